Source: an optimization exercise on an open RTL-to-GDS flow (aim: small area). Production flows keep margins and buffers that such runs may drop. At most, simulation tests tie the RTL to the original design; equivalence was not proved. Runs are listed by start time; runs that overlapped did not see each other's results, and the first one shown may already differ from the original design. Some runs may be left out. An edit can pass the tests and still lose a function that they never use. No functional check of the RTL was part of runs 1, 5, 6 and 10. No driver is modelled on the clock port, so clocking that relies on it looks cheaper here than on a real chip. No activity file was given, so power comes from the tool's default toggle rates.

==> flow/design.v <==
`timescale 1ns / 1ps
module debouncer(
    input clk, button, 
    output reg clean,
    output reg [7:0] db_cnt
    );
    wire cnt_max = 8'hFF;
    always @(posedge clk) begin
        if(button == 0) begin
            db_cnt <= 0;
            clean <= 0;
            end
        else if(db_cnt == cnt_max) 
                clean <= 1; 
        else
            db_cnt <= db_cnt + 1; 
    end
endmodule
`timescale 1ns / 1ps
module button_inputs(
    input clk, reset,
    input up, down, left, right,   
    output reg [2:0] direction   
);
    wire c_up, c_down, c_left, c_right;
    debouncer clean_up(.clk(clk), .button(up), .clean(c_up));
    debouncer clean_down(.clk(clk), .button(down), .clean(c_down));
    debouncer clean_left(.clk(clk), .button(left), .clean(c_left));
    debouncer clean_right(.clk(clk), .button(right), .clean(c_right));
    always @(posedge clk) begin
        if (reset)
            direction <= 3'b100;
        else begin
            if (c_up) direction <= 3'b011;         
            else if (c_down) direction <= 3'b001;   
            else if (c_left) direction <= 3'b010;  
            else if (c_right) direction <= 3'b000;  
        end
    end
endmodule
`timescale 1ns / 1ps
module apple_gen(
    input [9:0] headx,  
    input [9:0] heady,
    input clk,
    input reset,
    input endgame,
    output reg [9:0] applex,
    output reg [9:0] appley,
    output reg [7:0] score_cnt  
    );
    reg [11:0] counter;  
    reg [9:0] ax, ay;
    always@ (posedge clk) begin
        if(reset || endgame) begin
            applex<=200;
            appley<=240;
            counter <= 2000;  
            score_cnt <= 0;
         end
         else begin
        if(counter == 4000)
            counter <= 0;
        else
        counter <= counter + 1;
        if(headx < applex + 20 && headx > applex - 20 && heady < appley + 20 && heady > appley - 20) begin  
            score_cnt <= score_cnt + 1;
            ax = (counter % 28) + 3;
            ay = (counter % 20) + 3;
            if(headx == ax && heady == ay && headx == 0 && heady == 0) begin  
                ax = ax + 4;
                ay = ay + 7;
            end
            else if(headx == ax && heady == ay) begin  
                ax = ax - 1;
                ay = ay - 1;
            end
            applex <= ax*5'd20;
            appley <= ay*5'd20;
        end
        end
    end
endmodule
`timescale 1ns / 1ps
module end_game(
    input vga_clk,
    input resetButton,
    input [7:0] score_cnt,
    input [9:0] current_x,  
    input [9:0] current_y,
    input [9:0] xPixel,
    input [9:0] yPixel,
    input [199:0] stored_x,  
    input [199:0] stored_y, 
    output reg endgame,
    output reg border
    );
    reg body;
    reg borderCollision;
    always @ (*)
    begin
        border = (xPixel < 10 || (xPixel > 630 && xPixel < 640) || yPixel < 10 || (yPixel > 470 && yPixel < 480));  
	   if (((current_x<10) || ((current_x+20)>630)) || ((current_y<10) || ((current_y+20)>470)))  
	       borderCollision = 1;
	   else
	       borderCollision = 0;
	end
    always@(*) begin  
        body = ((current_x == stored_x[9:0] && current_y == stored_y[9:0] && (score_cnt >= 8'd0))
        ||  (current_x == stored_x[19:10] && current_y == stored_y[19:10] && (score_cnt >= 8'd0))
        ||  (current_x == stored_x[29:20] && current_y == stored_y[29:20] && (score_cnt > 8'd0))
        ||  (current_x == stored_x[39:30] && current_y == stored_y[39:30] && (score_cnt > 8'd1))
        ||  (current_x == stored_x[49:40] && current_y == stored_y[49:40] && (score_cnt > 8'd2))
        ||  (current_x == stored_x[59:50] && current_y == stored_y[59:50] && (score_cnt > 8'd3))
        ||  (current_x == stored_x[69:60] && current_y == stored_y[69:60] && (score_cnt > 8'd4))
        ||  (current_x == stored_x[79:70] && current_y == stored_y[79:70] && (score_cnt > 8'd5))
        ||  (current_x == stored_x[89:80] && current_y == stored_y[89:80] && (score_cnt > 8'd6))
        ||  (current_x == stored_x[99:90] && current_y == stored_y[99:90] && (score_cnt > 8'd7))
        ||  (current_x == stored_x[109:100] && current_y == stored_y[109:100] && (score_cnt > 8'd8))
        ||  (current_x == stored_x[119:110] && current_y == stored_y[119:110] && (score_cnt > 8'd9))
        ||  (current_x == stored_x[129:120] && current_y == stored_y[129:120] && (score_cnt > 8'd10))
        ||  (current_x == stored_x[139:130] && current_y == stored_y[139:130] && (score_cnt > 8'd11))
        ||  (current_x == stored_x[149:140] && current_y == stored_y[149:140] && (score_cnt > 8'd12))
        ||  (current_x == stored_x[159:150] && current_y == stored_y[159:150] && (score_cnt > 8'd13))
        ||  (current_x == stored_x[169:160] && current_y == stored_y[169:160] && (score_cnt > 8'd14))
        ||  (current_x == stored_x[179:170] && current_y == stored_y[179:170] && (score_cnt > 8'd15))
        ||  (current_x == stored_x[189:180] && current_y == stored_y[189:180] && (score_cnt > 8'd16))
        ||  (current_x == stored_x[199:190] && current_y == stored_y[199:190] && (score_cnt > 8'd17))); 
    end
    always @(posedge vga_clk) begin     
        if (body || borderCollision) 
            endgame <= 1;
        else
           endgame <= 0;
        end
endmodule
`timescale 1ns / 1ps
module vga_display(
    input [2:0] inmove,
    input resetButton,
    input step,
    input [9:0] x,
    input [9:0] y,
    input clk,
    input di,
    input palette,
    output reg [3:0] r,
    output reg [3:0] g,
    output reg [3:0] b,
    output reg [7:0] score_cnt
    );
    reg [9:0] headx;
    reg [9:0] heady;
    wire [9:0] applex;
    wire [9:0] appley;
    reg [199:0] stored_x;
    reg [199:0] stored_y;
    wire endgame;
    wire border;
    wire [7:0] score_cnt_temp;
    apple_gen AppleGen(.headx(headx), .heady (heady), .clk(clk), .score_cnt(score_cnt_temp), .endgame(endgame), .applex(applex), .appley(appley), .reset(resetButton));
    end_game lose(.vga_clk(clk),.resetButton(resetButton), .score_cnt(score_cnt), .current_x(headx), .current_y(heady), .stored_x(stored_x), .stored_y(stored_y), .xPixel(x), .yPixel(y), .endgame(endgame), .border(border));
    always @ (posedge clk) begin
        if(resetButton) begin
            headx <= 10'd380;
            heady <= 10'd280;
            stored_x[199:20] <= 180'b0;  
            stored_y[199:20] <= 180'b0;
            stored_x[9:0] <= 10'd360;  
            stored_y[9:0] <= 10'd280;
            stored_x[19:10] <= 10'd340;  
            stored_y[19:10] <= 10'd280;
            score_cnt <= 0;
        end
        else if(step) begin
            if(endgame) begin
                headx <= 10'd380;
                heady <= 10'd280;
                stored_x[199:20] <= 180'b0;  
                stored_y[199:20] <= 180'b0;
                stored_x[9:0] <= 10'd360;  
                stored_y[9:0] <= 10'd280;
                stored_x[19:10] <= 10'd340;  
                stored_y[19:10] <= 10'd280;
                score_cnt <= 0;
            end
            else begin
                case(inmove)
                    3'b000 : begin
                        stored_x <= {stored_x[189:0], headx};    
                        stored_y <= {stored_y[189:0], heady};
                        headx <= headx + 20;  
                        score_cnt <= score_cnt_temp;
                    end
                    3'b001 : begin
                        stored_x <= {stored_x[189:0], headx};  
                        stored_y <= {stored_y[189:0], heady};
                        heady <= heady - 20;
                        score_cnt <= score_cnt_temp;
                    end
                    3'b010 : begin
                        stored_x <= {stored_x[189:0], headx};  
                        stored_y <= {stored_y[189:0], heady};
                        headx <= headx - 20;
                        score_cnt <= score_cnt_temp;
                    end
                    3'b011 : begin
                        stored_x <= {stored_x[189:0], headx};  
                        stored_y <= {stored_y[189:0], heady};
                        heady <= heady + 20;
                        score_cnt <= score_cnt_temp;
                    end
                    3'b100 : begin  
                        headx <= 10'd380;
                        heady <= 10'd280;
                        stored_x[199:20] <= 180'b0;  
                        stored_y[199:20] <= 180'b0;
                        stored_x[9:0] <= 10'd360;  
                        stored_y[9:0] <= 10'd280;
                        stored_x[19:10] <= 10'd340;  
                        stored_y[19:10] <= 10'd280;
                        score_cnt <= 0;
                    end
                    default : ;
                endcase
            end
        end
    end
    always @ (posedge clk) begin
    if(di) begin
        if(~endgame) begin 
            if(((x < (applex + 20)) && (x >= applex)) && ((y < (appley + 20)) && (y >= appley))) begin   
               r = (palette) ? 4'hF : 4'h9;
               g = (palette) ? 4'h0 : 4'h5;
               b = (palette) ? 4'h0 : 4'h1;
            end
            else if(((x < (headx + 20)) && (x >= headx)) && ((y < (heady + 20)) && (y >= heady))) begin   
                r = (palette) ? 8'hCC : 4'h0;
                g = (palette) ? 8'h00 : 4'h0;
                b = (palette) ? 8'h00 : 4'h0;
            end
            else if(((x < (stored_x[9:0] + 20)) && (x >= stored_x[9:0])) && ((y < (stored_y[9:0] + 20)) && (y >= stored_y[9:0]))) begin   
                r = (palette) ? 8'h66 : 4'hF;
                g = (palette) ? 8'h99 : 4'h0;
                b = (palette) ? 8'h00 : 4'h0;
            end
            else if(((x < (stored_x[19:10] + 20)) && (x >= stored_x[19:10])) && ((y < (stored_y[19:10] + 20)) && (y >= stored_y[19:10]))) begin
                r = (palette) ? 8'h33 : 4'hE;
                g = (palette) ? 8'h99 : 4'hE;
                b = (palette) ? 8'h00 : 4'h2;
            end
            else if(((x < (stored_x[29:20] + 20)) && (x >= stored_x[29:20])) && ((y < (stored_y[29:20] + 20)) && (y >= stored_y[29:20])) && (score_cnt > 8'd0) ) begin
                r = (palette) ? 8'h66 : 4'h0;
                g = (palette) ? 8'h99 : 4'h0;
                b = (palette) ? 8'h00 : 4'h0;
            end
            else if(((x < (stored_x[39:30] + 20)) && (x >= stored_x[39:30])) && ((y < (stored_y[39:30] + 20)) && (y >= stored_y[39:30])) && (score_cnt > 8'd1)) begin
                r = (palette) ? 8'h33 : 4'hF;
                g = (palette) ? 8'h99 : 4'h0;
                b = (palette) ? 8'h00 : 4'h0;
            end
            else if(((x < (stored_x[49:40] + 20)) && (x >= stored_x[49:40])) && ((y < (stored_y[49:40] + 20)) && (y >= stored_y[49:40])) && (score_cnt > 8'd2)) begin
                r = (palette) ? 8'h66 : 4'hE;
                g = (palette) ? 8'h99 : 4'hE;
                b = (palette) ? 8'h00 : 4'h2;
            end
            else if(((x < (stored_x[59:50] + 20)) && (x >= stored_x[59:50])) && ((y < (stored_y[59:50] + 20)) && (y >= stored_y[59:50])) && (score_cnt > 8'd3)) begin
                r = (palette) ? 8'h33 : 4'h0;
                g = (palette) ? 8'h99 : 4'h0;
                b = (palette) ? 8'h00 : 4'h0;
            end
            else if(((x < (stored_x[69:60] + 20)) && (x >= stored_x[69:60])) && ((y < (stored_y[69:60] + 20)) && (y >= stored_y[69:60])) && (score_cnt > 8'd4)) begin
                r = (palette) ? 8'h66 : 4'hF;
                g = (palette) ? 8'h99 : 4'h0;
                b = (palette) ? 8'h00 : 4'h0;
            end
            else if(((x < (stored_x[79:70] + 20)) && (x >= stored_x[79:70])) && ((y < (stored_y[79:70] + 20)) && (y >= stored_y[79:70])) && (score_cnt > 8'd5)) begin
                r = (palette) ? 8'h33 : 4'hE;
                g = (palette) ? 8'h99 : 4'hE;
                b = (palette) ? 8'h00 : 4'h2;
            end
            else if(((x < (stored_x[89:80] + 20)) && (x >= stored_x[89:80])) && ((y < (stored_y[89:80] + 20)) && (y >= stored_y[89:80])) && (score_cnt > 8'd6)) begin
                r = (palette) ? 8'h66 : 4'h0;
                g = (palette) ? 8'h99 : 4'h0;
                b = (palette) ? 8'h00 : 4'h0;
            end
            else if(((x < (stored_x[99:90] + 20)) && (x >= stored_x[99:90])) && ((y < (stored_y[99:90] + 20)) && (y >= stored_y[99:90])) && (score_cnt > 8'd7)) begin
                r = (palette) ? 8'h33 : 4'hF;
                g = (palette) ? 8'h99 : 4'h0;
                b = (palette) ? 8'h00 : 4'h0;
            end
            else if(((x < (stored_x[109:100] + 20)) && (x >= stored_x[109:100])) && ((y < (stored_y[109:100] + 20)) && (y >= stored_y[109:100])) && (score_cnt > 8'd8)) begin
                r = (palette) ? 8'h66 : 4'hE;
                g = (palette) ? 8'h99 : 4'hE;
                b = (palette) ? 8'h00 : 4'h2;
            end
            else if(((x < (stored_x[119:110] + 20)) && (x >= stored_x[119:110])) && ((y < (stored_y[119:110] + 20)) && (y >= stored_y[119:110])) && (score_cnt > 8'd9)) begin
                r = (palette) ? 8'h33 : 4'h0;
                g = (palette) ? 8'h99 : 4'h0;
                b = (palette) ? 8'h00 : 4'h0;
            end
            else if(((x < (stored_x[129:120] + 20)) && (x >= stored_x[129:120])) && ((y < (stored_y[129:120] + 20)) && (y >= stored_y[129:120])) && (score_cnt > 8'd10)) begin
                r = (palette) ? 8'h66 : 4'hF;
                g = (palette) ? 8'h99 : 4'h0;
                b = (palette) ? 8'h00 : 4'h0;
            end
            else if(((x < (stored_x[139:130] + 20)) && (x >= stored_x[139:130])) && ((y < (stored_y[139:130] + 20)) && (y >= stored_y[139:130])) && (score_cnt > 8'd11)) begin
                r = (palette) ? 8'h33 : 4'hE;
                g = (palette) ? 8'h99 : 4'hE;
                b = (palette) ? 8'h00 : 4'h2;
            end
            else if(((x < (stored_x[149:140] + 20)) && (x >= stored_x[149:140])) && ((y < (stored_y[149:140] + 20)) && (y >= stored_y[149:140])) && (score_cnt > 8'd12)) begin
                r = (palette) ? 8'h66 : 4'h0;
                g = (palette) ? 8'h99 : 4'h0;
                b = (palette) ? 8'h00 : 4'h0;
            end
            else if(((x < (stored_x[159:150] + 20)) && (x >= stored_x[159:150])) && ((y < (stored_y[159:150] + 20)) && (y >= stored_y[159:150])) && (score_cnt > 8'd13)) begin
                r = (palette) ? 8'h33 : 4'hF;
                g = (palette) ? 8'h99 : 4'h0;
                b = (palette) ? 8'h00 : 4'h0;
            end
            else if(((x < (stored_x[169:160] + 20)) && (x >= stored_x[169:160])) && ((y < (stored_y[169:160] + 20)) && (y >= stored_y[169:160])) && (score_cnt > 8'd14)) begin
                r = (palette) ? 8'h66 : 4'hE;
                g = (palette) ? 8'h99 : 4'hE;
                b = (palette) ? 8'h00 : 4'h2;
            end
            else if(((x < (stored_x[179:170] + 20)) && (x >= stored_x[179:170])) && ((y < (stored_y[179:170] + 20)) && (y >= stored_y[179:170])) && (score_cnt > 8'd15)) begin
                r = (palette) ? 8'h33 : 4'h0;
                g = (palette) ? 8'h99 : 4'h0;
                b = (palette) ? 8'h00 : 4'h0;
            end
            else if(((x < (stored_x[189:180] + 20)) && (x >= stored_x[189:180])) && ((y < (stored_y[189:180] + 20)) && (y >= stored_y[189:180])) && (score_cnt > 8'd16)) begin
                r = (palette) ? 8'h66 : 4'hF;
                g = (palette) ? 8'h99 : 4'h0;
                b = (palette) ? 8'h00 : 4'h0;
            end
            else if(((x < (stored_x[199:190] + 20)) && (x >= stored_x[199:190])) && ((y < (stored_y[199:190] + 20)) && (y >= stored_y[199:190])) && (score_cnt > 8'd17)) begin
                r = (palette) ? 8'h33 : 4'hE;
                g = (palette) ? 8'h99 : 4'hE;
                b = (palette) ? 8'h00 : 4'h2;
            end
            else if(border) begin  
            r = (palette) ? 5'd27 : 4'h6;
            g = (palette) ? 7'd117 : 4'h0;
            b = (palette) ? 2'd2 : 4'h0;
            end
            else if(x % 20 == 0 || y % 20 == 0) begin  
            r = (palette) ? 4'h1 : 4'h8;
            g = (palette) ? 4'h3 : 4'h7;
            b = (palette) ? 4'h6 : 4'h5;
            end
            else begin   
            r = (palette) ? 4'h0 : 4'hB;
            g = (palette) ? 4'h6 : 4'hA;
            b = (palette) ? 4'h0 : 4'h6;
            end
        end
        else begin  
            r = 4'h8;
            g = 4'h0;
            b = 4'h0;
            end
    end
    else begin
        r = 4'h0;
        g = 4'h0;
        b = 4'h0;
    end
end
endmodule
`timescale 1ns / 1ps
module vga_display_2(
    input clk,
    input reset,
    output reg [9:0] x,
    output reg [9:0] y,
    output v_sync,
    output h_sync,
    output disp
    );
    parameter HA_END = 639;           
    parameter HS_STA = HA_END + 30;   
    parameter HS_END = HS_STA + 96;   
    parameter LINE   = 799;           
    parameter VA_END = 479;           
    parameter VS_STA = VA_END + 18;   
    parameter VS_END = VS_STA + 2;    
    parameter SCREEN = 524;           
    assign h_sync = ~(x >= HS_STA && x < HS_END);   
    assign v_sync = ~(y >= VS_STA && y < VS_END);   
    assign disp = (x <= HA_END  && y <= VA_END);    
    always@(posedge clk)
    begin
    if(reset)
    begin
        x <= 0;
        y <= 0;
    end
    else if(x == LINE)
    begin
        x <= 0;
        y <= (y == SCREEN) ? 0 : y + 1;
    end
    else
    begin
        x <= x + 1;
    end
    end
    endmodule
`timescale 1ns / 1ps
module refclk(clk, reset, newClk, tick);
    input clk, reset;
    output newClk;
    output tick;
    reg [29:0] cnt;
    parameter toggleVal = 10_000-1;  
    reg tempClk;
    assign newClk = tempClk;
    assign tick = ~(cnt < toggleVal) & ~tempClk;
    always@(posedge clk)
    begin
        if(reset)
        begin
            cnt <=0;
            tempClk <= 0;
        end
        else
        begin
            if(cnt < toggleVal)
                cnt <= cnt + 1;
            else
            begin
                cnt <= 0;
                tempClk <= ~tempClk;
            end
       end
    end
endmodule
`timescale 1ns / 1ps
module refcnt(
input clk,
input reset,
input tick,
output reg [2:0] refcnt
    );
always@(posedge clk)
    if (reset)
        refcnt <= 0;
    else if (tick)
        refcnt <= refcnt +1;  
endmodule
`timescale 1ns / 1ps
module anodes(
input [2:0] refcnt,
output reg [7:0] anode
    );
always@(*)
begin
    case(refcnt)  
   3'b000: anode = 8'b11111110; 
   3'b001: anode = 8'b11111101; 
   3'b010: anode = 8'b11111011; 
   3'b011: anode = 8'b11110111; 
   3'b100: anode = 8'b11101111; 
   3'b101: anode = 8'b11011111; 
   3'b110: anode = 8'b10111111; 
   3'b111: anode = 8'b01111111; 
    endcase
end
endmodule
`timescale 1ns / 1ps
module countercontrol(
input [7:0]outscore,  
input [2:0] refcnt, 
output reg [7:0] dig   
    );
    always@(*)
    begin
    case(refcnt)
        3'd000: begin  
            dig = outscore % 10; 
        end
        3'd001: begin  
            if(outscore > 6'b111011)begin
                dig = 8'b00000110;
            end
            else if(outscore > 6'b110001) begin
                dig = 8'b00000101;
            end
            else if(outscore > 6'b100111) begin
                dig = 8'b00000100;
            end
            else if(outscore > 5'b11101) begin
                dig = 8'b00000011;
            end
            else if(outscore > 5'b10011) begin
                dig = 8'b00000010;
            end
            else if(outscore > 4'b1001) begin
                dig = 8'b00000001;
            end
            else
                dig = 8'b11111111;
        end
        3'd2: dig = 8'b11111110; 
        3'd3: dig = 8'b00001110; 
        3'd4: dig = 8'b00001011; 
        3'd5: dig = 8'b00000000; 
        3'd6: dig = 8'b00001100; 
        3'd7: dig = 8'b00001010; 
     endcase
  end
endmodule
`timescale 1ns / 1ps
module counter(
input [7:0] digit,
output  reg  A,
output reg B,
output reg C,
output reg D,
output reg E,
output reg F,
output reg G
    );
reg [6:0] encde;
always@ (*) begin
    case(digit)
        8'b00000000 : encde = 7'b1111110; 
        8'b00000001 : encde = 7'b0110000; 
        8'b00000010 : encde = 7'b1101101; 
        8'b00000011 : encde = 7'b1111001; 
        8'b00000100 : encde = 7'b0110011; 
        8'b00000101 : encde = 7'b1011011; 
        8'b00000110 : encde = 7'b1011111; 
        8'b00000111 : encde = 7'b1110000; 
        8'b00001000 : encde = 7'b1111111; 
        8'b00001001 : encde = 7'b1111011; 
        8'b00001010 : encde = 7'b1011011; 
        8'b00001100 : encde = 7'b1001110; 
        8'b00001011 : encde = 7'b1000110; 
        8'b00001110 : encde = 7'b1001111; 
        8'b00010001 : encde = 7'b0001110; 
        8'b11111110 : encde = 7'b0000001; 
        8'b11111111 : encde = 7'b0000000; 
        default : encde = 7'b0000000;
        endcase
   A = ~encde[6];
   B = ~encde[5];
   C = ~encde[4];
   D = ~encde[3];
   E = ~encde[2];
   F = ~encde[1];
   G = ~encde[0];
end
endmodule
`timescale 1ns / 1ps
module topmodule(
    input clk,
    input reset,
    input [7:0]outscore,
    output [7:0]anode,
    output wire A,
    output wire B,
    output wire C,
    output wire D,
    output wire E,
    output wire F,
    output wire G
    );
wire div_refclk;
wire ref_tick;
wire [2:0] refcnt;
wire [7:0] dig;
refclk refreshclock(.clk(clk), .reset(reset), .newClk(div_refclk), .tick(ref_tick));
refcnt refreshcounter(.clk(clk), .reset(reset), .tick(ref_tick), .refcnt(refcnt));
anodes anodez(.refcnt(refcnt), .anode(anode));
countercontrol digcontrol(.outscore(outscore), .refcnt(refcnt), .dig(dig));
counter digitz(.digit(dig), .A(A),.B(B),.C(C),.D(D),.E(E),.F(F),.G(G));
endmodule
`timescale 1ns / 1ps
module snake_game(
    input clk,
    input resetButton,
    input palette,
    input step,
    input up, down, left, right,
    output [3:0]r,
    output [3:0]g,
    output [3:0]b,
    output vsync,
    output hsync,
    output [7:0]anode,
    output wire A,
    output wire B,
    output wire C,
    output wire D,
    output wire E,
    output wire F,
    output wire G,
    output wire [7:0] score_cnt
    );
    wire [9:0] x, y;
    wire di;
    wire [2:0] direction;
    button_inputs fpga(.clk(clk), .reset(resetButton), .up(up), .down(down), .left(left), .right(right), .direction(direction));
    vga_display snakemover( .inmove(direction), .x(x), .y(y), .di(di), .resetButton(resetButton), .step(step), .clk(clk), .r(r), .g(g), .b(b), .score_cnt(score_cnt), .palette(palette));
    vga_display_2 VGArefresh(.clk(clk), .reset(resetButton), .x(x), .y(y), .v_sync(vsync), .h_sync(hsync), .disp(di));
    topmodule top(.clk(clk), .reset(resetButton), .outscore(score_cnt), .anode(anode), .A(A), .B(B), .C(C), .D(D), .E(E), .F(F), .G(G));
endmodule
==> flow/run.sh <==
#!/bin/bash
# synth_recipe.tcl (not shown) runs the flow's synth.tcl, then flattens the netlist and writes it again
# the make line also repeats each setting of config.mk as NAME=value (left out here)
make -C /OpenROAD-flow-scripts/flow DESIGN_CONFIG=/design/flow/config.mk WORK_HOME=/design/flow/orfs CLKGATE_MAP_FILE= SYNTH_SCRIPT=/design/flow/synth_recipe.tcl finish
==> flow/config.mk <==
export PLATFORM = sky130hd
export DESIGN_NAME = snake_game
export DESIGN_NICKNAME = snake_game
export VERILOG_FILES = /design/flow/design.v
export SDC_FILE = /design/flow/constraint.sdc
export NUM_CORES = 4
export LEC_CHECK = 0
export CAP_MARGIN = 20
export CORE_MARGIN = 2
export CORE_UTILIZATION = 40
export PLACE_DENSITY = 0.6
export SLEW_MARGIN = 20
==> flow/constraint.sdc <==
create_clock -name core_clock -period 20.0 [get_ports {clk}]
set_input_delay 4.0000 -clock core_clock [delete_from_list [all_inputs] [get_ports {clk}]]
set_output_delay 4.0000 -clock core_clock [all_outputs]
set_load 0.01 [all_outputs]
==> results of run 1 <==
-- cells by family (layout without fill, tap and decap cells) --
family | Yosys count | in the layout | share of synthesized area
simple gates | 1797 | 1797 | 0.164
fa+ha+maj | 935 | 935 | 0.215
mux | 32 | 32 | 0.00610
flops | 513 | 513 | 0.189
xor+xnor | 750 | 750 | 0.122
other cells | 1 | 19 | 0.0000690
buf+inv | 926 | 782 | 0.0658
compound gates | 1905 | 1905 | 0.237
-- power by group through the flow --
| stage | Combinational (mW) | Clock (mW) | Sequential, mW |
|---|---|---|---|
| 4_1_cts | 1.20 | 1.36 | 1.19 |
| 5_1_grt | 1.33 | 1.40 | 1.20 |
| 3_5_place_dp | 1.19 | 0 | 1.21 |
| 3_3_place_gp | 1.18 | 0 | 1.21 |
| 6_report | 1.22 | 1.34 | 1.19 |
| 2_1_floorplan | 0.883 | 0 | 1.13 |
-- registers in the layout, summed over array words and instances, names as in the netlist, 8 cells and up --
register,cells
anode,8
fpga.clean_left.db_cnt,8
snakemover.AppleGen.score_cnt,8
snakemover.AppleGen.applex,8
VGArefresh.y,10
snakemover.heady,8
fpga.clean_up.db_cnt,8
fpga.clean_down.db_cnt,8
snakemover.AppleGen.appley,8
snakemover.stored_y,160
snakemover.AppleGen.counter,12
snakemover.headx,8
fpga.clean_right.db_cnt,8
top.refreshclock.cnt,30
VGArefresh.x,10
snakemover.score_cnt,8
snakemover.stored_x,180
-- worst max-delay path, cell delays in order, from the launching register on --
cell	delay (ns)
dfxtp_1	0.58
nor2_1	0.12
inv_1	0.09
ha_1	0.27
nand2b_1	0.16
o21ai_0	0.29
and2_0	0.60
and3_1	0.29
o311a_1	0.47
o21ai_0	0.20
and3_1	0.25
o311ai_2	0.67
a21boi_0	0.26
o211ai_1	0.14
xnor2_1	0.23
o21a_1	0.23
nand3_1	0.20
xnor2_1	0.19
nand2_1	0.07
o211ai_1	0.28
or2_2	0.42
or3_1	0.30
nor4_1	0.46
nor2_1	0.10
clkdlybuf4s50_1	0.50
-- routing by layer --
layer / share of wire / track usage / vias to the layer above
met3: 0.058 / 0.0318 / 302
met1: 0.46 / 0.337 / 23900
li1: - / - / 24200
met2: 0.45 / 0.405 / 1508
met5: 0.00016 / 0 / -
met4: 0.033 / 0.0809 / 4
-- Yosys cell counts, types with 20 or more instances --
cell / instances
ha_1: 925
nor2_1: 605
inv_1: 544
dfxtp_1: 513
xnor2_1: 446
a21oi_1: 413
a22oi_1: 345
a21o_1: 334
clkbuf_1: 311
xor2_1: 297
o21ai_0: 279
nand2_1: 206
nand2b_1: 178
nor3_1: 168
nand3_1: 167
nor2b_1: 127
nor4_1: 92
nand4_1: 84
o2111ai_1: 55
o22ai_1: 53
o21bai_1: 48
a31oi_1: 42
o21a_1: 41
o211ai_1: 39
buf_1: 33
a211oi_1: 30
and2_1: 30
and3_1: 30
mux2i_1: 26
or3_1: 24
o31ai_1: 20
-- through the flow --
stage / hold slack [ns] / power [mW] / utilization
floorplan: 0.413 / 2.01 / -
finish: 0.446 / 3.75 / 0.434
CTS: 0.449 / 3.75 / 0.434
detailed placement: 0.441 / 2.40 / 0.416
global placement: 0.428 / 2.39 / 0.416
global route: 0.466 / 3.93 / 0.434
-- worst paths after layout --
check | to | start | slack [ns]
min reg2reg | top.refreshclock.cnt[0]$_SDFF_PP0_ | top.refreshclock.cnt[0]$_SDFF_PP0_ | 0.45
max | F | snakemover.score_cnt[5]$_SDFFE_PP0P_ | 7.97
max reg2reg | snakemover.AppleGen.appley[9]$_SDFFE_PP0P_ | snakemover.AppleGen.counter[10]$_SDFF_PP1_ | 8.84
min | top.refreshclock.cnt[0]$_SDFF_PP0_ | top.refreshclock.cnt[0]$_SDFF_PP0_ | 0.45
-- final cells by class --
cell class / instances / area [um2] / area share
timing repair buffer: 111 / 976 / 0.0166
sequential: 513 / 10300 / 0.176
clock inverter: 33 / 452 / 0.00770
inverter: 550 / 2060 / 0.0352
antenna: 2 / 5.00 / 0.0000853
clock buffer: 88 / 1970 / 0.0336
multi-input combinational: 5436 / 40600 / 0.693
tap: 1781 / 2230 / 0.0380
==> out/qor.txt, run 1 <==
Startpoint Class: flop
most common cell after layout, fill and taps aside: ha_1
DR vias/cell: 5.85
initial antenna violation count: 4
first-pass GRT wire length: 277,000 um
Final HPWL DP: 122,000 um
register area share after synthesis: 0.189
H-tree depth: 3
post-route ant nets: 0
Fill cells: 13,500
clock power share: 0.357
max cap viols: 0
die width: 373 um
Placed Area: 0.0562 mm2
fin. max-slew vios: 0
CTS tree: built
DR iter-0 viols: 4,385
Internal: 2.32 mW
Top FF cell, synth: dfxtp_1
endpoints failing setup: 0
Num CTS Buffers: 68
Die Y: 373 um
Remaining Overflow, GRT: 0
Net Sw Frac: 0.382
dpl ws: 8.32 ns
Crit path required time: 16.00 ns
area delta synth->final: 7.93%
CTS root buffer: clkbuf_16
Clock transition at path regs: 0.06 ns
core area: 0.135 mm2
pin count of the biggest net entering global routing: 224
Avg WL per Cell: 20.8 um
Post-Synthesis Cells: 6,859
top cells by area, synth: ha_1 21%, dfxtp_1 19%, xnor2_1 7.2%
ys async rst share: 0
DRC: 0
worst setup margin: 7.97 ns
Max Fanout on Critical Path: 14
Leakage: 24.5 nW
Clock Sinks: 513
Synth cell types: 115
DIE AREA: 0.139 mm2
port bufs: 43
RD Place Congestion: 0.889
post-CTS setup buffer count: 0
Synth Cell Area: 0.0544 mm2
# nets final: 7,615
Seq pwr share: 0.318
min cycle time layout: 12.03 ns
min-delay worst type: reg2reg
max_slew headroom: 0.202
area share of the largest cell type after synthesis: 0.213
Final period util: 0.602
Synth Register Bits: 513
hold_buf cts: 0
Post-synth EDFFs: 0
Power Dens Cells: 63.9 mW/mm2
Ys Warns: 11
Worst EP arrival: 8.03 ns
Comb power frac: 0.325
Worst-Margin Slew: 1.19 ns
RSZ-0062 raised after global routing: false
NetSw: 1.43 mW
status: no timing/DRC/antenna violations
setup skew after layout: 0.0366 ns
DR vias: 49,800
fmax: 83.1 MHz
Peak supply drop: 0.0576 mV
Initial Util: 0.402
Crit Path Class: reg2out
hold path cells: 1
Final TNS setup: 0 ns
DRT Wirelength: 177,000 um
Final Cell Area: 0.0587 mm2
Yosys top cell by area: ha_1
Total GRT Usage: 0.248
drt pass-1 iters: 7
PostCTS Resize Cnt: 0
post-route insts no fill: 8,514
cell count after placement: 8,389
most frequent cells in the layout: 925 x ha_1, 604 x nor2_1, 544 x inv_1
share of layout cells above drive strength 1: 0.0425
final hold violations: 0
CP endpoint kind: output pin
R2R depth: 32
Skew-Pair Late Insertion Delay: 0.67 ns
vias in the first global route: 47,000
Avg Cell Area, Syn: 7.93 um2
CTS max path bufs: 3
I/O pin count: 45
# rows: 135
==> run 2, diff against run 1 <==
==> flow/design.v (replaced) <==
`timescale 1ns / 1ps
module snake_game(
    input clk,
    input resetButton,
    input palette,
    input step,
    input up, down, left, right,
    output [3:0]r,
    output [3:0]g,
    output [3:0]b,
    output vsync,
    output hsync,
    output [7:0]anode,
    output wire A,
    output wire B,
    output wire C,
    output wire D,
    output wire E,
    output wire F,
    output wire G,
    output wire [7:0] score_cnt
    );
    reg [5:0] col;    
    reg [4:0] xm;     
    reg [4:0] row;    
    reg [4:0] ym;     
    wire xm_end = (xm == 5'd19);
    wire line_end = xm_end && (col == 6'd39);
    always @(posedge clk) begin
        if (resetButton) begin
            col <= 0; xm <= 0; row <= 0; ym <= 0;
        end else begin
            if (xm_end) begin
                xm <= 0;
                if (col == 6'd39) begin
                    col <= 0;
                    if (row == 5'd26 && ym == 5'd4) begin
                        row <= 0; ym <= 0;
                    end else if (ym == 5'd19) begin
                        ym <= 0; row <= row + 1'b1;
                    end else
                        ym <= ym + 1'b1;
                end else
                    col <= col + 1'b1;
            end else
                xm <= xm + 1'b1;
        end
    end
    wire hs_on = ((col > 6'd33) || (col == 6'd33 && xm >= 5'd9)) &&
                 ((col < 6'd38) || (col == 6'd38 && xm <= 5'd4));
    assign hsync = ~hs_on;
    assign vsync = ~(row == 5'd24 && (ym == 5'd17 || ym == 5'd18));
    wire di = (col < 6'd32) && (row < 5'd24);
    reg [3:0] btn_d;           
    reg       pend_v;          
    reg [1:0] pend_c;
    reg       dir_none;        
    reg [1:0] dir_c;           
    wire [3:0] btn = {up, down, left, right};
    wire [3:0] clean = btn & btn_d;
    always @(posedge clk) begin
        btn_d <= btn;
        pend_v <= |clean;
        pend_c <= clean[3] ? 2'b11 : clean[2] ? 2'b10 : clean[1] ? 2'b01 : 2'b00;
        if (resetButton)
            dir_none <= 1'b1;
        else if (pend_v) begin
            dir_none <= 1'b0;
            dir_c <= pend_c;
        end
    end
    reg [4:0] hc, hr;           
    reg [39:0] mv;              
    reg [7:0] score;            
    reg endgame;
    reg [7:0] ascore;           
    reg [4:0] ac, ar;           
    assign score_cnt = score;
    wire restart = resetButton || (step && (endgame || dir_none));
    always @(posedge clk) begin
        if (restart) begin
            hc <= 5'd19; hr <= 5'd14;
            mv[3:0] <= 4'b0000;
            score <= 0;
        end else if (step) begin
            case (dir_c)
                2'b00: hc <= hc + 1'b1;
                2'b01: hc <= hc - 1'b1;
                2'b10: hr <= hr - 1'b1;
                2'b11: hr <= hr + 1'b1;
            endcase
            mv <= {mv[37:0], dir_c};
            score <= ascore;
        end
    end
    wire [4:0] dx0 = hc - col[4:0];
    wire [4:0] dy0 = hr - row;
    function [4:0] incdec(input [4:0] x, input e, input s);
        integer j;
        reg c;
        begin
            c = e;
            for (j = 0; j < 5; j = j + 1) begin
                incdec[j] = x[j] ^ c;
                c = c & ~(x[j] ^ s);
            end
        end
    endfunction
    wire [4:0] tx [0:20];
    wire [4:0] ty [0:20];
    assign tx[0] = dx0;
    assign ty[0] = dy0;
    wire [19:0] hit;       
    wire [19:0] bump;      
    genvar i;
    generate
        for (i = 0; i < 20; i = i + 1) begin : chain
            wire [1:0] m = mv[2*i+1:2*i];
            assign tx[i+1] = incdec(tx[i], ~m[1], m[0]);
            assign ty[i+1] = incdec(ty[i], m[1], ~m[0]);
            wire vis;
            if (i < 2) begin : v0
                assign vis = 1'b1;
            end else begin : v1
                assign vis = (score > i - 2);
            end
            assign hit[i] = vis && (tx[i+1] == 5'd0) && (ty[i+1] == 5'd0);
            if (i % 2 == 1) begin : b1
                assign bump[i] = vis && (tx[i+1] == dx0) && (ty[i+1] == dy0);
            end else begin : b0
                assign bump[i] = 1'b0;
            end
        end
    endgenerate
    wire border_hit = (hc == 5'd0) || (hc == 5'd31) || (hr == 5'd0) || (hr == 5'd23);
    always @(posedge clk)
        endgame <= border_hit || (|bump);
    reg [4:0] q;
    reg [4:0] c28;    
    reg [4:0] c20;    
    wire eat = (hc == ac) && (hr == ar);
    always @(posedge clk) begin
        if (resetButton || endgame) begin
            ac <= 5'd10; ar <= 5'd12;
            q <= 5'd14; c28 <= 5'd15; c20 <= 5'd3;
            ascore <= 0;
        end else begin
            if (q == 5'd28 && c28 == 5'd27 && c20 == 5'd3) begin
                q <= 0; c28 <= 5'd3; c20 <= 5'd3;
            end else begin
                c28 <= (c28 == 5'd30) ? 5'd3 : c28 + 1'b1;
                c20 <= (c20 == 5'd22) ? 5'd3 : c20 + 1'b1;
                if (c28 == 5'd30 && c20 == 5'd22)
                    q <= q + 1'b1;
            end
            if (eat) begin
                ascore <= ascore + 1'b1;
                ac <= c28;
                ar <= c20;
            end
        end
    end
    wire apple_pix = (col[4:0] == ac) && (row == ar);
    wire head_pix = (dx0 == 5'd0) && (dy0 == 5'd0);
    wire border_pix = (col == 6'd0 && xm < 5'd10) || (col == 6'd31 && xm > 5'd10) ||
                      (row == 5'd0 && ym < 5'd10) || (row == 5'd23 && ym > 5'd10);
    wire grid_pix = (xm == 5'd0) || (ym == 5'd0);
    reg [11:0] seg_rgb;
    reg seg_any;
    integer k;
    always @(*) begin
        seg_rgb = 12'h000;
        seg_any = 1'b0;
        for (k = 19; k >= 0; k = k - 1) begin
            if (hit[k]) begin
                seg_any = 1'b1;
                if (palette)
                    seg_rgb = (k % 2 == 0) ? 12'h690 : 12'h390;
                else
                    seg_rgb = (k % 3 == 0) ? 12'hF00 : (k % 3 == 1) ? 12'hEE2 : 12'h000;
            end
        end
    end
    reg [11:0] rgb_n;
    always @(*) begin
        if (!di) rgb_n = 12'h000;
        else if (endgame) rgb_n = 12'h800;
        else if (apple_pix) rgb_n = palette ? 12'hF00 : 12'h951;
        else if (head_pix) rgb_n = palette ? 12'hC00 : 12'h000;
        else if (seg_any) rgb_n = seg_rgb;
        else if (border_pix) rgb_n = palette ? 12'hB52 : 12'h600;
        else if (grid_pix) rgb_n = palette ? 12'h136 : 12'h875;
        else rgb_n = palette ? 12'h060 : 12'hBA6;
    end
    reg [11:0] rgb;
    always @(posedge clk) rgb <= rgb_n;
    assign r = rgb[11:8];
    assign g = rgb[7:4];
    assign b = rgb[3:0];
    reg [2:0] refcnt;
    reg [2:0] row5;
    always @(*) begin
        case (row)
            5'd0, 5'd5, 5'd10, 5'd15, 5'd20, 5'd25: row5 = 3'd0;
            5'd1, 5'd6, 5'd11, 5'd16, 5'd21, 5'd26: row5 = 3'd1;
            5'd2, 5'd7, 5'd12, 5'd17, 5'd22: row5 = 3'd2;
            5'd3, 5'd8, 5'd13, 5'd18, 5'd23: row5 = 3'd3;
            default: row5 = 3'd4;
        endcase
    end
    wire tick_line = (row5 == 3'd0 && ym == 5'd12) || (row5 == 3'd1 && ym == 5'd17) ||
                     (row5 == 3'd3 && ym == 5'd2) || (row5 == 3'd4 && ym == 5'd7);
    wire tick = tick_line && col == 6'd19 && xm_end;
    always @(posedge clk)
        if (resetButton) refcnt <= 0;
        else if (tick) refcnt <= refcnt + 1'b1;
    assign anode = ~(8'd1 << refcnt);
    reg [6:0] seg7;    
    reg [3:0] ones;
    always @(*) begin
        ones = score % 10;
        case (refcnt)
            3'd0: case (ones)
                4'd0: seg7 = 7'b1111110;
                4'd1: seg7 = 7'b0110000;
                4'd2: seg7 = 7'b1101101;
                4'd3: seg7 = 7'b1111001;
                4'd4: seg7 = 7'b0110011;
                4'd5: seg7 = 7'b1011011;
                4'd6: seg7 = 7'b1011111;
                4'd7: seg7 = 7'b1110000;
                4'd8: seg7 = 7'b1111111;
                default: seg7 = 7'b1111011;
            endcase
            3'd1: begin
                if (score > 8'd59) seg7 = 7'b1011111;
                else if (score > 8'd49) seg7 = 7'b1011011;
                else if (score > 8'd39) seg7 = 7'b0110011;
                else if (score > 8'd29) seg7 = 7'b1111001;
                else if (score > 8'd19) seg7 = 7'b1101101;
                else if (score > 8'd9) seg7 = 7'b0110000;
                else seg7 = 7'b0000000;
            end
            3'd2: seg7 = 7'b0000001;
            3'd3: seg7 = 7'b1001111;
            3'd4: seg7 = 7'b1000110;
            3'd5: seg7 = 7'b1111110;
            3'd6: seg7 = 7'b1001110;
            default: seg7 = 7'b1011011;
        endcase
    end
    assign {A, B, C, D, E, F, G} = ~seg7;
endmodule
==> run 2 against run 1 <==
Compared with the run above: first-iteration DRC count shrank 69%; non-clock buffer count decreased by 48; still clean on timing, DRC and antenna; critical path depth unchanged; fmax up 11%.
==> out/qor.txt, run 2 <==
status: no timing/DRC/antenna violations
DR iter-0 viols: 1,381 (-69%)
CTS max path bufs: 2 (-1)
Skew-Pair Late Insertion Delay: 0.49 ns (-0.18 ns)
final hold violations: 0 (unchanged)
CTS tree: built
drt pass-1 iters: 5 (-2)
max FFs per register: 40 (-78%)
DIE AREA: 0.0476 mm2 (-66%)
CP endpoint kind: output pin
Avg Cell Area, Syn: 8.13 um2 (+2.5%)
Clock Sinks: 140 (-73%)
initial antenna violation count: 0 (-4)
ys async rst share: 0 (unchanged)
Post-synth top cells: 237 x xnor2_1, 214 x nor2_1, 182 x nand2_1
Startpoint Class: flop
post-route ant nets: 0 (unchanged)
Post-synth EDFFs: 38 (+38)
met2 routed WL: 25,400 um (-68%)
max_slew headroom: 0.233 (+0.0308)
Avg WL per Cell: 19.1 um (-8.4%)
endpoints failing setup: 0 (unchanged)
Ys Warns: 1 (-10)
I/O pin count: 45 (unchanged)
post-CTS setup buffer count: 0 (unchanged)
Yosys top cell by area: xnor2_1
Initial Util: 0.405 (+0.00221)
Worst EP arrival: 6.84 ns (-1.19 ns)
Remaining Overflow, GRT: 0 (unchanged)
DR top layer: met4
top cells by area, synth: xnor2_1 11%, dfxtp_1 11%, edfxtp_1 6.2%
most frequent cells in the layout: 236 x xnor2_1, 214 x nor2_1, 182 x nand2_1
pin count of the biggest net entering global routing: 37 (-83%)
hold_buf cts: 0 (unchanged)
DRT Wirelength: 54,100 um (-69%)
Top FF cell, synth: dfxtp_1
Max Fanout on Critical Path: 19 (+5)
port bufs: 43 (unchanged)
Synth Register Bits: 140 (-73%)
Fill cells: 4,537 (-66%)
share of layout cells above drive strength 1: 0.0815 (+0.0390)
Ant. Diodes: 0 (-2)
fmax: 92.3 MHz (+11%)
vias in the first global route: 15,600 (-67%)
PostCTS Resize Cnt: 0 (unchanged)
DR vias: 16,400 (-67%)
largest reg by FF count: mv
Die Y: 218 um (-41%)
fin. max-slew vios: 0 (unchanged)
Clock transition at path regs: 0.07 ns (about the same)
# rows: 78 (-42%)
area share of the largest cell type after synthesis: 0.113 (-0.0998)
core area: 0.0454 mm2 (-66%)
Final period util: 0.542 (-0.0596)
Num CTS Buffers: 17 (-75%)
Post-Synthesis Cells: 2,259 (-67%)
min cycle time layout: 10.84 ns (-1.19 ns)
count leader, synth: xnor2_1
wire length on met3: 2950 um (-71%)
wl on met1: 24,300 um (-70%)
# nets final: 2,285 (-70%)
H-tree depth: 4 (+1)
Synth Cell Area: 0.0184 mm2 (-66%)
max cap viols: 0 (unchanged)
Final TNS setup: 0 ns (unchanged)
most common cell after layout, fill and taps aside: xnor2_1
Crit path required time: 16.00 ns (about the same)
CTS root buffer: clkbuf_16
DRC: 0 (unchanged)
Synth cell types: 127 (+10%)
largest registers: mv (40), rgb (11)
Total GRT Usage: 0.227 (-0.0211)
DR vias/cell: 5.79 (-1.0%)
Final HPWL DP: 40,400 um (-67%)
area delta synth->final: 7.63%
Crit Path Class: reg2out
RSZ-0062 raised after global routing: false
Worst-Margin Slew: 1.14 ns (-0.0452 ns)
register area share after synthesis: 0.173 (-0.0155)
die width: 218 um (-41%)
min-delay worst type: reg2reg
setup skew after layout: 0.0258 ns (-0.0107 ns)
first-pass GRT wire length: 86,200 um (-69%)
RD Place Congestion: 0.917 (+3.2%)
-- run 2: cells by family (layout without fill, tap and decap cells) --
logic type      Yosys count  after routing  synth area share
compound gates          417            417             0.155
other cells               1              1          0.000204
mux                     100            100            0.0579
buf+inv                 203            178            0.0448
simple gates            890            890             0.251
flops                   140            140             0.173
fa+ha+maj                57             57            0.0403
xor+xnor                451            451             0.278
-- run 2: final timing paths --
kind / from / endpoint / slack, ns / cells after the start
worst min-delay path: pend_c[1]$_SDFF_PP1_ / dir_c[1]$_DFFE_PP_ / 0.42 / 0
worst min register to register: pend_c[1]$_SDFF_PP1_ / dir_c[1]$_DFFE_PP_ / 0.42 / 0
worst max-delay path: score[5]$_SDFFE_PP0P_ / G / 9.16 / 24
worst max register to register: hc[0]$_SDFFE_PP1P_ / rgb[4]$_SDFF_PP0_ / 10.13 / 28
-- run 2: metal layers --
| metal | vias up | GRT usage |
|---|---|---|
| li1 | 7986 | - |
| met1 | 7814 | 0.299 |
| met2 | 537 | 0.377 |
| met3 | 84 | 0.0349 |
| met4 | 0 | 0.0771 |
| met5 | - | 0 |
-- run 2: layout make-up --
cell class              count  area, um2  area share
clock inverters            14        130     0.00659
flip-flops and latches    140       3180       0.161
well taps                 600        751      0.0380
repair buffers             63        581      0.0294
inverters                  83        312      0.0158
clock buffers              18        429      0.0217
multi-input cells        1916      14400       0.727
-- run 2: critical path, cell delays in order (launching register included) --
cell and delay (ns):
dfxtp_1 0.69, nor2_1 0.18, inv_1 0.11, ha_1 0.27
nor3_1 0.14, o21ai_0 0.09, a21boi_0 0.27, nand2b_1 0.16
nand2b_1 0.41, mux2_2 0.39, o2111ai_1 0.08, o311ai_0 0.16
a21oi_1 0.22, and3_1 0.39, o21ai_0 0.21, or2_2 0.31
a221oi_1 0.27, a211oi_1 0.14, xnor2_1 0.42, ha_1 0.23
nor2_1 0.04, nor2_1 0.17, a21oi_1 0.08, a2111oi_0 0.32
clkdlybuf4s50_1 0.62
-- run 2: through the flow --
step	setup WS, ns	instance area (um2)	std cells	utilization	hold WS, ns
after floorplan	10.89	18400	2259	-	0.386
after global placement	9.97	19200	2802	0.423	0.394
after detailed placement	9.75	19200	2802	0.423	0.389
after CTS	9.15	19800	2834	0.435	0.421
after global routing	8.34	19800	2834	0.435	0.424
final	9.16	19800	2834	0.435	0.417
Power of run 2 is not shown: the default activity estimate is doubtful for this run.
==> run 3, diff against run 2 <==
--- a/flow/design.v
+++ b/flow/design.v
@@ -76,4 +76,6 @@
     reg [7:0] ascore;           
     reg [4:0] ac, ar;           
+    reg [3:0] aones;            
+    reg [3:0] dones;            
     assign score_cnt = score;
     wire restart = resetButton || (step && (endgame || dir_none));
@@ -83,4 +85,5 @@
             mv[3:0] <= 4'b0000;
             score <= 0;
+            dones <= 0;
         end else if (step) begin
             case (dir_c)
@@ -92,19 +95,9 @@
             mv <= {mv[37:0], dir_c};
             score <= ascore;
+            dones <= aones;
         end
     end
     wire [4:0] dx0 = hc - col[4:0];
     wire [4:0] dy0 = hr - row;
-    function [4:0] incdec(input [4:0] x, input e, input s);
-        integer j;
-        reg c;
-        begin
-            c = e;
-            for (j = 0; j < 5; j = j + 1) begin
-                incdec[j] = x[j] ^ c;
-                c = c & ~(x[j] ^ s);
-            end
-        end
-    endfunction
     wire [4:0] tx [0:20];
     wire [4:0] ty [0:20];
@@ -117,6 +110,5 @@
         for (i = 0; i < 20; i = i + 1) begin : chain
             wire [1:0] m = mv[2*i+1:2*i];
-            assign tx[i+1] = incdec(tx[i], ~m[1], m[0]);
-            assign ty[i+1] = incdec(ty[i], m[1], ~m[0]);
+            snake_step st(.tx(tx[i]), .ty(ty[i]), .m(m), .ox(tx[i+1]), .oy(ty[i+1]));
             wire vis;
             if (i < 2) begin : v0
@@ -145,4 +137,5 @@
             q <= 5'd14; c28 <= 5'd15; c20 <= 5'd3;
             ascore <= 0;
+            aones <= 0;
         end else begin
             if (q == 5'd28 && c28 == 5'd27 && c20 == 5'd3) begin
@@ -156,4 +149,5 @@
             if (eat) begin
                 ascore <= ascore + 1'b1;
+                aones <= (ascore == 8'd255 || aones == 4'd9) ? 4'd0 : aones + 1'b1;
                 ac <= c28;
                 ar <= c20;
@@ -166,33 +160,36 @@
                       (row == 5'd0 && ym < 5'd10) || (row == 5'd23 && ym > 5'd10);
     wire grid_pix = (xm == 5'd0) || (ym == 5'd0);
-    reg [11:0] seg_rgb;
-    reg seg_any;
+    reg seg_any, fpar;
+    reg [1:0] fm3;
     integer k;
     always @(*) begin
-        seg_rgb = 12'h000;
-        seg_any = 1'b0;
-        for (k = 19; k >= 0; k = k - 1) begin
+        seg_any = 1'b0; fpar = 1'b0; fm3 = 2'd0;
+        for (k = 19; k >= 0; k = k - 1)
             if (hit[k]) begin
-                seg_any = 1'b1;
-                if (palette)
-                    seg_rgb = (k % 2 == 0) ? 12'h690 : 12'h390;
-                else
-                    seg_rgb = (k % 3 == 0) ? 12'hF00 : (k % 3 == 1) ? 12'hEE2 : 12'h000;
-            end
-        end
-    end
-    reg [11:0] rgb_n;
-    always @(*) begin
-        if (!di) rgb_n = 12'h000;
-        else if (endgame) rgb_n = 12'h800;
-        else if (apple_pix) rgb_n = palette ? 12'hF00 : 12'h951;
-        else if (head_pix) rgb_n = palette ? 12'hC00 : 12'h000;
-        else if (seg_any) rgb_n = seg_rgb;
-        else if (border_pix) rgb_n = palette ? 12'hB52 : 12'h600;
-        else if (grid_pix) rgb_n = palette ? 12'h136 : 12'h875;
-        else rgb_n = palette ? 12'h060 : 12'hBA6;
-    end
+                seg_any = 1'b1; fpar = k % 2; fm3 = k % 3;
+            end
+    end
+    reg [3:0] code_n;
+    always @(*) begin
+        if (!di) code_n = 4'd0;
+        else if (endgame) code_n = 4'd1;
+        else if (apple_pix) code_n = palette ? 4'd2 : 4'd3;
+        else if (head_pix) code_n = palette ? 4'd4 : 4'd0;
+        else if (seg_any) code_n = palette ? (fpar ? 4'd6 : 4'd5) :
+                                   (fm3 == 2'd0 ? 4'd2 : fm3 == 2'd1 ? 4'd7 : 4'd0);
+        else if (border_pix) code_n = palette ? 4'd8 : 4'd9;
+        else if (grid_pix) code_n = palette ? 4'd10 : 4'd11;
+        else code_n = palette ? 4'd12 : 4'd13;
+    end
+    reg [3:0] code;
+    always @(posedge clk) code <= code_n;
     reg [11:0] rgb;
-    always @(posedge clk) rgb <= rgb_n;
+    always @(*)
+        case (code)
+            4'd0: rgb = 12'h000;  4'd1: rgb = 12'h800;  4'd2: rgb = 12'hF00;  4'd3: rgb = 12'h951;
+            4'd4: rgb = 12'hC00;  4'd5: rgb = 12'h690;  4'd6: rgb = 12'h390;  4'd7: rgb = 12'hEE2;
+            4'd8: rgb = 12'hB52;  4'd9: rgb = 12'h600;  4'd10: rgb = 12'h136; 4'd11: rgb = 12'h875;
+            4'd12: rgb = 12'h060; 4'd13: rgb = 12'hBA6; default: rgb = 12'h000;
+        endcase
     assign r = rgb[11:8];
     assign g = rgb[7:4];
@@ -219,5 +216,5 @@
     reg [3:0] ones;
     always @(*) begin
-        ones = score % 10;
+        ones = dones;
         case (refcnt)
             3'd0: case (ones)
@@ -252,2 +249,21 @@
     assign {A, B, C, D, E, F, G} = ~seg7;
 endmodule
+module snake_step(
+    input [4:0] tx, ty,
+    input [1:0] m,
+    output [4:0] ox, oy
+    );
+    function [4:0] incdec(input [4:0] x, input e, input s);
+        integer j;
+        reg c;
+        begin
+            c = e;
+            for (j = 0; j < 5; j = j + 1) begin
+                incdec[j] = x[j] ^ c;
+                c = c & ~(x[j] ^ s);
+            end
+        end
+    endfunction
+    assign ox = incdec(tx, ~m[1], m[0]);
+    assign oy = incdec(ty, m[1], ~m[0]);
+endmodule
--- a/flow/config.mk
+++ b/flow/config.mk
@@ -11,2 +11,3 @@
 export PLACE_DENSITY = 0.6
 export SLEW_MARGIN = 20
+export SYNTH_HIERARCHICAL = 1
==> run 3 against run 2 <==
Compared with the run above: area after synthesis fell by 18%; hold slack lost 0.0064 ns; wire length shrank 27%.
==> out/qor.txt, run 3 <==
status: no timing/DRC/antenna violations
CP max stage delay: 0.95 ns (+0.26 ns)
count leader, synth: xor2_1
DR iter-0 viols: 838 (-39%)
pin count of the biggest net entering global routing: 37 (unchanged)
max_slew headroom: 0.344 (+0.112)
Post-synth top cells: 209 x xor2_1, 204 x xnor2_1, 143 x nor2_1
Top FF cell, synth: dfxtp_1
slowest CP cell: ha_1
R2R Path Start: hr[0]$_SDFFE_PP0P_
Crit path max-delay family: XOR/XNOR gates
Worst Path Buf+Inv: 2 (unchanged)
largest reg by FF count: mv
first-pass GRT wire length: 63,700 um (-26%)
min-delay worst type: reg2reg
met2 routed WL: 18,100 um (-29%)
Worst EP arrival: 15.39 ns (+8.55 ns)
hold_buf cts: 0 (unchanged)
Initial Util: 0.408 (+0.00375)
Startpoint Class: flop
drt pass-1 iters: 5 (unchanged)
Min-Delay Endpoint: dir_c[0]$_DFFE_PP_
Synth cell types: 81 (-36%)
# nets final: 1,869 (-18%)
DR top layer: met4
endpoints failing setup: 0 (unchanged)
top cells by area, synth: dfxtp_1 15%, xor2_1 12%, xnor2_1 12%
port bufs: 43 (unchanged)
most common cell after layout, fill and taps aside: xor2_1
max FFs per register: 40 (unchanged)
Remaining Overflow, GRT: 0 (unchanged)
final hold violations: 0 (unchanged)
DRT Wirelength: 39,400 um (-27%)
Synth Cell Area: 0.0150 mm2 (-18%)
Num CTS Buffers: 17 (unchanged)
Final TNS setup: 0 ns (unchanged)
Avg WL per Cell: 17.3 um (-9.4%)
CTS tree: built
Post-Synthesis Cells: 1,814 (-20%)
H-tree depth: 4 (unchanged)
initial antenna violation count: 0 (unchanged)
Clock transition at path regs: 0.07 ns (about the same)
Post-synth EDFFs: 38 (unchanged)
Ant. Diodes: 0 (unchanged)
register area share after synthesis: 0.223 (+0.0492)
hold path cells: 0 (unchanged)
core area: 0.0368 mm2 (-19%)
area delta synth->final: 8.35%
cell count after placement: 2,248 (-20%)
RD Place Congestion: 0.843 (-8.2%)
most frequent cells in the layout: 209 x xor2_1, 198 x xnor2_1, 143 x nor2_1
Final period util: 0.750 (+0.208)
area share of the largest cell type after synthesis: 0.147 (+0.0336)
post-route insts no fill: 2,280 (-20%)
Crit. Startpoint: hr[0]$_SDFFE_PP0P_
Avg Cell Area, Syn: 8.28 um2 (+1.9%)
Final HPWL DP: 29,000 um (-28%)
RSZ-0062 raised after global routing: false
Crit path required time: 20.39 ns (+4.39 ns)
Die Y: 198 um (-9.4%)
max cap viols: 0 (unchanged)
ys async rst share: 0 (unchanged)
setup skew after layout: 0.0107 ns (-0.0151 ns)
Fill cells: 3,626 (-20%)
Ys Warns: 8 (+7)
Max Fanout on Critical Path: 11 (-8)
die width: 198 um (-9.4%)
post-CTS setup buffer count: 0 (unchanged)
DR vias: 12,900 (-22%)
DR vias/cell: 5.65 (-2.6%)
Finished Core Util: 0.442 (+0.00695)
Clock Sinks: 148 (+5.7%)
wire length on met3: 1880 um (-36%)
R2R depth: 38 (+36%)
vias in the first global route: 12,000 (-24%)
largest registers: mv (40), ascore (8), score (8)
PostCTS Resize Cnt: 0 (unchanged)
Crit Path Class: reg2reg
Synth Register Bits: 148 (+5.7%)
min cycle time layout: 15.01 ns (+4.17 ns)
share of layout cells above drive strength 1: 0.0828 (+0.00131)
wl on met1: 18,700 um (-23%)
internal reg-to-reg setup slack: 4.99 ns (-5.14 ns)
fmax: 66.6 MHz (-28%)
CTS max path bufs: 2 (unchanged)
post-route ant nets: 0 (unchanged)
DIE AREA: 0.0391 mm2 (-18%)
Total GRT Usage: 0.205 (-0.0225)
Crit Reg-Reg Endpoint: code[2]$_SDFF_PP0_
fin. max-slew vios: 0 (unchanged)
CP endpoint kind: flop
Hold Path Origin: pend_c[0]$_SDFF_PP1_
CTS root buffer: clkbuf_16
I/O pin count: 45 (unchanged)
Worst-Margin Slew: 0.984 ns (-0.159 ns)
# rows: 70 (-10%)
Yosys top cell by area: dfxtp_1
DRC: 0 (unchanged)
CP most frequent cell: xor2_1
Skew-Pair Late Insertion Delay: 0.46 ns (-0.03 ns)
-- run 3: worst reg2reg max path, delay by kind of cell (launching register included) --
family / cells / cell delay, ns
XOR/XNOR: 21 / 10.51
buffers and inverters: 2 / 0.47
AND/OR/NAND/NOR: 6 / 1.22
AO/OA/AOI/OAI: 8 / 1.32
adder cells (fa/ha/maj): 1 / 0.95
flip-flops: 1 / 0.47
-- run 3: kinds of logic (layout without fill, tap and decap cells) --
logic type,after synthesis,in the layout,synth area share
AO/OA/AOI/OAI,299,299,0.130
XOR/XNOR,413,413,0.241
adder cells (fa/ha/maj),62,62,0.0536
buffers and inverters,147,145,0.0498
flip-flops,148,148,0.223
multiplexers,36,36,0.0245
other,1,1,0.000250
AND/OR/NAND/NOR,708,708,0.279
-- run 3: how the worst max path moves through the flow --
stage | cells past startpoint | slack, ns | endpoint
2_1_floorplan | 38 | 8.66 | code[2]$_SDFF_PP0_
3_3_place_gp | 38 | 5.50 | code[2]$_SDFF_PP0_
3_5_place_dp | 35 | 5.35 | code[2]$_SDFF_PP0_
4_1_cts | 36 | 5.28 | code[2]$_SDFF_PP0_
5_1_grt | 38 | 3.71 | code[2]$_SDFF_PP0_
6_report | 38 | 4.99 | code[2]$_SDFF_PP0_
-- run 3: area by class of cell --
cell class              instances  area, um2  share of cell area
multi-input cells            1519      11000               0.675
flip-flops and latches        148       3340               0.205
well taps                     468        586              0.0360
repair buffers                 57        536              0.0329
clock buffers                  17        425              0.0261
inverters                      56        210              0.0129
clock inverters                15        189              0.0116
-- run 3: modules after synthesis, one instance, submodules excluded --
| module | flops+latches | area [um2] | cells inside | copies in the design |
|---|---|---|---|---|
| snake_game | 148 | 9960 | 1134 | 1 |
| snake_step | 0 | 253 | 34 | 20 |
-- run 3: through the flow --
stage | hold slack [ns] | instance area [um2] | setup WS, ns
finish | 0.411 | 16300 | 4.99
global route | 0.413 | 16300 | 3.71
CTS | 0.411 | 16300 | 5.28
detailed placement | 0.394 | 15700 | 5.35
global placement | 0.394 | 15700 | 5.50
floorplan | 0.386 | 15000 | 8.66
-- run 3: per-layer routing --
metal | global-route usage | up-vias
met2 | 0.332 | 268
met4 | 0.0674 | 0
met1 | 0.273 | 6108
li1 | - | 6448
met3 | 0.0380 | 47
met5 | 0 | -
Power of run 3 is left out: the tool's default activity adds up to more than one toggle a clock period on the data nets, which glitch-free logic cannot reach.
==> run 4, diff against run 3 <==
==> flow/design.v (replaced) <==
`timescale 1ns / 1ps
module snake_game(
    input clk,
    input resetButton,
    input palette,
    input step,
    input up, down, left, right,
    output [3:0]r,
    output [3:0]g,
    output [3:0]b,
    output vsync,
    output hsync,
    output [7:0]anode,
    output wire A,
    output wire B,
    output wire C,
    output wire D,
    output wire E,
    output wire F,
    output wire G,
    output wire [7:0] score_cnt
    );
    reg [5:0] col;    
    reg [4:0] xm;     
    reg [4:0] row;    
    reg [4:0] ym;     
    wire xm_end = (xm == 5'd19);
    always @(posedge clk) begin
        if (resetButton) begin
            col <= 0; xm <= 0; row <= 0; ym <= 0;
        end else begin
            if (xm_end) begin
                xm <= 0;
                if (col == 6'd39) begin
                    col <= 0;
                    if (row == 5'd26 && ym == 5'd4) begin
                        row <= 0; ym <= 0;
                    end else if (ym == 5'd19) begin
                        ym <= 0; row <= row + 1'b1;
                    end else
                        ym <= ym + 1'b1;
                end else
                    col <= col + 1'b1;
            end else
                xm <= xm + 1'b1;
        end
    end
    wire hs_on = ((col > 6'd33) || (col == 6'd33 && xm >= 5'd9)) &&
                 ((col < 6'd38) || (col == 6'd38 && xm <= 5'd4));
    assign hsync = ~hs_on;
    assign vsync = ~(row == 5'd24 && (ym == 5'd17 || ym == 5'd18));
    wire di = (col < 6'd32) && (row < 5'd24);
    reg [3:0] btn_d;           
    reg       pend_v;          
    reg [1:0] pend_c;
    reg       dir_none;        
    reg [1:0] dir_c;           
    wire [3:0] btn = {up, down, left, right};
    wire [3:0] clean = btn & btn_d;
    always @(posedge clk) begin
        btn_d <= btn;
        pend_v <= |clean;
        pend_c <= clean[3] ? 2'b11 : clean[2] ? 2'b10 : clean[1] ? 2'b01 : 2'b00;
        if (resetButton)
            dir_none <= 1'b1;
        else if (pend_v) begin
            dir_none <= 1'b0;
            dir_c <= pend_c;
        end
    end
    reg [4:0] hc, hr;           
    reg [39:0] mv;              
    reg [7:0] score;            
    reg [3:0] dones;            
    reg endgame;
    reg [1:0] delta;            
    reg [4:0] ac, ar;           
    assign score_cnt = score;
    wire restart = resetButton || (step && (endgame || dir_none));
    wire [8:0] nscore = {1'b0, score} + {7'b0, delta};
    wire [3:0] sones = dones + {2'b0, delta};
    wire [3:0] nones = nscore[8] ? {2'b0, nscore[1:0]} :
                       (sones >= 4'd10) ? sones - 4'd10 : sones;
    always @(posedge clk) begin
        if (restart) begin
            hc <= 5'd19; hr <= 5'd14;
            mv[3:0] <= 4'b0000;
            score <= 0;
            dones <= 0;
        end else if (step) begin
            case (dir_c)
                2'b00: hc <= hc + 1'b1;
                2'b01: hc <= hc - 1'b1;
                2'b10: hr <= hr - 1'b1;
                2'b11: hr <= hr + 1'b1;
            endcase
            mv <= {mv[37:0], dir_c};
            score <= nscore[7:0];
            dones <= nones;
        end
    end
    wire [4:0] dx0 = hc - col[4:0];
    wire [4:0] dy0 = hr - row;
    wire [4:0] ux [0:10];
    wire [4:0] uy [0:10];
    assign ux[0] = dx0;
    assign uy[0] = dy0;
    wire [19:0] hit;       
    wire [19:0] bump;      
    wire [19:0] vis;
    genvar i;
    generate
        for (i = 0; i < 20; i = i + 1) begin : vg
            if (i < 2) begin : v0
                assign vis[i] = 1'b1;
            end else begin : v1
                assign vis[i] = (score > i - 2);
            end
        end
        for (i = 0; i < 10; i = i + 1) begin : chain
            wire [1:0] ma = mv[4*i+1:4*i];
            snake_link2 link(.tx(ux[i]), .ty(uy[i]), .ma(ma), .mb(mv[4*i+3:4*i+2]),
                .ox(ux[i+1]), .oy(uy[i+1]));
            wire [4:0] vx = ma[1] ? 5'd0 : (ma[0] ? 5'b11111 : 5'd1);
            wire [4:0] vy = ma[1] ? (ma[0] ? 5'd1 : 5'b11111) : 5'd0;
            assign hit[2*i] = vis[2*i] && (ux[i] == vx) && (uy[i] == vy);
            assign hit[2*i+1] = vis[2*i+1] && (ux[i+1] == 5'd0) && (uy[i+1] == 5'd0);
            assign bump[2*i] = 1'b0;
            assign bump[2*i+1] = vis[2*i+1] && (ux[i+1] == dx0) && (uy[i+1] == dy0);
        end
    endgenerate
    wire border_hit = (hc == 5'd0) || (hc == 5'd31) || (hr == 5'd0) || (hr == 5'd23);
    always @(posedge clk)
        endgame <= border_hit || (|bump);
    reg [4:0] q;
    reg [4:0] c28;    
    reg [4:0] c20;    
    wire eat = (hc == ac) && (hr == ar);
    always @(posedge clk) begin
        if (resetButton || endgame) begin
            ac <= 5'd10; ar <= 5'd12;
            q <= 5'd14; c28 <= 5'd15; c20 <= 5'd3;
            delta <= 0;
        end else begin
            if (q == 5'd28 && c28 == 5'd27 && c20 == 5'd3) begin
                q <= 0; c28 <= 5'd3; c20 <= 5'd3;
            end else begin
                c28 <= (c28 == 5'd30) ? 5'd3 : c28 + 1'b1;
                c20 <= (c20 == 5'd22) ? 5'd3 : c20 + 1'b1;
                if (c28 == 5'd30 && c20 == 5'd22)
                    q <= q + 1'b1;
            end
            delta <= (step ? 2'd0 : delta) + eat;
            if (eat) begin
                ac <= c28;
                ar <= c20;
            end
        end
    end
    wire apple_pix = (col[4:0] == ac) && (row == ar);
    wire head_pix = (dx0 == 5'd0) && (dy0 == 5'd0);
    wire border_pix = (col == 6'd0 && xm < 5'd10) || (col == 6'd31 && xm > 5'd10) ||
                      (row == 5'd0 && ym < 5'd10) || (row == 5'd23 && ym > 5'd10);
    wire grid_pix = (xm == 5'd0) || (ym == 5'd0);
    wire [3:0] code_n;
    snake_colour colour(.di(di), .endgame(endgame), .apple_pix(apple_pix), .head_pix(head_pix),
        .border_pix(border_pix), .grid_pix(grid_pix), .palette(palette), .hit(hit), .code(code_n));
    reg [3:0] code;
    always @(posedge clk) code <= code_n;
    snake_rgb rgbdec(.code(code), .r(r), .g(g), .b(b));
    reg [2:0] refcnt;
    reg [2:0] row5;
    always @(*) begin
        case (row)
            5'd0, 5'd5, 5'd10, 5'd15, 5'd20, 5'd25: row5 = 3'd0;
            5'd1, 5'd6, 5'd11, 5'd16, 5'd21, 5'd26: row5 = 3'd1;
            5'd2, 5'd7, 5'd12, 5'd17, 5'd22: row5 = 3'd2;
            5'd3, 5'd8, 5'd13, 5'd18, 5'd23: row5 = 3'd3;
            default: row5 = 3'd4;
        endcase
    end
    wire tick_line = (row5 == 3'd0 && ym == 5'd12) || (row5 == 3'd1 && ym == 5'd17) ||
                     (row5 == 3'd3 && ym == 5'd2) || (row5 == 3'd4 && ym == 5'd7);
    wire tick = tick_line && col == 6'd19 && xm_end;
    always @(posedge clk)
        if (resetButton) refcnt <= 0;
        else if (tick) refcnt <= refcnt + 1'b1;
    assign anode = ~(8'd1 << refcnt);
    snake_seg7 seg7(.refcnt(refcnt), .score(score), .ones(dones), .seg({A, B, C, D, E, F, G}));
endmodule
module snake_link2(
    input [4:0] tx, ty,
    input [1:0] ma, mb,
    output [4:0] ox, oy
    );
    function [2:0] negvx(input [1:0] m);
        negvx = m[1] ? 3'd0 : (m[0] ? 3'd1 : 3'b111);
    endfunction
    function [2:0] negvy(input [1:0] m);
        negvy = m[1] ? (m[0] ? 3'b111 : 3'd1) : 3'd0;
    endfunction
    wire [2:0] dx = negvx(ma) + negvx(mb);
    wire [2:0] dy = negvy(ma) + negvy(mb);
    assign ox = tx + {{2{dx[2]}}, dx};
    assign oy = ty + {{2{dy[2]}}, dy};
endmodule
module snake_colour(
    input di, endgame, apple_pix, head_pix, border_pix, grid_pix, palette,
    input [19:0] hit,
    output reg [3:0] code
    );
    reg seg_any, fpar;
    reg [1:0] fm3;
    integer k;
    always @(*) begin
        seg_any = 1'b0; fpar = 1'b0; fm3 = 2'd0;
        for (k = 19; k >= 0; k = k - 1)
            if (hit[k]) begin
                seg_any = 1'b1; fpar = k % 2; fm3 = k % 3;
            end
    end
    always @(*) begin
        if (!di) code = 4'd0;
        else if (endgame) code = 4'd1;
        else if (apple_pix) code = palette ? 4'd2 : 4'd3;
        else if (head_pix) code = palette ? 4'd4 : 4'd0;
        else if (seg_any) code = palette ? (fpar ? 4'd6 : 4'd5) :
                                 (fm3 == 2'd0 ? 4'd2 : fm3 == 2'd1 ? 4'd7 : 4'd0);
        else if (border_pix) code = palette ? 4'd8 : 4'd9;
        else if (grid_pix) code = palette ? 4'd10 : 4'd11;
        else code = palette ? 4'd12 : 4'd13;
    end
endmodule
module snake_rgb(
    input [3:0] code,
    output [3:0] r, g, b
    );
    reg [11:0] rgb;
    always @(*)
        case (code)
            4'd0: rgb = 12'h000;  4'd1: rgb = 12'h800;  4'd2: rgb = 12'hF00;  4'd3: rgb = 12'h951;
            4'd4: rgb = 12'hC00;  4'd5: rgb = 12'h690;  4'd6: rgb = 12'h390;  4'd7: rgb = 12'hEE2;
            4'd8: rgb = 12'hB52;  4'd9: rgb = 12'h600;  4'd10: rgb = 12'h136; 4'd11: rgb = 12'h875;
            4'd12: rgb = 12'h060; 4'd13: rgb = 12'hBA6; default: rgb = 12'h000;
        endcase
    assign r = rgb[11:8];
    assign g = rgb[7:4];
    assign b = rgb[3:0];
endmodule
module snake_seg7(
    input [2:0] refcnt,
    input [7:0] score,
    input [3:0] ones,
    output [6:0] seg
    );
    reg [6:0] lit;    
    always @(*) begin
        case (refcnt)
            3'd0: case (ones)
                4'd0: lit = 7'b1111110;
                4'd1: lit = 7'b0110000;
                4'd2: lit = 7'b1101101;
                4'd3: lit = 7'b1111001;
                4'd4: lit = 7'b0110011;
                4'd5: lit = 7'b1011011;
                4'd6: lit = 7'b1011111;
                4'd7: lit = 7'b1110000;
                4'd8: lit = 7'b1111111;
                default: lit = 7'b1111011;
            endcase
            3'd1: begin
                if (score > 8'd59) lit = 7'b1011111;
                else if (score > 8'd49) lit = 7'b1011011;
                else if (score > 8'd39) lit = 7'b0110011;
                else if (score > 8'd29) lit = 7'b1111001;
                else if (score > 8'd19) lit = 7'b1101101;
                else if (score > 8'd9) lit = 7'b0110000;
                else lit = 7'b0000000;
            end
            3'd2: lit = 7'b0000001;
            3'd3: lit = 7'b1001111;
            3'd4: lit = 7'b1000110;
            3'd5: lit = 7'b1111110;
            3'd6: lit = 7'b1001110;
            default: lit = 7'b1011011;
        endcase
    end
    assign seg = ~lit;
endmodule
==> run 4 against run 3 <==
Compared with the run above: still clean on timing, DRC and antenna; global-route usage is 0.070 points higher; die area is 4.9% lower; non-clock buffer count is 1 lower; area after synthesis is 5.0% lower; sequential cell count is 17 lower; cell area is 3.8% lower.
==> out/qor.txt, run 4 <==
Worst EP arrival: 12.03 ns (-3.36 ns)
Crit path max-delay family: XOR/XNOR gates
DR iter-0 viols: 857 (+2.3%)
Skew-Pair Late Insertion Delay: 0.44 ns (-0.02 ns)
min cycle time layout: 11.65 ns (-3.36 ns)
Final TNS setup: 0 ns (unchanged)
internal reg-to-reg setup slack: 8.35 ns (+3.36 ns)
DR vias/cell: 5.56 (-1.4%)
fmax: 85.8 MHz (+29%)
hold path cells: 0 (unchanged)
Worst Path Buf+Inv: 1 (-1)
most common cell after layout, fill and taps aside: ha_1
Worst path depth: 33 (-13%)
Avg Cell Area, Syn: 8.97 um2 (+8.4%)
max FFs per register: 40 (unchanged)
hold_buf cts: 0 (unchanged)
Synth Register Bits: 131 (-11%)
first-pass GRT wire length: 59,900 um (-5.9%)
vias in the first global route: 11,200 (-6.7%)
area of the multi-input gates: 0.0105 mm2 (-4.0%)
die width: 193 um (-2.5%)
initial antenna violation count: 0 (unchanged)
R2R depth: 33 (-13%)
status: no timing/DRC/antenna violations
DIE AREA: 0.0372 mm2 (-4.9%)
# rows: 69 (-1.4%)
min-delay worst type: reg2reg
CTS root buffer: clkbuf_16
final hold violations: 0 (unchanged)
CTS max path bufs: 2 (unchanged)
Clock Sinks: 131 (-11%)
endpoints failing setup: 0 (unchanged)
Synth Cell Area: 0.0143 mm2 (-5.0%)
CTS tree: built
DRT Wirelength: 36,900 um (-6.4%)
Clock transition at path regs: 0.07 ns (about the same)
register area share after synthesis: 0.211 (-0.0120)
Ys Warns: 11 (+3)
core area: 0.0353 mm2 (-4.0%)
count leader, synth: ha_1
DRC: 0 (unchanged)
setup skew after layout: 0.0154 ns (+0.00473 ns)
Avg WL per Cell: 17.6 um (+1.9%)
Num CTS Buffers: 17 (unchanged)
CP most frequent cell: ha_1
Total GRT Usage: 0.205 (+0.000697)
Final period util: 0.583 (-0.168)
RD Place Congestion: 0.882 (+4.6%)
RSZ-0062 raised after global routing: false
area delta synth->final: 9.80%
largest reg by FF count: mv
ys async rst share: 0 (unchanged)
Worst-Margin Slew: 1.04 ns (+0.0589 ns)
slowest CP cell: or4_4
Initial Util: 0.404 (-0.00442)
# nets final: 1,839 (-1.6%)
CP endpoint kind: flop
share of layout cells above drive strength 1: 0.0741 (-0.00868)
Fill cells: 3,399 (-6.3%)
max cap viols: 0 (unchanged)
DR vias: 11,700 (-9.5%)
CP max stage delay: 0.55 ns (-0.40 ns)
drt pass-1 iters: 5 (unchanged)
max_slew headroom: 0.299 (-0.0457)
H-tree depth: 4 (unchanged)
Synth cell types: 106 (+31%)
top cells by area, synth: ha_1 14%, dfxtp_1 13%, xnor2_1 8.5%
Crit path required time: 20.37 ns (-0.02 ns)
Ant. Diodes: 0 (unchanged)
Startpoint Class: flop
Post-synth EDFFs: 38 (unchanged)
most frequent cells in the layout: 165 x ha_1, 139 x xnor2_1, 111 x inv_1
Die Y: 193 um (-2.5%)
Top FF cell, synth: dfxtp_1
Post-synth top cells: 165 x ha_1, 139 x xnor2_1, 111 x inv_1
port bufs: 43 (unchanged)
pin count of the biggest net entering global routing: 37 (unchanged)
Crit Path Class: reg2reg
fin. max-slew vios: 0 (unchanged)
area share of the largest cell type after synthesis: 0.145 (-0.00186)
PostCTS Resize Cnt: 0 (unchanged)
largest registers: mv (40), score (8), col (6)
I/O pin count: 45 (unchanged)
post-CTS setup buffer count: 0 (unchanged)
post-route ant nets: 0 (unchanged)
Storage cell area: 0.00300 mm2 (-10%)
Yosys top cell by area: ha_1
Post-Synthesis Cells: 1,589 (-12%)
Remaining Overflow, GRT: 0 (unchanged)
Final HPWL DP: 28,300 um (-2.2%)
Max Fanout on Critical Path: 7 (-4)
-- run 4: per-stage QoR --
stage	util	worst slack (ns)	hold slack [ns]	instances	area, um2
2_1_floorplan	-	10.25	0.386	1589	14300
4_1_cts	0.443	8.03	0.407	2093	15700
3_5_place_dp	0.427	8.07	0.391	2061	15100
3_3_place_gp	0.427	8.25	0.390	2061	15100
5_1_grt	0.443	7.63	0.416	2094	15700
6_report	0.443	8.35	0.404	2094	15700
-- run 4: cell type report --
type,count,area share
Timing Repair Buffer,56,0.0337
Sequential cell,131,0.192
Multi-Input combinational cell,1301,0.674
Inverter,113,0.0271
Tap cell,461,0.0368
Clock inverter,14,0.00959
Clock buffer,18,0.0274
-- run 4: path summary, 6_finish.rpt --
kind / start / endpoint
setup / recovery: col[2]$_SDFFE_PP0N_ / code[1]$_DFF_P_
hold reg to reg: pend_c[0]$_SDFF_PP1_ / dir_c[0]$_DFFE_PP_
setup reg to reg: col[2]$_SDFFE_PP0N_ / code[1]$_DFF_P_
hold / removal: pend_c[0]$_SDFF_PP1_ / dir_c[0]$_DFFE_PP_
-- run 4: worst reg2reg max path, delay by kind of cell (launching register included) --
kind,cells,cell delay [ns]
buf+inv,1,0.16
simple gates,7,2.12
compound gates,3,0.41
fa+ha+maj,11,3.96
flops,1,0.47
xor+xnor,11,4.47
-- run 4: modules after synthesis, one instance, submodules excluded --
module        area [um2]  cells inside
snake_colour         387            64
snake_link2          368            38
snake_seg7           433            67
snake_game          9350          1025
snake_rgb            415            53
-- run 4: cells by family after synthesis --
kind of cell / after synthesis / synth area share
flops: 131 / 0.211
compound gates: 287 / 0.137
buf+inv: 157 / 0.0503
mux: 39 / 0.0281
simple gates: 531 / 0.208
fa+ha+maj: 212 / 0.210
other cells: 1 / 0.000263
xor+xnor: 231 / 0.155
-- run 4: routing by layer --
metal  up-vias  part of all wire  routed length (um)  global-route usage
met4         0             0.020                 721              0.0619
met1      5564              0.48               17600               0.285
li1       5746                 -                   -                   -
met3        43             0.047                1740              0.0340
met5         -                 0                   0                   0
met2       299              0.46               16800               0.325
Power of run 4 is left out for the same reason.
==> run 5, diff against run 4 <==
--- a/flow/design.v
+++ b/flow/design.v
@@ -108,13 +108,18 @@
     wire [19:0] hit;       
     wire [19:0] bump;      
-    wire [19:0] vis;
+    wire [10:0] fx0, fxp, fxm, fy0, fyp, fym;
     genvar i;
     generate
-        for (i = 0; i < 20; i = i + 1) begin : vg
-            if (i < 2) begin : v0
-                assign vis[i] = 1'b1;
-            end else begin : v1
-                assign vis[i] = (score > i - 2);
-            end
+        for (i = 0; i < 11; i = i + 1) begin : fl
+            wire xh0 = (ux[i][4:1] == 4'd0);
+            wire xh1 = (ux[i][4:1] == 4'hF);
+            wire yh0 = (uy[i][4:1] == 4'd0);
+            wire yh1 = (uy[i][4:1] == 4'hF);
+            assign fx0[i] = xh0 & ~ux[i][0];
+            assign fxp[i] = xh0 & ux[i][0];
+            assign fxm[i] = xh1 & ux[i][0];
+            assign fy0[i] = yh0 & ~uy[i][0];
+            assign fyp[i] = yh0 & uy[i][0];
+            assign fym[i] = yh1 & uy[i][0];
         end
         for (i = 0; i < 10; i = i + 1) begin : chain
@@ -122,10 +127,13 @@
             snake_link2 link(.tx(ux[i]), .ty(uy[i]), .ma(ma), .mb(mv[4*i+3:4*i+2]),
                 .ox(ux[i+1]), .oy(uy[i+1]));
-            wire [4:0] vx = ma[1] ? 5'd0 : (ma[0] ? 5'b11111 : 5'd1);
-            wire [4:0] vy = ma[1] ? (ma[0] ? 5'd1 : 5'b11111) : 5'd0;
-            assign hit[2*i] = vis[2*i] && (ux[i] == vx) && (uy[i] == vy);
-            assign hit[2*i+1] = vis[2*i+1] && (ux[i+1] == 5'd0) && (uy[i+1] == 5'd0);
+            assign hit[2*i] = ma[1] ? (fx0[i] & (ma[0] ? fyp[i] : fym[i])) :
+                                      (fy0[i] & (ma[0] ? fxm[i] : fxp[i]));
+            assign hit[2*i+1] = fx0[i+1] & fy0[i+1];
             assign bump[2*i] = 1'b0;
-            assign bump[2*i+1] = vis[2*i+1] && (ux[i+1] == dx0) && (uy[i+1] == dy0);
+            if (i == 0) begin : b0
+                assign bump[1] = (mv[1] == mv[3]) && (mv[0] != mv[2]);
+            end else begin : b1
+                assign bump[2*i+1] = (score > 2*i - 1) && (ux[i+1] == dx0) && (uy[i+1][4:1] == dy0[4:1]);
+            end
         end
     endgenerate
@@ -159,5 +167,5 @@
     end
     wire apple_pix = (col[4:0] == ac) && (row == ar);
-    wire head_pix = (dx0 == 5'd0) && (dy0 == 5'd0);
+    wire head_pix = fx0[0] & fy0[0];
     wire border_pix = (col == 6'd0 && xm < 5'd10) || (col == 6'd31 && xm > 5'd10) ||
                       (row == 5'd0 && ym < 5'd10) || (row == 5'd23 && ym > 5'd10);
@@ -165,5 +173,5 @@
     wire [3:0] code_n;
     snake_colour colour(.di(di), .endgame(endgame), .apple_pix(apple_pix), .head_pix(head_pix),
-        .border_pix(border_pix), .grid_pix(grid_pix), .palette(palette), .hit(hit), .code(code_n));
+        .border_pix(border_pix), .grid_pix(grid_pix), .palette(palette), .hit(hit), .score(score), .code(code_n));
     reg [3:0] code;
     always @(posedge clk) code <= code_n;
@@ -208,16 +216,19 @@
     input di, endgame, apple_pix, head_pix, border_pix, grid_pix, palette,
     input [19:0] hit,
+    input [7:0] score,
     output reg [3:0] code
     );
-    reg seg_any, fpar;
+    reg hit_any, fpar;
     reg [1:0] fm3;
+    reg [4:0] fidx;
     integer k;
     always @(*) begin
-        seg_any = 1'b0; fpar = 1'b0; fm3 = 2'd0;
+        hit_any = 1'b0; fpar = 1'b0; fm3 = 2'd0; fidx = 5'd0;
         for (k = 19; k >= 0; k = k - 1)
             if (hit[k]) begin
-                seg_any = 1'b1; fpar = k % 2; fm3 = k % 3;
-            end
-    end
+                hit_any = 1'b1; fpar = k % 2; fm3 = k % 3; fidx = k;
+            end
+    end
+    wire seg_any = hit_any && (fidx < 5'd2 || {3'b0, fidx} <= score + 8'd1);
     always @(*) begin
         if (!di) code = 4'd0;
==> flow/flow/run.sh (new file) <==
#!/bin/bash
# Layout flow: the standard ORFS flow (standard.sh), with two changes:
#  - ABC maps the logic with an area-oriented script (Yosys, registers and
#    everything else in synthesis unchanged);
#  - ports are buffered with sky130_fd_sc_hd__buf_1.
# Each tool's output goes to orfs/logs/ as usual; make's output to flow.log.
set -euo pipefail
W=$(pwd)
rm -rf "$W/scripts"
cp -r "$FLOW_HOME/scripts" "$W/scripts"
cat > "$W/scripts/abc_speed.script" <<'ABC'
&get -n
&st
&syn2
&dch
&nf -R 1000 -p
&st
&syn2
&dch
&nf -R 1000 -p
&put
ABC
export SCRIPTS_DIR="$W/scripts"
export BUFFER_PORTS_ARGS="-buffer_cell sky130_fd_sc_hd__buf_1"
bash standard.sh > "$W/flow.log" 2>&1
==> flow/standard.sh (new file) <==
#!/bin/bash
# synth_recipe.tcl (not shown) runs the flow's synth.tcl, then flattens the netlist and writes it again
# the make line also repeats each setting of config.mk as NAME=value (left out here)
make -C /OpenROAD-flow-scripts/flow DESIGN_CONFIG=/design/flow/config.mk WORK_HOME=/design/flow/orfs CLKGATE_MAP_FILE= SYNTH_SCRIPT=/design/flow/synth_recipe.tcl "${@:-finish}"
--- a/flow/config.mk
+++ b/flow/config.mk
@@ -9,4 +9,5 @@
 export CORE_MARGIN = 2
 export CORE_UTILIZATION = 40
+export CTS_BUF_LIST = sky130_fd_sc_hd__clkbuf_8
 export PLACE_DENSITY = 0.6
 export SLEW_MARGIN = 20
removed: flow/run.sh
==> run 5 against run 4 <==
Compared with the run above: sequential share of layout area increased by 2.1 points; largest cell class unchanged; global-route usage shrank 0.51 points; wire length fell by 11%; highest routed layer is now met5.
==> out/qor.txt, run 5 <==
RD Place Congestion: 0.829 (-6.0%)
min-delay worst type: reg2reg
Post-synth top cells: 171 x ha_1, 139 x xnor2_1, 118 x a21oi_1
CP endpoint kind: flop
post-route ant nets: 0 (unchanged)
Crit path required time: 20.42 ns (+0.05 ns)
# nets final: 1,780 (-3.2%)
min cycle time layout: 13.08 ns (+1.42 ns)
max cap viols: 0 (unchanged)
Remaining Overflow, GRT: 0 (unchanged)
Avg WL per Cell: 16.7 um (-5.4%)
Synth Cell Area: 0.0129 mm2 (-9.5%)
Total GRT Usage: 0.200 (-0.00514)
DRT Wirelength: 32,900 um (-11%)
H-tree depth: 4 (unchanged)
slowest CP cell: dfxtp_1
Die Y: 184 um (-4.8%)
core area: 0.0316 mm2 (-10%)
register area share after synthesis: 0.233 (+0.0222)
pin count of the biggest net entering global routing: 37 (unchanged)
hold_buf cts: 0 (unchanged)
area share of the largest cell type after synthesis: 0.166 (+0.0211)
PostCTS Resize Cnt: 0 (unchanged)
DRC: 0 (unchanged)
Initial Util: 0.408 (+0.00395)
Max Fanout on Critical Path: 8 (+1)
# rows: 65 (-5.8%)
post-CTS setup buffer count: 0 (unchanged)
fmax: 76.5 MHz (-11%)
Worst EP arrival: 13.50 ns (+1.47 ns)
ys async rst share: 0 (unchanged)
DIE AREA: 0.0337 mm2 (-9.3%)
setup skew after layout: 0.0260 ns (+0.0106 ns)
Yosys top cell by area: ha_1
CTS root buffer: clkbuf_8
Top FF cell, synth: dfxtp_1
max FFs per register: 40 (unchanged)
Synth Register Bits: 131 (unchanged)
Ys Warns: 11 (unchanged)
largest reg by FF count: mv
initial antenna violation count: 1 (+1)
drt pass-1 iters: 5 (unchanged)
DR vias: 10,900 (-6.2%)
top cells by area, synth: ha_1 17%, dfxtp_1 14%, xnor2_1 9.4%
post-route insts no fill: 1,970 (-5.9%)
die width: 184 um (-4.8%)
final hold violations: 0 (unchanged)
Post-Synthesis Cells: 1,480 (-6.9%)
Startpoint Class: flop
vias in the first global route: 10,600 (-4.5%)
max_slew headroom: 0.311 (+0.0121)
cell count after placement: 1,938 (-6.0%)
largest registers: mv (40), score (8), col (6)
most frequent cells in the layout: 171 x ha_1, 139 x xnor2_1, 118 x a21oi_1
share of layout cells above drive strength 1: 0.0306 (-0.0435)
CP most frequent cell: ha_1
CTS max path bufs: 2 (unchanged)
I/O pin count: 45 (unchanged)
Clock transition at path regs: 0.11 ns (+0.04 ns)
area delta synth->final: 9.27%
endpoints failing setup: 0 (unchanged)
Post-synth EDFFs: 38 (unchanged)
first-pass GRT wire length: 54,000 um (-9.9%)
Final HPWL DP: 25,300 um (-11%)
RSZ-0062 raised after global routing: false
Num CTS Buffers: 17 (unchanged)
Final TNS setup: 0 ns (unchanged)
Crit Path Class: reg2reg
port bufs: 43 (unchanged)
Clock Sinks: 131 (unchanged)
fin. max-slew vios: 0 (unchanged)
Worst-Margin Slew: 1.03 ns (-0.00978 ns)
Final period util: 0.654 (+0.0711)
CP max stage delay: 0.53 ns (-0.02 ns)
DR vias/cell: 5.55 (-0.29%)
CTS tree: built
status: no timing/DRC/antenna violations
DR iter-0 viols: 641 (-25%)
most common cell after layout, fill and taps aside: ha_1
count leader, synth: ha_1
Skew-Pair Late Insertion Delay: 0.49 ns (+0.05 ns)
Synth cell types: 58 (-45%)
Ant. Diodes: 0 (unchanged)
Avg Cell Area, Syn: 8.72 um2 (-2.9%)
-- run 5: changes by cell type after synthesis, sizes merged, moves of 13 or more --
| cell | delta |
|---|---|
| clkinv | +113 |
| inv | -113 |
| o21ai | +27 |
| clkbuf | -25 |
| mux2i | -25 |
| a21oi | +19 |
| buf | -17 |
| nand4 | -15 |
| and3 | -13 |
| xnor3 | -13 |
-- run 5: routing by layer --
layer	part of all wire	routed length [um]	global-route usage	up-vias
li1	-	-	-	5501
met1	0.46	15000	0.251	5208
met2	0.49	16000	0.348	167
met3	0.035	1140	0.0353	52
met4	0.022	708	0.0646	2
met5	0.00052	17	0	-
-- run 5: Yosys stat by module, one instance, submodules excluded --
module / times used / cell area (um2) / cells inside / flip-flops and latches
snake_rgb: 1 / 303 / 48 / 0
snake_seg7: 1 / 364 / 61 / 0
snake_link2: 10 / 360 / 38 / 0
snake_colour: 1 / 598 / 105 / 0
snake_game: 1 / 8030 / 886 / 131
-- run 5: cell families (layout without fill, tap and decap cells) --
| group | Yosys count | in the layout | synth area share |
|---|---|---|---|
| AOI/OAI and AO/OA | 351 | 351 | 0.170 |
| xor gates and xnor gates | 210 | 210 | 0.143 |
| adders and majority gates | 217 | 217 | 0.237 |
| buffers and inverters | 114 | 202 | 0.0335 |
| DFF | 131 | 131 | 0.233 |
| muxes | 9 | 9 | 0.00698 |
| other | 1 | 1 | 0.000291 |
| and+or+nand+nor | 447 | 447 | 0.176 |
-- run 5: final timing paths --
kind,start,endpoint,slack (ns),cells past startpoint
worst max-delay path,row[0]$_SDFFE_PP0N_,code[1]$_DFF_P_,6.92,55
worst min-delay path,pend_c[0]$_SDFF_PP1_,dir_c[0]$_DFFE_PP_,0.41,0
worst min register to register,pend_c[0]$_SDFF_PP1_,dir_c[0]$_DFFE_PP_,0.41,0
worst max register to register,row[0]$_SDFFE_PP0N_,code[1]$_DFF_P_,6.92,55
-- run 5: through the flow --
step	setup WS, ns	instance area, um2	hold WS [ns]	util
2_1_floorplan	8.70	12900	0.386	-
3_3_place_gp	7.23	13700	0.388	0.432
3_5_place_dp	7.22	13700	0.389	0.432
4_1_cts	7.11	14100	0.411	0.446
5_1_grt	6.04	14100	0.418	0.446
6_report	6.92	14100	0.411	0.446
-- run 5: layout make-up --
cell class / instances / area, um2
clock buffer: 17 / 234
timing repair buffer: 57 / 267
inverter: 113 / 424
tap: 402 / 503
sequential: 131 / 3000
clock inverter: 15 / 189
fill: 3135 / 17500
multi-input combinational: 1235 / 9480
-- run 5: critical path, delay by kind of cell, from the launching register on --
family	cells	cell delay, ns
compound gates	9	1.31
xor+xnor	11	3.75
fa+ha+maj	13	4.28
buf+inv	3	0.67
flops	1	0.53
simple gates	19	2.43
Power of run 5 is left out for the same reason.
==> run 6, diff against run 5 <==
--- a/flow/design.v
+++ b/flow/design.v
@@ -25,8 +25,9 @@
     reg [4:0] row;    
     reg [4:0] ym;     
+    reg [2:0] row5;   
     wire xm_end = (xm == 5'd19);
     always @(posedge clk) begin
         if (resetButton) begin
-            col <= 0; xm <= 0; row <= 0; ym <= 0;
+            col <= 0; xm <= 0; row <= 0; ym <= 0; row5 <= 0;
         end else begin
             if (xm_end) begin
@@ -35,7 +36,8 @@
                     col <= 0;
                     if (row == 5'd26 && ym == 5'd4) begin
-                        row <= 0; ym <= 0;
+                        row <= 0; ym <= 0; row5 <= 0;
                     end else if (ym == 5'd19) begin
                         ym <= 0; row <= row + 1'b1;
+                        row5 <= (row5 == 3'd4) ? 3'd0 : row5 + 1'b1;
                     end else
                         ym <= ym + 1'b1;
@@ -134,5 +136,7 @@
                 assign bump[1] = (mv[1] == mv[3]) && (mv[0] != mv[2]);
             end else begin : b1
-                assign bump[2*i+1] = (score > 2*i - 1) && (ux[i+1] == dx0) && (uy[i+1][4:1] == dy0[4:1]);
+                localparam W = (2*i + 2 < 8) ? 3 : (2*i + 2 < 16) ? 4 : 5;
+                assign bump[2*i+1] = (score > 2*i - 1) && (ux[i+1][W-1:0] == dx0[W-1:0]) &&
+                                     (uy[i+1][W-1:1] == dy0[W-1:1]);
             end
         end
@@ -178,14 +182,4 @@
     snake_rgb rgbdec(.code(code), .r(r), .g(g), .b(b));
     reg [2:0] refcnt;
-    reg [2:0] row5;
-    always @(*) begin
-        case (row)
-            5'd0, 5'd5, 5'd10, 5'd15, 5'd20, 5'd25: row5 = 3'd0;
-            5'd1, 5'd6, 5'd11, 5'd16, 5'd21, 5'd26: row5 = 3'd1;
-            5'd2, 5'd7, 5'd12, 5'd17, 5'd22: row5 = 3'd2;
-            5'd3, 5'd8, 5'd13, 5'd18, 5'd23: row5 = 3'd3;
-            default: row5 = 3'd4;
-        endcase
-    end
     wire tick_line = (row5 == 3'd0 && ym == 5'd12) || (row5 == 3'd1 && ym == 5'd17) ||
                      (row5 == 3'd3 && ym == 5'd2) || (row5 == 3'd4 && ym == 5'd7);
@@ -232,13 +226,13 @@
     wire seg_any = hit_any && (fidx < 5'd2 || {3'b0, fidx} <= score + 8'd1);
     always @(*) begin
-        if (!di) code = 4'd0;
-        else if (endgame) code = 4'd1;
-        else if (apple_pix) code = palette ? 4'd2 : 4'd3;
-        else if (head_pix) code = palette ? 4'd4 : 4'd0;
-        else if (seg_any) code = palette ? (fpar ? 4'd6 : 4'd5) :
-                                 (fm3 == 2'd0 ? 4'd2 : fm3 == 2'd1 ? 4'd7 : 4'd0);
-        else if (border_pix) code = palette ? 4'd8 : 4'd9;
-        else if (grid_pix) code = palette ? 4'd10 : 4'd11;
-        else code = palette ? 4'd12 : 4'd13;
+        if (!di) code = 4'd8;
+        else if (endgame) code = 4'd9;
+        else if (apple_pix) code = palette ? 4'd0 : 4'd1;
+        else if (head_pix) code = palette ? 4'd4 : 4'd8;
+        else if (seg_any) code = palette ? (fpar ? 4'd13 : 4'd12) :
+                                 (fm3 == 2'd0 ? 4'd0 : fm3 == 2'd1 ? 4'd11 : 4'd8);
+        else if (border_pix) code = palette ? 4'd2 : 4'd10;
+        else if (grid_pix) code = palette ? 4'd15 : 4'd3;
+        else code = palette ? 4'd7 : 4'd5;
     end
 endmodule
@@ -250,8 +244,19 @@
     always @(*)
         case (code)
-            4'd0: rgb = 12'h000;  4'd1: rgb = 12'h800;  4'd2: rgb = 12'hF00;  4'd3: rgb = 12'h951;
-            4'd4: rgb = 12'hC00;  4'd5: rgb = 12'h690;  4'd6: rgb = 12'h390;  4'd7: rgb = 12'hEE2;
-            4'd8: rgb = 12'hB52;  4'd9: rgb = 12'h600;  4'd10: rgb = 12'h136; 4'd11: rgb = 12'h875;
-            4'd12: rgb = 12'h060; 4'd13: rgb = 12'hBA6; default: rgb = 12'h000;
+            4'd0: rgb = 12'hF00;
+            4'd1: rgb = 12'h951;
+            4'd2: rgb = 12'hB52;
+            4'd3: rgb = 12'h875;
+            4'd4: rgb = 12'hC00;
+            4'd5: rgb = 12'hBA6;
+            4'd7: rgb = 12'h060;
+            4'd8: rgb = 12'h000;
+            4'd9: rgb = 12'h800;
+            4'd10: rgb = 12'h600;
+            4'd11: rgb = 12'hEE2;
+            4'd12: rgb = 12'h690;
+            4'd13: rgb = 12'h390;
+            4'd15: rgb = 12'h136;
+            default: rgb = 12'h000;
         endcase
     assign r = rgb[11:8];
==> flow/flow/run.sh (replaced) <==
#!/bin/bash
# Layout flow: the standard ORFS flow (standard.sh), with these changes:
#  - ABC maps the logic with an area-oriented script (Yosys, registers and
#    everything else in synthesis unchanged);
#  - ports are buffered with sky130_fd_sc_hd__buf_1;
#  - clock tree: clkbuf_8 buffers, no dummy loads.
# Each tool's output goes to orfs/logs/ as usual; make's output to flow.log.
set -euo pipefail
W=$(pwd)
rm -rf "$W/scripts"
cp -r "$FLOW_HOME/scripts" "$W/scripts"
cat > "$W/scripts/abc_speed.script" <<'ABC'
&get -n
&st
&syn2
&dch
&nf -R 1000 -p
&st
&syn2
&dch
&nf -R 1000 -p
&put
ABC
export SCRIPTS_DIR="$W/scripts"
export BUFFER_PORTS_ARGS="-buffer_cell sky130_fd_sc_hd__buf_1"
export CTS_ARGS="-sink_clustering_enable -repair_clock_nets -dont_use_dummy_load -buf_list sky130_fd_sc_hd__clkbuf_8"
bash standard.sh > "$W/flow.log" 2>&1
--- a/flow/config.mk
+++ b/flow/config.mk
@@ -9,5 +9,5 @@
 export CORE_MARGIN = 2
 export CORE_UTILIZATION = 40
-export CTS_BUF_LIST = sky130_fd_sc_hd__clkbuf_8
+export GPL_TIMING_DRIVEN = 0
 export PLACE_DENSITY = 0.6
 export SLEW_MARGIN = 20
==> run 6 against run 5 <==
Compared with the run above: utilization is 0.51 points lower; register-to-register slack worse by 0.38 ns; area after synthesis is 2.9% lower; sequential cell count stayed put; die area is 2.8% lower; fmax is 2.8% lower; first-iteration DRC count is 12% lower; count of clock-buffer cells in the layout stayed put; setup slack worse by 0.38 ns; cell area is 3.9% lower; global-route usage is 0.98 points lower; critical path type unchanged.
==> out/qor.txt, run 6 <==
Skew-Pair Late Insertion Delay: 0.48 ns (about the same)
first-pass GRT wire length: 50,900 um (-5.8%)
core area: 0.0307 mm2 (-2.8%)
CP endpoint kind: flop
Final period util: 0.673 (+0.0191)
Remaining Overflow, GRT: 0 (unchanged)
DR vias: 10,400 (-4.9%)
area share of the largest cell type after synthesis: 0.164 (-0.00209)
ys async rst share: 0 (unchanged)
max_slew headroom: 0.336 (+0.0257)
Hold WS: 0.393 ns (-0.0185 ns)
DR iter-0 viols: 565 (-12%)
largest reg by FF count: mv
die width: 181 um (-1.4%)
Fill cells: 3,055 (-2.6%)
Synth Cell Area: 0.0125 mm2 (-2.9%)
status: no timing/DRC/antenna violations
most frequent cells in the layout: 164 x ha_1, 122 x xnor2_1, 113 x a21oi_1
top cells by area, synth: ha_1 16%, dfxtp_1 15%, edfxtp_1 9.1%
area delta synth->final: 8.09%
post-CTS setup buffer count: 0 (unchanged)
Total GRT Usage: 0.190 (-0.00979)
Worst-Margin Slew: 0.994 ns (-0.0385 ns)
Top FF cell, synth: dfxtp_1
# nets final: 1,722 (-3.3%)
DIE AREA: 0.0328 mm2 (-2.8%)
CTS tree: built
Synth Register Bits: 131 (unchanged)
hold_buf cts: 0 (unchanged)
fin. max-slew vios: 0 (unchanged)
Clock transition at path regs: 0.08 ns (-0.03 ns)
Avg WL per Cell: 15.8 um (-5.1%)
H-tree depth: 4 (unchanged)
CP most frequent cell: nor2_1
register area share after synthesis: 0.240 (+0.00688)
Storage cell area: 0.00300 mm2 (unchanged)
Initial Util: 0.408 (about the same)
RD Place Congestion: 0.826 (-0.40%)
final hold violations: 0 (unchanged)
largest registers: mv (40), score (8), col (6)
pin count of the biggest net entering global routing: 25 (-32%)
DRT Wirelength: 30,000 um (-8.6%)
Final HPWL DP: 23,600 um (-6.8%)
share of layout cells above drive strength 1: 0.0226 (-0.00798)
Worst EP arrival: 13.81 ns (+0.31 ns)
CP max stage delay: 1.15 ns (+0.62 ns)
Startpoint Class: flop
min cycle time layout: 13.46 ns (+0.383 ns)
Yosys top cell by area: ha_1
setup skew after layout: 0.0292 ns (+0.00313 ns)
DRC: 0 (unchanged)
drt pass-1 iters: 5 (unchanged)
Crit path required time: 20.35 ns (-0.07 ns)
DR vias/cell: 5.48 (-1.3%)
# rows: 64 (-1.5%)
Clock Sinks: 131 (unchanged)
Num CTS Buffers: 17 (unchanged)
Post-synth EDFFs: 38 (unchanged)
I/O pin count: 45 (unchanged)
CTS root buffer: clkbuf_8
most common cell after layout, fill and taps aside: ha_1
max FFs per register: 40 (unchanged)
Final TNS setup: 0 ns (unchanged)
CTS max path bufs: 2 (unchanged)
PostCTS Resize Cnt: 0 (unchanged)
Ant. Diodes: 0 (unchanged)
port bufs: 43 (unchanged)
max cap viols: 0 (unchanged)
Crit Path Class: reg2reg
count leader, synth: ha_1
area of the multi-input gates: 0.00918 mm2 (-3.2%)
post-route ant nets: 0 (unchanged)
min-delay worst type: reg2reg
vias in the first global route: 10,300 (-3.6%)
Max Fanout on Critical Path: 13 (+5)
fmax: 74.3 MHz (-2.8%)
Ys Warns: 11 (unchanged)
RSZ-0062 raised after global routing: false
Post-synth top cells: 164 x ha_1, 123 x xnor2_1, 113 x a21oi_1
Die Y: 181 um (-1.4%)
Post-Synthesis Cells: 1,433 (-3.2%)
Avg Cell Area, Syn: 8.75 um2 (+0.32%)
Synth cell types: 59 (+1.7%)
slowest CP cell: fa_1
initial antenna violation count: 0 (-1)
endpoints failing setup: 0 (unchanged)
## run 6: cell types whose count changed in the layout (fill, tap and decap cells not counted), moves of 6 or more
| cell | delta |
|---|---|
| a31oi_1 | -6 |
| buf_4 | -8 |
| clkinv_1 | -11 |
| ha_1 | -7 |
| nor2_1 | +8 |
| nor3b_1 | -7 |
| o21ai_0 | -9 |
| o22ai_1 | -7 |
| xnor2_1 | -17 |
| xor2_1 | +8 |
## run 6: worst paths after layout
path | start | to | slack (ns) | cells after the start
max | row[0]$_SDFFE_PP0P_ | code[3]$_DFF_P_ | 6.54 | 50
min | pend_c[0]$_SDFF_PP1_ | dir_c[0]$_DFFE_PP_ | 0.39 | 0
max reg2reg | row[0]$_SDFFE_PP0P_ | code[3]$_DFF_P_ | 6.54 | 50
min reg2reg | pend_c[0]$_SDFF_PP1_ | dir_c[0]$_DFFE_PP_ | 0.39 | 0
## run 6: cell families (layout without fill, tap and decap cells)
logic type               Yosys count  in the layout  share of synthesized area
buffers and inverters            103            172                     0.0312
AO/OA/AOI/OAI                    309            309                      0.153
XOR/XNOR                         205            205                      0.143
adder cells (fa/ha/maj)          210            210                      0.237
AND/OR/NAND/NOR                  465            465                      0.188
other                              1              1                   0.000299
flip-flops                       131            131                      0.240
multiplexers                       9              9                    0.00719
## run 6: cell type report
| cell class | count | share of cell area |
|---|---|---|
| buffer | 1 | 0.000554 |
| sequential | 131 | 0.222 |
| multi-input combinational | 1199 | 0.678 |
| clock buffer | 17 | 0.0173 |
| inverter | 102 | 0.0283 |
| tap | 396 | 0.0366 |
| timing repair buffer | 52 | 0.0179 |
## run 6: critical path, delay by kind of cell (launching register included)
| kind | cells | cell delay [ns] |
|---|---|---|
| adder cells (fa/ha/maj) | 13 | 5.41 |
| XOR/XNOR | 9 | 3.33 |
| AND/OR/NAND/NOR | 17 | 2.41 |
| AO/OA/AOI/OAI | 10 | 1.59 |
| flip-flops | 1 | 0.48 |
| buffers and inverters | 1 | 0.09 |
## run 6: Yosys stat by module, one instance, submodules excluded
module	area, um2	flip-flops and latches
snake_colour	627	0
snake_game	7730	131
snake_link2	360	0
snake_rgb	200	0
snake_seg7	372	0
## run 6: per-layer routing
| layer | track usage | share of wire |
|---|---|---|
| met5 | 0 | 0 |
| met4 | 0.0481 | 0.015 |
| met3 | 0.0335 | 0.034 |
| met2 | 0.330 | 0.48 |
| met1 | 0.245 | 0.47 |
## run 6: through the flow
stage	instances	area (um2)	util	setup WS, ns
5_1_grt	1898	13500	0.441	5.59
3_5_place_dp	1881	13300	0.433	6.61
3_3_place_gp	1872	13200	0.429	5.92
2_1_floorplan	1433	12500	-	9.01
6_report	1898	13500	0.441	6.54
4_1_cts	1898	13500	0.441	6.50
Power of run 6 is left out for the same reason.
==> run 7, diff against run 6 <==
--- a/flow/design.v
+++ b/flow/design.v
@@ -102,41 +102,37 @@
         end
     end
-    wire [4:0] dx0 = hc - col[4:0];
-    wire [4:0] dy0 = hr - row;
-    wire [4:0] ux [0:10];
-    wire [4:0] uy [0:10];
-    assign ux[0] = dx0;
-    assign uy[0] = dy0;
+    wire [5:0] dx6 = {1'b0, hc} - col;
+    wire [5:0] dy6 = {1'b0, hr} - {1'b0, row};
+    wire [5:0] dp = dx6 + dy6;
+    wire [5:0] dq = dx6 - dy6;
+    wire rp = dp[0];
+    wire [4:0] cp [0:10];
+    wire [4:0] cq [0:10];
+    assign cp[0] = dp[5:1];
+    assign cq[0] = dq[5:1];
     wire [19:0] hit;       
     wire [19:0] bump;      
-    wire [10:0] fx0, fxp, fxm, fy0, fyp, fym;
+    wire [10:0] fp0, fp1, fq0, fq1;
     genvar i;
     generate
         for (i = 0; i < 11; i = i + 1) begin : fl
-            wire xh0 = (ux[i][4:1] == 4'd0);
-            wire xh1 = (ux[i][4:1] == 4'hF);
-            wire yh0 = (uy[i][4:1] == 4'd0);
-            wire yh1 = (uy[i][4:1] == 4'hF);
-            assign fx0[i] = xh0 & ~ux[i][0];
-            assign fxp[i] = xh0 & ux[i][0];
-            assign fxm[i] = xh1 & ux[i][0];
-            assign fy0[i] = yh0 & ~uy[i][0];
-            assign fyp[i] = yh0 & uy[i][0];
-            assign fym[i] = yh1 & uy[i][0];
+            assign fp0[i] = (cp[i] == 5'd0);
+            assign fp1[i] = (cp[i] == 5'h1F);
+            assign fq0[i] = (cq[i] == 5'd0);
+            assign fq1[i] = (cq[i] == 5'h1F);
         end
         for (i = 0; i < 10; i = i + 1) begin : chain
             wire [1:0] ma = mv[4*i+1:4*i];
-            snake_link2 link(.tx(ux[i]), .ty(uy[i]), .ma(ma), .mb(mv[4*i+3:4*i+2]),
-                .ox(ux[i+1]), .oy(uy[i+1]));
-            assign hit[2*i] = ma[1] ? (fx0[i] & (ma[0] ? fyp[i] : fym[i])) :
-                                      (fy0[i] & (ma[0] ? fxm[i] : fxp[i]));
-            assign hit[2*i+1] = fx0[i+1] & fy0[i+1];
+            snake_link2 link(.tp(cp[i]), .tq(cq[i]), .ma(ma), .mb(mv[4*i+3:4*i+2]),
+                .op(cp[i+1]), .oq(cq[i+1]));
+            assign hit[2*i] = rp & ((ma[1] == ma[0]) ? fp0[i] : fp1[i]) & (ma[0] ? fq1[i] : fq0[i]);
+            assign hit[2*i+1] = ~rp & fp0[i+1] & fq0[i+1];
             assign bump[2*i] = 1'b0;
             if (i == 0) begin : b0
                 assign bump[1] = (mv[1] == mv[3]) && (mv[0] != mv[2]);
             end else begin : b1
-                localparam W = (2*i + 2 < 8) ? 3 : (2*i + 2 < 16) ? 4 : 5;
-                assign bump[2*i+1] = (score > 2*i - 1) && (ux[i+1][W-1:0] == dx0[W-1:0]) &&
-                                     (uy[i+1][W-1:1] == dy0[W-1:1]);
+                localparam W = (i + 1 < 4) ? 2 : (i + 1 < 8) ? 3 : 4;
+                assign bump[2*i+1] = (score > 2*i - 1) && (cp[i+1][W-1:0] == cp[0][W-1:0]) &&
+                                     (cq[i+1][W-1:0] == cq[0][W-1:0]);
             end
         end
@@ -171,5 +167,5 @@
     end
     wire apple_pix = (col[4:0] == ac) && (row == ar);
-    wire head_pix = fx0[0] & fy0[0];
+    wire head_pix = ~rp & fp0[0] & fq0[0];
     wire border_pix = (col == 6'd0 && xm < 5'd10) || (col == 6'd31 && xm > 5'd10) ||
                       (row == 5'd0 && ym < 5'd10) || (row == 5'd23 && ym > 5'd10);
@@ -192,18 +188,22 @@
 endmodule
 module snake_link2(
-    input [4:0] tx, ty,
+    input [4:0] tp, tq,
     input [1:0] ma, mb,
-    output [4:0] ox, oy
+    output [4:0] op, oq
     );
-    function [2:0] negvx(input [1:0] m);
-        negvx = m[1] ? 3'd0 : (m[0] ? 3'd1 : 3'b111);
-    endfunction
-    function [2:0] negvy(input [1:0] m);
-        negvy = m[1] ? (m[0] ? 3'b111 : 3'd1) : 3'd0;
+    function [4:0] incdec(input [4:0] x, input e, input s);
+        integer j;
+        reg c;
+        begin
+            c = e;
+            for (j = 0; j < 5; j = j + 1) begin
+                incdec[j] = x[j] ^ c;
+                c = c & ~(x[j] ^ s);
+            end
+        end
     endfunction
-    wire [2:0] dx = negvx(ma) + negvx(mb);
-    wire [2:0] dy = negvy(ma) + negvy(mb);
-    assign ox = tx + {{2{dx[2]}}, dx};
-    assign oy = ty + {{2{dy[2]}}, dy};
+    wire pa = (ma[1] == ma[0]), pb = (mb[1] == mb[0]);
+    assign op = incdec(tp, pa == pb, ~pa);
+    assign oq = incdec(tq, ma[0] == mb[0], ma[0]);
 endmodule
 module snake_colour(
--- a/flow/flow/run.sh
+++ b/flow/flow/run.sh
@@ -4,5 +4,5 @@
 #    everything else in synthesis unchanged);
 #  - ports are buffered with sky130_fd_sc_hd__buf_1;
-#  - clock tree: clkbuf_8 buffers, no dummy loads.
+#  - clock tree: clkbuf_8 buffers in clusters of up to 40 flip-flops, no dummy loads.
 # Each tool's output goes to orfs/logs/ as usual; make's output to flow.log.
 set -euo pipefail
@@ -24,4 +24,4 @@
 export SCRIPTS_DIR="$W/scripts"
 export BUFFER_PORTS_ARGS="-buffer_cell sky130_fd_sc_hd__buf_1"
-export CTS_ARGS="-sink_clustering_enable -repair_clock_nets -dont_use_dummy_load -buf_list sky130_fd_sc_hd__clkbuf_8"
+export CTS_ARGS="-sink_clustering_enable -repair_clock_nets -dont_use_dummy_load -buf_list sky130_fd_sc_hd__clkbuf_8 -sink_clustering_size 40 -sink_clustering_max_diameter 150"
 bash standard.sh > "$W/flow.log" 2>&1
--- a/flow/config.mk
+++ b/flow/config.mk
@@ -6,9 +6,9 @@
 export NUM_CORES = 4
 export LEC_CHECK = 0
-export CAP_MARGIN = 20
+export CAP_MARGIN = 0
 export CORE_MARGIN = 2
 export CORE_UTILIZATION = 40
 export GPL_TIMING_DRIVEN = 0
 export PLACE_DENSITY = 0.6
-export SLEW_MARGIN = 20
+export SLEW_MARGIN = 0
 export SYNTH_HIERARCHICAL = 1
==> run 7 against run 6 <==
Compared with the run above: synthesized cell count is 2.9% higher; sequential cell count unchanged; clock skew shrank 0.0053 ns; global-route usage grew 0.62 points; area after synthesis decreased by 6.3%; via count increased by 1.3%; critical path depth grew 3; cell area decreased by 6.0%.
==> out/qor.txt, run 7 <==
Num CTS Buffers: 17 (unchanged)
status: no timing/DRC/antenna violations
I/O pin count: 45 (unchanged)
hold_buf cts: 0 (unchanged)
Skew-Pair Late Insertion Delay: 0.46 ns (-0.02 ns)
Initial Util: 0.408 (about the same)
Finished Core Util: 0.442 (+0.00180)
Post-synth EDFFs: 38 (unchanged)
CTS max path bufs: 2 (unchanged)
fmax: 68.4 MHz (-7.9%)
CP most frequent cell: xnor2_1
Synth cell types: 56 (-5.1%)
PostCTS Resize Cnt: 0 (unchanged)
min-delay worst type: reg2reg
min cycle time layout: 14.62 ns (+1.16 ns)
first-pass GRT wire length: 49,400 um (-2.9%)
H-tree depth: 4 (unchanged)
Max Fanout on Critical Path: 13 (unchanged)
Final period util: 0.731 (+0.0578)
CTS tree: built
Die Y: 175 um (-3.1%)
count leader, synth: xnor2_1
most frequent cells in the layout: 175 x xnor2_1, 139 x nand2_1, 139 x nor2_1
setup skew after layout: 0.0239 ns (-0.00531 ns)
worst setup margin: 5.38 ns (-1.16 ns)
CTS root buffer: clkbuf_8
Remaining Overflow, GRT: 0 (unchanged)
max_slew headroom: 0.264 (-0.0725)
endpoints failing setup: 0 (unchanged)
Clock Sinks: 131 (unchanged)
Hold Path Origin: pend_c[0]$_SDFF_PP1_
Crit. Startpoint: hc[0]$_SDFFE_PP1P_
port bufs: 43 (unchanged)
pin count of the biggest net entering global routing: 27 (+8.0%)
slowest CP cell: fa_1
DR iter-0 viols: 613 (+8.5%)
top cells by area, synth: dfxtp_1 16%, xnor2_1 13%, edfxtp_1 9.7%
Post-synth top cells: 178 x xnor2_1, 139 x nand2_1, 139 x nor2_1
Total GRT Usage: 0.197 (+0.00624)
die width: 175 um (-3.1%)
Worst-Margin Slew: 1.10 ns (+0.102 ns)
Final HPWL DP: 22,500 um (-4.5%)
Startpoint Class: flop
CP max stage delay: 1.20 ns (+0.05 ns)
Ant. Diodes: 0 (unchanged)
DRT Wirelength: 29,600 um (-1.5%)
core area: 0.0288 mm2 (-6.4%)
DIE AREA: 0.0307 mm2 (-6.2%)
share of layout cells above drive strength 1: 0.0195 (-0.00316)
Avg Cell Area, Syn: 7.96 um2 (-8.9%)
Synth Cell Area: 0.0117 mm2 (-6.3%)
RSZ-0062 raised after global routing: false
max FFs per register: 40 (unchanged)
Final TNS setup: 0 ns (unchanged)
R2R Path Start: hc[0]$_SDFFE_PP1P_
final hold violations: 0 (unchanged)
DR vias/cell: 5.47 (about the same)
Worst EP arrival: 14.95 ns (+1.14 ns)
DR vias: 10,500 (+1.3%)
# rows: 62 (-3.1%)
CP endpoint kind: flop
RD Place Congestion: 0.844 (+2.2%)
post-route ant nets: 0 (unchanged)
Avg WL per Cell: 15.4 um (-2.8%)
largest registers: mv (40), score (8), col (6)
fin. max-slew vios: 0 (unchanged)
Crit path required time: 20.34 ns (about the same)
max cap viols: 0 (unchanged)
Clock transition at path regs: 0.09 ns (about the same)
Ys Warns: 11 (unchanged)
dpl ws: 5.51 ns (-1.09 ns)
# nets final: 1,634 (-5.1%)
most common cell after layout, fill and taps aside: xnor2_1
area delta synth->final: 8.44%
ys async rst share: 0 (unchanged)
Yosys top cell by area: dfxtp_1
Top FF cell, synth: dfxtp_1
Synth Register Bits: 131 (unchanged)
register area share after synthesis: 0.256 (+0.0162)
vias in the first global route: 9,875 (-3.8%)
post-CTS setup buffer count: 0 (unchanged)
area share of the largest cell type after synthesis: 0.159 (-0.00514)
initial antenna violation count: 0 (unchanged)
largest reg by FF count: mv
DRC: 0 (unchanged)
Crit Path Class: reg2reg
drt pass-1 iters: 5 (unchanged)
Post-Synthesis Cells: 1,474 (+2.9%)
-- run 7: cell count changes after synthesis, sizes merged, moves of 28 or more --
cell / previous run / this run
nor3: 39 / 72
nand2: 107 / 139
ha: 164 / 76
fa: 46 / 8
a21o: 54 / 16
nor2: 108 / 139
xnor2: 123 / 178
xor2: 82 / 110
-- run 7: area by class of cell --
type,instances,area (um2)
fillers,2899,16100
multi-input cells,1263,8470
flip-flops and latches,131,3000
well taps,384,480
inverters,79,297
repair buffers,49,241
clock buffers,17,234
plain buffers,1,7.51
-- run 7: kinds of logic (layout without fill, tap and decap cells) --
logic type | after synthesis | after routing | share of synthesized area
mux | 17 | 17 | 0.0145
fa+ha+maj | 84 | 84 | 0.0946
buf+inv | 80 | 146 | 0.0259
simple gates | 597 | 597 | 0.251
flops | 131 | 131 | 0.256
compound gates | 276 | 276 | 0.143
other cells | 1 | 1 | 0.000319
xor+xnor | 288 | 288 | 0.215
-- run 7: Yosys stat by module, one instance, submodules excluded --
module        cells  flip-flops and latches  area, um2
snake_colour    110                       0        627
snake_game      918                     131       8110
snake_link2      35                       0        243
snake_rgb        32                       0        200
snake_seg7       64                       0        372
-- run 7: routing by layer --
| layer | track usage | routed length [um] | vias to the layer above |
|---|---|---|---|
| met1 | 0.262 | 14300 | 4938 |
| li1 | - | - | 5397 |
| met4 | 0.0542 | 464 | 0 |
| met3 | 0.0320 | 1050 | 31 |
| met2 | 0.329 | 13800 | 164 |
| met5 | 0 | 0 | - |
-- run 7: final timing paths --
kind	endpoint	slack (ns)	cells past startpoint
worst max register to register	code[3]$_DFF_P_	5.38	53
worst min-delay path	dir_c[0]$_DFFE_PP_	0.39	0
worst max-delay path	code[3]$_DFF_P_	5.38	53
worst min register to register	dir_c[0]$_DFFE_PP_	0.39	0
-- run 7: worst max-delay path: cells and delay by family, from the launching register on --
| family | cells | cell delay, ns |
|---|---|---|
| AOI/OAI and AO/OA | 10 | 1.51 |
| xor gates and xnor gates | 19 | 7.13 |
| adders and majority gates | 4 | 2.21 |
| buffers and inverters | 2 | 0.59 |
| DFF | 1 | 0.47 |
| and+or+nand+nor | 18 | 2.54 |
-- run 7: per-stage QoR --
stage	hold slack [ns]	instance area (um2)	instances
global route	0.400	12700	1924
CTS	0.397	12700	1924
floorplan	0.386	11700	1474
global placement	0.391	12400	1901
finish	0.392	12700	1924
detailed placement	0.389	12500	1907
Power of run 7 is left out for the same reason.
==> run 8, diff against run 7 <==
==> flow/flow/run.sh (replaced) <==
#!/bin/bash
# Layout flow: the standard ORFS flow (standard.sh), with these changes:
#  - ABC maps the logic with an area-oriented script (Yosys, registers and
#    everything else in synthesis unchanged);
#  - ports are buffered with sky130_fd_sc_hd__buf_1;
#  - clock tree: clkbuf_8 buffers in clusters of up to 25 flip-flops, no dummy loads.
# Each tool's output goes to orfs/logs/ as usual; make's output to flow.log.
set -euo pipefail
W=$(pwd)
rm -rf "$W/scripts"
cp -r "$FLOW_HOME/scripts" "$W/scripts"
cat > "$W/scripts/abc_speed.script" <<'ABC'
&get -n
&st
&syn2
&dch
&nf -R 1000 -p
&st
&syn2
&dch
&nf -R 1000 -p
&put
ABC
export SCRIPTS_DIR="$W/scripts"
export BUFFER_PORTS_ARGS="-buffer_cell sky130_fd_sc_hd__buf_1"
export CTS_ARGS="-sink_clustering_enable -repair_clock_nets -dont_use_dummy_load -buf_list sky130_fd_sc_hd__clkbuf_8 -sink_clustering_size 25 -sink_clustering_max_diameter 80"
bash standard.sh > "$W/flow.log" 2>&1
--- a/flow/config.mk
+++ b/flow/config.mk
@@ -6,9 +6,9 @@
 export NUM_CORES = 4
 export LEC_CHECK = 0
-export CAP_MARGIN = 0
+export CAP_MARGIN = 20
 export CORE_MARGIN = 2
 export CORE_UTILIZATION = 40
 export GPL_TIMING_DRIVEN = 0
 export PLACE_DENSITY = 0.6
-export SLEW_MARGIN = 0
+export SLEW_MARGIN = 20
 export SYNTH_HIERARCHICAL = 1
==> run 8 against run 7 <==
Compared with the run above: still clean on timing, DRC and antenna; hold slack better by 0.019 ns; die area is the same; area after synthesis did not move; sequential share of layout area is essentially flat; utilization is essentially flat; wire length is 0.78% higher.
==> out/qor.txt, run 8 <==
Clock transition at path regs: 0.09 ns (about the same)
Storage cell area: 0.00300 mm2 (unchanged)
post-route ant nets: 0 (unchanged)
Min-Delay Endpoint: dir_c[0]$_DFFE_PP_
Avg WL per Cell: 15.5 um (+0.67%)
Hold Path Origin: pend_c[0]$_SDFF_PP1_
setup skew after layout: 0.0255 ns (+0.00166 ns)
hold_buf cts: 0 (unchanged)
Crit Reg-Reg Endpoint: code[3]$_DFF_P_
Worst EP arrival: 14.83 ns (-0.12 ns)
fin. max-slew vios: 0 (unchanged)
area of the multi-input gates: 0.00847 mm2 (unchanged)
Final TNS setup: 0 ns (unchanged)
CP most frequent cell: xnor2_1
initial antenna violation count: 0 (unchanged)
PostCTS Resize Cnt: 0 (unchanged)
fmax: 69.0 MHz (+0.89%)
Ys Warns: 11 (unchanged)
CP endpoint kind: flop
min cycle time layout: 14.49 ns (-0.129 ns)
DR iter-0 viols: 665 (+8.5%)
DRT Wirelength: 29,800 um (+0.78%)
port bufs: 43 (unchanged)
max_slew headroom: 0.334 (+0.0700)
Placed Area: 0.0125 mm2 (about the same)
Remaining Overflow, GRT: 0 (unchanged)
R2R depth: 53 (unchanged)
Fill cells: 2,909 (+0.34%)
first-pass GRT wire length: 49,900 um (+0.98%)
vias in the first global route: 9,998 (+1.2%)
register area share after synthesis: 0.256 (unchanged)
Die Y: 175 um (unchanged)
final hold violations: 0 (unchanged)
most common cell after layout, fill and taps aside: xnor2_1
Post-Synthesis Cells: 1,474 (unchanged)
R2R Path Start: hc[0]$_SDFFE_PP1P_
drt pass-1 iters: 5 (unchanged)
# rows: 62 (unchanged)
pin count of the biggest net entering global routing: 27 (unchanged)
# nets final: 1,636 (+0.12%)
Total GRT Usage: 0.199 (+0.00208)
Final period util: 0.724 (-0.00646)
internal reg-to-reg setup slack: 5.51 ns (+0.13 ns)
core area: 0.0288 mm2 (unchanged)
hold path cells: 0 (unchanged)
status: no timing/DRC/antenna violations
CTS tree: built
largest reg by FF count: mv
CP max stage delay: 1.20 ns (about the same)
share of layout cells above drive strength 1: 0.0208 (+0.00127)
DRC: 0 (unchanged)
DIE AREA: 0.0307 mm2 (unchanged)
I/O pin count: 45 (unchanged)
area delta synth->final: 8.47% (about the same)
endpoints failing setup: 0 (unchanged)
Skew-Pair Late Insertion Delay: 0.46 ns (about the same)
Synth Register Bits: 131 (unchanged)
max FFs per register: 40 (unchanged)
wire length on met3: 1160 um (+11%)
die width: 175 um (unchanged)
Top FF cell, synth: dfxtp_1
Final Cell Area: 0.0127 mm2 (about the same)
CTS max path bufs: 2 (unchanged)
H-tree depth: 4 (unchanged)
RD Place Congestion: 0.844 (unchanged)
wl on met1: 14,300 um (about the same)
area share of the largest cell type after synthesis: 0.159 (unchanged)
Clock Sinks: 131 (unchanged)
largest registers: mv (40), score (8), col (6)
Final HPWL DP: 22,600 um (+0.23%)
Post-synth top cells: 178 x xnor2_1, 139 x nand2_1, 139 x nor2_1
RSZ-0062 raised after global routing: false
Synth cell types: 56 (unchanged)
Crit path required time: 20.34 ns (about the same)
DR vias: 10,600 (+1.0%)
top cells by area, synth: dfxtp_1 16%, xnor2_1 13%, edfxtp_1 9.7%
met2 routed WL: 13,700 um (-0.20%)
Post-synth EDFFs: 38 (unchanged)
count leader, synth: xnor2_1
Startpoint Class: flop
DR vias/cell: 5.52 (+0.93%)
post-CTS setup buffer count: 0 (unchanged)
Crit Path Class: reg2reg
DR top layer: met4
slowest CP cell: fa_1
Worst-Margin Slew: 0.992 ns (-0.104 ns)
Num CTS Buffers: 17 (unchanged)
Synth Cell Area: 0.0117 mm2 (unchanged)
ys async rst share: 0 (unchanged)
most frequent cells in the layout: 175 x xnor2_1, 139 x nand2_1, 139 x nor2_1
min-delay worst type: reg2reg
CTS root buffer: clkbuf_8
max cap viols: 0 (unchanged)
Max Fanout on Critical Path: 13 (unchanged)
Ant. Diodes: 0 (unchanged)
Avg Cell Area, Syn: 7.96 um2 (unchanged)
Finished Core Util: 0.442 (about the same)
Yosys top cell by area: dfxtp_1
Initial Util: 0.408 (unchanged)
run 8: Yosys stat by module (local to each module, per instance):
module / cell area (um2) / flip-flops and latches / cells inside
snake_game: 8110 / 131 / 918
snake_link2: 243 / 0 / 35
snake_colour: 627 / 0 / 110
snake_seg7: 372 / 0 / 64
snake_rgb: 200 / 0 / 32
run 8: kinds of logic after synthesis:
kind of cell	share of synthesized area
other	0.000319
XOR/XNOR	0.215
AND/OR/NAND/NOR	0.251
multiplexers	0.0145
adder cells (fa/ha/maj)	0.0946
buffers and inverters	0.0259
flip-flops	0.256
AO/OA/AOI/OAI	0.143
run 8: worst max-delay path by stage:
stage	startpoint	end	slack, ns	cells past startpoint
2_1_floorplan	hc[0]$_SDFFE_PP1P_	code[3]$_DFF_P_	8.42	54
3_3_place_gp	hc[0]$_SDFFE_PP1P_	code[3]$_DFF_P_	5.73	53
3_5_place_dp	hc[0]$_SDFFE_PP1P_	code[3]$_DFF_P_	5.53	53
4_1_cts	hc[0]$_SDFFE_PP1P_	code[3]$_DFF_P_	5.47	53
5_1_grt	hc[0]$_SDFFE_PP1P_	code[3]$_DFF_P_	3.87	54
6_report	hc[0]$_SDFFE_PP1P_	code[3]$_DFF_P_	5.51	53
run 8: area by class of cell:
type | count | share of cell area
Inverter | 79 | 0.0233
Multi-Input combinational cell | 1263 | 0.665
Timing Repair Buffer | 51 | 0.0193
Sequential cell | 131 | 0.236
Buffer | 1 | 0.000590
Clock buffer | 17 | 0.0184
Tap cell | 384 | 0.0377
run 8: stage by stage:
stage / hold WS, ns / setup WS [ns] / cells
2_1_floorplan: 0.386 / 8.42 / 1474
4_1_cts: 0.412 / 5.47 / 1926
3_5_place_dp: 0.389 / 5.53 / 1909
5_1_grt: 0.418 / 3.87 / 1926
3_3_place_gp: 0.391 / 5.73 / 1901
6_report: 0.411 / 5.51 / 1926
run 8: metal layers:
| metal | global-route usage | up-vias |
|---|---|---|
| li1 | - | 5408 |
| met1 | 0.266 | 4988 |
| met2 | 0.326 | 203 |
| met3 | 0.0333 | 40 |
| met4 | 0.0622 | 0 |
| met5 | 0 | - |
run 8: worst max-delay path, delay by kind of cell, from the launching register on:
family	cells	cell delay, ns
fa+ha+maj	4	2.21
xor+xnor	19	7.05
flops	1	0.47
buf+inv	2	0.58
simple gates	18	2.53
compound gates	10	1.50
Power of run 8 is left out for the same reason.
==> run 9, diff against run 8 <==
--- a/flow/design.v
+++ b/flow/design.v
@@ -111,5 +111,5 @@
     assign cp[0] = dp[5:1];
     assign cq[0] = dq[5:1];
-    wire [19:0] hit;       
+    wire [9:0] phit;       
     wire [19:0] bump;      
     wire [10:0] fp0, fp1, fq0, fq1;
@@ -126,6 +126,6 @@
             snake_link2 link(.tp(cp[i]), .tq(cq[i]), .ma(ma), .mb(mv[4*i+3:4*i+2]),
                 .op(cp[i+1]), .oq(cq[i+1]));
-            assign hit[2*i] = rp & ((ma[1] == ma[0]) ? fp0[i] : fp1[i]) & (ma[0] ? fq1[i] : fq0[i]);
-            assign hit[2*i+1] = ~rp & fp0[i+1] & fq0[i+1];
+            assign phit[i] = rp ? (((ma[1] == ma[0]) ? fp0[i] : fp1[i]) & (ma[0] ? fq1[i] : fq0[i])) :
+                                  (fp0[i+1] & fq0[i+1]);
             assign bump[2*i] = 1'b0;
             if (i == 0) begin : b0
@@ -173,5 +173,5 @@
     wire [3:0] code_n;
     snake_colour colour(.di(di), .endgame(endgame), .apple_pix(apple_pix), .head_pix(head_pix),
-        .border_pix(border_pix), .grid_pix(grid_pix), .palette(palette), .hit(hit), .score(score), .code(code_n));
+        .border_pix(border_pix), .grid_pix(grid_pix), .palette(palette), .phit(phit), .odd(~rp), .score(score), .code(code_n));
     reg [3:0] code;
     always @(posedge clk) code <= code_n;
@@ -209,19 +209,23 @@
 module snake_colour(
     input di, endgame, apple_pix, head_pix, border_pix, grid_pix, palette,
-    input [19:0] hit,
+    input [9:0] phit,
+    input odd,
     input [7:0] score,
     output reg [3:0] code
     );
-    reg hit_any, fpar;
-    reg [1:0] fm3;
-    reg [4:0] fidx;
+    reg hit_any;
+    reg [3:0] fpair;
     integer k;
     always @(*) begin
-        hit_any = 1'b0; fpar = 1'b0; fm3 = 2'd0; fidx = 5'd0;
-        for (k = 19; k >= 0; k = k - 1)
-            if (hit[k]) begin
-                hit_any = 1'b1; fpar = k % 2; fm3 = k % 3; fidx = k;
+        hit_any = 1'b0; fpair = 4'd0;
+        for (k = 9; k >= 0; k = k - 1)
+            if (phit[k]) begin
+                hit_any = 1'b1; fpair = k;
             end
     end
+    wire [4:0] fidx = {fpair, odd};
+    wire fpar = odd;
+    reg [1:0] fm3;
+    always @(*) fm3 = fidx % 3;
     wire seg_any = hit_any && (fidx < 5'd2 || {3'b0, fidx} <= score + 8'd1);
     always @(*) begin
--- a/flow/flow/run.sh
+++ b/flow/flow/run.sh
@@ -14,9 +14,13 @@
 &st
 &syn2
-&dch
+&dch -f
 &nf -R 1000 -p
 &st
-&syn2
-&dch
+&syn4
+&dch -f
+&nf -R 1000 -p
+&st
+&syn4
+&dch -f
 &nf -R 1000 -p
 &put
==> run 9 against run 8 <==
Compared with the run above: synthesized cell count is 1.6% lower; count of clock-buffer cells in the layout did not move; global-route usage fell by 0.89 points; highest routed layer unchanged; first-iteration DRC count decreased by 3.6%; non-clock buffer count decreased by 5; cell area is 1.7% lower; fmax decreased by 8.0%; critical path depth is 3 higher; sequential cell count stayed put.
==> out/qor.txt, run 9 <==
status: no timing/DRC/antenna violations
Max Fanout on Critical Path: 16 (+3)
H-tree depth: 4 (unchanged)
Yosys top cell by area: dfxtp_1
core area: 0.0285 mm2 (-0.81%)
Worst Setup EP: code[3]$_DFF_P_
max cap viols: 0 (unchanged)
CTS max path bufs: 2 (unchanged)
DIE AREA: 0.0302 mm2 (-1.7%)
fmax: 63.5 MHz (-8.0%)
DR iter-0 viols: 641 (-3.6%)
share of layout cells above drive strength 1: 0.0198 (-0.000937)
register area share after synthesis: 0.260 (+0.00447)
count leader, synth: nand2_1
Startpoint Class: flop
DR vias: 10,400 (-2.0%)
R2R Path Start: hc[0]$_SDFFE_PP1P_
CTS root buffer: clkbuf_8
Skew-Pair Late Insertion Delay: 0.46 ns (about the same)
CTS tree: built
fin. max-slew vios: 0 (unchanged)
Crit Path Class: reg2reg
min cycle time layout: 15.75 ns (+1.26 ns)
# rows: 62 (unchanged)
Worst EP arrival: 16.01 ns (+1.18 ns)
PostCTS Resize Cnt: 0 (unchanged)
R2R depth: 56 (+5.7%)
final hold violations: 0 (unchanged)
initial antenna violation count: 0 (unchanged)
Final TNS setup: 0 ns (unchanged)
area share of the largest cell type after synthesis: 0.161 (+0.00277)
post-CTS setup buffer count: 0 (unchanged)
Synth Cell Area: 0.0115 mm2 (-1.7%)
ys async rst share: 0 (unchanged)
post-route ant nets: 0 (unchanged)
Fill cells: 2,960 (+1.8%)
slowest CP cell: fa_1
Synth Register Bits: 131 (unchanged)
Post-synth top cells: 157 x nand2_1, 146 x nor2_1, 128 x xnor2_1
I/O pin count: 45 (unchanged)
Initial Util: 0.404 (-0.00373)
CP max stage delay: 1.14 ns (-0.06 ns)
RD Place Congestion: 0.861 (+2.0%)
Worst-Margin Slew: 1.14 ns (+0.147 ns)
# nets final: 1,611 (-1.5%)
Ant. Diodes: 0 (unchanged)
Crit Reg-Reg Endpoint: code[3]$_DFF_P_
RSZ-0062 raised after global routing: false
worst setup margin: 4.25 ns (-1.26 ns)
Clock Sinks: 131 (unchanged)
most frequent cells in the layout: 157 x nand2_1, 145 x nor2_1, 125 x xnor2_1
CP most frequent cell: o21ai_0
Num CTS Buffers: 17 (unchanged)
Post-Synthesis Cells: 1,451 (-1.6%)
max FFs per register: 40 (unchanged)
DRC: 0 (unchanged)
internal reg-to-reg setup slack: 4.25 ns (-1.26 ns)
Post-synth EDFFs: 38 (unchanged)
dpl ws: 4.47 ns (-1.07 ns)
endpoints failing setup: 0 (unchanged)
Final period util: 0.787 (+0.0631)
Crit path required time: 20.27 ns (-0.07 ns)
Die Y: 174 um (-0.84%)
min-delay worst type: reg2reg
Total GRT Usage: 0.190 (-0.00889)
Avg Cell Area, Syn: 7.95 um2 (-0.16%)
first-pass GRT wire length: 47,400 um (-4.9%)
port bufs: 43 (unchanged)
largest reg by FF count: mv
die width: 174 um (-0.84%)
Ys Warns: 11 (unchanged)
pin count of the biggest net entering global routing: 30 (+11%)
CP endpoint kind: flop
drt pass-1 iters: 5 (unchanged)
vias in the first global route: 9,492 (-5.1%)
Avg WL per Cell: 15.0 um (-3.4%)
largest registers: mv (40), score (8), col (6)
top cells by area, synth: dfxtp_1 16%, edfxtp_1 9.9%, xnor2_1 9.7%
DRT Wirelength: 28,400 um (-4.8%)
Final HPWL DP: 21,500 um (-4.8%)
Remaining Overflow, GRT: 0 (unchanged)
Crit. Startpoint: hc[0]$_SDFFE_PP1P_
Top FF cell, synth: dfxtp_1
DR vias/cell: 5.49 (-0.58%)
hold_buf cts: 0 (unchanged)
most common cell after layout, fill and taps aside: nand2_1
Clock transition at path regs: 0.08 ns (about the same)
Synth cell types: 60 (+7.1%)
setup skew after layout: 0.0356 ns (+0.0101 ns)
area delta synth->final: 8.49% (about the same)
max_slew headroom: 0.234 (-0.100)
## run 9: cell types whose count changed in the layout (fill, tap and decap cells not counted), moves of 12 or more
cell,delta
a21oi_1,-21
a21o_1,+18
o21ai_0,+17
and4_1,-12
nand2_1,+18
nor4_1,-15
nor3_1,-25
xnor2_1,-50
## run 9: modules after synthesis, one instance, submodules excluded
module	cells inside	flip-flops and latches	area, um2
snake_colour	99	0	579
snake_game	919	131	8080
snake_link2	34	0	231
snake_seg7	60	0	377
snake_rgb	33	0	183
## run 9: through the flow
step	cell area (um2)	utilization	hold slack (ns)	cells
after detailed placement	12300	0.430	0.394	1881
after CTS	12500	0.438	0.414	1898
after floorplan	11500	-	0.386	1451
after global placement	12200	0.427	0.386	1878
final	12500	0.438	0.412	1898
after global routing	12500	0.438	0.419	1898
## run 9: cell families (layout without fill, tap and decap cells)
kind of cell | after synthesis | in the layout | share of synthesized area
mux | 11 | 11 | 0.00965
xor+xnor | 240 | 240 | 0.182
other cells | 1 | 1 | 0.000325
fa+ha+maj | 87 | 87 | 0.0996
compound gates | 339 | 339 | 0.191
simple gates | 566 | 566 | 0.232
flops | 131 | 131 | 0.260
buf+inv | 76 | 139 | 0.0251
## run 9: worst min-delay path by stage
stage / from / to / cells past startpoint
finish: pend_c[0]$_SDFF_PP1_ / dir_c[0]$_DFFE_PP_ / 0
global route: pend_c[0]$_SDFF_PP1_ / dir_c[0]$_DFFE_PP_ / 0
CTS: pend_c[0]$_SDFF_PP1_ / dir_c[0]$_DFFE_PP_ / 0
detailed placement: pend_c[0]$_SDFF_PP1_ / dir_c[0]$_DFFE_PP_ / 0
global placement: pend_c[1]$_SDFF_PP1_ / dir_c[1]$_DFFE_PP_ / 0
floorplan: pend_c[0]$_SDFF_PP1_ / dir_c[0]$_DFFE_PP_ / 0
## run 9: worst max-delay path: cells and delay by family (launching register included)
family | cells | cell delay [ns]
and+or+nand+nor | 15 | 2.66
muxes | 1 | 0.11
AOI/OAI and AO/OA | 32 | 9.17
xor gates and xnor gates | 1 | 0.20
adders and majority gates | 5 | 2.45
buffers and inverters | 2 | 0.47
DFF | 1 | 0.47
## run 9: routing by layer
layer | GRT usage | vias up | routed length, um
li1 | - | 5357 | -
met1 | 0.256 | 4849 | 13700
met2 | 0.318 | 192 | 13200
met3 | 0.0268 | 25 | 1070
met4 | 0.0494 | 0 | 431
met5 | 0 | - | 0
## run 9: layout make-up
cell class,instances,area [um2],area share
buffer,1,7.51,0.000600
clock buffer,17,234,0.0187
inverter,75,283,0.0226
multi-input combinational,1244,8300,0.663
sequential,131,3000,0.240
tap,384,480,0.0384
timing repair buffer,46,211,0.0169
Power of run 9 is not shown: the default activity estimate is doubtful for this run.
==> run 10, diff against run 9 <==
--- a/flow/design.v
+++ b/flow/design.v
@@ -148,14 +148,14 @@
         if (resetButton || endgame) begin
             ac <= 5'd10; ar <= 5'd12;
-            q <= 5'd14; c28 <= 5'd15; c20 <= 5'd3;
+            q <= 5'd30; c28 <= 5'd15; c20 <= 5'd3;
             delta <= 0;
         end else begin
-            if (q == 5'd28 && c28 == 5'd27 && c20 == 5'd3) begin
-                q <= 0; c28 <= 5'd3; c20 <= 5'd3;
+            if (q == 5'd20 && c28 == 5'd27 && c20 == 5'd3) begin
+                q <= 5'd1; c28 <= 5'd3; c20 <= 5'd3;
             end else begin
                 c28 <= (c28 == 5'd30) ? 5'd3 : c28 + 1'b1;
                 c20 <= (c20 == 5'd22) ? 5'd3 : c20 + 1'b1;
                 if (c28 == 5'd30 && c20 == 5'd22)
-                    q <= q + 1'b1;
+                    q <= {q[3:0], q[4] ^ q[2]};
             end
             delta <= (step ? 2'd0 : delta) + eat;
--- a/flow/config.mk
+++ b/flow/config.mk
@@ -6,9 +6,9 @@
 export NUM_CORES = 4
 export LEC_CHECK = 0
-export CAP_MARGIN = 20
+export CAP_MARGIN = 0
 export CORE_MARGIN = 2
-export CORE_UTILIZATION = 40
+export CORE_UTILIZATION = 60
 export GPL_TIMING_DRIVEN = 0
-export PLACE_DENSITY = 0.6
-export SLEW_MARGIN = 20
+export PLACE_DENSITY = 0.75
+export SLEW_MARGIN = 0
 export SYNTH_HIERARCHICAL = 1
==> run 10 against run 9 <==
Compared with the run above: utilization rose by 21 points; highest routed layer unchanged; critical endpoint unchanged; wire length fell by 3.2%; count of clock-buffer cells in the layout did not move; die area fell by 33%.
==> out/qor.txt, run 10 <==
Final period util: 0.762 (-0.0251)
DIE AREA: 0.0203 mm2 (-33%)
Final Cell Area: 0.0122 mm2 (-2.7%)
RSZ-0062 raised after global routing: false
most frequent cells in the layout: 149 x nand2_1, 141 x xnor2_1, 139 x nor2_1
Ant. Diodes: 0 (unchanged)
Worst EP arrival: 15.48 ns (-0.53 ns)
internal reg-to-reg setup slack: 4.75 ns (+0.50 ns)
final hold violations: 0 (unchanged)
H-tree depth: 4 (unchanged)
largest reg by FF count: mv
CTS tree: built
Synth Cell Area: 0.0115 mm2 (-0.50%)
register area share after synthesis: 0.262 (+0.00130)
CP most frequent cell: o21ai_0
DR iter-0 viols: 638 (-0.47%)
hold_buf cts: 0 (unchanged)
Worst-Margin Slew: 1.39 ns (+0.253 ns)
port bufs: 43 (unchanged)
R2R depth: 56 (unchanged)
ys async rst share: 0 (unchanged)
pin count of the biggest net entering global routing: 46 (+53%)
Hold Path Origin: pend_c[0]$_SDFF_PP1_
slowest CP cell: fa_1
setup skew after layout: 0.0373 ns (+0.00171 ns)
status: no timing/DRC/antenna violations
largest registers: mv (40), score (8), col (6)
CP max stage delay: 1.13 ns (about the same)
Ys Warns: 11 (unchanged)
Remaining Overflow, GRT: 0 (unchanged)
core area: 0.0188 mm2 (-34%)
hold path cells: 0 (unchanged)
max FFs per register: 40 (unchanged)
# nets final: 1,586 (-1.6%)
DRT Wirelength: 27,500 um (-3.2%)
R2R Path Start: hc[0]$_SDFFE_PP1P_
Min-Delay Endpoint: dir_c[0]$_DFFE_PP_
Final TNS setup: 0 ns (unchanged)
CP endpoint kind: flop
CTS root buffer: clkbuf_8
I/O pin count: 45 (unchanged)
Hold WS: 0.409 ns (-0.00281 ns)
Startpoint Class: flop
vias in the first global route: 9,663 (+1.8%)
area share of the largest cell type after synthesis: 0.162 (+0.000809)
Crit Path Class: reg2reg
cell count after placement: 1,708 (-9.2%)
endpoints failing setup: 0 (unchanged)
drt pass-1 iters: 5 (unchanged)
CTS max path bufs: 2 (unchanged)
Post-synth EDFFs: 38 (unchanged)
Placed Area: 0.0119 mm2 (-2.7%)
first-pass GRT wire length: 45,600 um (-3.9%)
share of layout cells above drive strength 1: 0.0134 (-0.00640)
max cap viols: 0 (unchanged)
Synth cell types: 57 (-5.0%)
Yosys top cell by area: dfxtp_1
Crit path required time: 20.24 ns (-0.03 ns)
initial antenna violation count: 0 (unchanged)
# rows: 50 (-19%)
Post-synth top cells: 149 x nand2_1, 141 x xnor2_1, 139 x nor2_1
post-CTS setup buffer count: 0 (unchanged)
max_slew headroom: 0.0654 (-0.168)
fin. max-slew vios: 0 (unchanged)
Die Y: 142 um (-18%)
Num CTS Buffers: 17 (unchanged)
Synth Register Bits: 131 (unchanged)
Avg Cell Area, Syn: 8.02 um2 (+0.89%)
post-route ant nets: 0 (unchanged)
count leader, synth: nand2_1
top cells by area, synth: dfxtp_1 16%, xnor2_1 11%, edfxtp_1 9.9%
Final HPWL DP: 20,600 um (-3.8%)
DRC: 0 (unchanged)
Crit Reg-Reg Endpoint: code[3]$_DFF_P_
Total GRT Usage: 0.275 (+0.0849)
DR vias: 10,500 (+0.78%)
Initial Util: 0.612 (+0.208)
Max Fanout on Critical Path: 14 (-2)
post-route insts no fill: 1,725 (-9.1%)
Clock Sinks: 131 (unchanged)
die width: 142 um (-18%)
Top FF cell, synth: dfxtp_1
PostCTS Resize Cnt: 0 (unchanged)
area delta synth->final: 6.07%
Clock transition at path regs: 0.08 ns (about the same)
Post-Synthesis Cells: 1,431 (-1.4%)
min-delay worst type: reg2reg
min cycle time layout: 15.25 ns (-0.501 ns)
most common cell after layout, fill and taps aside: nand2_1
DR vias/cell: 6.09 (+11%)
RD Place Congestion: 0.890 (+3.4%)
fmax: 65.6 MHz (+3.3%)
Avg WL per Cell: 15.9 um (+6.5%)
Skew-Pair Late Insertion Delay: 0.46 ns (about the same)
[run 10: changes by cell type after synthesis, moves of 4 or more]
cell      before  now
a221o_1        1    6
clkinv_1      75   71
nor2_1       146  139
xor2_1       112  106
nand2_1      157  149
xnor2_1      128  141
[run 10: area by class of cell]
type	count	area [um2]
Clock buffer	17	234
Inverter	71	268
Timing Repair Buffer	43	161
Sequential cell	131	3000
Buffer	1	7.51
Tap cell	234	293
Multi-Input combinational cell	1228	8210
Fill cell	1687	6590
[run 10: Yosys stat by module, one instance, submodules excluded]
module / flip-flops and latches / area (um2)
snake_seg7: 0 / 377
snake_rgb: 0 / 181
snake_colour: 0 / 579
snake_game: 131 / 8030
snake_link2: 0 / 231
[run 10: layer usage]
metal,GRT usage,vias up,wire (um)
met4,0.0948,0,817
met1,0.342,4919,12300
met3,0.0485,57,1170
met5,0,-,0
met2,0.480,244,13200
li1,-,5284,-
[run 10: how the worst max path moves through the flow]
| stage | start | to | slack [ns] |
|---|---|---|---|
| 4_1_cts | hc[0]$_SDFFE_PP1P_ | code[3]$_DFF_P_ | 4.88 |
| 5_1_grt | hc[0]$_SDFFE_PP1P_ | code[3]$_DFF_P_ | 3.19 |
| 2_1_floorplan | hc[0]$_SDFFE_PP1P_ | code[3]$_DFF_P_ | 8.06 |
| 6_report | hc[0]$_SDFFE_PP1P_ | code[3]$_DFF_P_ | 4.75 |
| 3_3_place_gp | hc[0]$_SDFFE_PP1P_ | code[3]$_DFF_P_ | 5.11 |
| 3_5_place_dp | hc[0]$_SDFFE_PP1P_ | code[3]$_DFF_P_ | 5.02 |
[run 10: cells by family after synthesis]
kind of cell	Yosys count	synth area share
AND/OR/NAND/NOR	556	0.232
multiplexers	11	0.00970
flip-flops	131	0.262
adder cells (fa/ha/maj)	85	0.0979
XOR/XNOR	247	0.188
other	1	0.000327
buffers and inverters	72	0.0239
AO/OA/AOI/OAI	328	0.186
[run 10: metrics by stage]
step | util | worst slack [ns]
after floorplan | - | 8.06
after global placement | 0.636 | 5.11
after detailed placement | 0.636 | 5.02
after CTS | 0.649 | 4.88
after global routing | 0.649 | 3.19
final | 0.649 | 4.75
[run 10: critical path: cells and delay by family (launching register included)]
family | cells | cell delay, ns
AND/OR/NAND/NOR | 15 | 2.60
XOR/XNOR | 1 | 0.21
multiplexers | 1 | 0.11
AO/OA/AOI/OAI | 32 | 8.68
adder cells (fa/ha/maj) | 5 | 2.46
flip-flops | 1 | 0.48
buffers and inverters | 2 | 0.49
Power of run 10 is not shown: the default activity estimate is doubtful for this run.
==> run 11, diff against run 10 <==
--- a/flow/design.v
+++ b/flow/design.v
@@ -133,5 +133,5 @@
             end else begin : b1
                 localparam W = (i + 1 < 4) ? 2 : (i + 1 < 8) ? 3 : 4;
-                assign bump[2*i+1] = (score > 2*i - 1) && (cp[i+1][W-1:0] == cp[0][W-1:0]) &&
+                assign bump[2*i+1] = ((|score[7:5]) || (score[4:0] >= 2*i)) && (cp[i+1][W-1:0] == cp[0][W-1:0]) &&
                                      (cq[i+1][W-1:0] == cq[0][W-1:0]);
             end
@@ -228,5 +228,5 @@
     reg [1:0] fm3;
     always @(*) fm3 = fidx % 3;
-    wire seg_any = hit_any && (fidx < 5'd2 || {3'b0, fidx} <= score + 8'd1);
+    wire seg_any = hit_any && ((|score[7:5]) || ({1'b0, fidx} <= {1'b0, score[4:0]} + 6'd1));
     always @(*) begin
         if (!di) code = 4'd8;
==> run 11 against run 10 <==
Compared with the run above: still clean; first-iteration DRC count shrank 5.3%; area after synthesis shrank 0.84%; clock skew down 0.011 ns; global-route usage is 0.15 points higher; die area is 0.81% lower; synthesized cell count down 1.0%.
==> out/qor.txt, run 11 <==
cell count after placement: 1,695 (-0.76%)
endpoints failing setup: 0 (unchanged)
final hold violations: 0 (unchanged)
Skew-Pair Late Insertion Delay: 0.44 ns (-0.02 ns)
port bufs: 43 (unchanged)
slowest CP cell: fa_1
# nets final: 1,572 (-0.88%)
Worst EP arrival: 15.09 ns (-0.39 ns)
Post-synth top cells: 142 x nand2_1, 139 x nor2_1, 136 x xnor2_1
Avg Cell Area, Syn: 8.04 um2 (+0.21%)
pin count of the biggest net entering global routing: 44 (-4.3%)
Final TNS setup: 0 ns (unchanged)
status: no timing/DRC/antenna violations
Crit Path Class: reg2reg
share of layout cells above drive strength 1: 0.0162 (+0.00282)
core area: 0.0186 mm2 (-0.67%)
DR vias/cell: 5.97 (-2.0%)
PostCTS Resize Cnt: 0 (unchanged)
Ys Warns: 11 (unchanged)
area delta synth->final: 6.45%
Num CTS Buffers: 17 (unchanged)
RSZ-0062 raised after global routing: false
Worst-Margin Slew: 1.06 ns (-0.330 ns)
post-route insts no fill: 1,712 (-0.75%)
fmax: 68.0 MHz (+3.7%)
Yosys top cell by area: dfxtp_1
Die Y: 142 um (-0.41%)
CP max stage delay: 1.12 ns (about the same)
Synth Register Bits: 131 (unchanged)
die width: 142 um (-0.41%)
Post-Synthesis Cells: 1,416 (-1.0%)
most frequent cells in the layout: 142 x nand2_1, 139 x nor2_1, 134 x xnor2_1
H-tree depth: 4 (unchanged)
first-pass GRT wire length: 45,700 um (+0.23%)
Post-synth EDFFs: 38 (unchanged)
Hold WS: 0.410 ns (+0.000642 ns)
Ant. Diodes: 0 (unchanged)
Synth cell types: 59 (+3.5%)
min cycle time layout: 14.70 ns (-0.545 ns)
Fill cells: 1,682 (-0.30%)
Initial Util: 0.611 (-0.00106)
Top FF cell, synth: dfxtp_1
DR vias: 10,200 (-2.8%)
post-route ant nets: 0 (unchanged)
Clock transition at path regs: 0.08 ns (about the same)
most common cell after layout, fill and taps aside: nand2_1
Avg WL per Cell: 15.6 um (-2.3%)
Final Cell Area: 0.0121 mm2 (-0.48%)
largest registers: mv (40), score (8), col (6)
CTS max path bufs: 2 (unchanged)
largest reg by FF count: mv
CTS tree: built
Final HPWL DP: 20,100 um (-2.8%)
Final period util: 0.735 (-0.0273)
CP endpoint kind: flop
Synth Cell Area: 0.0114 mm2 (-0.84%)
max cap viols: 0 (unchanged)
drt pass-1 iters: 5 (unchanged)
setup skew after layout: 0.0260 ns (-0.0113 ns)
hold_buf cts: 0 (unchanged)
fin. max-slew vios: 0 (unchanged)
area share of the largest cell type after synthesis: 0.164 (+0.00137)
RD Place Congestion: 0.900 (+1.1%)
Crit path max-delay family: compound AO/OA/AOI/OAI gates
CTS root buffer: clkbuf_8
Worst Path Buf+Inv: 2 (unchanged)
max FFs per register: 40 (unchanged)
min-delay worst type: reg2reg
I/O pin count: 45 (unchanged)
DRT Wirelength: 26,600 um (-3.1%)
ys async rst share: 0 (unchanged)
register area share after synthesis: 0.264 (+0.00221)
Remaining Overflow, GRT: 0 (unchanged)
Startpoint Class: flop
DIE AREA: 0.0201 mm2 (-0.81%)
vias in the first global route: 9,528 (-1.4%)
count leader, synth: nand2_1
top cells by area, synth: dfxtp_1 16%, xnor2_1 10%, edfxtp_1 10%
Clock Sinks: 131 (unchanged)
Placed Area: 0.0119 mm2 (-0.56%)
Max Fanout on Critical Path: 14 (unchanged)
initial antenna violation count: 0 (unchanged)
# rows: 50 (unchanged)
DRC: 0 (unchanged)
Total GRT Usage: 0.276 (+0.00152)
Crit path required time: 20.38 ns (+0.14 ns)
post-CTS setup buffer count: 0 (unchanged)
max_slew headroom: 0.287 (+0.221)
DR iter-0 viols: 604 (-5.3%)
[run 11: path summary, 6_finish.rpt]
path | cells past startpoint | to | slack (ns) | startpoint
max | 53 | code[0]$_DFF_P_ | 5.30 | hc[0]$_SDFFE_PP1P_
max reg2reg | 53 | code[0]$_DFF_P_ | 5.30 | hc[0]$_SDFFE_PP1P_
min reg2reg | 0 | dir_c[1]$_DFFE_PP_ | 0.41 | pend_c[1]$_SDFF_PP1_
min | 0 | dir_c[1]$_DFFE_PP_ | 0.41 | pend_c[1]$_SDFF_PP1_
[run 11: stage by stage]
| stage | worst slack (ns) | utilization |
|---|---|---|
| final | 5.30 | 0.650 |
| after floorplan | 8.05 | - |
| after global placement | 5.83 | 0.635 |
| after global routing | 3.74 | 0.650 |
| after CTS | 5.47 | 0.650 |
| after detailed placement | 5.54 | 0.637 |
[run 11: final cells by class]
type	count	area (um2)	share of cell area
plain buffers	1	7.51	0.000620
clock buffers	17	234	0.0193
inverters	77	290	0.0240
multi-input cells	1207	8110	0.669
flip-flops and latches	131	3000	0.248
well taps	234	293	0.0242
repair buffers	45	184	0.0152
[run 11: Yosys stat by module, one instance, submodules excluded]
module        area (um2)  cells inside
snake_game          8010           895
snake_link2          231            34
snake_rgb            181            31
snake_colour         494            85
snake_seg7           387            65
[run 11: cell families after synthesis]
kind of cell / Yosys count / share of synthesized area
AO/OA/AOI/OAI: 316 / 0.183
multiplexers: 11 / 0.00967
buffers and inverters: 78 / 0.0261
adder cells (fa/ha/maj): 84 / 0.0976
AND/OR/NAND/NOR: 545 / 0.228
other: 1 / 0.000329
XOR/XNOR: 250 / 0.192
flip-flops: 131 / 0.264
[run 11: metal layers]
layer / part of all wire / track usage
met1: 0.46 / 0.354
met2: 0.49 / 0.482
met3: 0.029 / 0.0439
met4: 0.019 / 0.0779
met5: 0 / 0
Power of run 11 is not shown: default switching activity piles up to over one toggle a cycle in this logic, so the estimate is an artifact.
==> run 12, diff against run 11 <==
--- a/flow/config.mk
+++ b/flow/config.mk
@@ -8,7 +8,7 @@
 export CAP_MARGIN = 0
 export CORE_MARGIN = 2
-export CORE_UTILIZATION = 60
+export CORE_UTILIZATION = 72
 export GPL_TIMING_DRIVEN = 0
-export PLACE_DENSITY = 0.75
+export PLACE_DENSITY = 0.88
 export SLEW_MARGIN = 0
 export SYNTH_HIERARCHICAL = 1
==> run 12 against run 11 <==
Compared with the run above: register-to-register slack worse by 0.32 ns; utilization up 14 points; first-iteration DRC count up 51%; sequential cell count unchanged; synthesized cell count unchanged; fmax down 2.2%; via count up 4.1%; count of clock-buffer cells in the layout unchanged; hold slack better by 0.0024 ns; critical path depth up 2; area after synthesis unchanged; clock skew up 0.012 ns; critical path type unchanged; critical endpoint is now code[3]$_DFF_P_; highest routed layer unchanged.
==> out/qor.txt, run 12 <==
status: no timing/DRC/antenna violations
RD Place Congestion: 0.869 (-3.5%)
area of the multi-input gates: 0.00811 mm2 (unchanged)
max cap viols: 0 (unchanged)
Synth cell types: 59 (unchanged)
Crit Path Class: reg2reg
DR iter-0 viols: 912 (+51%)
DIE AREA: 0.0168 mm2 (-16%)
CTS tree: built
Ant. Diodes: 0 (unchanged)
Fill cells: 1,120 (-33%)
DR vias/cell: 6.30 (+5.6%)
Storage cell area: 0.00300 mm2 (unchanged)
CTS max path bufs: 2 (unchanged)
most frequent cells in the layout: 142 x nand2_1, 139 x nor2_1, 134 x xnor2_1
top cells by area, synth: dfxtp_1 16%, xnor2_1 10%, edfxtp_1 10%
setup skew after layout: 0.0376 ns (+0.0116 ns)
vias in the first global route: 9,754 (+2.4%)
Remaining Overflow, GRT: 0 (unchanged)
min cycle time layout: 15.03 ns (+0.323 ns)
share of layout cells above drive strength 1: 0.0149 (-0.00133)
Initial Util: 0.743 (+0.133)
Post-synth EDFFs: 38 (unchanged)
initial antenna violation count: 0 (unchanged)
Total GRT Usage: 0.329 (+0.0533)
DRT Wirelength: 27,400 um (+2.9%)
# nets final: 1,570 (-0.13%)
Num CTS Buffers: 17 (unchanged)
RSZ-0062 raised after global routing: false
core area: 0.0153 mm2 (-18%)
max FFs per register: 40 (unchanged)
DRC: 0 (unchanged)
Final HPWL DP: 20,200 um (+0.43%)
fin. max-slew vios: 0 (unchanged)
Synth Cell Area: 0.0114 mm2 (unchanged)
CTS root buffer: clkbuf_8
Top FF cell, synth: dfxtp_1
Clock transition at path regs: 0.09 ns (about the same)
Post-Synthesis Cells: 1,416 (unchanged)
Worst-Margin Slew: 1.09 ns (+0.0251 ns)
Worst EP arrival: 15.32 ns (+0.23 ns)
Avg Cell Area, Syn: 8.04 um2 (unchanged)
register area share after synthesis: 0.264 (unchanged)
H-tree depth: 4 (unchanged)
# rows: 45 (-10%)
post-route ant nets: 0 (unchanged)
endpoints failing setup: 0 (unchanged)
post-CTS setup buffer count: 0 (unchanged)
PostCTS Resize Cnt: 0 (unchanged)
hold_buf cts: 0 (unchanged)
Die Y: 130 um (-8.5%)
most common cell after layout, fill and taps aside: nand2_1
largest registers: mv (40), score (8), col (6)
Skew-Pair Late Insertion Delay: 0.47 ns (+0.03 ns)
slowest CP cell: fa_1
I/O pin count: 45 (unchanged)
DR vias: 10,600 (+4.1%)
Clock Sinks: 131 (unchanged)
count leader, synth: nand2_1
ys async rst share: 0 (unchanged)
Yosys top cell by area: dfxtp_1
Final TNS setup: 0 ns (unchanged)
die width: 130 um (-8.5%)
area delta synth->final: 6.00%
drt pass-1 iters: 5 (unchanged)
fmax: 66.6 MHz (-2.2%)
Avg WL per Cell: 16.3 um (+4.5%)
port bufs: 43 (unchanged)
CP most frequent cell: o21ai_0
area share of the largest cell type after synthesis: 0.164 (unchanged)
Crit path required time: 20.29 ns (-0.09 ns)
Max Fanout on Critical Path: 14 (unchanged)
Startpoint Class: flop
max_slew headroom: 0.271 (-0.0152)
first-pass GRT wire length: 45,200 um (-1.1%)
final hold violations: 0 (unchanged)
Ys Warns: 11 (unchanged)
min-delay worst type: reg2reg
Post-synth top cells: 142 x nand2_1, 139 x nor2_1, 136 x xnor2_1
CP endpoint kind: flop
pin count of the biggest net entering global routing: 44 (unchanged)
Synth Register Bits: 131 (unchanged)
largest reg by FF count: mv
CP max stage delay: 1.12 ns (about the same)
Final period util: 0.751 (+0.0162)
## run 12: cell types whose count changed in the layout (fill, tap and decap cells not counted)
| cell | delta |
|---|---|
| buf_6 | -2 |
## run 12: critical path: cells and delay by family (launching register included)
family	cells	cell delay [ns]
flip-flops	1	0.45
buffers and inverters	2	0.51
adder cells (fa/ha/maj)	5	2.44
AND/OR/NAND/NOR	14	2.45
multiplexers	1	0.11
XOR/XNOR	1	0.21
AO/OA/AOI/OAI	32	8.66
## run 12: cell type report
cell class	count	share of cell area
inverters	77	0.0241
multi-input cells	1207	0.672
repair buffers	43	0.0134
flip-flops and latches	131	0.249
well taps	211	0.0219
plain buffers	1	0.000622
clock buffers	17	0.0194
## run 12: layer usage
| layer | track usage | routed length, um |
|---|---|---|
| met3 | 0.0521 | 1380 |
| met4 | 0.115 | 700 |
| met1 | 0.406 | 11700 |
| met5 | 0 | 0 |
| met2 | 0.586 | 13600 |
## run 12: modules after synthesis (local to each module, per instance)
module,flops+latches,area [um2],cells,times used
snake_link2,0,231,34,10
snake_colour,0,494,85,1
snake_seg7,0,387,65,1
snake_rgb,0,181,31,1
snake_game,131,8010,895,1
## run 12: stage by stage
stage	instance area, um2	instances	utilization	hold WS [ns]	worst slack (ns)
floorplan	11400	1416	-	0.386	8.05
global placement	11800	1670	0.771	0.390	5.89
detailed placement	11800	1670	0.772	0.389	5.48
CTS	12100	1687	0.787	0.413	5.38
global route	12100	1687	0.788	0.416	3.66
finish	12100	1687	0.788	0.412	4.97
## run 12: path summary, 6_finish.rpt
kind	from	endpoint	slack (ns)	cells past startpoint
max	hc[0]$_SDFFE_PP1P_	code[3]$_DFF_P_	4.97	55
min reg2reg	pend_c[0]$_SDFF_PP1_	dir_c[0]$_DFFE_PP_	0.41	0
min	pend_c[0]$_SDFF_PP1_	dir_c[0]$_DFFE_PP_	0.41	0
max reg2reg	hc[0]$_SDFFE_PP1P_	code[3]$_DFF_P_	4.97	55
## run 12: cells by family (layout without fill, tap and decap cells)
family	after synthesis	count (layout)	synth area share
AO/OA/AOI/OAI	316	316	0.183
XOR/XNOR	250	250	0.192
adder cells (fa/ha/maj)	84	84	0.0976
buffers and inverters	78	138	0.0261
flip-flops	131	131	0.264
multiplexers	11	11	0.00967
other	1	1	0.000329
AND/OR/NAND/NOR	545	545	0.228
Power of run 12 is left out for the same reason.
==> run 13, diff against run 12 <==
--- a/flow/design.v
+++ b/flow/design.v
@@ -63,5 +63,5 @@
         btn_d <= btn;
         pend_v <= |clean;
-        pend_c <= clean[3] ? 2'b11 : clean[2] ? 2'b10 : clean[1] ? 2'b01 : 2'b00;
+        pend_c <= clean[3] ? 2'b10 : clean[2] ? 2'b01 : clean[1] ? 2'b00 : 2'b11;
         if (resetButton)
             dir_none <= 1'b1;
@@ -87,13 +87,13 @@
         if (restart) begin
             hc <= 5'd19; hr <= 5'd14;
-            mv[3:0] <= 4'b0000;
+            mv[3:0] <= 4'b1111;
             score <= 0;
             dones <= 0;
         end else if (step) begin
             case (dir_c)
-                2'b00: hc <= hc + 1'b1;
-                2'b01: hc <= hc - 1'b1;
-                2'b10: hr <= hr - 1'b1;
-                2'b11: hr <= hr + 1'b1;
+                2'b11: hc <= hc + 1'b1;
+                2'b00: hc <= hc - 1'b1;
+                2'b01: hr <= hr - 1'b1;
+                2'b10: hr <= hr + 1'b1;
             endcase
             mv <= {mv[37:0], dir_c};
@@ -126,9 +126,9 @@
             snake_link2 link(.tp(cp[i]), .tq(cq[i]), .ma(ma), .mb(mv[4*i+3:4*i+2]),
                 .op(cp[i+1]), .oq(cq[i+1]));
-            assign phit[i] = rp ? (((ma[1] == ma[0]) ? fp0[i] : fp1[i]) & (ma[0] ? fq1[i] : fq0[i])) :
+            assign phit[i] = rp ? ((ma[1] ? fp0[i] : fp1[i]) & (ma[0] ? fq0[i] : fq1[i])) :
                                   (fp0[i+1] & fq0[i+1]);
             assign bump[2*i] = 1'b0;
             if (i == 0) begin : b0
-                assign bump[1] = (mv[1] == mv[3]) && (mv[0] != mv[2]);
+                assign bump[1] = (mv[1] != mv[3]) && (mv[0] != mv[2]);
             end else begin : b1
                 localparam W = (i + 1 < 4) ? 2 : (i + 1 < 8) ? 3 : 4;
@@ -203,7 +203,6 @@
         end
     endfunction
-    wire pa = (ma[1] == ma[0]), pb = (mb[1] == mb[0]);
-    assign op = incdec(tp, pa == pb, ~pa);
-    assign oq = incdec(tq, ma[0] == mb[0], ma[0]);
+    assign op = incdec(tp, ma[1] == mb[1], ~ma[1]);
+    assign oq = incdec(tq, ma[0] == mb[0], ~ma[0]);
 endmodule
 module snake_colour(
--- a/flow/flow/run.sh
+++ b/flow/flow/run.sh
@@ -15,13 +15,13 @@
 &syn2
 &dch -f
-&nf -R 1000 -p
+&nf -R 1000 -p -F 8 -A 8
 &st
 &syn4
 &dch -f
-&nf -R 1000 -p
+&nf -R 1000 -p -F 8 -A 8
 &st
 &syn4
 &dch -f
-&nf -R 1000 -p
+&nf -R 1000 -p -F 8 -A 8
 &put
 ABC
==> run 13 against run 12 <==
Compared with the run above: still clean; sequential share of layout area up 0.64 points; count of clock-buffer cells in the layout unchanged; cell area down 2.5%; global-route usage down 0.71 points; non-clock buffer count up 1; critical path depth down 10; die area down 2.3%; critical endpoint is now code[0]$_DFF_P_.
==> out/qor.txt, run 13 <==
status: no timing/DRC/antenna violations
DR vias/cell: 6.29 (-0.22%)
Final TNS setup: 0 ns (unchanged)
post-route ant nets: 0 (unchanged)
I/O pin count: 45 (unchanged)
first-pass GRT wire length: 43,500 um (-3.7%)
DR vias: 10,300 (-3.5%)
port bufs: 43 (unchanged)
most frequent cells in the layout: 176 x nor2_1, 136 x xnor2_1, 119 x nand2_1
largest reg by FF count: mv
PostCTS Resize Cnt: 0 (unchanged)
Final period util: 0.613 (-0.138)
CP most frequent cell: nor2_1
pin count of the biggest net entering global routing: 42 (-4.5%)
fmax: 81.5 MHz (+23%)
register area share after synthesis: 0.270 (+0.00654)
H-tree depth: 4 (unchanged)
Post-synth EDFFs: 38 (unchanged)
Yosys top cell by area: dfxtp_1
Post-synth top cells: 176 x nor2_1, 138 x xnor2_1, 119 x nand2_1
top cells by area, synth: dfxtp_1 17%, xnor2_1 11%, edfxtp_1 10%
Synth Cell Area: 0.0111 mm2 (-2.4%)
CTS tree: built
ys async rst share: 0 (unchanged)
area share of the largest cell type after synthesis: 0.168 (+0.00405)
RD Place Congestion: 0.873 (+0.47%)
CTS root buffer: clkbuf_8
vias in the first global route: 9,485 (-2.8%)
Total GRT Usage: 0.322 (-0.00712)
drt pass-1 iters: 5 (unchanged)
die width: 128 um (-1.2%)
Hold WS: 0.415 ns (+0.00256 ns)
CTS max path bufs: 2 (unchanged)
Max Fanout on Critical Path: 14 (unchanged)
area delta synth->final: 5.89%
post-CTS setup buffer count: 0 (unchanged)
DIE AREA: 0.0164 mm2 (-2.3%)
CP endpoint kind: flop
Clock transition at path regs: 0.08 ns (about the same)
Avg WL per Cell: 16.1 um (-1.1%)
count leader, synth: nor2_1
max_slew headroom: 0.125 (-0.147)
slowest CP cell: fa_1
Clock Sinks: 131 (unchanged)
# nets final: 1,540 (-1.9%)
Worst EP arrival: 12.65 ns (-2.67 ns)
Crit path required time: 20.39 ns (+0.10 ns)
endpoints failing setup: 0 (unchanged)
most common cell after layout, fill and taps aside: nor2_1
max cap viols: 0 (unchanged)
Skew-Pair Late Insertion Delay: 0.44 ns (-0.03 ns)
Finished Core Util: 0.777 (-0.0113)
Crit Path Class: reg2reg
Top FF cell, synth: dfxtp_1
initial antenna violation count: 0 (unchanged)
Remaining Overflow, GRT: 0 (unchanged)
Worst-Margin Slew: 1.30 ns (+0.216 ns)
Num CTS Buffers: 17 (unchanged)
Final HPWL DP: 19,500 um (-3.4%)
min-delay worst type: reg2reg
max FFs per register: 40 (unchanged)
Post-Synthesis Cells: 1,383 (-2.3%)
core area: 0.0151 mm2 (-1.1%)
largest registers: mv (40), score (8), col (6)
Ys Warns: 11 (unchanged)
Initial Util: 0.733 (-0.00988)
DRT Wirelength: 26,200 um (-4.3%)
Startpoint Class: flop
setup skew after layout: 0.0200 ns (-0.0176 ns)
min cycle time layout: 12.26 ns (-2.76 ns)
CP max stage delay: 1.13 ns (about the same)
hold_buf cts: 0 (unchanged)
Ant. Diodes: 0 (unchanged)
# rows: 45 (unchanged)
final hold violations: 0 (unchanged)
Synth Register Bits: 131 (unchanged)
fin. max-slew vios: 0 (unchanged)
DR iter-0 viols: 842 (-7.7%)
Die Y: 128 um (-1.2%)
RSZ-0062 raised after global routing: false
share of layout cells above drive strength 1: 0.0152 (+0.000330)
Synth cell types: 57 (-3.4%)
Avg Cell Area, Syn: 8.03 um2 (about the same)
DRC: 0 (unchanged)
==> run 13: cell count changes after synthesis, sizes merged, moves of 22 or more <==
cell,change
a21oi,+22
xor2,-24
o21ai,-27
nor2,+37
and3,+22
nor3,+23
nand2,-23
nand4,-22
==> run 13: worst max-delay path, delay by kind of cell (launching register included) <==
kind | cells | cell delay [ns]
fa+ha+maj | 4 | 2.25
flops | 1 | 0.46
xor+xnor | 10 | 3.72
compound gates | 12 | 3.09
simple gates | 16 | 1.94
mux | 1 | 0.22
buf+inv | 2 | 0.54
==> run 13: layout make-up <==
cell class,instances,area (um2)
Buffer,1,7.51
Inverter,74,279
Multi-Input combinational cell,1177,7840
Timing Repair Buffer,44,169
Tap cell,188,235
Sequential cell,131,3000
Clock buffer,17,234
Fill cell,1083,3380
==> run 13: Yosys stat by module, one instance, submodules excluded <==
| module | times used | flops+latches | area [um2] | cells inside |
|---|---|---|---|---|
| snake_colour | 1 | 0 | 494 | 85 |
| snake_game | 1 | 131 | 7950 | 883 |
| snake_link2 | 10 | 0 | 210 | 32 |
| snake_rgb | 1 | 0 | 180 | 33 |
| snake_seg7 | 1 | 0 | 383 | 62 |
==> run 13: worst paths after layout <==
check                            start                  to  slack, ns  depth (start not counted)
setup / recovery    hc[0]$_SDFFE_PP1P_     code[0]$_DFF_P_       7.74                         45
hold / removal    pend_c[0]$_SDFF_PP0_  dir_c[0]$_DFFE_PP_       0.41                          0
setup reg to reg    hc[0]$_SDFFE_PP1P_     code[0]$_DFF_P_       7.74                         45
hold reg to reg   pend_c[0]$_SDFF_PP0_  dir_c[0]$_DFFE_PP_       0.41                          0
==> run 13: routing by layer <==
layer,vias up,global-route usage,wire length [um]
li1,5087,-,-
met1,4756,0.395,11100
met2,348,0.554,12800
met3,67,0.0643,1590
met4,0,0.133,667
met5,-,0,0
==> run 13: through the flow <==
step / instances / area (um2) / setup slack, ns
6_report: 1632 / 11800 / 7.74
5_1_grt: 1632 / 11800 / 6.90
3_3_place_gp: 1614 / 11500 / 8.26
2_1_floorplan: 1383 / 11100 / 10.08
3_5_place_dp: 1615 / 11500 / 8.04
4_1_cts: 1632 / 11800 / 7.91
==> run 13: cells by family after synthesis <==
group | count (synthesis) | synth area share
flops | 131 | 0.270
xor+xnor | 228 | 0.180
buf+inv | 75 | 0.0257
fa+ha+maj | 86 | 0.102
simple gates | 547 | 0.231
compound gates | 293 | 0.171
mux | 22 | 0.0199
other cells | 1 | 0.000338
Power of run 13 is not shown: the default activity estimate is doubtful for this run.
==> run 14, diff against run 13 <==
--- a/flow/design.v
+++ b/flow/design.v
@@ -80,4 +80,15 @@
     assign score_cnt = score;
     wire restart = resetButton || (step && (endgame || dir_none));
+    function [4:0] incdec(input [4:0] x, input e, input s);
+        integer j;
+        reg c;
+        begin
+            c = e;
+            for (j = 0; j < 5; j = j + 1) begin
+                incdec[j] = x[j] ^ c;
+                c = c & ~(x[j] ^ s);
+            end
+        end
+    endfunction
     wire [8:0] nscore = {1'b0, score} + {7'b0, delta};
     wire [3:0] sones = dones + {2'b0, delta};
@@ -91,10 +102,6 @@
             dones <= 0;
         end else if (step) begin
-            case (dir_c)
-                2'b11: hc <= hc + 1'b1;
-                2'b00: hc <= hc - 1'b1;
-                2'b01: hr <= hr - 1'b1;
-                2'b10: hr <= hr + 1'b1;
-            endcase
+            hc <= incdec(hc, dir_c[1] == dir_c[0], dir_c[1]);
+            hr <= incdec(hr, dir_c[1] != dir_c[0], dir_c[1]);
             mv <= {mv[37:0], dir_c};
             score <= nscore[7:0];
@@ -213,19 +220,26 @@
     output reg [3:0] code
     );
-    reg hit_any;
-    reg [3:0] fpair;
-    integer k;
-    always @(*) begin
-        hit_any = 1'b0; fpair = 4'd0;
-        for (k = 9; k >= 0; k = k - 1)
-            if (phit[k]) begin
-                hit_any = 1'b1; fpair = k;
+    wire [9:0] first;      
+    genvar k;
+    generate
+        for (k = 0; k < 10; k = k + 1) begin : f
+            if (k == 0) begin : f0
+                assign first[k] = phit[k];
+            end else begin : f1
+                assign first[k] = phit[k] & ~|phit[k-1:0];
             end
-    end
-    wire [4:0] fidx = {fpair, odd};
+        end
+    endgenerate
+    wire g0 = first[0] | first[3] | first[6] | first[9];
+    wire g1 = first[1] | first[4] | first[7];
     wire fpar = odd;
-    reg [1:0] fm3;
-    always @(*) fm3 = fidx % 3;
-    wire seg_any = hit_any && ((|score[7:5]) || ({1'b0, fidx} <= {1'b0, score[4:0]} + 6'd1));
+    wire [1:0] fm3 = odd ? (g0 ? 2'd1 : g1 ? 2'd0 : 2'd2) : (g0 ? 2'd0 : g1 ? 2'd2 : 2'd1);
+    wire [9:0] visk;
+    generate
+        for (k = 0; k < 10; k = k + 1) begin : v
+            assign visk[k] = (|score[7:5]) || ({1'b0, score[4:0]} + 6'd1 >= 2*k + odd);
+        end
+    endgenerate
+    wire seg_any = |(first & visk);
     always @(*) begin
         if (!di) code = 4'd8;
==> run 14 against run 13 <==
Compared with the run above: fmax is 15% higher; register-to-register slack better by 1.6 ns; setup slack better by 1.6 ns; highest routed layer unchanged; count of clock-buffer cells in the layout stayed put.
==> out/qor.txt, run 14 <==
internal reg-to-reg setup slack: 9.29 ns (+1.56 ns)
Synth Cell Area: 0.0110 mm2 (-1.1%)
DR iter-0 viols: 804 (-4.5%)
count leader, synth: nor2_1
R2R Path Start: row[0]$_SDFFE_PP0P_
Storage cell area: 0.00300 mm2 (unchanged)
CTS root buffer: clkbuf_8
Fill cells: 1,094 (+1.0%)
initial antenna violation count: 0 (unchanged)
ys async rst share: 0 (unchanged)
CTS tree: built
share of layout cells above drive strength 1: 0.0171 (+0.00189)
R2R depth: 35 (-22%)
max_slew headroom: 0.152 (+0.0269)
hold path cells: 0 (unchanged)
Clock transition at path regs: 0.09 ns (about the same)
post-CTS setup buffer count: 0 (unchanged)
die width: 127 um (-0.56%)
CP max stage delay: 1.14 ns (about the same)
Avg WL per Cell: 16.0 um (-0.77%)
Crit path required time: 20.32 ns (-0.07 ns)
Ys Warns: 11 (unchanged)
min-delay worst type: reg2reg
Initial Util: 0.730 (-0.00300)
DIE AREA: 0.0163 mm2 (-1.1%)
Crit Path Class: reg2reg
largest reg by FF count: mv
post-route ant nets: 0 (unchanged)
pin count of the biggest net entering global routing: 42 (unchanged)
Post-synth EDFFs: 38 (unchanged)
fmax: 93.4 MHz (+15%)
register area share after synthesis: 0.273 (+0.00314)
# nets final: 1,540 (unchanged)
CTS max path bufs: 2 (unchanged)
drt pass-1 iters: 5 (unchanged)
endpoints failing setup: 0 (unchanged)
area of the multi-input gates: 0.00774 mm2 (-1.2%)
vias in the first global route: 9,568 (+0.88%)
Num CTS Buffers: 17 (unchanged)
Synth cell types: 58 (+1.8%)
hold_buf cts: 0 (unchanged)
fin. max-slew vios: 0 (unchanged)
core area: 0.0150 mm2 (-0.74%)
DRC: 0 (unchanged)
Max Fanout on Critical Path: 14 (unchanged)
DR vias/cell: 6.29 (about the same)
PostCTS Resize Cnt: 0 (unchanged)
CP endpoint kind: flop
most frequent cells in the layout: 188 x nor2_1, 142 x xnor2_1, 129 x nand2_1
Startpoint Class: flop
Die Y: 127 um (-0.56%)
area share of the largest cell type after synthesis: 0.170 (+0.00195)
Avg Cell Area, Syn: 7.86 um2 (-2.1%)
Clock Sinks: 131 (unchanged)
Top FF cell, synth: dfxtp_1
Ant. Diodes: 0 (unchanged)
Min-Delay Endpoint: dir_c[0]$_DFFE_PP_
Hold Path Origin: pend_c[0]$_SDFF_PP0_
top cells by area, synth: dfxtp_1 17%, xnor2_1 11%, edfxtp_1 10%
area delta synth->final: 6.27%
slowest CP cell: fa_1
RD Place Congestion: 0.905 (+3.7%)
largest registers: mv (40), score (8), col (6)
final hold violations: 0 (unchanged)
first-pass GRT wire length: 44,200 um (+1.6%)
RSZ-0062 raised after global routing: false
max FFs per register: 40 (unchanged)
Worst-Margin Slew: 1.26 ns (-0.0474 ns)
DRT Wirelength: 26,300 um (+0.20%)
Synth Register Bits: 131 (unchanged)
I/O pin count: 45 (unchanged)
H-tree depth: 4 (unchanged)
max cap viols: 0 (unchanged)
Final HPWL DP: 19,300 um (-0.79%)
port bufs: 43 (unchanged)
# rows: 45 (unchanged)
status: no timing/DRC/antenna violations
DR vias: 10,400 (+0.97%)
Yosys top cell by area: dfxtp_1
most common cell after layout, fill and taps aside: nor2_1
Final TNS setup: 0 ns (unchanged)
Remaining Overflow, GRT: 0 (unchanged)
Final period util: 0.535 (-0.0779)
Skew-Pair Late Insertion Delay: 0.46 ns (+0.02 ns)
Crit Reg-Reg Endpoint: code[0]$_DFF_P_
setup skew after layout: 0.0297 ns (+0.00975 ns)
Worst EP arrival: 11.03 ns (-1.62 ns)
Post-Synthesis Cells: 1,397 (+1.0%)
Total GRT Usage: 0.328 (+0.00543)
Post-synth top cells: 188 x nor2_1, 144 x xnor2_1, 129 x nand2_1
min cycle time layout: 10.71 ns (-1.56 ns)
## run 14: area by class of cell
type	count	share of cell area
multi-input cells	1197	0.663
flip-flops and latches	131	0.257
inverters	68	0.0220
well taps	188	0.0202
clock buffers	17	0.0201
repair buffers	46	0.0167
plain buffers	1	0.000643
## run 14: Yosys stat by module (local to each module, per instance)
| module | cells | cell area, um2 | times used |
|---|---|---|---|
| snake_rgb | 31 | 175 | 1 |
| snake_colour | 83 | 458 | 1 |
| snake_link2 | 32 | 210 | 10 |
| snake_seg7 | 62 | 383 | 1 |
| snake_game | 901 | 7860 | 1 |
## run 14: kinds of logic (layout without fill, tap and decap cells)
group | after synthesis | after routing | share of synthesized area
and+or+nand+nor | 578 | 578 | 0.245
AOI/OAI and AO/OA | 299 | 299 | 0.172
xor gates and xnor gates | 229 | 229 | 0.183
DFF | 131 | 131 | 0.273
adders and majority gates | 70 | 70 | 0.0839
buffers and inverters | 69 | 132 | 0.0239
muxes | 20 | 20 | 0.0182
other | 1 | 1 | 0.000342
## run 14: per-stage QoR
step,utilization,instances,worst slack (ns),instance area [um2],hold slack (ns)
after floorplan,-,1397,11.31,11000,0.386
after global placement,0.757,1628,9.60,11400,0.386
after detailed placement,0.760,1631,9.51,11400,0.389
after CTS,0.776,1648,9.45,11700,0.381
after global routing,0.776,1648,8.63,11700,0.383
final,0.776,1648,9.29,11700,0.379
## run 14: routing by layer
| layer | wire (um) | track usage | share of wire | vias to the layer above |
|---|---|---|---|---|
| li1 | - | - | - | 5127 |
| met4 | 773 | 0.133 | 0.029 | 0 |
| met1 | 11000 | 0.393 | 0.42 | 4839 |
| met2 | 13100 | 0.578 | 0.50 | 325 |
| met3 | 1380 | 0.0620 | 0.053 | 67 |
| met5 | 0 | 0 | 0 | - |
## run 14: worst max path at each step
stage / start / endpoint / slack [ns] / cells past startpoint
floorplan: row[0]$_SDFFE_PP0P_ / code[0]$_DFF_P_ / 11.31 / 37
global placement: row[0]$_SDFFE_PP0P_ / code[0]$_DFF_P_ / 9.60 / 29
detailed placement: row[0]$_SDFFE_PP0P_ / code[0]$_DFF_P_ / 9.51 / 37
CTS: row[0]$_SDFFE_PP0P_ / code[0]$_DFF_P_ / 9.45 / 37
global route: row[0]$_SDFFE_PP0P_ / code[0]$_DFF_P_ / 8.63 / 35
finish: row[0]$_SDFFE_PP0P_ / code[0]$_DFF_P_ / 9.29 / 35
## run 14: worst max-delay path, delay by kind of cell (launching register included)
kind | cells | cell delay, ns
XOR/XNOR | 10 | 3.18
AO/OA/AOI/OAI | 12 | 3.01
adder cells (fa/ha/maj) | 3 | 1.90
AND/OR/NAND/NOR | 6 | 1.03
buffers and inverters | 3 | 0.58
flip-flops | 1 | 0.49
multiplexers | 1 | 0.35
Power of run 14 is left out: the tool's default activity adds up to more than one toggle a clock period on the data nets, which glitch-free logic cannot reach.
==> run 15, diff against run 14 <==
--- a/flow/flow/run.sh
+++ b/flow/flow/run.sh
@@ -4,5 +4,6 @@
 #    everything else in synthesis unchanged);
 #  - ports are buffered with sky130_fd_sc_hd__buf_1;
-#  - clock tree: clkbuf_8 buffers in clusters of up to 25 flip-flops, no dummy loads.
+#  - clock tree: clkbuf_8 buffers, no dummy loads; after CTS, clock buffers
+#    that drive only flip-flops, at most 8 of them, become clkbuf_4.
 # Each tool's output goes to orfs/logs/ as usual; make's output to flow.log.
 set -euo pipefail
@@ -28,4 +29,24 @@
 export SCRIPTS_DIR="$W/scripts"
 export BUFFER_PORTS_ARGS="-buffer_cell sky130_fd_sc_hd__buf_1"
-export CTS_ARGS="-sink_clustering_enable -repair_clock_nets -dont_use_dummy_load -buf_list sky130_fd_sc_hd__clkbuf_8 -sink_clustering_size 25 -sink_clustering_max_diameter 80"
+export CTS_ARGS="-sink_clustering_enable -repair_clock_nets -dont_use_dummy_load -buf_list sky130_fd_sc_hd__clkbuf_8"
+cat > "$W/post_cts.tcl" <<'TCL'
+# Downsize lightly loaded leaf clock buffers.
+foreach inst [[ord::get_db_block] getInsts] {
+  if {[string match "clkbuf_*" [$inst getName]] && [[$inst getMaster] getName] eq "sky130_fd_sc_hd__clkbuf_8"} {
+    set net [[$inst findITerm X] getNet]
+    set leaf 1
+    set n 0
+    foreach it [$net getITerms] {
+      if {[$it isOutputSignal]} continue
+      incr n
+      if {![string match "*df*" [[[$it getInst] getMaster] getName]]} { set leaf 0 }
+    }
+    if {$leaf && $n <= 8} {
+      puts "post_cts: [$inst getName] drives $n flip-flops, now clkbuf_4"
+      replace_cell [$inst getName] sky130_fd_sc_hd__clkbuf_4
+    }
+  }
+}
+TCL
+export POST_CTS_TCL="$W/post_cts.tcl"
 bash standard.sh > "$W/flow.log" 2>&1
==> run 15 against run 14 <==
Compared with the run above: wire length is 0.40% lower; synthesized cell count unchanged; die area is the same; hold slack improved by 0.032 ns; critical path depth up 3; setup slack better by 0.0050 ns; fmax hardly changed; utilization is 0.46 points lower; first-iteration DRC count rose by 1.6%; highest routed layer unchanged.
==> out/qor.txt, run 15 <==
Post-Synth Simple-Gate Area: 0.245 (unchanged)
Total GRT Usage: 0.328 (about the same)
RSZ-0062 raised after global routing: false
Initial Util: 0.730 (unchanged)
area delta synth->final: 5.64%
Avg WL per Cell: 15.9 um (-0.40%)
DR iter-0 viols: 817 (+1.6%)
slowest CP cell: fa_1
DR vias: 10,300 (-0.29%)
Final HPWL DP: 19,300 um (unchanged)
Hold WS: 0.411 ns (+0.0322 ns)
Synth Register Bits: 131 (unchanged)
Final TNS setup: 0 ns (unchanged)
RD Place Congestion: 0.905 (unchanged)
min-delay worst type: reg2reg
CP endpoint kind: flop
count leader, synth: nor2_1
top cells by area, synth: dfxtp_1 17%, xnor2_1 11%, edfxtp_1 10%
Ant. Diodes: 0 (unchanged)
Remaining Overflow, GRT: 0 (unchanged)
CP max stage delay: 1.15 ns (about the same)
initial antenna violation count: 0 (unchanged)
die width: 127 um (unchanged)
fmax: 93.5 MHz (about the same)
vias in the first global route: 9,578 (+0.10%)
largest registers: mv (40), score (8), col (6)
area share of the largest cell type after synthesis: 0.170 (unchanged)
DRC: 0 (unchanged)
Worst-Margin Slew: 1.24 ns (-0.0141 ns)
largest family of logic cells by synthesized area: simple AND/OR/NAND/NOR gates
setup skew after layout: 0.0267 ns (-0.00300 ns)
register area share after synthesis: 0.273 (unchanged)
DR vias/cell: 6.27 (-0.29%)
post-synthesis compound-gate area fraction: 0.172 (unchanged)
Crit path required time: 20.32 ns (about the same)
mux share of post-synthesis cell area: 0.0182 (unchanged)
Yosys top cell by area: dfxtp_1
Die Y: 127 um (unchanged)
Worst Path Buf+Inv: 4 (+1)
largest reg by FF count: mv
Top FF cell, synth: dfxtp_1
Synth Area in XOR/XNOR: 0.183 (unchanged)
pin count of the biggest net entering global routing: 42 (unchanged)
CTS tree: built
Avg Cell Area, Syn: 7.86 um2 (unchanged)
Clock transition at path regs: 0.09 ns (about the same)
Synth cell types: 58 (unchanged)
post-route ant nets: 0 (unchanged)
Skew-Pair Late Insertion Delay: 0.43 ns (-0.03 ns)
min cycle time layout: 10.70 ns (-0.00495 ns)
# nets final: 1,540 (unchanged)
status: no timing/DRC/antenna violations
most common cell after layout, fill and taps aside: nor2_1
Final period util: 0.535 (about the same)
internal reg-to-reg setup slack: 9.30 ns (about the same)
max_slew headroom: 0.161 (+0.00950)
final hold violations: 0 (unchanged)
# rows: 45 (unchanged)
drt pass-1 iters: 6 (+1)
Max Fanout on Critical Path: 14 (unchanged)
I/O pin count: 45 (unchanged)
share of layout cells above drive strength 1: 0.0171 (unchanged)
fin. max-slew vios: 0 (unchanged)
ys async rst share: 0 (unchanged)
Post-synth top cells: 188 x nor2_1, 144 x xnor2_1, 129 x nand2_1
first-pass GRT wire length: 44,100 um (about the same)
max cap viols: 0 (unchanged)
max FFs per register: 40 (unchanged)
core area: 0.0150 mm2 (unchanged)
DIE AREA: 0.0163 mm2 (unchanged)
Crit path max-delay family: compound AO/OA/AOI/OAI gates
Crit Path Class: reg2reg
Clock Sinks: 131 (unchanged)
most frequent cells in the layout: 188 x nor2_1, 142 x xnor2_1, 129 x nand2_1
Synth Area in Adders: 0.0839 (unchanged)
Post-synth EDFFs: 38 (unchanged)
Ys Warns: 11 (unchanged)
endpoints failing setup: 0 (unchanged)
Startpoint Class: flop
Post-Synthesis Cells: 1,397 (unchanged)
Synth Cell Area: 0.0110 mm2 (unchanged)
DRT Wirelength: 26,200 um (-0.40%)
Worst EP arrival: 11.02 ns (about the same)
port bufs: 43 (unchanged)
## run 15: cell count changes in the layout (fill, tap and decap cells not counted)
| cell | change |
|---|---|
| clkbuf_8 | -11 |
| clkbuf_4 | +11 |
## run 15: final timing paths
path,from,to,cells after the start
max reg2reg,hr[0]$_SDFFE_PP0P_,code[0]$_DFF_P_,38
max,hr[0]$_SDFFE_PP0P_,code[0]$_DFF_P_,38
min reg2reg,pend_c[1]$_SDFF_PP1_,dir_c[1]$_DFFE_PP_,0
min,pend_c[1]$_SDFF_PP1_,dir_c[1]$_DFFE_PP_,0
## run 15: logic make-up after synthesis
group | after synthesis
AOI/OAI and AO/OA | 299
xor gates and xnor gates | 229
adders and majority gates | 70
buffers and inverters | 69
DFF | 131
muxes | 20
other | 1
and+or+nand+nor | 578
## run 15: layout make-up
cell class,count,area [um2]
sequential,131,3000
inverter,68,256
timing repair buffer,46,195
buffer,1,7.51
tap,188,235
multi-input combinational,1197,7740
clock buffer,17,165
fill,1108,3430
## run 15: through the flow
step	setup WS, ns	instances	utilization	instance area (um2)
5_1_grt	8.67	1648	0.772	11600
3_3_place_gp	9.60	1628	0.757	11400
3_5_place_dp	9.51	1631	0.760	11400
6_report	9.30	1648	0.772	11600
2_1_floorplan	11.31	1397	-	11000
## run 15: metal layers
layer  GRT usage  share of wire  vias to the layer above
met2       0.579           0.50                      322
met4       0.132          0.032                        0
met5           0              0                        -
met1       0.391           0.42                     4811
met3      0.0624          0.052                       73
li1            -              -                     5122
## run 15: modules after synthesis (local to each module, per instance)
module,copies in the design,cell area [um2]
snake_link2,10,210
snake_game,1,7860
snake_rgb,1,175
snake_colour,1,458
snake_seg7,1,383
Power of run 15 is left out for the same reason.
==> run 16, diff against run 15 <==
--- a/flow/flow/run.sh
+++ b/flow/flow/run.sh
@@ -16,13 +16,13 @@
 &syn2
 &dch -f
-&nf -R 1000 -p -F 8 -A 8
+&nf -R 1000 -p -F 16 -A 16 -C 32
 &st
 &syn4
 &dch -f
-&nf -R 1000 -p -F 8 -A 8
+&nf -R 1000 -p -F 16 -A 16 -C 32
 &st
 &syn4
 &dch -f
-&nf -R 1000 -p -F 8 -A 8
+&nf -R 1000 -p -F 16 -A 16 -C 32
 &put
 ABC
==> run 16 against run 15 <==
Compared with the run above: global-route usage up 0.53 points; register-to-register slack worse by 0.07 ns; non-clock buffer count down 2; final cell count down 0.85%; count of clock-buffer cells in the layout unchanged; sequential cell count unchanged; setup slack worse by 0.072 ns; critical path type unchanged.
==> out/qor.txt, run 16 <==
CTS tree: built
Final TNS setup: 0 ns (unchanged)
Crit Path Class: reg2reg
most common cell after layout, fill and taps aside: nor2_1
# rows: 45 (unchanged)
port bufs: 43 (unchanged)
top cells by area, synth: dfxtp_1 17%, xnor2_1 11%, edfxtp_1 10%
R2R depth: 35 (-7.9%)
Clock Sinks: 131 (unchanged)
endpoints failing setup: 0 (unchanged)
Synth cell types: 59 (+1.7%)
max FFs per register: 40 (unchanged)
slowest CP cell: fa_1
Startpoint Class: flop
# nets final: 1,526 (-0.91%)
register area share after synthesis: 0.274 (+0.000907)
Worst-Margin Slew: 1.23 ns (-0.00964 ns)
DR iter-0 viols: 1,047 (+28%)
Worst EP arrival: 11.07 ns (+0.05 ns)
DR vias: 10,400 (+0.81%)
status: no timing/DRC/antenna violations
core area: 0.0150 mm2 (unchanged)
area delta synth->final: 5.54% (about the same)
Initial Util: 0.728 (-0.00241)
final hold violations: 0 (unchanged)
Remaining Overflow, GRT: 0 (unchanged)
Yosys top cell by area: dfxtp_1
Avg Cell Area, Syn: 7.90 um2 (+0.53%)
max cap viols: 0 (unchanged)
pin count of the biggest net entering global routing: 42 (unchanged)
Placed Area: 0.0114 mm2 (-0.42%)
min-delay worst type: reg2reg
count leader, synth: nor2_1
share of layout cells above drive strength 1: 0.0159 (-0.00122)
Clock transition at path regs: 0.10 ns (about the same)
post-route ant nets: 0 (unchanged)
DR vias/cell: 6.37 (+1.7%)
Ys Warns: 11 (unchanged)
Skew-Pair Late Insertion Delay: 0.45 ns (+0.02 ns)
min cycle time layout: 10.77 ns (+0.0721 ns)
ys async rst share: 0 (unchanged)
I/O pin count: 45 (unchanged)
Post-synth EDFFs: 38 (unchanged)
fin. max-slew vios: 0 (unchanged)
most frequent cells in the layout: 184 x nor2_1, 138 x xnor2_1, 125 x nand2_1
max_slew headroom: 0.178 (+0.0173)
Final Cell Area: 0.0116 mm2 (-0.42%)
Synth Cell Area: 0.0109 mm2 (-0.33%)
vias in the first global route: 9,711 (+1.4%)
DRT Wirelength: 26,900 um (+2.7%)
DIE AREA: 0.0162 mm2 (-0.32%)
drt pass-1 iters: 6 (unchanged)
Die Y: 127 um (-0.16%)
Max Fanout on Critical Path: 14 (unchanged)
fmax: 92.8 MHz (-0.67%)
RSZ-0062 raised after global routing: false
Final period util: 0.539 (+0.00360)
Post-synth top cells: 184 x nor2_1, 140 x xnor2_1, 125 x nand2_1
DRC: 0 (unchanged)
RD Place Congestion: 0.901 (-0.46%)
setup skew after layout: 0.0423 ns (+0.0156 ns)
largest registers: mv (40), score (8), col (6)
CP max stage delay: 1.17 ns (+0.02 ns)
area share of the largest cell type after synthesis: 0.170 (+0.000562)
Ant. Diodes: 0 (unchanged)
Crit Reg-Reg Endpoint: code[0]$_DFF_P_
Crit path required time: 20.30 ns (-0.02 ns)
largest reg by FF count: mv
R2R Path Start: hc[0]$_SDFFE_PP1P_
internal reg-to-reg setup slack: 9.23 ns (-0.07 ns)
Synth Register Bits: 131 (unchanged)
first-pass GRT wire length: 44,600 um (+1.1%)
Avg WL per Cell: 16.5 um (+3.6%)
Total GRT Usage: 0.333 (+0.00535)
Final HPWL DP: 19,800 um (+2.4%)
initial antenna violation count: 0 (unchanged)
Worst Setup EP: code[0]$_DFF_P_
die width: 127 um (-0.16%)
Crit. Startpoint: hc[0]$_SDFFE_PP1P_
Post-Synthesis Cells: 1,385 (-0.86%)
Top FF cell, synth: dfxtp_1
CP endpoint kind: flop
-- run 16: cell count changes in the layout (fill, tap and decap cells not counted), moves of 4 or more --
cell / before / now
nand3_1: 49 / 44
nor3_1: 82 / 77
nand2_1: 129 / 125
nor2_1: 188 / 184
o2111ai_1: 2 / 6
xnor2_1: 142 / 138
-- run 16: kinds of logic (layout without fill, tap and decap cells) --
family,after synthesis,after routing,share of synthesized area
XOR/XNOR,228,228,0.182
buffers and inverters,69,130,0.0240
flip-flops,131,131,0.274
multiplexers,20,20,0.0183
other,1,1,0.000343
adder cells (fa/ha/maj),70,70,0.0841
AO/OA/AOI/OAI,306,306,0.178
AND/OR/NAND/NOR,560,560,0.238
-- run 16: layer usage --
metal,GRT usage,part of all wire,up-vias
li1,-,-,5115
met1,0.405,0.42,4838
met2,0.590,0.50,378
met3,0.0549,0.054,81
met4,0.130,0.027,0
met5,0,0,-
-- run 16: stage by stage --
stage          hold slack, ns  utilization  setup WS (ns)  std cells
2_1_floorplan           0.386            -          11.44       1385
3_3_place_gp            0.391        0.754           9.68       1616
3_5_place_dp            0.389        0.757           9.63       1617
5_1_grt                 0.425        0.768           8.67       1634
6_report                0.413        0.768           9.23       1634
-- run 16: cell type report --
class,count,area [um2]
tap,188,235
multi-input combinational,1185,7700
buffer,1,7.51
inverter,68,256
fill,1105,3480
sequential,131,3000
clock buffer,17,171
timing repair buffer,44,176
-- run 16: worst max-delay path: cells and delay by family (launching register included) --
kind	cells	cell delay (ns)
flip-flops	1	0.51
XOR/XNOR	9	2.51
AND/OR/NAND/NOR	6	1.28
adder cells (fa/ha/maj)	3	1.94
buffers and inverters	2	0.49
multiplexers	1	0.37
AO/OA/AOI/OAI	14	3.53
-- run 16: per-module statistics from Yosys, one instance, submodules excluded --
module | cells inside | cell area (um2) | flip-flops and latches
snake_rgb | 32 | 176 | 0
snake_game | 889 | 7830 | 131
snake_seg7 | 62 | 383 | 0
snake_link2 | 32 | 210 | 0
snake_colour | 82 | 450 | 0
-- run 16: worst min path at each step --
stage | cells after the start | to | slack [ns] | from
3_5_place_dp | 0 | dir_c[0]$_DFFE_PP_ | 0.39 | pend_c[0]$_SDFF_PP0_
3_3_place_gp | 0 | dir_c[1]$_DFFE_PP_ | 0.39 | pend_c[1]$_SDFF_PP1_
2_1_floorplan | 0 | dir_c[0]$_DFFE_PP_ | 0.39 | pend_c[0]$_SDFF_PP0_
5_1_grt | 0 | dir_c[0]$_DFFE_PP_ | 0.43 | pend_c[0]$_SDFF_PP0_
6_report | 0 | dir_c[0]$_DFFE_PP_ | 0.41 | pend_c[0]$_SDFF_PP0_
Power of run 16 is left out for the same reason.

[re-timing with driven ports]
In the flow no input, the clock included, has a driving cell. The finished layouts below were timed again as built, in two steps.
Step 1: set_driving_cell puts a clkbuf_16 on clk and a buf_2 on each other input, an assumption about the parent block.
Step 2 times the ports against the registers' clock, not the clock port: input delays grow and output delays shrink by t, the midpoint of the rising clock arrivals with the driver on.
Slacks: no drivers / after step 1 / after step 2; pairs: no drivers / after step 1.
| run | t (ns) | setup WS [ns] | hold slack, ns | clock arrival spread, ns | pins driven straight from the clock port |
|---|---|---|---|---|---|
| run 1 | 0.732 | 7.969 / 7.891 / 8.623 | 0.446 / 0.446 / 0.446 | 0.044 / 0.044 | 1 |
| run 2 | 0.535 | 9.161 / 9.105 / 9.640 | 0.417 / 0.417 / 0.417 | 0.028 / 0.028 | 1 |
| run 3 | 0.510 | 4.991 / 4.991 / 4.991 | 0.411 / 0.411 / 0.411 | 0.011 / 0.011 | 1 |
| run 4 | 0.487 | 8.346 / 8.346 / 8.346 | 0.404 / 0.404 / 0.404 | 0.016 / 0.016 | 1 |
| run 5 | 0.529 | 6.924 / 6.924 / 6.924 | 0.411 / 0.411 / 0.411 | 0.026 / 0.026 | 1 |
| run 6 | 0.510 | 6.541 / 6.541 / 6.541 | 0.393 / 0.393 / 0.393 | 0.037 / 0.038 | 1 |
| run 7 | 0.497 | 5.384 / 5.384 / 5.384 | 0.392 / 0.392 / 0.392 | 0.036 / 0.036 | 1 |
| run 8 | 0.497 | 5.514 / 5.514 / 5.514 | 0.411 / 0.411 / 0.411 | 0.037 / 0.036 | 1 |
| run 9 | 0.492 | 4.252 / 4.252 / 4.252 | 0.412 / 0.412 / 0.412 | 0.051 / 0.051 | 1 |
| run 10 | 0.490 | 4.753 / 4.753 / 4.753 | 0.409 / 0.409 / 0.409 | 0.039 / 0.039 | 1 |
| run 11 | 0.475 | 5.298 / 5.298 / 5.298 | 0.410 / 0.410 / 0.410 | 0.035 / 0.035 | 1 |
| run 12 | 0.490 | 4.975 / 4.975 / 4.975 | 0.412 / 0.412 / 0.412 | 0.037 / 0.038 | 1 |
| run 13 | 0.480 | 7.737 / 7.737 / 7.737 | 0.415 / 0.415 / 0.415 | 0.029 / 0.030 | 1 |
| run 14 | 0.482 | 9.294 / 9.294 / 9.294 | 0.379 / 0.379 / 0.379 | 0.030 / 0.030 | 1 |
| run 15 | 0.461 | 9.299 / 9.299 / 9.299 | 0.411 / 0.411 / 0.411 | 0.027 / 0.028 | 1 |
| run 16 | 0.475 | 9.227 / 9.227 / 9.227 | 0.413 / 0.413 / 0.413 | 0.043 / 0.043 | 1 |
After both steps setup and hold are still met in every run listed.
